What follows belongs to an exercise in optimizing a design on an open flow for small area; a production flow would make more cautious choices.
At most, simulation tests tie the RTL to the original design; equivalence was not proved.
The runs stand in the order in which they began. Some may have run side by side, so a run need not build on the results above it, and the first need not be the original design.
Some runs may be left out. An edit can pass the tests and still lose a function that they never use.
No functional check of the RTL was part of runs 4 to 8, 15, 20 to 24 and 26.
Power figures rest on the tool's default switching activity, not on a simulated workload.

==> flow/design.v <==
package types_pkg;
typedef struct packed {logic start, fg_opto, phase, wire_sensor, detector_ready;} input_signals_t;
typedef struct packed {logic detonator_triggered, output_trigger, valid_scenario; logic [7:0] scenario_state;} output_signals_t;
typedef struct packed {integer FG_OPEN_DELAY, DETECTOR_READY_TIMEOUT, PHASE_SHIFT, DETONATE_LEN, TRIGGER_LEN;} parameters_t;
typedef enum byte {SELF_TEST, EXPERIMENT, CALIBRATION, EXPERIMENT_PHASE, CALIBRATION_PHASE} variants_t;
endpackage
module fsm_experiment(
	input  clock, reset,
	input types_pkg::input_signals_t  in,
	input types_pkg::parameters_t     par,
	output types_pkg::output_signals_t out
);
reg[31:0] counter;
reg[1:0] start_history; 
reg[1:0] fg_history; 
reg[1:0] wire_history;
logic detonator_triggered_reg;
logic output_trigger_reg   ;
assign out.output_trigger = output_trigger_reg;
assign out.detonator_triggered = detonator_triggered_reg;
enum logic [7:0] {IDLE, FG_WAIT_OPTO, FG_WAIT_OPEN, DETONATE, WIRE_TRIGGER, TRIGGER_PROLONG, DETECTOR_BUSY, DETECTOR_WAIT, DETECTOR_FINISHED} state;
assign out.scenario_state [7:0] = {4'b0, state [3:0]};
assign out.valid_scenario = 1;
always @(posedge clock) begin
	start_history[1:0] = {start_history[0], in.start}; 
    fg_history[1:0] = {fg_history[0], in.fg_opto};
	wire_history[1:0] = {wire_history[0], in.wire_sensor};
	if (reset) begin
		state <= IDLE;
		{detonator_triggered_reg, output_trigger_reg, counter} <= '0;
	end else
	case (state)
		IDLE: begin
			if (start_history == 2'b01) 
				state <= FG_WAIT_OPTO;
		end
		FG_WAIT_OPTO: begin
			if (fg_history == 2'b01) begin
				state <= FG_WAIT_OPEN;
                counter <= '0;
            end
		end
		FG_WAIT_OPEN: begin
			if (counter < par.FG_OPEN_DELAY)
				counter <= counter + 1;
            else begin
				state <= DETONATE;
				counter <= 0;
			end
		end
		DETONATE: begin
			if (counter < par.DETONATE_LEN) begin
				detonator_triggered_reg <= '1;
				counter <= counter + 1;
			end
			else begin
				detonator_triggered_reg <= '0;
				state <= WIRE_TRIGGER;
                counter <= 0;
			end
	   end
		WIRE_TRIGGER: begin
			if (wire_history == 2'b01) begin
                state <= TRIGGER_PROLONG;
                counter <= 0;
			end
		end
        TRIGGER_PROLONG: begin
			if (counter < par.TRIGGER_LEN) begin
                output_trigger_reg <= '1;
				counter <= counter + 1;
			end 
            else begin
                output_trigger_reg <= 0;
				state <= DETECTOR_BUSY;
			end
		end
        DETECTOR_BUSY: begin
            if (~in.detector_ready) begin
                state <= DETECTOR_WAIT;
			end
        end
		DETECTOR_WAIT: begin
			if ((counter < par.DETECTOR_READY_TIMEOUT) && (~in.detector_ready))
				counter <= counter + 1;
			else begin
				state <= DETECTOR_FINISHED;
				output_trigger_reg <= '0;
				counter <= 0;
			end
		end
		DETECTOR_FINISHED: begin
            if (in.start == '0)
                state <= IDLE;
		end
		default:
			state <= IDLE;
    endcase
end
endmodule
module fsm_experiment_phase(
	input  clock, reset,
	input types_pkg::input_signals_t  in,
	input types_pkg::parameters_t     par,
	output types_pkg::output_signals_t out
);
reg[31:0] counter;
reg[1:0] start_history; 
reg[1:0] phase_history; 
reg[1:0] fg_history; 
reg[1:0] wire_history;
reg detonator_triggered_reg;
reg output_trigger_reg   ;
assign out.output_trigger = output_trigger_reg;
assign out.detonator_triggered = detonator_triggered_reg;
enum logic [7:0] {IDLE, FG_WAIT_OPTO, FG_WAIT_OPEN, DETONATE, WIRE_TRIGGER, WAIT_PHASE_FRONT, WAIT_PHASE_DELAY, TRIGGER_PROLONG, DETECTOR_BUSY, DETECTOR_WAIT, DETECTOR_FINISHED} state;
assign out.scenario_state [7:0] = {4'b0, state [3:0]};
assign out.valid_scenario = 1;
always @(posedge clock) begin
	start_history[1:0] = {start_history[0], in.start}; 
    phase_history[1:0] = {phase_history[0], in.phase};
    fg_history[1:0] = {fg_history[0], in.fg_opto};
	wire_history[1:0] = {wire_history[0], in.wire_sensor};
	if (reset) begin
		state <= IDLE;
		{detonator_triggered_reg, output_trigger_reg, counter} <= '0;
	end else
	case (state)
		IDLE: begin
			if (start_history == 2'b01) 
				state <= FG_WAIT_OPTO;
		end
		FG_WAIT_OPTO: begin
			if (fg_history == 2'b01) begin
				state <= FG_WAIT_OPEN;
                counter <= '0;
            end
		end
		FG_WAIT_OPEN: begin
			if (counter < par.FG_OPEN_DELAY)
				counter <= counter + 1;
            else begin
				state <= DETONATE;
				counter <= 0;
			end
		end
		DETONATE: begin
			if (counter < par.DETONATE_LEN) begin
				detonator_triggered_reg <= '1;
				counter <= counter + 1;
			end
			else begin
				detonator_triggered_reg <= '0;
				state <= WIRE_TRIGGER;
                counter <= 0;
			end
	   end
		WIRE_TRIGGER: begin
			if (wire_history == 2'b01) begin
                state <= WAIT_PHASE_FRONT;
			end
		end
        WAIT_PHASE_FRONT: begin
            if (phase_history == 2'b01) begin
                state <= WAIT_PHASE_DELAY;
				counter <= 0;
			end
        end
        WAIT_PHASE_DELAY: begin
            if (counter < par.PHASE_SHIFT)
				counter <= counter + 1;
			else begin
                output_trigger_reg <= '1;
				state <= TRIGGER_PROLONG;
                counter <= 0;
			end
		end
        TRIGGER_PROLONG: begin
			if (counter < par.TRIGGER_LEN) begin
				counter <= counter + 1;
			end 
            else begin
                output_trigger_reg <= 0;
				state <= DETECTOR_BUSY;
			end
		end
        DETECTOR_BUSY: begin
            if (~in.detector_ready) begin
                state <= DETECTOR_WAIT;
			end
        end
		DETECTOR_WAIT: begin
			if ((counter < par.DETECTOR_READY_TIMEOUT) && (~in.detector_ready))
				counter <= counter + 1;
			else begin
				state <= DETECTOR_FINISHED;
				output_trigger_reg <= '0;
				counter <= 0;
			end
		end
		DETECTOR_FINISHED: begin
            if (in.start == '0)
                state <= IDLE;
		end
		default:
			state <= IDLE;
    endcase
end
endmodule
module fsm_calibration(
    input  clock, reset,
    input types_pkg::input_signals_t  in,
    input types_pkg::parameters_t     par,
    output types_pkg::output_signals_t out
);
reg[31:0] counter;
reg[1:0] start_history; 
reg[1:0] fg_history; 
logic output_trigger;
assign out.output_trigger = output_trigger;
enum logic [7:0] {IDLE, FG_WAIT_OPTO, FG_WAIT_OPEN, TRIGGER_PROLONG} state;
assign out.scenario_state = {6'b0, state [1:0]};
assign out.valid_scenario = 1;
assign out.detonator_triggered = 0;
always @(posedge clock) begin
    start_history[1:0] = {start_history[0], in.start}; 
    fg_history[1:0] = {fg_history[0], in.fg_opto};
	if (reset) begin
		state <= IDLE;
		counter <= 0;
        output_trigger <= 0;
	end else
	case (state)
		IDLE: begin
			if (start_history == 2'b01) 
				state <= FG_WAIT_OPTO;
		end
		FG_WAIT_OPTO: begin
			if (fg_history == 2'b01)
				state <= FG_WAIT_OPEN;
            counter <= 0;
		end
		FG_WAIT_OPEN: begin
			if (counter < par.FG_OPEN_DELAY)
				counter <= counter + 1;
			else begin
				state <= TRIGGER_PROLONG;
                counter <= 0;
			end
		end
		TRIGGER_PROLONG: begin
			if (counter < par.TRIGGER_LEN) begin
				counter <= counter + 1;
                output_trigger <= 1;
			end 
            else begin
                output_trigger <= 0;
				state <= IDLE;
			end
		end
		default:
			state <= IDLE;
    endcase
end
endmodule
module fsm_calibration_phase(
    input  clock, reset,
    input types_pkg::input_signals_t  in,
    input types_pkg::parameters_t     par,
    output types_pkg::output_signals_t out
);
logic output_trigger;
assign out.output_trigger = output_trigger;
reg[31:0] counter;
reg[1:0] start_history; 
reg[1:0] phase_history; 
reg[1:0] fg_history; 
enum logic [7:0] {IDLE, FG_WAIT_OPTO, FG_WAIT_OPEN, WAIT_PHASE_FRONT, WAIT_PHASE_DELAY, TRIGGER_PROLONG} state;
assign out.scenario_state = {5'b0, state [2:0]};
assign out.valid_scenario = 1;
assign out.detonator_triggered = 0;
always @(posedge clock) begin
    start_history[1:0] = {start_history[0], in.start}; 
    phase_history[1:0] = {phase_history[0], in.phase};
    fg_history[1:0] = {fg_history[0], in.fg_opto};
	if (reset) begin
		state <= IDLE;
		counter <= 0;
        output_trigger <= 0;
	end else
	case (state)
		IDLE: begin
			if (start_history == 2'b01) 
				state <= FG_WAIT_OPTO;
		end
		FG_WAIT_OPTO: begin
			if (fg_history == 2'b01)
				state <= FG_WAIT_OPEN;
            counter <= 0;
		end
		FG_WAIT_OPEN: begin
			if (counter < par.FG_OPEN_DELAY)
				counter <= counter + 1;
			else begin
				state <= WAIT_PHASE_FRONT;
                counter <= 0;
			end
		end
        WAIT_PHASE_FRONT: begin
            if (phase_history == 2'b01) 
                state <= WAIT_PHASE_DELAY;
            counter <= 0;
        end
        WAIT_PHASE_DELAY: begin
            if (counter < par.PHASE_SHIFT)
				counter <= counter + 1;
			else begin
				state <= TRIGGER_PROLONG;
                counter <= 0;
			end
		end
		TRIGGER_PROLONG: begin
			if (counter < par.TRIGGER_LEN) begin
				counter <= counter + 1;
                output_trigger <= 1;
			end 
            else begin
                output_trigger <= 0;
				state <= IDLE;
			end
		end
		default:
			state <= IDLE;
    endcase
end
endmodule
module fsm_self_test(
    input  clock, reset,
    input types_pkg::input_signals_t  in,
    output types_pkg::output_signals_t out
);
reg[63:0] counter;
enum logic {IDLE, TEST} state;
assign out.scenario_state = {counter[6:0], state};  
assign out.valid_scenario = 0;
assign out.output_trigger = 0;
assign out.detonator_triggered = 0;
always @(posedge clock) begin
	if (reset) begin
		state   <= IDLE;
		counter <= '0;
	end else
	case (state)
		IDLE: begin
            counter <= '0;
			if (in.start) 
				state <= TEST;
		end
		TEST: begin
            counter <= counter + 64'd1;
		end
    endcase
end
endmodule
module strategy_mux (
    input  clock, reset,
    input types_pkg::variants_t strategy_sel,
    input types_pkg::input_signals_t  in,
    input types_pkg::parameters_t     par,
    output types_pkg::output_signals_t out
);
types_pkg::output_signals_t out_self_test, out_experiment, out_calibration, out_experiment_phase, out_calibration_phase;
fsm_experiment fsm_exp(.clock(clock), .reset(reset), .in(in), .par(par), .out(out_experiment));
fsm_calibration fsm_clbr(.clock(clock), .reset(reset), .in(in), .par(par), .out(out_calibration));
fsm_experiment_phase fsm_exp_phase(.clock(clock), .reset(reset), .in(in), .par(par), .out(out_experiment_phase));
fsm_calibration_phase fsm_clbr_phase(.clock(clock), .reset(reset), .in(in), .par(par), .out(out_calibration_phase));
fsm_self_test fsm_self_tst(.clock(clock), .reset(reset), .in(in), .out(out_self_test));
always_comb begin 
    case (strategy_sel)
        types_pkg::SELF_TEST:          out = out_self_test;
        types_pkg::EXPERIMENT:         out = out_experiment;
        types_pkg::CALIBRATION:        out = out_calibration;
        types_pkg::EXPERIMENT_PHASE:   out = out_experiment_phase;
        types_pkg::CALIBRATION_PHASE:  out = out_calibration_phase;
        default:                       out = '0;
    endcase
end
endmodule
module sync_block (
    input         clock,
    input         reset,
    input  [7:0]  strategy_sel,
    input         start,
    input         fg_opto,
    input         phase,
    input         wire_sensor,
    input         detector_ready,
    input  [31:0] fg_open_delay,
    input  [31:0] detector_ready_timeout,
    input  [31:0] phase_shift,
    input  [31:0] detonate_len,
    input  [31:0] trigger_len,
    output        detonator_triggered,
    output        output_trigger,
    output        valid_scenario,
    output [7:0]  scenario_state
);
types_pkg::input_signals_t  in;
types_pkg::parameters_t     par;
types_pkg::output_signals_t out;
assign in  = {start, fg_opto, phase, wire_sensor, detector_ready};
assign par = {fg_open_delay, detector_ready_timeout, phase_shift, detonate_len, trigger_len};
assign {detonator_triggered, output_trigger, valid_scenario, scenario_state} = out;
strategy_mux mux (
    .clock(clock),
    .reset(reset),
    .strategy_sel(types_pkg::variants_t'(strategy_sel)),
    .in(in),
    .par(par),
    .out(out)
);
endmodule
==> flow/run.sh <==
#!/bin/bash
# synth_recipe.tcl (not shown) runs the flow's synth.tcl, then flattens the netlist and writes it again
# the make line also repeats each setting of config.mk as NAME=value (left out here)
make -C /OpenROAD-flow-scripts/flow DESIGN_CONFIG=/design/flow/config.mk WORK_HOME=/design/flow/orfs CLKGATE_MAP_FILE= SYNTH_SCRIPT=/design/flow/synth_recipe.tcl finish
==> flow/config.mk <==
export PLATFORM = sky130hd
export DESIGN_NAME = sync_block
export DESIGN_NICKNAME = sync_block
export VERILOG_FILES = /design/flow/design.v
export SDC_FILE = /design/flow/constraint.sdc
export NUM_CORES = 4
export LEC_CHECK = 0
export CAP_MARGIN = 20
export CORE_MARGIN = 2
export CORE_UTILIZATION = 40
export SLEW_MARGIN = 20
==> flow/constraint.sdc <==
create_clock -name core_clock -period 6.0 [get_ports {clock}]
set_input_delay 1.2000 -clock core_clock [delete_from_list [all_inputs] [get_ports {clock}]]
set_output_delay 1.2000 -clock core_clock [all_outputs]
set_load 0.01 [all_outputs]
==> flow_summary.toml, run 1 <==
[worst_hold_path]
hold_path.class = "reg2reg"

[grt]
gr-total-overflow = 0
first_global_vias = 18280
grt_start_max_net_pins = 46
grt_pass1_wl_um = 103700
antenna_found_initial = 0
grt_usage_pct = 28.23

[timing]
fin_crit_sh_pct = 86.08
setup_tns_ns = 0
timing.hold.ws_ns = 0.4698
slew_headroom_pct = 34.91
rsz0062_at_grt = "no"
finalSetupViolations = 0
min_period_ns = 5.165
final_max_slew_viol_count = 0
timing.fmax_ghz = 0.1936
final.setup_skew_ns = 0.01280
tightest_slew_ns = 0.9637
finalHoldViolations = 0

[clock_tree]
htreeDepth = 4
clkLatencyLatePin_ns = 0.46
cts_setup_buffers = 0
holdBufCountCts = 0
cts_made_buffers = 17
cts_resized = 0
clk_pin_slew_worst_paths_ns = 0.08
clock_sinks = 159
clockBufferDepth = 2
clock-root-buffer = "clkbuf_16"
cts_tree = "done"

[yosys]
synth_area_per_cell_um2 = 7.777
ys_types = 75
syn_nets = 2962
synth_seq_area_share_pct = 17.47
ys.flop_type = "dfxtp_1"
yosys_warnings = 6
synth_edf_count = 0
syn_inst = 2343
async_flop_share_pct = 0
ys_ff_latch = 159
synth_area_mm2 = 0.01822

[cells_and_area]
area_delta_synth_final_pct = 17.66
fin_area_mm2 = 0.02144
drive_gt1_share_pct = 3.402
diodes = 0
layout.nets = 3135
num-fill-cells = 4430
fin_util_pct = 47.45

[routing]
drtPass1Iterations = 5
drc_errors = 0
vias = 18750
wirelength_um = 66860
final_antenna_net_count = 0
via_per_inst = 5.994
drtIter0Drc = 1371
wl_per_cell_um = 21.38

[power]
powerDensity_mw_per_mm2 = 153.4
p_leak_nw = 10.08
peakVddDrop_mv = 0.1453
p_total_mw = 3.289

[critical_path]
crit_required_ns = 6.33
arrival_ns = 5.49
worstSetupPathType = "in2reg"
endpoint_kind = "flop"
path_max_fanout = 23
critPathLaunchType = "primary input"

[place]
dp_hpwl_um = 53870
io_buffers = 185
gp_congestion = 0.9468
place_area_mm2 = 0.02081

[job]
drv_cap = 0

[die]
core.rowCount = 78
die_area_mm2 = 0.04728
core_area_mm2 = 0.04519
start_util_pct = 40.33
die_h_um = 217.4
io_pins = 186
die_x_um = 217.4

[run_status]
status = "no timing/DRC/antenna violations"
==> Yosys cell counts (5+ instances only) <==
master	count	area, um^2
a2111oi_0	7	61.31
a211oi_1	38	285.3
a21o_1	58	435.4
a21oi_1	212	1061
a221o_1	6	60.06
a221oi_1	9	78.83
a22o_1	9	78.83
a22oi_1	14	105.1
a31oi_1	10	62.56
and2_1	17	106.4
and3_1	39	244.0
and4_1	12	105.1
clkbuf_1	47	176.4
dfxtp_1	159	3183
ha_1	444	5555
inv_1	206	773.2
mux2i_1	16	160.2
nand2_1	184	690.7
nand2b_1	19	118.9
nand3_1	95	475.5
nand3b_1	16	120.1
nand4_1	73	456.7
nor2_1	153	574.3
nor2b_1	18	112.6
nor3_1	63	315.3
nor3b_1	6	45.04
nor4_1	19	118.9
nor4b_1	5	43.79
o2111ai_1	5	43.79
o211ai_1	12	90.09
o21a_1	19	142.6
o21ai_0	161	805.8
o221ai_1	6	52.55
o22ai_1	10	62.56
o311ai_0	5	43.79
o31a_1	8	70.07
o31ai_1	28	210.2
o41ai_1	12	105.1
or2_2	6	37.54
or3_1	26	162.7
or4_1	21	157.7
xnor2_1	5	43.79
xor2_1	12	105.1
==> stage by stage <==
stage          cells  setup slack, ns
2_1_floorplan   2343            2.063
3_3_place_gp    3097           0.5848
3_5_place_dp    3097           0.4750
4_1_cts         3128           0.9438
5_1_grt         3128           0.5585
6_report        3128           0.8350
==> kinds of logic after synthesis <==
kind of cell    synth area share, %
flops                         17.47
fa+ha+maj                     30.49
buf+inv                       5.562
simple gates                  21.99
xor+xnor                     0.8171
compound gates                22.54
mux                           1.126
==> cell usage in the layout (no fill, tap or decap), drive strengths merged, types with 12 or more instances in the layout <==
master         netlist  final
ha                 444    444
a21oi              213    213
inv                206    212
nand2              185    185
clkdlybuf4s50        0    184
o21ai              162    162
dfxtp              159    159
nor2               153    153
nand3               95     95
nand4               73     73
nor3                65     65
a21o                58     58
and3                39     39
a211oi              39     39
o31ai               28     28
buf                 10     27
or3                 26     26
or4                 21     21
nor4                19     19
nand2b              19     19
o21a                19     19
nor2b               18     18
and2                18     18
clkbuf              47     17
mux2i               16     16
nand3b              16     16
a22oi               14     14
o41ai               14     14
xor2                12     12
and4                12     12
o211ai              12     12
==> critical path, stage by stage <==
cell and delay, ns:
clkdlybuf4s50_1 0.45, inv_1 0.06, ha_1 0.30, a211oi_1 0.24
o21ai_0 0.13, a21oi_1 0.21, o21ai_0 0.40, a41oi_1 0.70
nor4b_4 0.19, a21oi_4 0.61, nand2_2 0.46, o311ai_0 0.52
==> metal layers <==
layer	GRT usage (%)	share of wire (%)
met1	36.51	44
met2	47.98	47
met3	3.515	5.9
met4	10.27	3.5
met5	0	0
==> final timing paths <==
check | from | endpoint | slack (ns) | cells after the start
setup / recovery | detector_ready_timeout[2] | mux.fsm_exp_phase.counter[22] | 0.84 | 12
hold / removal | mux.fsm_self_tst.counter[0] | mux.fsm_self_tst.counter[0] | 0.47 | 1
setup reg to reg | mux.fsm_exp_phase.counter[14] | mux.fsm_exp_phase.counter[22] | 1.43 | 10
hold reg to reg | mux.fsm_self_tst.counter[0] | mux.fsm_self_tst.counter[0] | 0.47 | 1
==> where the power goes <==
part	switching (mW)	internal [mW]
clock network	0.514	0.670
registers	0.0618	1.08
logic	0.588	0.376
==> layout make-up <==
class,instances,area (um^2),share of cell area [%]
multi-input cells,1921,14050,65.53
repair buffers,211,2057,9.594
clock buffers,17,425.4,1.984
well taps,600,750.7,3.502
flip-flops and latches,159,3183,14.85
clock inverters,14,200.2,0.9338
inverters,206,773.2,3.607
==> run 2, diff against run 1 <==
==> flow/design.v (replaced) <==
module sync_block (
    input         clock,
    input         reset,
    input  [7:0]  strategy_sel,
    input         start,
    input         fg_opto,
    input         phase,
    input         wire_sensor,
    input         detector_ready,
    input  [31:0] fg_open_delay,
    input  [31:0] detector_ready_timeout,
    input  [31:0] phase_shift,
    input  [31:0] detonate_len,
    input  [31:0] trigger_len,
    output        detonator_triggered,
    output        output_trigger,
    output        valid_scenario,
    output [7:0]  scenario_state
);
wire s0 = (strategy_sel == 8'd0);
wire s1 = (strategy_sel == 8'd1);
wire s2 = (strategy_sel == 8'd2);
wire s3 = (strategy_sel == 8'd3);
wire s4 = (strategy_sel == 8'd4);
wire valid = s1 | s2 | s3 | s4;
reg [3:0]  st;
reg [31:0] cnt;
reg        det, trig;
reg        start_p, fg_p, wire_p, phase_p;
wire start_e = start & ~start_p;
wire fg_e    = fg_opto & ~fg_p;
wire wire_e  = wire_sensor & ~wire_p;
wire phase_e = phase & ~phase_p;
wire is_fgo  = (st == 4'd2);                                    
wire is_det  = (s1 | s3) & (st == 4'd3);
wire is_tp   = (s1 & st == 4'd5) | (s2 & st == 4'd3) | (s3 & st == 4'd7) | (s4 & st == 4'd5);
wire is_wpd  = (s3 & st == 4'd6) | (s4 & st == 4'd4);
wire is_db   = (s1 & st == 4'd6) | (s3 & st == 4'd8);
wire is_dw   = (s1 & st == 4'd7) | (s3 & st == 4'd9);
wire is_test = s0 & st[0];
reg [31:0] lim;
always @(*) begin
    lim = fg_open_delay;
    if (is_det) lim = detonate_len;
    if (is_tp)  lim = trigger_len;
    if (is_wpd) lim = phase_shift;
    if (is_dw)  lim = detector_ready_timeout;
end
wire lt  = cnt < lim;
wire inc = is_test | ((is_fgo | is_det | is_tp | is_wpd) & lt) | (is_dw & lt & ~detector_ready);
wire hold = is_tp | is_db;
reg [3:0] st_n;
always @(*) begin
    st_n = st;
    if (s0) begin
        if (st == 4'd0 && start) st_n = 4'd1;
    end else if (valid) begin
        case (st)
            4'd0: if (start_e) st_n = 4'd1;
            4'd1: if (fg_e) st_n = 4'd2;
            4'd2: if (!lt) st_n = 4'd3;
            default: ;
        endcase
        if (is_det & !lt) st_n = 4'd4;
        if (is_tp & !lt) st_n = (s1 | s3) ? st + 4'd1 : 4'd0;
        if (is_wpd & !lt) st_n = st + 4'd1;
        if (s3 & st == 4'd4 & wire_e) st_n = 4'd5;
        if (s1 & st == 4'd4 & wire_e) st_n = 4'd5;
        if ((s3 & st == 4'd5 | s4 & st == 4'd3) & phase_e) st_n = st + 4'd1;
        if (is_db & ~detector_ready) st_n = st + 4'd1;
        if (is_dw & ~(lt & ~detector_ready)) st_n = st + 4'd1;
        if ((s1 & st == 4'd8 | s3 & st == 4'd10) & ~start) st_n = 4'd0;
    end
end
always @(posedge clock) begin
    start_p <= start;
    fg_p    <= fg_opto;
    wire_p  <= wire_sensor;
    phase_p <= phase;
    if (reset) begin
        st   <= 4'd0;
        cnt  <= 32'd0;
        det  <= 1'b0;
        trig <= 1'b0;
    end else begin
        st   <= st_n;
        cnt  <= inc ? cnt + 32'd1 : (hold ? cnt : 32'd0);
        det  <= is_det & lt;
        trig <= (is_tp & lt) | (s3 & is_wpd & ~lt);
    end
end
assign detonator_triggered = det;
assign output_trigger      = trig;
assign valid_scenario      = valid;
assign scenario_state      = {cnt[6:3] & {4{s0}}, (cnt[2:0] & {3{s0}}) | st[3:1], st[0]};
endmodule
==> run 2 against run 1 <==
Effect of this change: clock-buffer cell count decreased by 11; global-route usage increased by 0.84 points; sequential share of layout area is 3.1 points lower; setup slack lost 0.72 ns; critical path type unchanged.
==> flow_summary.toml, run 2 <==
[routing]
via_per_inst = 5.851
final_antenna_net_count = 0
drtPass1Iterations = 5
wl_per_cell_um = 18.89
vias = 5728
drtIter0Drc = 407
wirelength_um = 18490
drc_errors = 0

[critical_path]
crit_family = "compound AO/OA/AOI/OAI gates"
path_max_fanout = 19
arrival_ns = 6.08
max_stage_delay_ns = 0.56
worstSetupPathType = "in2reg"
crit_required_ns = 6.20
cp_slowest_cell = "or4_4"
ff2ff_path_depth = 18
critPathLaunchType = "primary input"
crit_buf_inv = 5
worstPathCellList = "clkdlybuf4s50_1 > or4_4 > nor4b_4 > a22oi_2 > buf_6 > buf_4 > nand2_1 > o211ai_1 > a21oi_2 > a21oi_1 > ha_1 > nand4_1 > nor4_2 > buf_4 > nand3b_1 > a311oi_2 > a211oi_4 > a22o_2 > a21oi_4 > buf_12 > a21oi_1 > a211oi_1"
endpoint_kind = "flop"
worst_r2r_endpoint = "st[2]"
rrSetupSlack_ns = 0.91
reg2reg_from = "st[0]"

[power]
peakVddDrop_mv = 0.1308
powerDensity_mw_per_mm2 = 112.2
p_leak_nw = 2.948

[place]
dp_hpwl_um = 14710
io_buffers = 185
gp_congestion = 0.8910

[yosys]
yosys.area.top_type = "dfxtp_1"
synth-xor-area-share_pct = 0.7621
ys.flop_type = "dfxtp_1"
synth_top_family_by_area = "compound AO/OA/AOI/OAI gates"
ys_ff_latch = 42
synth_seq_area_share_pct = 18.29
syn_nets = 851
yosys.area_share.simple_pct = 27.74
synth_fa_ha_area_share_pct = 9.799
synth_edf_count = 0
synth_compound_area_share_pct = 30.92
synth.area.top_cells = "dfxtp_1, a21oi_1, ha_1"
yosysMostFrequentCell = "a21oi_1"
syn_inst = 640
synth_mux_area_share_pct = 7.539
synth_commonest_cells = "a21oi_1, nand2_1, nor2_1"
synth_area_mm2 = 0.004597
yosys_warnings = 1
ys_types = 61
netlist.area_leader.share_pct = 18.29
synth_area_per_cell_um2 = 7.183
async_flop_share_pct = 0

[clock_tree]
clockBufferDepth = 2
clock-root-buffer = "clkbuf_16"
cts_made_buffers = 5
htreeDepth = 2
clock_sinks = 42
holdBufCountCts = 0
cts_tree = "done"
clkLatencyLatePin_ns = 0.29
clk_pin_slew_worst_paths_ns = 0.06

[grt]
antenna_found_initial = 0
grt_start_max_net_pins = 39
gr-total-overflow = 0
first_global_vias = 5430
grt_pass1_wl_um = 29190
grt_usage_pct = 29.07

[worst_hold_path]
min_to = "cnt[31]"
hp-start = "cnt[31]"
hold_depth = 1
hold_path.class = "reg2reg"

[die]
die_x_um = 111.2
core_area_mm2 = 0.01132
io_pins = 186
die_h_um = 111.2
die_area_mm2 = 0.01237
start_util_pct = 40.61
core.rowCount = 39

[cells_and_area]
layout.nets = 1047
diodes = 0
fin_util_pct = 63.16
regMostFlops = "cnt"
area_delta_synth_final_pct = 55.55
final_common_cell = "clkdlybuf4s50_1"
top_regs = "cnt x32, st x4"
drive_gt1_share_pct = 10.05
mostFrequentLayoutCells = "clkdlybuf4s50_1, a21oi_1, nand2_1"
largest_reg_flops = 32

[run_status]
status = "no timing/DRC/antenna violations"

[timing]
finalSetupViolations = 0
finalHoldViolations = 0
final.setup_skew_ns = 0.004688
fin_crit_sh_pct = 98.02
final_max_slew_viol_count = 0
setup_tns_ns = 0
tightest_slew_ns = 0.6869
timing.fmax_ghz = 0.1700
min_period_ns = 5.881
slew_headroom_pct = 53.85

[job]
drv_cap = 0
run 2: metal layers:
metal	up-vias	global-route usage, %	part of all wire (%)
li1	2823	-	-
met1	2676	41.77	47
met2	204	44.80	45
met3	25	5.522	6.2
met4	0	7.160	1.8
met5	-	0	0
run 2: logic make-up after synthesis:
logic type / count (synthesis)
buffers and inverters: 53
xor gates and xnor gates: 4
DFF: 42
AOI/OAI and AO/OA: 231
and+or+nand+nor: 240
muxes: 34
adders and majority gates: 36
run 2: final cells by class:
cell class                      count  area [um^2]
Clock buffer                        6        138.9
Clock inverter                      1        30.03
Fill cell                        1017         4170
Inverter                            7        26.28
Multi-Input combinational cell    545         3592
Sequential cell                    42        840.8
Tap cell                          143        178.9
Timing Repair Buffer              235         2344
run 2: worst max-delay path by stage:
stage               startpoint  endpoint  slack [ns]  depth (start not counted)
2_1_floorplan  strategy_sel[5]     st[1]        0.52                         20
3_3_place_gp   strategy_sel[5]     st[2]        -0.1                         21
3_5_place_dp   strategy_sel[4]     st[1]       -0.19                         20
4_1_cts        strategy_sel[4]     st[1]        0.10                         20
5_1_grt        strategy_sel[4]   cnt[28]       -0.04                         22
6_report       strategy_sel[4]   cnt[15]        0.12                         22
run 2: through the flow:
step / area, um^2 / setup WS (ns) / cells / hold slack, ns / total power, mW
after global routing: 7151 / -0.04163 / 979 / 0.5176 / 0.8314
after global placement: 6874 / -0.09660 / 970 / 0.4794 / 0.4790
final: 7151 / 0.1188 / 979 / 0.4973 / 0.8022
after floorplan: 4597 / 0.5230 / 640 / 0.4467 / 0.3376
after detailed placement: 6874 / -0.1917 / 970 / 0.4865 / 0.4801
after CTS: 7043 / 0.1044 / 977 / 0.4990 / 0.8042
run 2: repair_timing:
item,CTS,global route
buffers inserted,0,1
endpoints found under the setup margin,0,36
gates resized for setup,0,19
run 2: report_power, final:
group | total (mW) | leakage [nW] | internal [mW] | switching [mW]
registers | 0.281 | 0.340 | 0.280 | 0.000381
logic | 0.197 | 2.53 | 0.131 | 0.0660
clock network | 0.324 | 0.0829 | 0.206 | 0.119
total | 0.802 | 2.95 | 0.617 | 0.185
run 2: worst reg2reg max path, delay by kind of cell (launching register included):
kind	cells	cell delay (ns)
AND/OR/NAND/NOR	4	1.20
flip-flops	1	0.61
AO/OA/AOI/OAI	9	2.00
adder cells (fa/ha/maj)	2	0.70
buffers and inverters	3	0.54
==> run 3, diff against run 2 <==
==> flow/flow/run.sh (new file) <==
#!/bin/bash
# Standard layout, with the port buffers made from the smallest buffer cell.
set -euo pipefail
export BUFFER_PORTS_ARGS="-buffer_cell sky130_fd_sc_hd__buf_1"
bash standard.sh > standard_flow.log 2>&1
==> flow/standard.sh (new file) <==
#!/bin/bash
# synth_recipe.tcl (not shown) runs the flow's synth.tcl, then flattens the netlist and writes it again
# the make line also repeats each setting of config.mk as NAME=value (left out here)
make -C /OpenROAD-flow-scripts/flow DESIGN_CONFIG=/design/flow/config.mk WORK_HOME=/design/flow/orfs CLKGATE_MAP_FILE= SYNTH_SCRIPT=/design/flow/synth_recipe.tcl "${@:-finish}"
removed: flow/run.sh
==> run 3 against run 2 <==
Effect of this change: final cell count shrank 2.5%; clock-buffer cell count shrank 1; register-to-register slack lost 0.07 ns; core utilization shrank 13 points; flip-flop and latch count is the same; fmax grew 5.2%; sequential power is essentially flat; non-clock buffer count shrank 25; global-route usage shrank 3.0 points; highest routed layer unchanged.
==> flow_summary.toml, run 3 <==
[routing]
drtPass1Iterations = 6
drc_errors = 0
drtIter0Drc = 460
via_per_inst = 5.855
wl_per_cell_um = 17.37
vias = 5592
wirelength_um = 16580
final_antenna_net_count = 0

[yosys]
syn_inst = 640
synth_mux_area_share_pct = 7.539
synth_compound_area_share_pct = 30.92
synth_commonest_cells = "a21oi_1, nand2_1, nor2_1"
synth_area_per_cell_um2 = 7.183
synth_area_mm2 = 0.004597
synth_seq_area_share_pct = 18.29
ys.flop_type = "dfxtp_1"
synth.area.top_cells = "dfxtp_1, a21oi_1, ha_1"
yosys.area.top_type = "dfxtp_1"
syn_nets = 851
netlist.area_leader.share_pct = 18.29
ys_types = 61
async_flop_share_pct = 0
synth_fa_ha_area_share_pct = 9.799
yosysMostFrequentCell = "a21oi_1"
yosys_warnings = 1
synth_edf_count = 0
ys_ff_latch = 42
synth_top_family_by_area = "compound AO/OA/AOI/OAI gates"
synth-xor-area-share_pct = 0.7621
yosys.area_share.simple_pct = 27.74

[grt]
grt_start_max_net_pins = 39
use_met1_pct = 37.02
grt_usage_pct = 26.07
gr-total-overflow = 0
grt_use_met2_pct = 40.61
grt_pass1_wl_um = 26500
met3_usage_pct = 5.577
antenna_found_initial = 0
first_global_vias = 5198
top_usage_layer = "met2"

[critical_path]
crit_family = "compound AO/OA/AOI/OAI gates"
cp_slowest_cell = "or4_4"
crit_required_ns = 6.24
worstPathCellList = "buf_1 > or4_4 > nor4b_4 > a22oi_2 > nand2_1 > o211ai_1 > a21oi_1 > a21oi_1 > ha_1 > a211oi_1 > o21ai_0 > a2111oi_0 > o22ai_1 > a211oi_4 > buf_4 > a21oi_2 > or4_4 > a21oi_1 > a22o_1"
arrival_ns = 5.83
critPathLaunchType = "primary input"
crit_buf_inv = 2
path_max_fanout = 9
cp_common_cell = "a21oi_1"
endpoint_kind = "flop"
max_stage_delay_ns = 0.58
worstSetupPathType = "in2reg"

[die]
core.rowCount = 39
start_util_pct = 40.61
core_area_mm2 = 0.01132
die_x_um = 111.2
io_pins = 186
die_area_mm2 = 0.01237
die_h_um = 111.2

[timing]
finalHoldViolations = 0
final_max_slew_viol_count = 0
setup_tns_ns = 0
min_period_ns = 5.593
final.setup_skew_ns = 0.006148
rsz0062_at_grt = "no"
tightest_slew_ns = 0.5406
fin_crit_sh_pct = 93.21
finalSetupViolations = 0
timing.fmax_ghz = 0.1788
setup_ws_ns = 0.4072
slew_headroom_pct = 63.83

[worst_hold_path]
hold_path.class = "reg2reg"

[run_status]
status = "no timing/DRC/antenna violations"

[clock_tree]
clock-root-buffer = "clkbuf_16"
clockBufferDepth = 2
clkLatencyLatePin_ns = 0.29
clock_sinks = 42
holdBufCountCts = 0
cts_setup_buffers = 0
htreeDepth = 2
cts_made_buffers = 5
clk_pin_slew_worst_paths_ns = 0.07
cts_tree = "done"

[cells_and_area]
layout.nets = 1022
regMostFlops = "cnt"
diodes = 0
mostFrequentLayoutCells = "buf_1, a21oi_1, nand2_1"
largest_reg_flops = 32
final_common_cell = "buf_1"
drive_gt1_share_pct = 6.034
top_regs = "cnt x32, st x4"
area_delta_synth_final_pct = 22.73

[power]
peakVddDrop_mv = 0.08992
p_leak_nw = 2.275
powerDensity_mw_per_mm2 = 119.4

[place]
io_buffers = 185
dp_hpwl_um = 13290
pre_cts_slack_ns = 0.05781
gp_congestion = 0.9638

[job]
drv_cap = 0
-- run 3: cell counts after synthesis --
No cell type changed its count.
-- run 3: cell type report --
class | instances | area [um^2]
flip-flops and latches | 42 | 840.8
clock buffers | 5 | 125.1
well taps | 143 | 178.9
clock inverters | 3 | 21.27
multi-input cells | 545 | 3542
inverters | 7 | 26.28
repair buffers | 210 | 907.1
fillers | 1177 | 5679
-- run 3: final timing paths --
| path | cells after the start | end | slack [ns] | start |
|---|---|---|---|---|
| min reg2reg | 1 | cnt[29] | 0.51 | cnt[29] |
| max | 19 | st[2] | 0.41 | strategy_sel[5] |
| min | 1 | cnt[29] | 0.51 | cnt[29] |
| max reg2reg | 19 | st[2] | 0.84 | st[2] |
-- run 3: cell families (layout without fill, tap and decap cells) --
group	Yosys count	count (layout)
AND/OR/NAND/NOR	240	240
AO/OA/AOI/OAI	231	231
buffers and inverters	53	225
flip-flops	42	42
adder cells (fa/ha/maj)	36	36
multiplexers	34	34
XOR/XNOR	4	4
-- run 3: where the power goes --
group	switching, mW	total (mW)	internal (mW)	leakage, nW
clock network	0.120	0.274	0.154	0.0698
registers	0.000389	0.281	0.280	0.340
logic	0.0634	0.119	0.0553	1.87
-- run 3: metrics by stage --
stage                     power [mW]  cells  cell area, um^2  utilization, %  hold slack [ns]
after global routing          0.7046    955             5642           49.83           0.5395
after global placement        0.4031    947             5482           48.42           0.4967
after detailed placement      0.4032    947             5482           48.42           0.4994
after CTS                     0.6784    955             5628           49.71           0.5111
final                         0.6733    955             5642           49.83           0.5131
after floorplan               0.3376    640             4597               -           0.4467
-- run 3: what timing repair did --
action	in CTS	in global routing
gates resized for setup	0	2
endpoints found under the setup margin	0	2
endpoints found under the hold margin	0	0
-- run 3: layer usage --
layer	wire, um	up-vias
li1	-	2760
met1	7559	2589
met2	7479	224
met3	1310	19
met5	0	-
met4	234	0
==> run 4, diff against run 3 <==
--- a/flow/design.v
+++ b/flow/design.v
@@ -40,13 +40,8 @@
 wire is_test = s0 & st[0];
-reg [31:0] lim;
-always @(*) begin
-    lim = fg_open_delay;
-    if (is_det) lim = detonate_len;
-    if (is_tp)  lim = trigger_len;
-    if (is_wpd) lim = phase_shift;
-    if (is_dw)  lim = detector_ready_timeout;
-end
+wire [31:0] lim = ({32{is_fgo}} & fg_open_delay) | ({32{is_det}} & detonate_len) |
+                  ({32{is_tp}} & trigger_len) | ({32{is_wpd}} & phase_shift) |
+                  ({32{is_dw}} & detector_ready_timeout);
 wire lt  = cnt < lim;
 wire inc = is_test | ((is_fgo | is_det | is_tp | is_wpd) & lt) | (is_dw & lt & ~detector_ready);
-wire hold = is_tp | is_db;
+wire keep = inc | is_tp | is_db;
 reg [3:0] st_n;
@@ -79,5 +74,5 @@
     phase_p <= phase;
+    cnt <= (cnt + {31'd0, inc}) & {32{keep & ~reset}};
     if (reset) begin
         st   <= 4'd0;
-        cnt  <= 32'd0;
         det  <= 1'b0;
@@ -86,3 +81,2 @@
         st   <= st_n;
-        cnt  <= inc ? cnt + 32'd1 : (hold ? cnt : 32'd0);
         det  <= is_det & lt;
==> flow/flow/run.sh (replaced) <==
#!/bin/bash
# Standard layout, with two changes:
#  - the port buffers use the smallest buffer cell (buf_1);
#  - synthesis maps logic with an area-oriented ABC script (flow/abc_area.script).
# Every tool's output goes to a log file in this folder.
set -euo pipefail
HERE=$(pwd)
mkdir -p "$HERE/scripts"
cp -r "$FLOW_HOME/scripts/." "$HERE/scripts/"
cp "$HERE/flow/abc_area.script" "$HERE/scripts/abc_area.script"
export SCRIPTS_DIR="$HERE/scripts"
export ABC_AREA=1
export BUFFER_PORTS_ARGS="-buffer_cell sky130_fd_sc_hd__buf_1"
bash standard.sh > standard_flow.log 2>&1
==> flow/flow/abc_area.script (new file) <==
strash
&get -n
&st
&dch
&nf -a
&put
topo
==> run 4 against run 3 <==
Effect of this change: still clean; routed wire length shrank 9.9%; combinational power shrank 37%; register-to-register slack lost 0.39 ns; sequential power is essentially flat; final area shrank 1.8%; die area shrank 20%; via count shrank 13%; critical path type unchanged; critical endpoint is now cnt[28]; largest cell class unchanged; highest routed layer unchanged.
==> flow_summary.toml, run 4 <==
[yosys]
syn_nets = 688
yosys.area.top_type = "dfxtp_1"
synth_edf_count = 0
synth_seq_area_share_pct = 22.92
syn_inst = 476
synth_area_per_cell_um2 = 7.707
async_flop_share_pct = 0
synth_area_mm2 = 0.003669
synth.area.top_cells = "dfxtp_1, ha_1, a21oi_1"
synth_commonest_cells = "a21oi_1, nand2_1, nor2_1"
ys_ff_latch = 42
yosysMostFrequentCell = "a21oi_1"
ys_types = 45
yosys_warnings = 1
netlist.area_leader.share_pct = 22.92
ys.flop_type = "dfxtp_1"

[timing]
min_period_ns = 5.879
timing.hold.ws_ns = 0.5630
tightest_slew_ns = 0.6629
finalSetupViolations = 0
timing.fmax_ghz = 0.1701
finalHoldViolations = 0
rsz0062_at_grt = "yes"
slew_headroom_pct = 55.34
final_max_slew_viol_count = 0
setup_tns_ns = 0
final.setup_skew_ns = 0.009590
fin_crit_sh_pct = 97.99

[grt]
grt_start_max_net_pins = 18
grt_pass1_wl_um = 22380
grt_usage_pct = 28.19
first_global_vias = 4735
gr-total-overflow = 0
antenna_found_initial = 0

[power]
p_total_uw = 553.0
peakVddDrop_mv = 0.06945
seq_power_share_pct = 50.7
p_sw_uw = 150.1
clkPwrFrac_pct = 35.7
p_leak_nw = 2.113
swShare_pct = 27.15
comb_power_share_pct = 13.6
intPower_uw = 402.9
powerDensity_mw_per_mm2 = 99.86

[critical_path]
cp_common_cell = "a21oi_2"
cp_slowest_cell = "nor4b_4"
path_max_fanout = 4
crit_required_ns = 6.17
rrSetupSlack_ns = 0.45
critPathLaunchType = "primary input"
max_stage_delay_ns = 0.40
arrival_ns = 6.05
endpoint_kind = "flop"
worstSetupPathType = "in2reg"

[place]
gp_congestion = 0.9022
dp_hpwl_um = 11800
io_buffers = 185

[clock_tree]
clockBufferDepth = 2
cts_tree = "done"
clkLatencyLatePin_ns = 0.31
holdBufCountCts = 0
cts_made_buffers = 5
clk_pin_slew_worst_paths_ns = 0.09
clock-root-buffer = "clkbuf_8"
clock_sinks = 42
htreeDepth = 2

[cells_and_area]
layout.nets = 951
regMostFlops = "cnt"
diodes = 0
area_delta_synth_final_pct = 50.95
num-fill-cells = 825
final_common_cell = "buf_1"
drive_gt1_share_pct = 18.38
largest_reg_flops = 32
mostFrequentLayoutCells = "buf_1, buf_4, nand2_1, nor2_1, dfxtp_1"
top_regs = "cnt x32, st x4"

[die]
die_x_um = 99.77
start_util_pct = 41.66
core.rowCount = 34
die_area_mm2 = 0.009953
die_h_um = 99.77
core_area_mm2 = 0.008806
io_pins = 186

[routing]
wirelength_um = 14950
vias = 4852
drc_errors = 0
wl_per_cell_um = 17.62
via_per_inst = 5.722
drtIter0Drc = 196
drtPass1Iterations = 5
final_antenna_net_count = 0

[run_status]
status = "no timing/DRC/antenna violations"

[job]
drv_cap = 0

[worst_hold_path]
hold_path.class = "reg2reg"
run 4: cell count changes after synthesis, sizes merged, moves of 16 or more:
cell	before	now
a221o	0	16
o211ai	32	0
a21oi	110	59
mux2i	32	0
nand2	75	57
a211oi	23	0
o21ai	29	10
clkbuf	31	0
run 4: stage by stage:
step	worst slack (ns)	util, %	instance area [um^2]	cells
after floorplan	0.01523	-	3725	476
final	0.1207	62.89	5538	848
after global routing	-0.1510	62.89	5538	848
after detailed placement	-0.3448	57.23	5040	827
after global placement	-0.1940	57.23	5040	827
after CTS	0.03767	58.35	5139	835
run 4: timing repair:
action / 4_1_cts / 5_1_grt
pin swaps: 0 / 31
gates resized for setup: 1 / 73
cloned: 0 / 1
endpoints found under the setup margin: 1 / 16
buffers inserted: 0 / 14
run 4: logic make-up (layout without fill, tap and decap cells):
group           after synthesis  after routing  synth area share, %
simple gates                209            209                27.59
compound gates              149            149                28.96
xor+xnor                     28             28                6.685
flops                        42             42                22.92
buf+inv                      11            275                1.228
fa+ha+maj                    37             37                12.62
run 4: routing by layer:
layer / part of all wire [%] / GRT usage, % / wire length, um / up-vias
met4: 2.4 / 9.168 / 356 / 0
met3: 5.9 / 3.233 / 876 / 26
li1: - / - / - / 2368
met5: 0 / 0 / 0 / -
met2: 50 / 50.31 / 7504 / 201
met1: 42 / 35.26 / 6208 / 2257
run 4: area by class of cell:
class	count	area [um^2]	area share, %
tap	108	135.1	2.440
multi-input combinational	423	3080	55.63
clock inverter	3	23.77	0.4293
timing repair buffer	257	1351	24.40
sequential	42	840.8	15.18
inverter	10	37.54	0.6778
clock buffer	5	68.82	1.243
run 4: power by group through the flow:
stage	Clock (mW)	Sequential (mW)	Combinational, mW
CTS	0.202	0.280	0.0674
global placement	0	0.287	0.0660
detailed placement	0	0.287	0.0670
floorplan	0	0.287	0.0113
finish	0.198	0.280	0.0750
global route	0.212	0.281	0.0812
run 4: worst max-delay path, delay by kind of cell:
family                   cells  cell delay, ns
AND/OR/NAND/NOR             13            2.19
XOR/XNOR                     1            0.15
buffers and inverters        6            0.76
adder cells (fa/ha/maj)      3            0.60
AO/OA/AOI/OAI                8            1.13
run 4: final timing paths:
kind,from,to,cells past startpoint
hold / removal,cnt[24],cnt[24],1
hold reg to reg,cnt[24],cnt[24],1
setup reg to reg,st[0],cnt[28],30
setup / recovery,strategy_sel[1],cnt[28],31
==> run 5, diff against run 4 <==
==> flow/flow/abc_area.script (replaced) <==
strash
dch
map -a
topo
dnsize
==> run 5 against run 4 <==
Effect of this change: fmax is 13% lower; via count is 12% higher; combinational power is 1% higher; critical path depth is 12 higher; hold slack worse by 0.058 ns; now fails the layout checks on setup timing; clock skew is 0.0024 ns higher; largest cell class unchanged; sequential power hardly changed; routed wire length is 9.4% higher; first-iteration DRC count is 22% higher; sequential share of layout area is 2.2 points lower; final cell count is 16% higher.
==> flow_summary.toml, run 5 <==
[critical_path]
cp_slowest_cell = "ha_1"
crit_required_ns = 6.21
critPathLaunchType = "primary input"
arrival_ns = 6.93
worstSetupPathType = "in2reg"
path_max_fanout = 7
max_stage_delay_ns = 0.31
endpoint_kind = "flop"

[clock_tree]
clock-root-buffer = "clkbuf_8"
cts_tree = "done"
cts_made_buffers = 5
clk_pin_slew_worst_paths_ns = 0.09
clockBufferDepth = 2
clock_sinks = 42
clkLatencyLatePin_ns = 0.30
htreeDepth = 2

[yosys]
yosys.area.top_type = "dfxtp_1"
ys_ff_latch = 42
async_flop_share_pct = 0
ys.flop_type = "dfxtp_1"
syn_nets = 750
syn_inst = 538
netlist.area_leader.share_pct = 22.77
synth_area_mm2 = 0.003692
synth_area_per_cell_um2 = 6.863
synth.area.top_cells = "dfxtp_1, ha_1, nand2_1"
synth_seq_area_share_pct = 22.77
yosysMostFrequentCell = "nand2_1"
synth_edf_count = 0
yosys_warnings = 1
ys_types = 34
synth_commonest_cells = "nand2_1, nor2_1, clkinv_1"

[cells_and_area]
layout.nets = 1081
num-fill-cells = 777
multiInputGateArea_mm2 = 0.003070
top_regs = "cnt x32, st x4"
regMostFlops = "cnt"
mostFrequentLayoutCells = "buf_1, buf_4, nand2_1"
area_delta_synth_final_pct = 75.23
regArea_um2 = 840.8
drive_gt1_share_pct = 28.05
final_common_cell = "buf_1"
diodes = 0
instances_no_fill = 981
largest_reg_flops = 32

[power]
p_total_uw = 642.1
powerDensity_mw_per_mm2 = 99.25
p_leak_nw = 2.539
peakVddDrop_mv = 0.1018

[timing]
tightest_slew_ns = 0.5851
finalHoldViolations = 0
finalSetupViolations = 17
rsz0062_at_grt = "yes"
min_period_ns = 6.722
final.setup_skew_ns = 0.01195
timing.fmax_ghz = 0.1488
setup_ws_ns = -0.7215
timing.hold.ws_ns = 0.5048
final_max_slew_viol_count = 0
slew_headroom_pct = 60.82
fin_crit_sh_pct = 112.0

[routing]
final_antenna_net_count = 0
wirelength_um = 16350
drtPass1Iterations = 5
via_per_inst = 5.560
wl_per_cell_um = 16.67
vias = 5454
drtIter0Drc = 239
drc_errors = 0

[place]
placed_cells = 908
io_buffers = 185
dp_hpwl_um = 11890
gp_congestion = 0.9031
pre_cts_slack_ns = -1.046

[job]
drv_cap = 0

[die]
core_area_mm2 = 0.009109
io_pins = 186
die_area_mm2 = 0.01002
start_util_pct = 40.54
core.rowCount = 35
die_h_um = 100.1
die_x_um = 100.1

[run_status]
status = "complete, but fails checks"
so.violations = "setup timing"

[grt]
grt_pass1_wl_um = 24660
gr-total-overflow = 0
antenna_found_initial = 0
first_global_vias = 5266
grt_usage_pct = 30.96
grt_start_max_net_pins = 14

[worst_hold_path]
hold_path.class = "reg2reg"
## run 5: cell types whose count changed after synthesis, moves of 9 or more
| cell | before | now |
|---|---|---|
| and2_0 | 13 | 0 |
| xnor2_1 | 15 | 3 |
| and3_1 | 11 | 1 |
| a32o_1 | 0 | 9 |
| a221oi_1 | 0 | 10 |
| nand4_1 | 23 | 6 |
| a22o_1 | 17 | 0 |
| clkinv_1 | 10 | 66 |
| a222oi_1 | 15 | 0 |
| nand2_1 | 57 | 89 |
| a221o_1 | 16 | 2 |
| a22oi_1 | 0 | 33 |
| nor2_1 | 54 | 69 |
## run 5: metal layers
metal	global-route usage (%)	routed length, um	share of wire (%)	vias up
met3	4.248	1021	6.2	29
li1	-	-	-	2632
met2	57.85	8222	50	250
met1	37.08	6816	42	2543
met4	8.219	289	1.8	0
met5	0	0	0	-
## run 5: logic make-up (layout without fill, tap and decap cells)
family / Yosys count / after routing / synth area share (%)
fa+ha+maj: 37 / 37 / 12.54
compound gates: 162 / 162 / 29.58
simple gates: 220 / 220 / 25.82
flops: 42 / 42 / 22.77
buf+inv: 67 / 399 / 6.913
xor+xnor: 10 / 10 / 2.372
## run 5: per-stage QoR
step,area [um^2],TNS (ns),util [%]
after floorplan,3865,-6.215,-
after global placement,5308,-8.845,58.27
after detailed placement,5308,-11.15,58.27
after CTS,6180,-15.46,67.84
after global routing,6470,-15.19,71.03
final,6470,-8.132,71.03
## run 5: area by class of cell
cell class	count	area share (%)
Inverter	66	4.100
Multi-Input combinational cell	429	47.46
Timing Repair Buffer	325	31.10
Tap cell	111	2.147
Clock buffer	6	1.276
Sequential cell	42	13.00
Clock inverter	2	0.9283
## run 5: critical path: cells and delay by family
kind,cells,cell delay [ns]
AOI/OAI and AO/OA,10,1.07
adders and majority gates,3,0.62
buffers and inverters,9,1.15
and+or+nand+nor,21,2.87
## run 5: path summary, 6_finish.rpt
check                  startpoint       to  slack [ns]  depth (start not counted)
setup / recovery  strategy_sel[5]  cnt[30]       -0.72                         43
hold / removal            cnt[13]  cnt[13]        0.50                          2
setup reg to reg            st[0]  cnt[30]       -0.11                         41
hold reg to reg           cnt[13]  cnt[13]        0.50                          2
## run 5: repair_timing
| action | CTS | global route |
|---|---|---|
| hold buffers | 0 | 0 |
| endpoints found under the setup margin | 14 | 32 |
| gates resized for setup | 52 | 47 |
| pin swaps | 31 | 36 |
| setup buffers | 55 | 16 |
| gates cloned | 2 | 1 |
## run 5: power breakdown
| group | total, mW | internal (mW) | switching, mW |
|---|---|---|---|
| combinational | 0.0760 | 0.0380 | 0.0380 |
| clock | 0.285 | 0.178 | 0.108 |
| sequential | 0.281 | 0.280 | 0.000611 |
==> run 6, diff against run 5 <==
==> flow/flow/abc_area.script (replaced) <==
strash
&get -n
&st
&dch
&nf -a
&put
topo
--- a/flow/config.mk
+++ b/flow/config.mk
@@ -10,2 +10,3 @@
 export CORE_UTILIZATION = 40
+export GPL_TIMING_DRIVEN = 0
 export SLEW_MARGIN = 20
==> run 6 against run 5 <==
Effect of this change: now clean on timing, DRC and antenna; core utilization decreased by 8.8 points; setup slack better by 0.81 ns; fmax up 14%; via count fell by 9.0%; combinational power barely moved; non-clock buffer count down 80; hold slack better by 0.040 ns; first-iteration DRC count increased by 31%; total power is 7.9% lower; critical path depth down 14; clock skew barely moved; critical endpoint is now cnt[28]; highest routed layer unchanged.
==> flow_summary.toml, run 6 <==
[run_status]
status = "no timing/DRC/antenna violations"

[critical_path]
worst_r2r_endpoint = "cnt[28]"
crit_required_ns = 6.17
crit_family = "simple AND/OR/NAND/NOR gates"
path_max_fanout = 8
max_stage_delay_ns = 0.38
cp_slowest_cell = "nor4_4"
critPathLaunchType = "primary input"
worstSetupPathType = "in2reg"
endpoint_kind = "flop"
ff2ff_path_depth = 27
arrival_ns = 6.08
rrSetupSlack_ns = 0.37
reg2reg_from = "st[0]"
crit_buf_inv = 6
cp_common_cell = "a21oi_2"

[yosys]
async_flop_share_pct = 0
synth_area_per_cell_um2 = 7.707
synth_edf_count = 0
netlist.area_leader.share_pct = 22.92
synth_seq_area_share_pct = 22.92
synth_area_mm2 = 0.003669
syn_nets = 688
synth.area.top_cells = "dfxtp_1, ha_1, a21oi_1"
yosysMostFrequentCell = "a21oi_1"
syn_inst = 476
synth_commonest_cells = "a21oi_1, nand2_1, nor2_1"
ys.flop_type = "dfxtp_1"
ys_ff_latch = 42
yosys_warnings = 1
ys_types = 45
yosys.area.top_type = "dfxtp_1"

[power]
seq_power_share_pct = 47.5
p_leak_nw = 2.134
peakVddDrop_mv = 0.08098
swShare_pct = 24.37
p_sw_uw = 144.1
intPower_uw = 447.1
clkPwrFrac_pct = 39.7
comb_power_share_pct = 12.8
powerDensity_mw_per_mm2 = 107.9

[grt]
gr-total-overflow = 0
grt_usage_pct = 28.13
grt_pass1_wl_um = 22310
antenna_found_initial = 0
first_global_vias = 4637
grt_start_max_net_pins = 34

[clock_tree]
clk_pin_slew_worst_paths_ns = 0.09
htreeDepth = 2
clkLatencyLatePin_ns = 0.30
holdBufCountCts = 0
clockBufferDepth = 2
cts_made_buffers = 5
clock-root-buffer = "clkbuf_8"
clock_sinks = 42
cts_tree = "done"

[timing]
final.setup_skew_ns = 0.01185
fin_crit_sh_pct = 98.54
final_max_slew_viol_count = 0
timing.fmax_ghz = 0.1691
slew_headroom_pct = 53.52
timing.hold.ws_ns = 0.5452
tightest_slew_ns = 0.6972
min_period_ns = 5.912
finalHoldViolations = 0
finalSetupViolations = 0
rsz0062_at_grt = "yes"
setup_tns_ns = 0
setup_ws_ns = 0.08789

[die]
core_area_mm2 = 0.008806
die_area_mm2 = 0.009953
io_pins = 186
die_x_um = 99.77
start_util_pct = 41.66
core.rowCount = 34
die_h_um = 99.77

[cells_and_area]
drive_gt1_share_pct = 17.08
num-fill-cells = 826
mostFrequentLayoutCells = "buf_1, nand2_1, buf_4"
regMostFlops = "cnt"
diodes = 0
top_regs = "cnt x32, st x4"
area_delta_synth_final_pct = 49.35
largest_reg_flops = 32
instances_no_fill = 840
layout.nets = 943
fin_util_pct = 62.22
final_common_cell = "buf_1"

[worst_hold_path]
hold_path.class = "reg2reg"
min_to = "cnt[31]"
hold_depth = 2
hp-start = "cnt[31]"

[routing]
drc_errors = 0
drtIter0Drc = 314
final_antenna_net_count = 0
vias = 4965
via_per_inst = 5.911
wl_per_cell_um = 18.13
wirelength_um = 15230
drtPass1Iterations = 8

[place]
pre_cts_slack_ns = -1.249
gp_congestion = 0.9150
dp_hpwl_um = 9737
placed_cells = 770
io_buffers = 185

[job]
drv_cap = 0
-- run 6: worst max-delay path by stage --
| stage | slack [ns] | to | depth (start not counted) | startpoint |
|---|---|---|---|---|
| 2_1_floorplan | 0.02 | cnt[31] | 25 | strategy_sel[6] |
| 3_3_place_gp | -1.24 | cnt[28] | 27 | strategy_sel[0] |
| 5_1_grt | -0.08 | cnt[28] | 28 | strategy_sel[0] |
| 4_1_cts | -0.004 | cnt[28] | 27 | strategy_sel[0] |
| 6_report | 0.09 | cnt[28] | 29 | strategy_sel[7] |
| 3_5_place_dp | -1.25 | cnt[28] | 27 | strategy_sel[0] |
-- run 6: area by class of cell --
cell class | instances | area [um^2] | share of cell area [%]
Sequential cell | 42 | 842.1 | 15.37
Inverter | 10 | 37.54 | 0.6851
Clock buffer | 5 | 68.82 | 1.256
Clock inverter | 3 | 43.79 | 0.7993
Multi-Input combinational cell | 427 | 3133 | 57.18
Buffer | 1 | 7.507 | 0.1370
Tap cell | 108 | 135.1 | 2.466
Timing Repair Buffer | 244 | 1211 | 22.11
-- run 6: power by group through the flow --
stage	Sequential [mW]	Combinational, mW	Clock [mW]
after floorplan	0.287	0.0113	0
after global routing	0.281	0.0827	0.252
final	0.281	0.0759	0.235
after CTS	0.280	0.0644	0.238
after global placement	0.287	0.0585	0
after detailed placement	0.287	0.0603	0
-- run 6: metal layers --
| metal | part of all wire, % | track usage, % | vias up |
|---|---|---|---|
| met5 | 0 | 0 | - |
| met4 | 3.4 | 9.800 | 0 |
| met3 | 7.5 | 4.357 | 39 |
| met2 | 48 | 49.06 | 258 |
| met1 | 42 | 35.16 | 2304 |
| li1 | - | - | 2364 |
-- run 6: metrics by stage --
step / cell area (um^2) / total power, mW
finish: 5479 / 0.5912
global route: 5479 / 0.6150
CTS: 5011 / 0.5827
detailed placement: 4568 / 0.3473
global placement: 4554 / 0.3454
floorplan: 3725 / 0.2982
-- run 6: worst min-delay path, cell delays in order (launching register included) --
cell and delay, ns:
dfxtp_1 0.36, xnor2_1 0.08, nor2_1 0.08
-- run 6: logic make-up (layout without fill, tap and decap cells) --
group	after synthesis	after routing	synth area share, %
adders and majority gates	37	37	12.62
xor gates and xnor gates	28	28	6.685
and+or+nand+nor	209	213	27.59
AOI/OAI and AO/OA	149	149	28.96
buffers and inverters	11	263	1.228
DFF	42	42	22.92
-- run 6: repair_timing --
| action | CTS | global route |
|---|---|---|
| pin swaps | 11 | 31 |
| gates resized for setup | 21 | 59 |
| cloned | 3 | 2 |
| endpoints found under the setup margin | 22 | 18 |
| setup buffers | 23 | 34 |
==> run 7, diff against run 6 <==
--- a/flow/design.v
+++ b/flow/design.v
@@ -43,3 +43,9 @@
                   ({32{is_dw}} & detector_ready_timeout);
-wire lt  = cnt < lim;
+wire [32:0] bw;
+assign bw[0] = 1'b0;
+genvar gi;
+generate for (gi = 0; gi < 32; gi = gi + 1) begin : g_lt
+    assign bw[gi+1] = (~cnt[gi] & lim[gi]) | (~cnt[gi] & bw[gi]) | (lim[gi] & bw[gi]);
+end endgenerate
+wire lt = bw[32];
 wire inc = is_test | ((is_fgo | is_det | is_tp | is_wpd) & lt) | (is_dw & lt & ~detector_ready);
==> run 7 against run 6 <==
Effect of this change: now fails the layout checks on setup timing; first-iteration DRC count stayed put; setup slack worse by 3.1 ns; flip-flop and latch count stayed put; non-clock buffer count is 6 lower; largest power group unchanged; highest routed layer unchanged.
==> flow_summary.toml, run 7 <==
[run_status]
status = "complete, but fails checks"
so.violations = "setup timing"

[clock_tree]
clk_pin_slew_worst_paths_ns = 0.08
clock-root-buffer = "clkbuf_8"
clockBufferDepth = 2
cts_made_buffers = 5
holdBufCountCts = 0
clkLatencyLatePin_ns = 0.30
clock_sinks = 42
cts_tree = "done"
htreeDepth = 2

[timing]
tightest_slew_ns = 0.7341
final.setup_skew_ns = 0.006644
finalHoldViolations = 0
fin_crit_sh_pct = 150.1
timing.fmax_ghz = 0.1111
setup_ws_ns = -3.004
slew_headroom_pct = 51.06
rsz0062_at_grt = "yes"
final_max_slew_viol_count = 0
finalSetupViolations = 38
setup_tns_ns = -62.71
min_period_ns = 9.004

[place]
place_area_mm2 = 0.004335
gp_congestion = 0.9218
dp_hpwl_um = 8814
io_buffers = 185

[cells_and_area]
mostFrequentLayoutCells = "buf_1, nand2_1, buf_4"
layout.nets = 879
largest_reg_flops = 32
final_common_cell = "buf_1"
area_delta_synth_final_pct = 55.41
fin_area_mm2 = 0.005071
top_regs = "cnt x32, st x4"
diodes = 0
drive_gt1_share_pct = 18.48
regMostFlops = "cnt"
num-fill-cells = 713

[power]
comb_power_share_pct = 13.3
p_total_uw = 592.6
powerDensity_mw_per_mm2 = 116.9
clkPwrFrac_pct = 39.3
intPower_uw = 456.8
seq_power_share_pct = 47.4
p_leak_nw = 1.840
peakVddDrop_mv = 0.07847
p_sw_uw = 135.8
swShare_pct = 22.92

[yosys]
synth_area_per_cell_um2 = 7.251
synth_seq_area_share_pct = 25.77
syn_nets = 631
synth.area.top_cells = "dfxtp_1, nand2_1, a222oi_1"
synth_commonest_cells = "nand2_1, a21oi_1, nor2_1"
yosys_warnings = 1
ys_ff_latch = 42
async_flop_share_pct = 0
synth_area_mm2 = 0.003263
ys_types = 45
ys.flop_type = "dfxtp_1"
netlist.area_leader.share_pct = 25.77
syn_inst = 450
yosysMostFrequentCell = "nand2_1"
synth_edf_count = 0
yosys.area.top_type = "dfxtp_1"

[grt]
use_met1_pct = 35.74
top_usage_layer = "met2"
first_global_vias = 4321
antenna_found_initial = 0
met3_usage_pct = 3.692
grt_usage_pct = 27.96
gr-total-overflow = 0
grt_start_max_net_pins = 35
grt_use_met2_pct = 49.35
grt_pass1_wl_um = 20190

[die]
die_x_um = 94.32
start_util_pct = 41.79
die_h_um = 94.32
io_pins = 186
core_area_mm2 = 0.007807
core.rowCount = 32
die_area_mm2 = 0.008896

[routing]
drtPass1Iterations = 6
via_per_inst = 5.766
drtIter0Drc = 314
wirelength_um = 12770
drc_errors = 0
wl_per_cell_um = 15.96
vias = 4613
final_antenna_net_count = 0

[critical_path]
critPathLaunchType = "primary input"
max_stage_delay_ns = 0.32
endpoint_kind = "flop"
cp_slowest_cell = "maj3_2"
cp_common_cell = "and3_4"
worstSetupPathType = "in2reg"
path_max_fanout = 8
arrival_ns = 9.19
crit_required_ns = 6.19

[worst_hold_path]
hold_path.class = "reg2reg"

[job]
drv_cap = 0
==> run 7: cell count changes after synthesis, sizes merged, moves of 9 or more <==
| cell | previous run | this run |
|---|---|---|
| a21oi | 59 | 48 |
| a221o | 16 | 0 |
| a222oi | 15 | 32 |
| a22o | 17 | 6 |
| ha | 37 | 6 |
| nand2 | 57 | 92 |
| nand3 | 17 | 8 |
| nand4 | 23 | 14 |
| nor2 | 54 | 45 |
| o22ai | 1 | 10 |
==> run 7: logic make-up after synthesis <==
logic type	Yosys count	synth area share, %
buf+inv	11	1.381
fa+ha+maj	13	4.448
xor+xnor	19	5.100
simple gates	221	31.82
compound gates	144	31.48
flops	42	25.77
==> run 7: what timing repair did <==
item,4_1_cts,5_1_grt
pin swaps,33,27
endpoints found under the setup margin,38,38
gates cloned,3,0
resized for setup,49,16
setup buffers,56,14
==> run 7: final timing paths <==
check                  start       to  slack [ns]  cells after the start
max          strategy_sel[6]  cnt[30]       -3.00                     52
min                   cnt[9]   cnt[9]        0.56                      2
max reg2reg            st[2]  cnt[30]       -2.85                     47
min reg2reg           cnt[9]   cnt[9]        0.56                      2
==> run 7: power by group through the flow <==
| stage | logic, mW | registers (mW) | clock network [mW] |
|---|---|---|---|
| CTS | 0.0740 | 0.281 | 0.236 |
| global placement | 0.0615 | 0.287 | 0 |
| detailed placement | 0.0630 | 0.287 | 0 |
| global route | 0.0856 | 0.281 | 0.253 |
| finish | 0.0790 | 0.281 | 0.233 |
| floorplan | 0.0158 | 0.287 | 0 |
==> run 7: metal layers <==
metal | vias to the layer above | wire (um)
li1 | 2253 | -
met1 | 2175 | 5506
met2 | 171 | 6430
met3 | 14 | 678
met4 | 0 | 150
met5 | - | 0
==> run 7: area by class of cell <==
type / count / area [um^2] / area share [%]
multi-input cells: 400 / 2755 / 54.33
repair buffers: 238 / 1187 / 23.41
flip-flops and latches: 42 / 840.8 / 16.58
well taps: 102 / 127.6 / 2.517
clock buffers: 6 / 82.58 / 1.628
inverters: 10 / 40.04 / 0.7895
clock inverters: 1 / 30.03 / 0.5922
plain buffers: 1 / 7.507 / 0.1480
==> run 7: per-stage QoR <==
step           hold WS [ns]  worst slack (ns)  util, %  instances
3_3_place_gp         0.5404            -5.920    54.36        737
2_1_floorplan        0.5059            -4.059        -        450
5_1_grt              0.5796            -3.403    64.95        800
4_1_cts              0.5631            -2.975    64.50        800
3_5_place_dp         0.5515            -4.442    55.53        743
6_report             0.5634            -3.004    64.95        800
==> run 7: critical path, delay by kind of cell <==
| family | cells | cell delay (ns) |
|---|---|---|
| AOI/OAI and AO/OA | 17 | 2.02 |
| xor gates and xnor gates | 1 | 0.14 |
| adders and majority gates | 9 | 2.29 |
| buffers and inverters | 5 | 0.64 |
| and+or+nand+nor | 20 | 2.84 |
==> run 8, diff against run 7 <==
==> flow/design.v (replaced) <==
module sync_block (
    input         clock,
    input         reset,
    input  [7:0]  strategy_sel,
    input         start,
    input         fg_opto,
    input         phase,
    input         wire_sensor,
    input         detector_ready,
    input  [31:0] fg_open_delay,
    input  [31:0] detector_ready_timeout,
    input  [31:0] phase_shift,
    input  [31:0] detonate_len,
    input  [31:0] trigger_len,
    output        detonator_triggered,
    output        output_trigger,
    output        valid_scenario,
    output [7:0]  scenario_state
);
localparam [3:0] IDLE = 4'd0, FG_WAIT_OPTO = 4'd1, FG_WAIT_OPEN = 4'd2, DETONATE = 4'd3,
                 WIRE_TRIGGER = 4'd4, WAIT_PHASE_FRONT = 4'd5, WAIT_PHASE_DELAY = 4'd6,
                 TRIGGER_PROLONG = 4'd7, DETECTOR_BUSY = 4'd8, DETECTOR_WAIT = 4'd9,
                 DETECTOR_FINISHED = 4'd10;
wire s0 = (strategy_sel == 8'd0);
wire s1 = (strategy_sel == 8'd1);
wire s2 = (strategy_sel == 8'd2);
wire s3 = (strategy_sel == 8'd3);
wire s4 = (strategy_sel == 8'd4);
wire valid = s1 | s2 | s3 | s4;
reg [3:0]  st;       
reg [31:0] cnt;
reg        det, trig;
reg        start_p, fg_p, wire_p, phase_p;
wire start_e = start & ~start_p;
wire fg_e    = fg_opto & ~fg_p;
wire wire_e  = wire_sensor & ~wire_p;
wire phase_e = phase & ~phase_p;
wire is_fgo  = (st == FG_WAIT_OPEN);
wire is_det  = (st == DETONATE);
wire is_wpd  = (st == WAIT_PHASE_DELAY);
wire is_tp   = (st == TRIGGER_PROLONG);
wire is_db   = (st == DETECTOR_BUSY);
wire is_dw   = (st == DETECTOR_WAIT);
wire is_test = s0 & st[0];
wire [31:0] lim = ({32{is_fgo}} & fg_open_delay) | ({32{is_det}} & detonate_len) |
                  ({32{is_tp}} & trigger_len) | ({32{is_wpd}} & phase_shift) |
                  ({32{is_dw}} & detector_ready_timeout);
wire [32:0] bw;
assign bw[0] = 1'b0;
genvar gi;
generate for (gi = 0; gi < 32; gi = gi + 1) begin : g_lt
    assign bw[gi+1] = (~cnt[gi] & lim[gi]) | (~cnt[gi] & bw[gi]) | (lim[gi] & bw[gi]);
end endgenerate
wire lt = bw[32];
wire inc  = is_test | ((is_fgo | is_det | is_tp | is_wpd) & lt) | (is_dw & lt & ~detector_ready);
wire keep = inc | is_tp | is_db;
wire [31:0] all_ones_below;
assign all_ones_below[0] = 1'b1;
generate for (gi = 1; gi < 32; gi = gi + 1) begin : g_inc
    assign all_ones_below[gi] = all_ones_below[gi-1] & cnt[gi-1];
end endgenerate
reg [3:0] st_n;
always @(*) begin
    st_n = st;
    if (s0) begin
        if (st == IDLE && start) st_n = FG_WAIT_OPTO;
    end else if (valid) begin
        case (st)
            IDLE:              if (start_e) st_n = FG_WAIT_OPTO;
            FG_WAIT_OPTO:      if (fg_e) st_n = FG_WAIT_OPEN;
            FG_WAIT_OPEN:      if (!lt) st_n = s2 ? TRIGGER_PROLONG : s4 ? WAIT_PHASE_FRONT : DETONATE;
            DETONATE:          if (!lt) st_n = WIRE_TRIGGER;
            WIRE_TRIGGER:      if (wire_e) st_n = s1 ? TRIGGER_PROLONG : WAIT_PHASE_FRONT;
            WAIT_PHASE_FRONT:  if (phase_e) st_n = WAIT_PHASE_DELAY;
            WAIT_PHASE_DELAY:  if (!lt) st_n = TRIGGER_PROLONG;
            TRIGGER_PROLONG:   if (!lt) st_n = (s2 | s4) ? IDLE : DETECTOR_BUSY;
            DETECTOR_BUSY:     if (~detector_ready) st_n = DETECTOR_WAIT;
            DETECTOR_WAIT:     if (!(lt & ~detector_ready)) st_n = DETECTOR_FINISHED;
            DETECTOR_FINISHED: if (~start) st_n = IDLE;
            default:           st_n = IDLE;
        endcase
    end
end
always @(posedge clock) begin
    start_p <= start;
    fg_p    <= fg_opto;
    wire_p  <= wire_sensor;
    phase_p <= phase;
    cnt <= (cnt ^ ({32{inc}} & all_ones_below)) & {32{keep & ~reset}};
    if (reset) begin
        st   <= IDLE;
        det  <= 1'b0;
        trig <= 1'b0;
    end else begin
        st   <= st_n;
        det  <= is_det & lt;
        trig <= (is_tp & lt) | (s3 & is_wpd & ~lt);
    end
end
reg [3:0] st_out;
always @(*) begin
    st_out = st;
    if (s1 & st[3]) st_out = st - 4'd2;                    
    if (s1 & st == TRIGGER_PROLONG) st_out = 4'd5;
    if (s2 & st == TRIGGER_PROLONG) st_out = 4'd3;
    if (s4 & st[2] & (st[1] | st[0])) st_out = st - 4'd2;  
end
assign detonator_triggered = det;
assign output_trigger      = trig;
assign valid_scenario      = valid;
assign scenario_state      = {cnt[6:3] & {4{s0}}, (cnt[2:0] & {3{s0}}) | st_out[3:1], st_out[0]};
endmodule
==> flow/flow/abc_area.script (replaced) <==
strash
dch
map -D 4000
topo
dnsize
==> run 8 against run 7 <==
Effect of this change: clock-buffer cell count decreased by 1; sequential power is essentially flat; sequential share of layout area is 0.95 points higher; first-iteration DRC count shrank 3.5%; hold slack got worse by 0.094 ns; combinational power shrank 9.5%; final cell count rose by 13%; via count is 10% higher; the run now finishes clean; core utilization decreased by 8.5 points; clock power about the same; synthesized area rose by 7.6%; final area shrank 4.3%.
==> flow_summary.toml, run 8 <==
[run_status]
status = "no timing/DRC/antenna violations"

[cells_and_area]
regMostFlops = "cnt"
final_common_cell = "buf_1"
drive_gt1_share_pct = 7.528
area_delta_synth_final_pct = 38.29
top_regs = "cnt x32, st x4"
fin_area_mm2 = 0.004853
diodes = 0
layout.nets = 973
regArea_um2 = 850.8
multiInputGateArea_mm2 = 0.002614
mostFrequentLayoutCells = "buf_1, nand2_1, nor2_1"
fin_util_pct = 56.48
instances_no_fill = 905
largest_reg_flops = 32
num-fill-cells = 908

[yosys]
yosysMostFrequentCell = "nand2_1"
yosys_warnings = 1
synth_seq_area_share_pct = 23.96
synth_edf_count = 0
synth_area_per_cell_um2 = 6.051
ys.flop_type = "dfxtp_1"
async_flop_share_pct = 0
ys_ff_latch = 42
netlist.area_leader.share_pct = 23.96
synth_area_mm2 = 0.003510
synth.area.top_cells = "dfxtp_1, nand2_1, nor2_1"
synth_commonest_cells = "nand2_1, nor2_1, clkinv_1"
yosys.area.top_type = "dfxtp_1"
syn_inst = 580
syn_nets = 757
ys_types = 37

[clock_tree]
cts_tree = "done"
htreeDepth = 2
clkLatencyLatePin_ns = 0.31
cts_made_buffers = 5
clk_pin_slew_worst_paths_ns = 0.09
clockBufferDepth = 2
clock_sinks = 42
holdBufCountCts = 0
clock-root-buffer = "clkbuf_8"

[grt]
grt_usage_pct = 26.35
grt_start_max_net_pins = 25
gr-total-overflow = 0
first_global_vias = 4615
antenna_found_initial = 0
grt_pass1_wl_um = 21180

[worst_hold_path]
hold_path.class = "reg2reg"

[place]
gp_congestion = 0.8801
placed_cells = 874
dp_hpwl_um = 9265
io_buffers = 185
place_area_mm2 = 0.004400

[die]
die_area_mm2 = 0.009539
core_area_mm2 = 0.008593
start_util_pct = 40.84
io_pins = 186
die_h_um = 97.67
die_x_um = 97.67
core.rowCount = 34

[timing]
final_max_slew_viol_count = 0
min_period_ns = 5.539
fin_crit_sh_pct = 92.31
final.setup_skew_ns = 0.004879
tightest_slew_ns = 0.9773
timing.fmax_ghz = 0.1805
finalSetupViolations = 0
slew_headroom_pct = 34.69
finalHoldViolations = 0

[power]
powerDensity_mw_per_mm2 = 121.0
p_total_uw = 587.2
peakVddDrop_mv = 0.07444
p_leak_nw = 1.540

[critical_path]
cp_slowest_cell = "a41oi_4"
arrival_ns = 5.78
worstSetupPathType = "reg2reg"
crit_required_ns = 6.24
critPathLaunchType = "flop"
cp_common_cell = "o22ai_1"
path_max_fanout = 15
endpoint_kind = "flop"
max_stage_delay_ns = 0.49

[routing]
vias = 5088
via_per_inst = 5.622
drc_errors = 0
top_layer_used = "met4"
wl_met1_um = 5638
final_antenna_net_count = 0
drtIter0Drc = 303
wl_per_cell_um = 15.05
wirelength_um = 13620
dr_wl_met2_um = 6544
dr_wl_met3_um = 1210
drtPass1Iterations = 5

[job]
drv_cap = 0
==> run 8: repair_timing <==
item                       in CTS  in global routing
buffers inserted                6                  8
setup endpoints to repair      36                 36
gates cloned                    5                  4
gates resized for setup        16                 15
pin swaps                       5                  5
==> run 8: worst paths after layout <==
kind	slack (ns)	start	cells after the start	end
max	0.46	st[1]	36	cnt[22]
min	0.47	cnt[30]	2	cnt[30]
max reg2reg	0.46	st[1]	36	cnt[22]
min reg2reg	0.47	cnt[30]	2	cnt[30]
==> run 8: cells by family (layout without fill, tap and decap cells) <==
logic type,after synthesis,after routing,synth area share (%)
and+or+nand+nor,291,299,35.65
AOI/OAI and AO/OA,166,167,31.23
buffers and inverters,79,287,8.449
DFF,42,42,23.96
adders and majority gates,2,2,0.7129
==> run 8: critical path: cells and delay by family (launching register included) <==
family                 cells  cell delay [ns]
AO/OA/AOI/OAI             27             3.56
buffers and inverters      2             0.34
AND/OR/NAND/NOR            7             1.11
flip-flops                 1             0.43
==> run 8: area by class of cell <==
cell class,count,area share (%)
multi-input cells,468,53.85
flip-flops and latches,42,17.53
repair buffers,200,17.14
inverters,78,6.290
well taps,108,2.784
clock buffers,5,1.418
clock inverters,3,0.9023
plain buffers,1,0.07734
==> run 8: power by group <==
part           switching [mW]  internal (mW)
Combinational          0.0365         0.0351
Sequential            0.00124          0.280
Clock                   0.110          0.125
Total                   0.148          0.440
==> run 8: layer usage <==
| layer | track usage [%] | vias up |
|---|---|---|
| met2 | 46.74 | 239 |
| li1 | - | 2528 |
| met4 | 7.051 | 0 |
| met3 | 3.453 | 23 |
| met1 | 33.52 | 2298 |
| met5 | 0 | - |
==> run 8: stage by stage <==
stage / hold WS (ns) / worst slack [ns] / setup TNS (ns)
after CTS: 0.4713 / 0.004637 / 0
after global placement: 0.4525 / -2.099 / -62.35
final: 0.4693 / 0.4611 / 0
after global routing: 0.5107 / -0.01572 / -0.04025
after floorplan: 0.4431 / 0.09573 / 0
after detailed placement: 0.4598 / -1.745 / -56.02
==> run 9, diff against run 8 <==
--- a/flow/design.v
+++ b/flow/design.v
@@ -47,9 +47,15 @@
                   ({32{is_dw}} & detector_ready_timeout);
-wire [32:0] bw;
-assign bw[0] = 1'b0;
-genvar gi;
-generate for (gi = 0; gi < 32; gi = gi + 1) begin : g_lt
-    assign bw[gi+1] = (~cnt[gi] & lim[gi]) | (~cnt[gi] & bw[gi]) | (lim[gi] & bw[gi]);
+wire [3:0] glt, geq;
+genvar gi, gj;
+generate for (gj = 0; gj < 4; gj = gj + 1) begin : g_grp
+    wire [8:0] bw;
+    assign bw[0] = 1'b0;
+    for (gi = 0; gi < 8; gi = gi + 1) begin : g_bit
+        wire c = cnt[8*gj+gi], l = lim[8*gj+gi];
+        assign bw[gi+1] = (~c & l) | (~c & bw[gi]) | (l & bw[gi]);
+    end
+    assign glt[gj] = bw[8];
+    assign geq[gj] = (cnt[8*gj+7:8*gj] == lim[8*gj+7:8*gj]);
 end endgenerate
-wire lt = bw[32];
+wire lt = glt[3] | geq[3] & (glt[2] | geq[2] & (glt[1] | geq[1] & glt[0]));
 wire inc  = is_test | ((is_fgo | is_det | is_tp | is_wpd) & lt) | (is_dw & lt & ~detector_ready);
==> run 9 against run 8 <==
Effect of this change: still clean; clock skew is 0.0027 ns higher; synthesized cell count is 8.1% lower; routed wire length is 16% lower; final area is 4.0% lower; sequential power hardly changed; setup slack better by 0.21 ns; synthesized area is 1.1% lower; sequential share of layout area is 0.54 points higher; clock-buffer cell count is 2 higher; global-route usage is 2.6 points lower.
==> flow_summary.toml, run 9 <==
[cells_and_area]
drive_gt1_share_pct = 4.336
regMostFlops = "cnt"
layout.nets = 938
top_regs = "cnt x32, st x4"
fin_area_mm2 = 0.004659
regArea_um2 = 842.1
area_delta_synth_final_pct = 34.25
diodes = 0
mostFrequentLayoutCells = "buf_1, clkinv_1, nor2_1, nand2_1, a22oi_1"
num-fill-cells = 833
fin_util_pct = 56.14
final_common_cell = "buf_1"
multiInputGateArea_mm2 = 0.002397
largest_reg_flops = 32

[routing]
final_antenna_net_count = 0
wl_per_cell_um = 13.58
drc_errors = 0
vias = 4584
drtPass1Iterations = 5
wirelength_um = 11450
via_per_inst = 5.438
drtIter0Drc = 191

[die]
start_util_pct = 41.82
die_h_um = 97.15
core.rowCount = 33
io_pins = 186
core_area_mm2 = 0.008299
die_x_um = 97.15
die_area_mm2 = 0.009438

[power]
peakVddDrop_mv = 0.08453
p_leak_nw = 1.539
powerDensity_mw_per_mm2 = 120.4

[yosys]
yosys_warnings = 1
yosys.area.top_type = "dfxtp_1"
syn_nets = 734
ys.flop_type = "dfxtp_1"
ys_ff_latch = 42
async_flop_share_pct = 0
syn_inst = 533
synth_seq_area_share_pct = 24.22
synth_commonest_cells = "clkinv_1, nor2_1, nand2_1"
ys_types = 26
synth_edf_count = 0
synth.area.top_cells = "dfxtp_1, a22oi_1, ha_1"
netlist.area_leader.share_pct = 24.22
synth_area_per_cell_um2 = 6.512
synth_area_mm2 = 0.003471

[clock_tree]
holdBufCountCts = 0
cts_made_buffers = 5
clk_pin_slew_worst_paths_ns = 0.08
clock-root-buffer = "clkbuf_8"
clockBufferDepth = 2
htreeDepth = 2
clock_sinks = 42
clkLatencyLatePin_ns = 0.29
cts_tree = "done"

[timing]
finalHoldViolations = 0
setup_ws_ns = 0.6665
tightest_slew_ns = 0.8006
slew_headroom_pct = 46.14
fin_crit_sh_pct = 88.89
final_max_slew_viol_count = 0
timing.fmax_ghz = 0.1875
setup_tns_ns = 0
finalSetupViolations = 0
final.setup_skew_ns = 0.007568
min_period_ns = 5.333
timing.hold.ws_ns = 0.4951
rsz0062_at_grt = "no"

[place]
gp_congestion = 0.8796
place_area_mm2 = 0.004453
io_buffers = 185
pre_cts_slack_ns = -0.3951
dp_hpwl_um = 9363

[grt]
grt_usage_pct = 23.79
first_global_vias = 4258
grt_start_max_net_pins = 33
gr-total-overflow = 0
grt_pass1_wl_um = 19310
antenna_found_initial = 0

[run_status]
status = "no timing/DRC/antenna violations"

[critical_path]
endpoint_kind = "flop"
arrival_ns = 5.54
critPathLaunchType = "flop"
crit_path_start = "st[2]"
crit_required_ns = 6.21
cp_slowest_cell = "dfxtp_1"
reg2reg_from = "st[2]"
cp_common_cell = "clkinv_1"
max_stage_delay_ns = 0.43
path_max_fanout = 19
worstSetupPathType = "reg2reg"

[worst_hold_path]
hp-start = "cnt[11]"
hold_path.class = "reg2reg"

[job]
drv_cap = 0
## run 9: changes by cell type after synthesis, moves of 7 or more
cell,previous run,this run
nand2_1,111,73
a22oi_1,46,63
ha_1,2,26
nor3_1,15,41
a31oi_1,23,4
o21ai_0,25,12
nand4_1,21,14
nor2_1,93,78
## run 9: where the power goes
part           internal (mW)  switching (mW)  leakage (nW)
Combinational         0.0318          0.0296          1.15
Sequential             0.280        0.000681         0.340
Clock                  0.125          0.0941        0.0524
## run 9: cells by family (layout without fill, tap and decap cells)
group | count (synthesis) | in the layout | synth area share [%]
flops | 42 | 42 | 24.23
compound gates | 132 | 132 | 25.81
simple gates | 253 | 253 | 31.76
buf+inv | 79 | 284 | 8.543
fa+ha+maj | 27 | 27 | 9.661
## run 9: metrics by stage
step | cells | power (mW)
global route | 843 | 0.5906
floorplan | 533 | 0.3002
global placement | 823 | 0.3459
detailed placement | 828 | 0.3480
CTS | 839 | 0.5698
finish | 843 | 0.5612
## run 9: routing by layer
metal	GRT usage (%)	routed length (um)	up-vias
met3	4.388	710	4
li1	-	-	2337
met1	31.92	5264	2076
met4	3.792	46	0
met2	40.54	5429	167
met5	0	0	-
## run 9: layout make-up
class | count | area share [%]
flip-flops and latches | 42 | 18.07
clock buffers | 7 | 1.638
plain buffers | 1 | 0.08056
repair buffers | 197 | 18.45
well taps | 105 | 2.820
clock inverters | 1 | 0.6445
multi-input cells | 412 | 51.45
inverters | 78 | 6.847
## run 9: what timing repair did
| action | CTS | global route |
|---|---|---|
| setup endpoints to repair | 23 | 5 |
| setup buffers | 3 | 4 |
| pin swaps | 3 | 2 |
| gates resized for setup | 2 | 10 |
## run 9: final timing paths
kind / cells after the start / endpoint / slack, ns
worst min register to register: 2 / cnt[11] / 0.50
worst min-delay path: 2 / cnt[11] / 0.50
worst max register to register: 36 / cnt[30] / 0.67
worst max-delay path: 36 / cnt[30] / 0.67
## run 9: worst max-delay path, delay by kind of cell (launching register included)
| family | cells | cell delay (ns) |
|---|---|---|
| AO/OA/AOI/OAI | 8 | 1.01 |
| adder cells (fa/ha/maj) | 1 | 0.36 |
| buffers and inverters | 8 | 0.86 |
| flip-flops | 1 | 0.43 |
| AND/OR/NAND/NOR | 19 | 2.57 |
==> run 10, diff against run 9 <==
--- a/flow/design.v
+++ b/flow/design.v
@@ -30,3 +30,5 @@
 reg [3:0]  st;       
-reg [31:0] cnt;
+reg [31:0] cq;        
+localparam [31:0] CPOL = 32'hFFFFFFFF;
+wire [31:0] cnt = cq ^ CPOL;
 reg        det, trig;
@@ -94,3 +96,3 @@
     phase_p <= phase;
-    cnt <= (cnt ^ ({32{inc}} & all_ones_below)) & {32{keep & ~reset}};
+    cq <= CPOL ^ ((cnt ^ ({32{inc}} & all_ones_below)) & {32{keep & ~reset}});
     if (reset) begin
==> run 10 against run 9 <==
Effect of this change: flip-flop and latch count stayed put; highest routed layer unchanged; register-to-register slack worse by 0.29 ns; combinational power is 7.8% higher; setup slack worse by 0.31 ns; hold slack worse by 0.020 ns; clock skew is 0.0022 ns higher; via count is 1.3% higher; clock power is 19% lower; synthesized area is 4.1% lower; largest cell class unchanged.
==> flow_summary.toml, run 10 <==
[yosys]
synth_seq_area_share_pct = 25.26
synth_area_mm2 = 0.003328
synth_commonest_cells = "nand2_1, nand3_1, a22oi_1"
syn_nets = 696
async_flop_share_pct = 0
syn_inst = 495
netlist.area_leader.share_pct = 25.26
yosys.area.top_type = "dfxtp_1"
ys_ff_latch = 42
yosys_warnings = 1
ys.flop_type = "dfxtp_1"
synth.area.top_cells = "dfxtp_1, a22oi_1, nand2_1"
synth_edf_count = 0
synth_area_per_cell_um2 = 6.724
yosysMostFrequentCell = "nand2_1"
ys_types = 32

[timing]
finalHoldViolations = 0
timing.fmax_ghz = 0.1772
rsz0062_at_grt = "no"
finalSetupViolations = 0
setup_ws_ns = 0.3578
tightest_slew_ns = 0.9458
slew_headroom_pct = 36.88
final.setup_skew_ns = 0.009798
fin_crit_sh_pct = 94.04
min_period_ns = 5.642
final_max_slew_viol_count = 0

[power]
powerDensity_mw_per_mm2 = 109.2
p_leak_nw = 1.856
peakVddDrop_mv = 0.08038
p_total_uw = 524.8

[die]
die_x_um = 95.22
core.rowCount = 33
io_pins = 186
die_area_mm2 = 0.009066
die_h_um = 95.22
start_util_pct = 40.92
core_area_mm2 = 0.008134

[routing]
vias = 4642
drc_errors = 0
drtIter0Drc = 232
drtPass1Iterations = 5
wl_per_cell_um = 15.50
wirelength_um = 12830
via_per_inst = 5.606
final_antenna_net_count = 0

[place]
place_area_mm2 = 0.004250
io_buffers = 185
gp_congestion = 0.8677
pre_cts_slack_ns = -1.118
dp_hpwl_um = 8456

[cells_and_area]
fin_util_pct = 59.10
fin_area_mm2 = 0.004807
largest_reg_flops = 32
top_regs = "cq x32, st x4"
area_delta_synth_final_pct = 44.44
diodes = 0
final_common_cell = "buf_1"
layout.nets = 924
mostFrequentLayoutCells = "buf_1, nand2_1, a22oi_1, nand3_1, clkinv_1"
drive_gt1_share_pct = 11.62
num-fill-cells = 805
regMostFlops = "cq"

[clock_tree]
cts_made_buffers = 5
clock-root-buffer = "clkbuf_8"
cts_tree = "done"
clk_pin_slew_worst_paths_ns = 0.09
clockBufferDepth = 2
htreeDepth = 2
clkLatencyLatePin_ns = 0.30
holdBufCountCts = 0
clock_sinks = 42

[critical_path]
endpoint_kind = "flop"
max_stage_delay_ns = 0.43
crit_family = "simple AND/OR/NAND/NOR gates"
arrival_ns = 5.88
critPathLaunchType = "primary input"
worstSetupPathType = "in2reg"
cp_slowest_cell = "or4_4"
rrSetupSlack_ns = 0.38
crit_required_ns = 6.24
path_max_fanout = 4
crit_buf_inv = 2

[grt]
first_global_vias = 4017
antenna_found_initial = 0
grt_pass1_wl_um = 19130
grt_usage_pct = 27.23
gr-total-overflow = 0
grt_start_max_net_pins = 27

[run_status]
status = "no timing/DRC/antenna violations"

[worst_hold_path]
hold_path.class = "reg2reg"

[job]
drv_cap = 0
==> run 10: cell types whose count changed after synthesis, moves of 4 or more <==
cell	change
nand2_1	+29
nand4_1	-4
nor2_1	-29
clkinv_1	-27
nor3_1	-33
nand3_1	+23
or2_2	+6
a21oi_1	-4
==> run 10: per-stage QoR <==
stage	std cells	setup TNS, ns	hold WS [ns]
2_1_floorplan	495	0	0.4367
3_3_place_gp	785	-19.15	0.4495
3_5_place_dp	786	-7.333	0.4540
4_1_cts	818	0	0.4761
5_1_grt	828	0	0.5345
6_report	828	0	0.4755
==> run 10: layout make-up <==
class                   count  area (um^2)  share of cell area [%]
flip-flops and latches     42        848.3                   17.65
inverters                  51        197.7                   4.112
plain buffers               1        3.754                 0.07808
repair buffers            216         1022                   21.26
clock inverters             2        10.01                  0.2082
well taps                 105        131.4                   2.733
clock buffers               5        68.82                   1.432
multi-input cells         406         2525                   52.52
==> run 10: layer usage <==
layer | up-vias | track usage, % | wire [um]
li1 | 2274 | - | -
met1 | 2149 | 36.92 | 5554
met2 | 201 | 43.90 | 6081
met3 | 18 | 5.455 | 994
met4 | 0 | 7.609 | 201
met5 | - | 0 | 0
==> run 10: final timing paths <==
path                  startpoint      to  depth (start not counted)
hold / removal             cq[7]   cq[7]                          2
setup / recovery  trigger_len[0]  cq[31]                         31
hold reg to reg            cq[7]   cq[7]                          2
setup reg to reg           st[3]  cq[31]                         32
==> run 10: logic make-up after synthesis <==
kind of cell               after synthesis  share of synthesized area, %
AOI/OAI and AO/OA                      127                         26.17
xor gates and xnor gates                 2                        0.5264
adders and majority gates               27                         10.08
buffers and inverters                   52                         5.864
DFF                                     42                         25.26
and+or+nand+nor                        245                         32.11
==> run 10: report_power, final <==
| group | switching, mW | total [mW] | leakage [nW] | internal [mW] |
|---|---|---|---|---|
| registers | 0.000872 | 0.281 | 0.344 | 0.280 |
| logic | 0.0314 | 0.0662 | 1.47 | 0.0348 |
| clock network | 0.0994 | 0.178 | 0.0438 | 0.0783 |
| total | 0.132 | 0.525 | 1.86 | 0.393 |
==> run 10: worst reg2reg max path: cells and delay by family, from the launching register on <==
kind                   cells  cell delay (ns)
AO/OA/AOI/OAI              9             1.18
buffers and inverters      2             0.34
flip-flops                 1             0.37
AND/OR/NAND/NOR           21             3.69
==> run 10: what timing repair did <==
item                       in CTS  in global routing
pin swaps                      12                 10
setup endpoints to repair      10                  6
buffers inserted               20                 10
cloned                          5                  0
resized for setup              19                 26
==> run 11, diff against run 10 <==
--- a/flow/design.v
+++ b/flow/design.v
@@ -30,5 +30,3 @@
 reg [3:0]  st;       
-reg [31:0] cq;        
-localparam [31:0] CPOL = 32'hFFFFFFFF;
-wire [31:0] cnt = cq ^ CPOL;
+reg [31:0] cnt;
 reg        det, trig;
@@ -96,3 +94,3 @@
     phase_p <= phase;
-    cq <= CPOL ^ ((cnt ^ ({32{inc}} & all_ones_below)) & {32{keep & ~reset}});
+    cnt <= (cnt ^ ({32{inc}} & all_ones_below)) & {32{keep & ~reset}};
     if (reset) begin
==> flow/flow/abc_area.script (replaced) <==
strash
dch
map -D 5000
topo
dnsize
--- a/flow/config.mk
+++ b/flow/config.mk
@@ -7,3 +7,3 @@
 export LEC_CHECK = 0
-export CAP_MARGIN = 20
+export CAP_MARGIN = 5
 export CORE_MARGIN = 2
@@ -11,2 +11,2 @@
 export GPL_TIMING_DRIVEN = 0
-export SLEW_MARGIN = 20
+export SLEW_MARGIN = 5
==> run 11 against run 10 <==
Effect of this change: still clean on timing, DRC and antenna; clock skew grew 0.00077 ns; synthesized area up 4.3%; setup slack improved by 0.22 ns; core utilization shrank 3.7 points; flip-flop and latch count did not move; sequential share of layout area is 0.67 points higher; sequential power hardly changed; global-route usage decreased by 2.1 points; combinational power fell by 7.6%; hold slack improved by 0.022 ns; register-to-register slack improved by 0.19 ns; critical endpoint is now cnt[30].
==> flow_summary.toml, run 11 <==
[grt]
grt_start_max_net_pins = 33
antenna_found_initial = 0
grt_usage_pct = 25.11
grt_pass1_wl_um = 20180
gr-total-overflow = 0
first_global_vias = 4407

[cells_and_area]
area_delta_synth_final_pct = 32.48
regMostFlops = "cnt"
layout.nets = 941
fin_area_mm2 = 0.004598
instances_no_fill = 846
top_regs = "cnt x32, st x4"
fin_util_pct = 55.40
diodes = 0
drive_gt1_share_pct = 4.993
final_common_cell = "buf_1"
num-fill-cells = 882
mostFrequentLayoutCells = "buf_1, clkinv_1, nor2_1, nand2_1, a22oi_1"
largest_reg_flops = 32

[routing]
drtIter0Drc = 215
wirelength_um = 12050
via_per_inst = 5.541
final_antenna_net_count = 0
vias = 4688
drtPass1Iterations = 5
drc_errors = 0
wl_per_cell_um = 14.24

[yosys]
synth_edf_count = 0
ys_types = 26
synth_area_mm2 = 0.003471
synth_area_per_cell_um2 = 6.512
synth_commonest_cells = "clkinv_1, nor2_1, nand2_1"
syn_inst = 533
yosys_warnings = 1
yosys.area.top_type = "dfxtp_1"
synth_seq_area_share_pct = 24.22
async_flop_share_pct = 0
syn_nets = 734
netlist.area_leader.share_pct = 24.22
ys_ff_latch = 42
synth.area.top_cells = "dfxtp_1, a22oi_1, ha_1"
ys.flop_type = "dfxtp_1"

[power]
clkPwrFrac_pct = 36.5
p_total_uw = 538.7
powerDensity_mw_per_mm2 = 117.2
comb_power_share_pct = 11.4
p_leak_nw = 1.510
intPower_uw = 404.7
swShare_pct = 24.88
p_sw_uw = 134.0
seq_power_share_pct = 52.2
peakVddDrop_mv = 0.1050

[critical_path]
crit_required_ns = 6.22
worst_r2r_endpoint = "cnt[30]"
ff2ff_path_depth = 35
critPathLaunchType = "flop"
cp_slowest_cell = "dfxtp_1"
max_stage_delay_ns = 0.43
path_max_fanout = 32
reg2reg_from = "st[0]"
worstSetupPathType = "reg2reg"
arrival_ns = 5.64
endpoint_kind = "flop"
cp_common_cell = "clkinv_1"
rrSetupSlack_ns = 0.57

[place]
gp_congestion = 0.8796
place_area_mm2 = 0.004355
pre_cts_slack_ns = -0.5185
placed_cells = 824
io_buffers = 185
dp_hpwl_um = 9022

[die]
start_util_pct = 41.82
core_area_mm2 = 0.008299
core.rowCount = 33
die_h_um = 97.15
io_pins = 186
die_x_um = 97.15
die_area_mm2 = 0.009438

[clock_tree]
cts_tree = "done"
cts_made_buffers = 5
clkLatencyLatePin_ns = 0.30
htreeDepth = 2
clockBufferDepth = 2
holdBufCountCts = 0
clock-root-buffer = "clkbuf_8"
clock_sinks = 42
clk_pin_slew_worst_paths_ns = 0.09

[timing]
timing.hold.ws_ns = 0.4974
tightest_slew_ns = 0.9687
fin_crit_sh_pct = 90.42
setup_ws_ns = 0.5748
final.setup_skew_ns = 0.01057
timing.fmax_ghz = 0.1843
finalHoldViolations = 0
finalSetupViolations = 0
min_period_ns = 5.425
setup_tns_ns = 0
slew_headroom_pct = 35.35
rsz0062_at_grt = "no"
final_max_slew_viol_count = 0

[worst_hold_path]
hold_depth = 2
hp-start = "cnt[11]"
hold_path.class = "reg2reg"
min_to = "cnt[11]"

[run_status]
status = "no timing/DRC/antenna violations"

[job]
drv_cap = 0
==> run 11: area by class of cell <==
class,count,area [um^2],area share [%]
inverters,78,319.1,6.939
clock buffers,6,82.58,1.796
plain buffers,1,3.754,0.08163
multi-input cells,416,2422,52.68
clock inverters,2,12.51,0.2721
repair buffers,196,784.5,17.06
well taps,105,131.4,2.857
flip-flops and latches,42,842.1,18.31
==> run 11: logic make-up (layout without fill, tap and decap cells) <==
| group | after synthesis | in the layout | synth area share [%] |
|---|---|---|---|
| buffers and inverters | 79 | 283 | 8.543 |
| DFF | 42 | 42 | 24.23 |
| and+or+nand+nor | 253 | 257 | 31.76 |
| AOI/OAI and AO/OA | 132 | 132 | 25.81 |
| adders and majority gates | 27 | 27 | 9.661 |
==> run 11: routing by layer <==
| layer | track usage (%) | wire (um) |
|---|---|---|
| met1 | 33.30 | 5256 |
| met2 | 42.57 | 5681 |
| met3 | 3.741 | 935 |
| met4 | 6.717 | 177 |
| met5 | 0 | 0 |
==> run 11: how the worst max path moves through the flow <==
stage                     start  endpoint  cells after the start
final                     st[0]   cnt[30]                     35
after global routing      st[0]   cnt[30]                     37
after CTS                 st[1]   cnt[30]                     35
after detailed placement  st[2]   cnt[30]                     37
after global placement    st[2]   cnt[17]                     17
after floorplan           st[2]   cnt[12]                     17
==> run 11: repair_timing <==
action,in CTS,in global routing
setup buffers,6,4
endpoints found under the setup margin,5,4
resized for setup,2,11
pin swaps,4,2
hold endpoints to repair,0,0
gates cloned,4,0
==> run 11: power by group through the flow <==
stage,sequential [mW],combinational (mW),clock (mW)
after floorplan,0.288,0.0124,0
after global placement,0.288,0.0582,0
after detailed placement,0.288,0.0598,0
after CTS,0.281,0.0608,0.199
after global routing,0.281,0.0694,0.209
final,0.281,0.0612,0.196
==> run 11: worst max-delay path: cells and delay by family (launching register included) <==
kind / cells / cell delay, ns
buffers and inverters: 7 / 0.82
and+or+nand+nor: 19 / 2.70
adders and majority gates: 1 / 0.36
AOI/OAI and AO/OA: 8 / 1.00
DFF: 1 / 0.43
==> run 12, diff against run 11 <==
--- a/flow/flow/run.sh
+++ b/flow/flow/run.sh
@@ -1,5 +1,6 @@
 #!/bin/bash
-# Standard layout, with two changes:
+# Standard layout, with these changes:
 #  - the port buffers use the smallest buffer cell (buf_1);
-#  - synthesis maps logic with an area-oriented ABC script (flow/abc_area.script).
+#  - synthesis maps logic with an area-oriented ABC script (flow/abc_area.script);
+#  - clock tree synthesis uses clkbuf_8 buffers and no dummy loads.
 # Every tool's output goes to a log file in this folder.
@@ -13,2 +14,3 @@
 export BUFFER_PORTS_ARGS="-buffer_cell sky130_fd_sc_hd__buf_1"
+export CTS_ARGS="-sink_clustering_enable -repair_clock_nets -buf_list sky130_fd_sc_hd__clkbuf_8 -dont_use_dummy_load"
 bash standard.sh > standard_flow.log 2>&1
==> flow/flow/abc_area.script (replaced) <==
strash
dch
map -D 4000
topo
dnsize
==> run 12 against run 11 <==
Effect of this change: still clean on timing, DRC and antenna; final cell count fell by 0.35%; core utilization fell by 0.38 points; sequential power barely moved; via count fell by 0.30%; register-to-register slack got worse by 0.02 ns; synthesized area did not move; highest routed layer unchanged.
==> flow_summary.toml, run 12 <==
[routing]
wl_per_cell_um = 14.28
vias = 4674
final_antenna_net_count = 0
drtIter0Drc = 223
drc_errors = 0
drtPass1Iterations = 5
via_per_inst = 5.544
wirelength_um = 12040

[critical_path]
crit_required_ns = 6.20
endpoint_kind = "flop"
rrSetupSlack_ns = 0.56
critPathLaunchType = "flop"
cp_common_cell = "clkinv_1"
cp_slowest_cell = "dfxtp_1"
worst_r2r_endpoint = "cnt[30]"
path_max_fanout = 32
reg2reg_from = "st[0]"
ff2ff_path_depth = 35
arrival_ns = 5.64
max_stage_delay_ns = 0.44
worstSetupPathType = "reg2reg"

[clock_tree]
clk_pin_slew_worst_paths_ns = 0.07
cts_made_buffers = 5
clock-root-buffer = "clkbuf_8"
clock_sinks = 42
clkLatencyLatePin_ns = 0.29
cts_tree = "done"
clockBufferDepth = 2
htreeDepth = 2

[timing]
min_period_ns = 5.444
fin_crit_sh_pct = 90.73
tightest_slew_ns = 0.9596
final.setup_skew_ns = 0.01503
finalHoldViolations = 0
slew_headroom_pct = 35.96
rsz0062_at_grt = "no"
timing.hold.ws_ns = 0.4963
final_max_slew_viol_count = 0
finalSetupViolations = 0
timing.fmax_ghz = 0.1837
setup_tns_ns = 0
setup_ws_ns = 0.5563

[worst_hold_path]
min_to = "cnt[11]"
hp-start = "cnt[11]"
hold_path.class = "reg2reg"
hold_depth = 2

[yosys]
syn_nets = 734
synth.area.top_cells = "dfxtp_1, a22oi_1, ha_1"
netlist.area_leader.share_pct = 24.22
syn_inst = 533
yosys_warnings = 1
ys.flop_type = "dfxtp_1"
synth_seq_area_share_pct = 24.22
synth_commonest_cells = "clkinv_1, nor2_1, nand2_1"
yosys.area.top_type = "dfxtp_1"
synth_area_per_cell_um2 = 6.512
synth_edf_count = 0
ys_ff_latch = 42
synth_area_mm2 = 0.003471
ys_types = 26
async_flop_share_pct = 0

[die]
core.rowCount = 33
die_x_um = 97.15
io_pins = 186
die_area_mm2 = 0.009438
core_area_mm2 = 0.008299
die_h_um = 97.15
start_util_pct = 41.82

[place]
dp_hpwl_um = 9022
pre_cts_slack_ns = -0.5185
gp_congestion = 0.8796
io_buffers = 185

[power]
p_leak_nw = 1.498
peakVddDrop_mv = 0.1012
powerDensity_mw_per_mm2 = 110.8

[cells_and_area]
top_regs = "cnt x32, st x4"
mostFrequentLayoutCells = "buf_1, clkinv_1, nor2_1, nand2_1, a22oi_1"
area_delta_synth_final_pct = 31.58
layout.nets = 941
diodes = 0
multiInputGateArea_mm2 = 0.002417
regArea_um2 = 842.1
regMostFlops = "cnt"
num-fill-cells = 882
final_common_cell = "buf_1"
drive_gt1_share_pct = 4.607
largest_reg_flops = 32
fin_util_pct = 55.03

[grt]
grt_start_max_net_pins = 33
antenna_found_initial = 0
first_global_vias = 4412
gr-total-overflow = 0
grt_usage_pct = 25.00
grt_pass1_wl_um = 20100

[run_status]
status = "no timing/DRC/antenna violations"

[job]
drv_cap = 0
run 12: cell counts after synthesis:
Identical to the previous run, type by type.
run 12: repair_timing:
action / in CTS / in global routing
hold buffers: 0 / 0
setup endpoints to repair: 5 / 4
resized for setup: 2 / 10
cloned: 4 / 0
pin swaps: 4 / 2
setup buffers: 6 / 4
run 12: power breakdown:
part           leakage [nW]  total [mW]  internal [mW]  switching (mW)
Sequential            0.340       0.281          0.281        0.000720
Clock                0.0359       0.164         0.0752          0.0887
Combinational          1.12      0.0611         0.0316          0.0295
run 12: layout make-up:
| class | instances | share of cell area (%) |
|---|---|---|
| multi-input cells | 416 | 52.93 |
| plain buffers | 1 | 0.08219 |
| inverters | 78 | 6.986 |
| flip-flops and latches | 42 | 18.44 |
| well taps | 105 | 2.877 |
| clock buffers | 5 | 1.507 |
| repair buffers | 196 | 17.18 |
run 12: metal layers:
layer	GRT usage, %	vias to the layer above	share of wire (%)	routed length [um]
met5	0	-	0	0
met4	7.151	0	1.2	139
met3	3.741	12	6.4	775
met2	42.20	178	47	5670
met1	33.13	2141	45	5454
li1	-	2343	-	-
run 12: through the flow:
stage / std cells / power (mW) / instance area [um^2]
after floorplan: 533 / 0.3002 / 3471
after detailed placement: 824 / 0.3476 / 4355
final: 843 / 0.5062 / 4567
after CTS: 839 / 0.5119 / 4501
after global placement: 823 / 0.3459 / 4297
after global routing: 843 / 0.5302 / 4567
run 12: critical path, delay by kind of cell (launching register included):
family | cells | cell delay [ns]
buffers and inverters | 7 | 0.84
and+or+nand+nor | 19 | 2.68
AOI/OAI and AO/OA | 8 | 1.01
adders and majority gates | 1 | 0.36
DFF | 1 | 0.44
run 12: how the worst max path moves through the flow:
stage	endpoint	from
6_report	cnt[30]	st[0]
5_1_grt	cnt[30]	st[0]
4_1_cts	cnt[30]	st[1]
3_5_place_dp	cnt[30]	st[2]
3_3_place_gp	cnt[17]	st[2]
2_1_floorplan	cnt[12]	st[2]
run 12: kinds of logic after synthesis:
kind of cell | Yosys count | share of synthesized area [%]
flops | 42 | 24.23
compound gates | 132 | 25.81
fa+ha+maj | 27 | 9.661
simple gates | 253 | 31.76
buf+inv | 79 | 8.543
==> run 13, diff against run 12 <==
--- a/flow/design.v
+++ b/flow/design.v
@@ -30,3 +30,5 @@
 reg [3:0]  st;       
-reg [31:0] cnt;
+reg [31:0] cq;        
+localparam [31:0] CPOL = 32'hFFFFFFFF;
+wire [31:0] cnt = cq ^ CPOL;
 reg        det, trig;
@@ -94,3 +96,3 @@
     phase_p <= phase;
-    cnt <= (cnt ^ ({32{inc}} & all_ones_below)) & {32{keep & ~reset}};
+    cq <= CPOL ^ ((cnt ^ ({32{inc}} & all_ones_below)) & {32{keep & ~reset}});
     if (reset) begin
==> flow/flow/abc_area.script (replaced) <==
strash
&get -n
&st
&dch
&nf -R 50
&put
topo
==> run 13 against run 12 <==
Effect of this change: still clean; hold slack gained 0.0037 ns; flip-flop and latch count is the same; sequential power is essentially flat; clock power is essentially flat; sequential share of layout area grew 1.0 points; die area shrank 7.4%; largest power group unchanged; final cell count shrank 16%; setup slack lost 0.14 ns.
==> flow_summary.toml, run 13 <==
[run_status]
status = "no timing/DRC/antenna violations"

[routing]
vias = 4105
wl_per_cell_um = 15.66
drc_errors = 0
via_per_inst = 5.814
wirelength_um = 11060
final_antenna_net_count = 0
drtPass1Iterations = 6
drtIter0Drc = 304

[place]
placed_cells = 696
io_buffers = 185
dp_hpwl_um = 8469
pre_cts_slack_ns = 0.1331
gp_congestion = 0.8565

[die]
io_pins = 186
die_h_um = 93.47
start_util_pct = 41.43
die_area_mm2 = 0.008737
die_x_um = 93.47
core.rowCount = 32
core_area_mm2 = 0.007727

[timing]
setup_ws_ns = 0.4195
finalHoldViolations = 0
slew_headroom_pct = 37.22
final.setup_skew_ns = 0.009408
timing.fmax_ghz = 0.1792
fin_crit_sh_pct = 93.01
min_period_ns = 5.581
setup_tns_ns = 0
tightest_slew_ns = 0.9407
final_max_slew_viol_count = 0
finalSetupViolations = 0

[clock_tree]
holdBufCountCts = 0
clkLatencyLatePin_ns = 0.29
clk_pin_slew_worst_paths_ns = 0.07
clock_sinks = 42
clock-root-buffer = "clkbuf_8"
cts_made_buffers = 5
htreeDepth = 2
clockBufferDepth = 2
cts_tree = "done"

[cells_and_area]
area_delta_synth_final_pct = 34.97
num-fill-cells = 768
mostFrequentLayoutCells = "buf_1, nand2_1, dfxtp_1"
drive_gt1_share_pct = 3.974
fin_util_pct = 55.93
instances_no_fill = 706
largest_reg_flops = 32
final_common_cell = "buf_1"
layout.nets = 807
regMostFlops = "cq"
diodes = 0
top_regs = "cq x32, st x4"

[grt]
first_global_vias = 3614
antenna_found_initial = 0
grt_start_max_net_pins = 36
gr-total-overflow = 0
grt_pass1_wl_um = 16850
grt_usage_pct = 23.47

[critical_path]
crit_required_ns = 6.17
critPathLaunchType = "flop"
reg2reg_from = "st[0]"
cp_common_cell = "a21oi_1"
worstSetupPathType = "reg2reg"
worstPathCellList = "nand2_1 > nor2_4 > a22oi_1 > a21oi_1 > maj3_1 > a21oi_1 > o21ai_0 > maj3_1 > a21oi_1 > o21ai_0 > a21oi_1 > o211ai_1 > a211o_1 > a211oi_4 > nor3b_1 > o31ai_2 > or4_1 > or4_1 > nor2_1 > nand3b_1 > nand2_1 > o211ai_1"
endpoint_kind = "flop"
path_max_fanout = 18
ff2ff_path_depth = 22
arrival_ns = 5.75
rrSetupSlack_ns = 0.42
worst_r2r_endpoint = "cq[31]"
cp_slowest_cell = "dfxtp_1"
max_stage_delay_ns = 0.60

[yosys]
yosys_warnings = 1
yosys.area_share.simple_pct = 27.24
netlist.area_leader.share_pct = 26.26
ys_ff_latch = 42
async_flop_share_pct = 0
yosys.area.top_type = "dfxtp_1"
syn_nets = 605
synth_fa_ha_area_share_pct = 10.79
yosysMostFrequentCell = "nand2_1"
synth_area_per_cell_um2 = 7.925
synth_compound_area_share_pct = 33.65
synth_edf_count = 0
synth_seq_area_share_pct = 26.26
syn_inst = 404
ys_types = 39
synth_commonest_cells = "nand2_1, dfxtp_1, a222oi_1, a22oi_1"
synth.area.top_cells = "dfxtp_1, ha_1, a222oi_1"
ys.flop_type = "dfxtp_1"
synth_area_mm2 = 0.003202
synth_mux_area_share_pct = 0
synth_top_family_by_area = "compound AO/OA/AOI/OAI gates"
synth-xor-area-share_pct = 1.368

[worst_hold_path]
min_to = "cq[30]"
hold_path.class = "reg2reg"
hold_depth = 2
hp-start = "cq[30]"

[job]
drv_cap = 0

[power]
p_total_uw = 510.5
p_leak_nw = 1.626
peakVddDrop_mv = 0.06578
powerDensity_mw_per_mm2 = 118.1
## run 13: how the worst max path moves through the flow
stage	startpoint	endpoint	slack [ns]	cells after the start
final	st[0]	cq[31]	0.42	22
after global routing	st[0]	cq[31]	-0.002	22
after CTS	st[3]	cq[31]	0.13	22
after detailed placement	detonate_len[8]	cq[31]	0.13	22
after global placement	st[1]	cq[7]	-1.42	19
after floorplan	st[0]	cq[31]	0.67	22
## run 13: cell type report
class	instances	area (um^2)	area share, %
Multi-Input combinational cell	357	2400	55.53
Timing Repair Buffer	194	862.1	19.95
Sequential cell	42	840.8	19.46
Tap cell	102	127.6	2.953
Clock buffer	5	68.82	1.592
Inverter	5	18.77	0.4343
Buffer	1	3.754	0.08686
## run 13: metrics by stage
stage	cell area, um^2	hold slack (ns)
global placement	4034	0.4877
global route	4322	0.5582
detailed placement	4182	0.4910
finish	4322	0.5001
floorplan	3212	0.4630
CTS	4250	0.5025
## run 13: power breakdown
group          switching (mW)  internal, mW  leakage [nW]
sequential           0.000904         0.280         0.341
clock                  0.0919        0.0752        0.0359
combinational          0.0291        0.0330          1.25
## run 13: kinds of logic after synthesis
family	after synthesis
adder cells (fa/ha/maj)	28
XOR/XNOR	5
buffers and inverters	6
AO/OA/AOI/OAI	141
AND/OR/NAND/NOR	182
flip-flops	42
## run 13: critical path: cells and delay by family, from the launching register on
kind	cells	cell delay, ns
DFF	1	0.60
adders and majority gates	2	0.37
and+or+nand+nor	8	2.80
AOI/OAI and AO/OA	12	1.68
## run 13: repair_timing
action,in CTS,in global routing
gates resized for setup,0,6
setup buffers,0,4
endpoints found under the setup margin,0,32
## run 13: per-layer routing
layer,vias up,wire length [um],track usage [%]
li1,2052,-,-
met1,1858,4779,30.43
met2,184,5218,41.37
met3,11,903,3.465
met4,0,157,4.657
met5,-,0,0
==> run 14, diff against run 13 <==
--- a/flow/flow/run.sh
+++ b/flow/flow/run.sh
@@ -4,3 +4,3 @@
 #  - synthesis maps logic with an area-oriented ABC script (flow/abc_area.script);
-#  - clock tree synthesis uses clkbuf_8 buffers and no dummy loads.
+#  - clock tree synthesis uses clkbuf_16 buffers, one sink cluster and no dummy loads.
 # Every tool's output goes to a log file in this folder.
@@ -14,3 +14,3 @@
 export BUFFER_PORTS_ARGS="-buffer_cell sky130_fd_sc_hd__buf_1"
-export CTS_ARGS="-sink_clustering_enable -repair_clock_nets -buf_list sky130_fd_sc_hd__clkbuf_8 -dont_use_dummy_load"
+export CTS_ARGS="-sink_clustering_enable -sink_clustering_size 50 -sink_clustering_max_diameter 500 -buf_list sky130_fd_sc_hd__clkbuf_16 -root_buf sky130_fd_sc_hd__clkbuf_16 -dont_use_dummy_load -repair_clock_nets"
 bash standard.sh > standard_flow.log 2>&1
==> run 14 against run 13 <==
Effect of this change: register-to-register slack barely moved; first-iteration DRC count rose by 4.3%; final area rose by 1.3%; clock power rose by 47%; largest cell class unchanged; global-route usage rose by 0.42 points; clock-buffer cell count did not move; core utilization rose by 0.73 points; sequential share of layout area fell by 0.25 points; highest routed layer unchanged; flip-flop and latch count did not move; final cell count did not move; fmax rose by 0.23%; sequential power barely moved.
==> flow_summary.toml, run 14 <==
[yosys]
ys_types = 39
syn_inst = 404
syn_nets = 605
synth_seq_area_share_pct = 26.26
synth_commonest_cells = "nand2_1, dfxtp_1, a222oi_1, a22oi_1"
yosys_warnings = 1
ys.flop_type = "dfxtp_1"
async_flop_share_pct = 0
synth_area_mm2 = 0.003202
yosys.area.top_type = "dfxtp_1"
synth_edf_count = 0
synth.area.top_cells = "dfxtp_1, ha_1, a222oi_1"
netlist.area_leader.share_pct = 26.26
synth_area_per_cell_um2 = 7.925
ys_ff_latch = 42
yosysMostFrequentCell = "nand2_1"

[place]
gp_congestion = 0.8565
placed_cells = 696
dp_hpwl_um = 8469
io_buffers = 185

[grt]
grt_start_max_net_pins = 36
antenna_found_initial = 0
grt_pass1_wl_um = 16970
first_global_vias = 3647
gr-total-overflow = 0
grt_usage_pct = 23.89

[power]
comb_power_share_pct = 10.5
intPower_uw = 460.8
p_sw_uw = 129.4
clkPwrFrac_pct = 41.7
swShare_pct = 21.93
peakVddDrop_mv = 0.1005
p_leak_nw = 1.651
powerDensity_mw_per_mm2 = 134.8
seq_power_share_pct = 47.7
p_total_uw = 590.3

[timing]
final.setup_skew_ns = 0.006178
fin_crit_sh_pct = 92.80
timing.fmax_ghz = 0.1796
finalSetupViolations = 0
finalHoldViolations = 0
min_period_ns = 5.568
final_max_slew_viol_count = 0
slew_headroom_pct = 35.93
tightest_slew_ns = 0.9600

[cells_and_area]
layout.nets = 807
final_common_cell = "buf_1"
drive_gt1_share_pct = 3.974
largest_reg_flops = 32
area_delta_synth_final_pct = 36.73
regMostFlops = "cq"
instances_no_fill = 706
fin_util_pct = 56.65
top_regs = "cq x32, st x4"
mostFrequentLayoutCells = "buf_1, nand2_1, dfxtp_1"
diodes = 0

[job]
drv_cap = 0

[die]
core_area_mm2 = 0.007727
core.rowCount = 32
die_h_um = 93.47
io_pins = 186
die_area_mm2 = 0.008737
die_x_um = 93.47
start_util_pct = 41.43

[critical_path]
arrival_ns = 5.73
crit_path_start = "st[0]"
path_max_fanout = 18
endpoint_kind = "flop"
crit_required_ns = 6.16
critPathLaunchType = "flop"
reg2reg_from = "st[0]"
worstSetupPathType = "reg2reg"

[clock_tree]
clock-root-buffer = "clkbuf_16"
clockBufferDepth = 2
htreeDepth = 2
clock_sinks = 42
clk_pin_slew_worst_paths_ns = 0.05
cts_tree = "done"
cts_made_buffers = 5
clkLatencyLatePin_ns = 0.28
holdBufCountCts = 0

[routing]
drtPass1Iterations = 8
wirelength_um = 11080
final_antenna_net_count = 0
drc_errors = 0
via_per_inst = 5.846
wl_per_cell_um = 15.69
vias = 4127
drtIter0Drc = 317

[worst_hold_path]
hp-start = "cq[30]"
hold_path.class = "reg2reg"

[run_status]
status = "no timing/DRC/antenna violations"
-- run 14: cell counts after synthesis --
Identical to the previous run, type by type.
-- run 14: routing by layer --
metal	part of all wire [%]	GRT usage [%]
met5	0	0
met4	1.8	6.127
met3	8.7	3.707
met2	47	41.67
met1	42	30.67
-- run 14: power groups by stage --
stage | Clock (mW) | Sequential (mW) | Combinational, mW
2_1_floorplan | 0 | 0.288 | 0.0114
3_3_place_gp | 0 | 0.288 | 0.0582
3_5_place_dp | 0 | 0.288 | 0.0603
4_1_cts | 0.254 | 0.282 | 0.0607
5_1_grt | 0.262 | 0.282 | 0.0693
6_report | 0.246 | 0.282 | 0.0621
-- run 14: path summary, 6_finish.rpt --
kind	end	slack, ns	cells after the start
max	cq[31]	0.43	22
min	cq[30]	0.50	2
max reg2reg	cq[31]	0.43	22
min reg2reg	cq[30]	0.50	2
-- run 14: area by class of cell --
type	instances	area (um^2)
fillers	756	3349
multi-input cells	357	2400
repair buffers	194	862.1
flip-flops and latches	42	840.8
well taps	102	127.6
clock buffers	5	125.1
inverters	5	18.77
plain buffers	1	3.754
-- run 14: timing repair --
item	4_1_cts	5_1_grt
buffers inserted	0	4
resized for setup	0	6
endpoints found under the setup margin	0	32
-- run 14: cell families after synthesis --
family                   after synthesis  share of synthesized area, %
AO/OA/AOI/OAI                        141                         33.65
flip-flops                            42                         26.26
adder cells (fa/ha/maj)               28                         10.79
XOR/XNOR                               5                         1.368
AND/OR/NAND/NOR                      182                         27.24
buffers and inverters                  6                        0.7033
-- run 14: per-stage QoR --
| step | setup slack (ns) | hold WS [ns] | setup TNS (ns) | area (um^2) |
|---|---|---|---|---|
| floorplan | 0.6691 | 0.4630 | 0 | 3212 |
| global placement | -1.423 | 0.4877 | -43.17 | 4034 |
| detailed placement | 0.1331 | 0.4910 | 0 | 4182 |
| CTS | 0.1339 | 0.4999 | 0 | 4307 |
| global route | -0.01546 | 0.5538 | -0.01546 | 4378 |
| finish | 0.4321 | 0.4960 | 0 | 4378 |
-- run 14: worst max-delay path, stage by stage, from the launching register on --
cell and delay (ns):
dfxtp_1 0.60, nand2_1 0.35, nor2_4 0.53, a22oi_1 0.13, a21oi_1 0.16, maj3_1 0.17
a21oi_1 0.04, o21ai_0 0.20, maj3_1 0.20, a21oi_1 0.04, o21ai_0 0.21, a21oi_1 0.07
o211ai_1 0.24, a211o_1 0.23, a211oi_4 0.12, nor3b_1 0.37, o31ai_2 0.16, or4_1 0.49
or4_1 0.50, nor2_1 0.27, nand3b_1 0.18, nand2_1 0.10, o211ai_1 0.08
==> run 15, diff against run 14 <==
--- a/flow/design.v
+++ b/flow/design.v
@@ -49,15 +49,20 @@
                   ({32{is_dw}} & detector_ready_timeout);
-wire [3:0] glt, geq;
-genvar gi, gj;
-generate for (gj = 0; gj < 4; gj = gj + 1) begin : g_grp
-    wire [8:0] bw;
-    assign bw[0] = 1'b0;
-    for (gi = 0; gi < 8; gi = gi + 1) begin : g_bit
-        wire c = cnt[8*gj+gi], l = lim[8*gj+gi];
-        assign bw[gi+1] = (~c & l) | (~c & bw[gi]) | (l & bw[gi]);
+function automatic borrow_out(input [10:0] c, input [10:0] l, input integer n, input bin);
+    integer k;
+    reg b;
+    begin
+        b = bin;
+        for (k = 0; k < n; k = k + 1)
+            b = (~c[k] & l[k]) | (~c[k] & b) | (l[k] & b);
+        borrow_out = b;
     end
-    assign glt[gj] = bw[8];
-    assign geq[gj] = (cnt[8*gj+7:8*gj] == lim[8*gj+7:8*gj]);
-end endgenerate
-wire lt = glt[3] | geq[3] & (glt[2] | geq[2] & (glt[1] | geq[1] & glt[0]));
+endfunction
+wire b1   = borrow_out(cnt[10:0], lim[10:0], 11, 1'b0);
+wire b2_0 = borrow_out(cnt[21:11], lim[21:11], 11, 1'b0);
+wire b2_1 = borrow_out(cnt[21:11], lim[21:11], 11, 1'b1);
+wire b3_0 = borrow_out({1'b0, cnt[31:22]}, {1'b0, lim[31:22]}, 10, 1'b0);
+wire b3_1 = borrow_out({1'b0, cnt[31:22]}, {1'b0, lim[31:22]}, 10, 1'b1);
+wire b2   = b1 ? b2_1 : b2_0;
+wire lt   = b2 ? b3_1 : b3_0;
+genvar gi;
 wire inc  = is_test | ((is_fgo | is_det | is_tp | is_wpd) & lt) | (is_dw & lt & ~detector_ready);
==> flow/flow/run.sh (replaced) <==
#!/bin/bash
# Standard layout, with these changes:
#  - the port buffers use the smallest buffer cell (buf_1);
#  - synthesis maps logic with an area-oriented ABC script (flow/abc_area.script);
#  - clock tree synthesis uses clkbuf_8 buffers and no dummy loads.
# Every tool's output goes to a log file in this folder.
set -euo pipefail
HERE=$(pwd)
mkdir -p "$HERE/scripts"
cp -r "$FLOW_HOME/scripts/." "$HERE/scripts/"
cp "$HERE/flow/abc_area.script" "$HERE/scripts/abc_area.script"
export SCRIPTS_DIR="$HERE/scripts"
export ABC_AREA=1
export BUFFER_PORTS_ARGS="-buffer_cell sky130_fd_sc_hd__buf_1"
export CTS_ARGS="-sink_clustering_enable -repair_clock_nets -buf_list sky130_fd_sc_hd__clkbuf_8 -dont_use_dummy_load"
bash standard.sh > standard_flow.log 2>&1
==> run 15 against run 14 <==
Effect of this change: now fails the layout checks on setup timing; total power decreased by 14%; core utilization increased by 6.3 points; largest cell class unchanged; clock-buffer cell count unchanged; critical endpoint unchanged; global-route usage increased by 0.19 points; die area decreased by 4.2%; non-clock buffer count increased by 26.
==> flow_summary.toml, run 15 <==
[run_status]
so.violations = "setup timing"
status = "complete, but fails checks"

[yosys]
netlist.area_leader.share_pct = 27.45
synth_area_per_cell_um2 = 7.657
ys_types = 49
async_flop_share_pct = 0
synth_edf_count = 0
yosys.area.top_type = "dfxtp_1"
synth_area_mm2 = 0.003063
synth_commonest_cells = "nand2_1, dfxtp_1, a22oi_1"
ys.flop_type = "dfxtp_1"
synth.area.top_cells = "dfxtp_1, a222oi_1, nand2_1"
yosysMostFrequentCell = "nand2_1"
synth_seq_area_share_pct = 27.45
syn_nets = 577
syn_inst = 400
yosys_warnings = 1
ys_ff_latch = 42

[power]
peakVddDrop_mv = 0.1119
powerDensity_mw_per_mm2 = 110.3
p_leak_nw = 1.648

[cells_and_area]
top_regs = "cq x32, st x4"
diodes = 0
largest_reg_flops = 32
fin_util_pct = 62.91
mostFrequentLayoutCells = "buf_1, nand2_1, dfxtp_1"
final_common_cell = "buf_1"
area_delta_synth_final_pct = 50.57
regMostFlops = "cq"
drive_gt1_share_pct = 17.25
num-fill-cells = 656
multiInputGateArea_mm2 = 0.002496
layout.nets = 805
regArea_um2 = 848.3

[clock_tree]
clockBufferDepth = 2
htreeDepth = 2
cts_made_buffers = 5
cts_tree = "done"
clkLatencyLatePin_ns = 0.28
clock_sinks = 42
clock-root-buffer = "clkbuf_8"
clk_pin_slew_worst_paths_ns = 0.08

[timing]
setup_tns_ns = -36.23
setup_ws_ns = -2.436
slew_headroom_pct = 32.58
rsz0062_at_grt = "yes"
finalHoldViolations = 0
fin_crit_sh_pct = 140.6
tightest_slew_ns = 1.007
timing.hold.ws_ns = 0.5076
min_period_ns = 8.436
timing.fmax_ghz = 0.1185
final.setup_skew_ns = 0.008546
finalSetupViolations = 36
final_max_slew_viol_count = 0

[grt]
grt_start_max_net_pins = 37
grt_usage_pct = 24.09
antenna_found_initial = 0
gr-total-overflow = 0
grt_pass1_wl_um = 17060
first_global_vias = 3813

[critical_path]
critPathLaunchType = "primary input"
path_max_fanout = 3
arrival_ns = 8.61
rrSetupSlack_ns = -2.35
crit_required_ns = 6.17
worstSetupPathType = "in2reg"
endpoint_kind = "flop"

[routing]
drc_errors = 0
wirelength_um = 10850
via_per_inst = 5.735
vias = 4158
drtIter0Drc = 265
final_antenna_net_count = 0
drtPass1Iterations = 7
wl_per_cell_um = 14.97

[die]
start_util_pct = 41.78
core_area_mm2 = 0.007331
die_area_mm2 = 0.008373
die_h_um = 91.51
core.rowCount = 31
die_x_um = 91.51
io_pins = 186

[place]
gp_congestion = 0.8571
dp_hpwl_um = 7795
io_buffers = 185

[worst_hold_path]
hold_path.class = "reg2reg"

[job]
drv_cap = 0
## run 15: cell count changes after synthesis, moves of 5 or more
cell | before | now
or4_1 | 3 | 8
ha_1 | 26 | 2
maj3_1 | 2 | 14
o22a_1 | 16 | 0
nand4_1 | 7 | 1
o21ai_0 | 18 | 23
## run 15: worst paths after layout
path         depth (start not counted)             start      to
max                                 27  fg_open_delay[0]  cq[31]
min                                  2             cq[9]   cq[9]
max reg2reg                         27             st[3]  cq[31]
min reg2reg                          2             cq[9]   cq[9]
## run 15: report_power, final
| group | switching (mW) | total, mW | leakage, nW | internal [mW] |
|---|---|---|---|---|
| registers | 0.00121 | 0.281 | 0.344 | 0.280 |
| clock network | 0.0888 | 0.164 | 0.0359 | 0.0752 |
| logic | 0.0278 | 0.0635 | 1.27 | 0.0357 |
| total | 0.118 | 0.509 | 1.65 | 0.391 |
## run 15: cell families (layout without fill, tap and decap cells)
group	after synthesis	count (layout)	synth area share, %
AO/OA/AOI/OAI	147	148	35.66
XOR/XNOR	3	3	0.8580
adder cells (fa/ha/maj)	16	16	5.392
buffers and inverters	10	235	1.225
flip-flops	42	42	27.45
multiplexers	2	2	0.6944
AND/OR/NAND/NOR	180	180	28.72
## run 15: metrics by stage
stage                     cells  power, mW  worst slack [ns]  area, um^2
after CTS                   714     0.5093            -2.452        4370
final                       725     0.5088            -2.436        4612
after floorplan             400     0.3024            -3.072        3154
after detailed placement    691     0.3492            -4.002        4094
after global placement      684     0.3477            -4.517        3973
after global routing        725     0.5296            -2.723        4612
## run 15: area by class of cell
class / count / area share, %
plain buffers: 1 / 0.08139
repair buffers: 220 / 22.49
well taps: 99 / 2.686
flip-flops and latches: 42 / 18.39
inverters: 9 / 0.7325
multi-input cells: 349 / 54.12
clock buffers: 5 / 1.492
## run 15: worst max-delay path: stages
cell,delay (ns)
buf_1,0.07
a222oi_1,0.30
a21oi_1,0.11
maj3_2,0.30
maj3_2,0.29
maj3_2,0.29
maj3_2,0.29
maj3_2,0.30
maj3_2,0.30
maj3_2,0.29
maj3_2,0.29
maj3_2,0.30
maj3_2,0.31
mux2_4,0.32
mux2i_4,0.20
or3_1,0.33
a21boi_2,0.17
a211o_1,0.30
or4_4,0.45
nor2_4,0.11
nand2_2,0.06
or4_4,0.44
or4_4,0.44
or4_4,0.44
or4_4,0.46
a21boi_2,0.14
o21ai_1,0.08
## run 15: layer usage
layer | GRT usage, % | share of wire, % | up-vias
met2 | 44.98 | 50 | 157
met1 | 29.98 | 43 | 1907
li1 | - | - | 2087
met3 | 3.154 | 5.9 | 7
met5 | 0 | 0 | -
met4 | 3.030 | 0.53 | 0
## run 15: repair_timing
item                                    CTS  global route
pin swaps                                13            20
resized for setup                        23            41
buffers inserted                         17            11
gates cloned                              1             0
hold buffers                              0             0
endpoints found under the setup margin   37            36
==> run 16, diff against run 15 <==
--- a/flow/design.v
+++ b/flow/design.v
@@ -49,20 +49,15 @@
                   ({32{is_dw}} & detector_ready_timeout);
-function automatic borrow_out(input [10:0] c, input [10:0] l, input integer n, input bin);
-    integer k;
-    reg b;
-    begin
-        b = bin;
-        for (k = 0; k < n; k = k + 1)
-            b = (~c[k] & l[k]) | (~c[k] & b) | (l[k] & b);
-        borrow_out = b;
+wire [3:0] glt, geq;
+genvar gi, gj;
+generate for (gj = 0; gj < 4; gj = gj + 1) begin : g_grp
+    wire [8:0] bw;
+    assign bw[0] = 1'b0;
+    for (gi = 0; gi < 8; gi = gi + 1) begin : g_bit
+        wire c = cnt[8*gj+gi], l = lim[8*gj+gi];
+        assign bw[gi+1] = (~c & l) | (~c & bw[gi]) | (l & bw[gi]);
     end
-endfunction
-wire b1   = borrow_out(cnt[10:0], lim[10:0], 11, 1'b0);
-wire b2_0 = borrow_out(cnt[21:11], lim[21:11], 11, 1'b0);
-wire b2_1 = borrow_out(cnt[21:11], lim[21:11], 11, 1'b1);
-wire b3_0 = borrow_out({1'b0, cnt[31:22]}, {1'b0, lim[31:22]}, 10, 1'b0);
-wire b3_1 = borrow_out({1'b0, cnt[31:22]}, {1'b0, lim[31:22]}, 10, 1'b1);
-wire b2   = b1 ? b2_1 : b2_0;
-wire lt   = b2 ? b3_1 : b3_0;
-genvar gi;
+    assign glt[gj] = bw[8];
+    assign geq[gj] = (cnt[8*gj+7:8*gj] == lim[8*gj+7:8*gj]);
+end endgenerate
+wire lt = glt[3] | geq[3] & (glt[2] | geq[2] & (glt[1] | geq[1] & glt[0]));
 wire inc  = is_test | ((is_fgo | is_det | is_tp | is_wpd) & lt) | (is_dw & lt & ~detector_ready);
--- a/flow/config.mk
+++ b/flow/config.mk
@@ -9,4 +9,5 @@
 export CORE_MARGIN = 2
-export CORE_UTILIZATION = 40
+export CORE_UTILIZATION = 50
 export GPL_TIMING_DRIVEN = 0
+export PLACE_DENSITY = 0.75
 export SLEW_MARGIN = 5
==> run 16 against run 15 <==
Effect of this change: the run now finishes clean; register-to-register slack gained 2.8 ns; synthesized area grew 4.5%; synthesized cell count grew 1.0%; via count grew 1.5%; setup slack gained 2.9 ns.
==> flow_summary.toml, run 16 <==
[run_status]
status = "no timing/DRC/antenna violations"

[critical_path]
reg2reg_from = "st[0]"
worstSetupPathType = "reg2reg"
crit_path_start = "st[0]"
cp-endpoint = "cq[31]"
rrSetupSlack_ns = 0.45
endpoint_kind = "flop"
worst_r2r_endpoint = "cq[31]"
arrival_ns = 5.68
crit_required_ns = 6.14
ff2ff_path_depth = 23
critPathLaunchType = "flop"
path_max_fanout = 18

[grt]
gr-total-overflow = 0
grt_usage_pct = 28.29
first_global_vias = 3833
antenna_found_initial = 0
grt_start_max_net_pins = 36
grt_pass1_wl_um = 16790

[timing]
timing.fmax_ghz = 0.1803
fin_crit_sh_pct = 92.42
final_max_slew_viol_count = 0
finalHoldViolations = 0
min_period_ns = 5.545
setup_tns_ns = 0
finalSetupViolations = 0
tightest_slew_ns = 0.9283
final.setup_skew_ns = 0.01555
slew_headroom_pct = 38.05

[clock_tree]
clk_pin_slew_worst_paths_ns = 0.07
holdBufCountCts = 0
cts_made_buffers = 5
clockBufferDepth = 2
clkLatencyLatePin_ns = 0.30
clock_sinks = 42
clock-root-buffer = "clkbuf_8"
cts_tree = "done"
htreeDepth = 2

[yosys]
async_flop_share_pct = 0
ys.flop_type = "dfxtp_1"
synth_edf_count = 0
synth_seq_area_share_pct = 26.26
syn_inst = 404
yosys_warnings = 1
synth.area.top_cells = "dfxtp_1, ha_1, a222oi_1"
synth_area_mm2 = 0.003202
ys_ff_latch = 42
synth_commonest_cells = "nand2_1, dfxtp_1, a222oi_1, a22oi_1"
syn_nets = 605
yosysMostFrequentCell = "nand2_1"
yosys.area.top_type = "dfxtp_1"
synth_area_per_cell_um2 = 7.925
netlist.area_leader.share_pct = 26.26
ys_types = 39

[cells_and_area]
layout.nets = 805
mostFrequentLayoutCells = "buf_1, nand2_1, dfxtp_1"
regMostFlops = "cq"
diodes = 0
largest_reg_flops = 32
drive_gt1_share_pct = 3.488
final_common_cell = "buf_1"
top_regs = "cq x32, st x4"
area_delta_synth_final_pct = 32.32

[routing]
drc_errors = 0
wl_per_cell_um = 15.97
wirelength_um = 10850
drtIter0Drc = 342
drtPass1Iterations = 6
final_antenna_net_count = 0
vias = 4219
via_per_inst = 6.214

[place]
gp_congestion = 0.8966
dp_hpwl_um = 8267
io_buffers = 185

[power]
comb_power_share_pct = 11.9
p_leak_nw = 1.608
intPower_uw = 388.0
seq_power_share_pct = 55.3
p_total_uw = 508.7
p_sw_uw = 120.7
powerDensity_mw_per_mm2 = 120.1
peakVddDrop_mv = 0.09601
clkPwrFrac_pct = 32.8
swShare_pct = 23.72

[die]
die_h_um = 84.02
io_pins = 186
start_util_pct = 51.01
core_area_mm2 = 0.006277
die_x_um = 84.02
die_area_mm2 = 0.007059
core.rowCount = 29

[job]
drv_cap = 0

[worst_hold_path]
hold_path.class = "reg2reg"
## run 16: layer usage
layer / share of wire (%) / vias up / track usage [%]
met3: 8.3 / 18 / 5.836
met4: 1.9 / 0 / 9.677
met5: 0 / - / 0
met2: 48 / 202 / 48.27
met1: 42 / 1942 / 35.26
li1: - / 2057 / -
## run 16: worst max-delay path, cell delays in order (launching register included)
cell	delay, ns
dfxtp_1	0.60
nor2b_1	0.28
and2_2	0.43
buf_16	0.20
a222oi_1	0.09
a21oi_1	0.16
maj3_1	0.17
a21oi_1	0.04
o21ai_0	0.20
maj3_1	0.21
a21oi_1	0.04
o21ai_0	0.20
a21oi_1	0.06
o211ai_1	0.23
a211o_1	0.18
a211oi_2	0.12
nor3b_1	0.33
o31ai_1	0.21
or4_1	0.51
or4_1	0.50
nor2_1	0.26
nand3b_1	0.17
nand2_1	0.11
o211ai_1	0.08
## run 16: repair_timing
item | in CTS | in global routing
buffers inserted | 0 | 2
endpoints found under the setup margin | 0 | 25
resized for setup | 0 | 4
## run 16: final cells by class
cell class              instances  area [um^2]
clock buffers                   5        68.82
inverters                       5        18.77
repair buffers                192        822.0
fillers                       575         2041
plain buffers                   1        3.754
flip-flops and latches         42        842.1
multi-input cells             357         2385
well taps                      77        96.34
## run 16: worst min path at each step
stage          depth (start not counted)      to  slack (ns)  startpoint
2_1_floorplan                          2  cq[30]        0.46      cq[30]
3_3_place_gp                           2  cq[30]        0.48      cq[30]
3_5_place_dp                           2  cq[30]        0.49      cq[30]
4_1_cts                                2  cq[30]        0.50      cq[30]
5_1_grt                                2  cq[25]        0.54      cq[25]
6_report                               2  cq[30]        0.50      cq[30]
## run 16: cells by family (layout without fill, tap and decap cells)
group | count (synthesis) | after routing | share of synthesized area (%)
simple gates | 182 | 183 | 27.24
fa+ha+maj | 28 | 28 | 10.79
compound gates | 141 | 141 | 33.65
flops | 42 | 42 | 26.26
buf+inv | 6 | 203 | 0.7033
xor+xnor | 5 | 5 | 1.368
## run 16: power by group through the flow
stage	Combinational (mW)	Clock, mW	Sequential (mW)
floorplan	0.0114	0	0.288
CTS	0.0595	0.168	0.281
global route	0.0670	0.181	0.282
finish	0.0604	0.167	0.281
detailed placement	0.0590	0	0.288
global placement	0.0572	0	0.288
## run 16: metrics by stage
step | area (um^2) | cells | setup slack (ns) | hold WS [ns] | utilization, %
after CTS | 4182 | 676 | 0.1151 | 0.5030 | 66.61
final | 4237 | 679 | 0.4546 | 0.4986 | 67.49
after global routing | 4237 | 679 | -0.01282 | 0.5434 | 67.49
after detailed placement | 4113 | 671 | 0.1526 | 0.4938 | 65.52
after floorplan | 3212 | 404 | 0.6691 | 0.4630 | -
after global placement | 4003 | 666 | -1.183 | 0.4846 | 63.76
==> run 17, diff against run 16 <==
--- a/flow/config.mk
+++ b/flow/config.mk
@@ -9,5 +9,5 @@
 export CORE_MARGIN = 2
-export CORE_UTILIZATION = 50
+export CORE_UTILIZATION = 55
 export GPL_TIMING_DRIVEN = 0
-export PLACE_DENSITY = 0.75
+export PLACE_DENSITY = 0.85
 export SLEW_MARGIN = 5
==> run 17 against run 16 <==
Effect of this change: synthesized area stayed put; clock skew increased by 0.0077 ns; critical path depth fell by 1; via count up 1.5%; fmax is 2.2% lower; routed wire length about the same; combinational power up 2%; clock power shrank 5%; critical path type unchanged; largest cell class unchanged; largest power group unchanged.
==> flow_summary.toml, run 17 <==
[place]
place_area_mm2 = 0.004129
pre_cts_slack_ns = 0.1274
gp_congestion = 0.9407
io_buffers = 185
dp_hpwl_um = 8387
placed_cells = 667

[yosys]
synth_compound_area_share_pct = 33.65
synth_edf_count = 0
synth_fa_ha_area_share_pct = 10.79
ys_ff_latch = 42
synth_commonest_cells = "nand2_1, dfxtp_1, a222oi_1, a22oi_1"
synth_seq_area_share_pct = 26.26
yosys.area_share.simple_pct = 27.24
netlist.area_leader.share_pct = 26.26
synth.area.top_cells = "dfxtp_1, ha_1, a222oi_1"
synth_area_per_cell_um2 = 7.925
yosys_warnings = 1
async_flop_share_pct = 0
ys.flop_type = "dfxtp_1"
yosysMostFrequentCell = "nand2_1"
synth-xor-area-share_pct = 1.368
ys_types = 39
synth_area_mm2 = 0.003202
syn_nets = 605
syn_inst = 404
synth_mux_area_share_pct = 0
synth_top_family_by_area = "compound AO/OA/AOI/OAI gates"
yosys.area.top_type = "dfxtp_1"

[clock_tree]
clock_sinks = 42
holdBufCountCts = 0
clk_pin_slew_worst_paths_ns = 0.08
htreeDepth = 2
cts_tree = "done"
clockBufferDepth = 2
clkLatencyLatePin_ns = 0.29
clock-root-buffer = "clkbuf_8"
cts_made_buffers = 5

[timing]
setup_tns_ns = 0
final.setup_skew_ns = 0.02321
timing.hold.ws_ns = 0.5136
finalHoldViolations = 0
setup_ws_ns = 0.3271
slew_headroom_pct = 53.15
fin_crit_sh_pct = 94.55
finalSetupViolations = 0
timing.fmax_ghz = 0.1763
rsz0062_at_grt = "no"
min_period_ns = 5.673
final_max_slew_viol_count = 0
tightest_slew_ns = 0.6975

[cells_and_area]
multiInputGateArea_mm2 = 0.002377
top_regs = "cq x32, st x4"
diodes = 0
final_common_cell = "buf_1"
instances_no_fill = 678
drive_gt1_share_pct = 4.125
layout.nets = 809
regArea_um2 = 843.3
regMostFlops = "cq"
area_delta_synth_final_pct = 33.72
largest_reg_flops = 32
mostFrequentLayoutCells = "buf_1, nand2_1, dfxtp_1"
num-fill-cells = 418
fin_area_mm2 = 0.004282

[critical_path]
path_max_fanout = 15
rrSetupSlack_ns = 0.33
worstPathCellList = "nor2b_1 > and2_1 > a222oi_1 > a21oi_1 > maj3_1 > a21oi_1 > o21ai_0 > maj3_1 > a21oi_1 > o21ai_0 > a21oi_1 > o211ai_1 > a211o_1 > a211oi_2 > nor3b_1 > o31ai_1 > or4_1 > or4_1 > nor2_1 > nand3b_1 > nand2_1 > o211ai_1"
worst_r2r_endpoint = "cq[31]"
ff2ff_path_depth = 22
endpoint_kind = "flop"
max_stage_delay_ns = 0.60
arrival_ns = 5.82
reg2reg_from = "st[1]"
cp_slowest_cell = "and2_1"
critPathLaunchType = "flop"
cp_common_cell = "a21oi_1"
crit_required_ns = 6.15
worstSetupPathType = "reg2reg"

[grt]
gr-total-overflow = 0
first_global_vias = 3837
grt_usage_pct = 32.06
grt_start_max_net_pins = 23
grt_pass1_wl_um = 16480
antenna_found_initial = 0

[power]
powerDensity_mw_per_mm2 = 117.3
peakVddDrop_mv = 0.1446
p_leak_nw = 1.640

[routing]
vias = 4281
drc_errors = 0
final_antenna_net_count = 0
drtIter0Drc = 390
via_per_inst = 6.314
wl_per_cell_um = 16.01
wirelength_um = 10860
drtPass1Iterations = 6

[run_status]
status = "no timing/DRC/antenna violations"

[die]
io_pins = 186
core_area_mm2 = 0.005574
die_area_mm2 = 0.006448
die_x_um = 80.30
core.rowCount = 27
start_util_pct = 57.44
die_h_um = 80.30

[job]
drv_cap = 0

[worst_hold_path]
hold_path.class = "reg2reg"
hold_depth = 2
min_to = "cq[30]"
hp-start = "cq[30]"
-- run 17: cell count changes in the layout (fill, tap and decap cells not counted) --
cell,before,now
and2_1,0,1
and2_2,2,1
buf_16,1,2
buf_4,0,4
dfxtp_1,41,40
dfxtp_2,1,2
nor2_2,2,1
-- run 17: through the flow --
stage	util [%]	power, mW
2_1_floorplan	-	0.2991
3_3_place_gp	71.69	0.3453
3_5_place_dp	74.07	0.3475
4_1_cts	75.31	0.5029
5_1_grt	76.81	0.5257
6_report	76.81	0.5023
-- run 17: how the worst max path moves through the flow --
stage | depth (start not counted) | end | start | slack (ns)
after floorplan | 22 | cq[31] | st[0] | 0.67
after global placement | 19 | cq[16] | st[0] | -1.12
after detailed placement | 23 | cq[31] | st[3] | 0.13
after CTS | 23 | cq[31] | st[3] | 0.11
after global routing | 22 | cq[31] | st[1] | 0.006
final | 22 | cq[31] | st[1] | 0.33
-- run 17: what timing repair did --
action	CTS	global route
endpoints found under the setup margin	0	26
gates resized for setup	0	5
setup buffers	0	6
-- run 17: logic make-up after synthesis --
family                   after synthesis
AND/OR/NAND/NOR                      182
buffers and inverters                  6
flip-flops                            42
XOR/XNOR                               5
adder cells (fa/ha/maj)               28
AO/OA/AOI/OAI                        141
-- run 17: power breakdown --
part | internal (mW) | total [mW] | switching (mW)
Combinational | 0.0324 | 0.0619 | 0.0294
Sequential | 0.281 | 0.281 | 0.000754
Clock | 0.0750 | 0.159 | 0.0842
Total | 0.388 | 0.502 | 0.114
-- run 17: final cells by class --
| type | count | share of cell area (%) |
|---|---|---|
| inverters | 5 | 0.4383 |
| plain buffers | 1 | 0.08767 |
| clock buffers | 5 | 1.607 |
| well taps | 72 | 2.104 |
| repair buffers | 197 | 20.54 |
| flip-flops and latches | 42 | 19.70 |
| multi-input cells | 356 | 55.52 |
-- run 17: routing by layer --
metal  global-route usage (%)  vias up  wire, um
met5                        0        -         0
met4                    11.86        0       314
met3                    4.831       24       912
met2                    56.83      261      5274
met1                    38.95     1943      4355
li1                         -     2053         -
-- run 17: worst max-delay path: cells and delay by family, from the launching register on --
kind,cells,cell delay [ns]
DFF,1,0.57
and+or+nand+nor,8,2.74
AOI/OAI and AO/OA,12,1.83
adders and majority gates,2,0.37
==> run 18, diff against run 17 <==
--- a/flow/config.mk
+++ b/flow/config.mk
@@ -9,5 +9,4 @@
 export CORE_MARGIN = 2
-export CORE_UTILIZATION = 55
+export CORE_UTILIZATION = 65
 export GPL_TIMING_DRIVEN = 0
-export PLACE_DENSITY = 0.85
 export SLEW_MARGIN = 5
==> run 18 against run 17 <==
Effect of this change: still clean; fmax shrank 1.2%; first-iteration DRC count up 46%; register-to-register slack worse by 0.07 ns; hold slack worse by 0.0048 ns; sequential share of layout area rose by 0.28 points; critical path type unchanged; largest cell class unchanged.
==> flow_summary.toml, run 18 <==
[cells_and_area]
regMostFlops = "cq"
regArea_um2 = 842.1
final_common_cell = "buf_1"
num-fill-cells = 238
fin_util_pct = 89.24
area_delta_synth_final_pct = 31.65
top_regs = "cq x32, st x4"
largest_reg_flops = 32
diodes = 0
mostFrequentLayoutCells = "buf_1, nand2_1, dfxtp_1"
multiInputGateArea_mm2 = 0.002391
layout.nets = 806
drive_gt1_share_pct = 3.814

[routing]
vias = 4605
wl_per_cell_um = 18.60
final_antenna_net_count = 0
drc_errors = 0
drtPass1Iterations = 10
wirelength_um = 12460
drtIter0Drc = 568
via_per_inst = 6.873

[yosys]
synth_area_per_cell_um2 = 7.925
synth_seq_area_share_pct = 26.26
synth_compound_area_share_pct = 33.65
synth_mux_area_share_pct = 0
yosys.area.top_type = "dfxtp_1"
netlist.area_leader.share_pct = 26.26
synth_area_mm2 = 0.003202
synth_top_family_by_area = "compound AO/OA/AOI/OAI gates"
synth_fa_ha_area_share_pct = 10.79
synth_edf_count = 0
syn_inst = 404
ys.flop_type = "dfxtp_1"
async_flop_share_pct = 0
syn_nets = 605
ys_ff_latch = 42
synth_commonest_cells = "nand2_1, dfxtp_1, a222oi_1, a22oi_1"
synth-xor-area-share_pct = 1.368
yosys_warnings = 1
ys_types = 39
yosys.area_share.simple_pct = 27.24
synth.area.top_cells = "dfxtp_1, ha_1, a222oi_1"
yosysMostFrequentCell = "nand2_1"

[run_status]
status = "no timing/DRC/antenna violations"

[critical_path]
critPathLaunchType = "flop"
path_max_fanout = 18
worstSetupPathType = "reg2reg"
endpoint_kind = "flop"
crit_required_ns = 6.19
arrival_ns = 5.93

[timing]
timing.hold.ws_ns = 0.5087
final.setup_skew_ns = 0.01491
slew_headroom_pct = 55.62
fin_crit_sh_pct = 95.67
timing.fmax_ghz = 0.1742
finalHoldViolations = 0
finalSetupViolations = 0
min_period_ns = 5.740
tightest_slew_ns = 0.6596
final_max_slew_viol_count = 0

[die]
die_h_um = 74.19
die_area_mm2 = 0.005503
core_area_mm2 = 0.004723
start_util_pct = 67.79
die_x_um = 74.19
io_pins = 186
core.rowCount = 25

[clock_tree]
holdBufCountCts = 0
clk_pin_slew_worst_paths_ns = 0.08
clock-root-buffer = "clkbuf_8"
cts_tree = "done"
clock_sinks = 42
cts_made_buffers = 5
clkLatencyLatePin_ns = 0.30
clockBufferDepth = 2
htreeDepth = 2

[power]
powerDensity_mw_per_mm2 = 122.5
p_total_uw = 516.2
p_leak_nw = 1.608
peakVddDrop_mv = 0.09780

[place]
dp_hpwl_um = 8670
gp_congestion = 0.9132
io_buffers = 185

[grt]
first_global_vias = 4051
grt_usage_pct = 39.69
gr-total-overflow = 0
antenna_found_initial = 0
grt_pass1_wl_um = 17110
grt_start_max_net_pins = 22

[job]
drv_cap = 0

[worst_hold_path]
hold_path.class = "reg2reg"
[run 18: cell counts after synthesis]
No cell type changed its count.
[run 18: final timing paths]
kind	startpoint	endpoint	slack (ns)	depth (start not counted)
worst max-delay path	st[2]	cq[31]	0.26	23
worst min-delay path	cq[30]	cq[30]	0.51	2
worst max register to register	st[2]	cq[31]	0.26	23
worst min register to register	cq[30]	cq[30]	0.51	2
[run 18: per-stage QoR]
stage               worst slack [ns]  setup TNS, ns  instance area (um^2)  cells
floorplan                     0.6691              0                  3212    404
global placement              -1.097         -32.90                  3990    656
detailed placement         -0.006944      -0.006944                  4098    662
CTS                          0.07239              0                  4172    667
global route                -0.05222       -0.05222                  4215    670
finish                        0.2598              0                  4215    670
[run 18: what timing repair did]
action,4_1_cts,5_1_grt
gates resized for setup,1,6
pin swaps,0,2
setup endpoints to repair,3,18
setup buffers,0,3
[run 18: final cells by class]
class | instances | share of cell area (%)
multi-input combinational | 356 | 56.72
sequential | 42 | 19.98
timing repair buffer | 194 | 19.15
tap | 67 | 1.989
clock buffer | 5 | 1.633
inverter | 5 | 0.4452
buffer | 1 | 0.08905
[run 18: routing by layer]
layer | share of wire [%] | up-vias | track usage, % | wire length [um]
met5 | 0 | - | 0 | 0
met4 | 4.6 | 0 | 23.84 | 574
met3 | 11 | 85 | 9.892 | 1358
met2 | 49 | 377 | 71.53 | 6148
met1 | 35 | 2100 | 41.39 | 4382
li1 | - | 2043 | - | -
[run 18: kinds of logic after synthesis]
logic type / Yosys count
xor gates and xnor gates: 5
and+or+nand+nor: 182
DFF: 42
buffers and inverters: 6
AOI/OAI and AO/OA: 141
adders and majority gates: 28
[run 18: report_power, final]
| group | switching (mW) | total, mW | internal (mW) |
|---|---|---|---|
| registers | 0.00122 | 0.282 | 0.280 |
| logic | 0.0305 | 0.0635 | 0.0330 |
| clock network | 0.0958 | 0.171 | 0.0752 |
| total | 0.128 | 0.516 | 0.389 |
[run 18: worst max-delay path, stage by stage (launching register included)]
cell and delay, ns:
dfxtp_1 0.59, nand2b_1 0.31, nor2_4 0.49, buf_8 0.24, a222oi_1 0.12, nand2_1 0.13
ha_1 0.18, o21a_1 0.12, o22a_1 0.13, o22a_1 0.13, o22a_1 0.13, o22a_1 0.16
o22a_1 0.14, o22a_1 0.15, a211o_1 0.15, a211oi_4 0.11, nor3b_1 0.45, o31ai_2 0.18
or4_1 0.51, or4_1 0.53, nor2_1 0.30, nand3b_1 0.18, nand2_1 0.10, o211ai_1 0.08
==> run 19, diff against run 18 <==
--- a/flow/flow/run.sh
+++ b/flow/flow/run.sh
@@ -4,3 +4,3 @@
 #  - synthesis maps logic with an area-oriented ABC script (flow/abc_area.script);
-#  - clock tree synthesis uses clkbuf_8 buffers and no dummy loads.
+#  - clock tree synthesis uses small sink clusters driven by clkbuf_4 buffers, and no dummy loads.
 # Every tool's output goes to a log file in this folder.
@@ -14,3 +14,3 @@
 export BUFFER_PORTS_ARGS="-buffer_cell sky130_fd_sc_hd__buf_1"
-export CTS_ARGS="-sink_clustering_enable -repair_clock_nets -buf_list sky130_fd_sc_hd__clkbuf_8 -dont_use_dummy_load"
+export CTS_ARGS="-sink_clustering_enable -sink_clustering_size 8 -sink_clustering_max_diameter 50 -buf_list sky130_fd_sc_hd__clkbuf_4 -root_buf sky130_fd_sc_hd__clkbuf_8 -dont_use_dummy_load -repair_clock_nets"
 bash standard.sh > standard_flow.log 2>&1
--- a/flow/config.mk
+++ b/flow/config.mk
@@ -9,4 +9,5 @@
 export CORE_MARGIN = 2
-export CORE_UTILIZATION = 65
+export CORE_UTILIZATION = 50
 export GPL_TIMING_DRIVEN = 0
+export PLACE_DENSITY = 0.75
 export SLEW_MARGIN = 5
==> run 19 against run 18 <==
Effect of this change: critical endpoint unchanged; largest cell class unchanged; clock-buffer cell count unchanged; combinational power down 4.9%; hold slack lost 0.010 ns; still clean; clock skew is 0.00065 ns higher; global-route usage is 11 points lower.
==> flow_summary.toml, run 19 <==
[routing]
vias = 4219
drtPass1Iterations = 6
via_per_inst = 6.214
drtIter0Drc = 342
wl_per_cell_um = 15.97
wirelength_um = 10850
drc_errors = 0
final_antenna_net_count = 0

[yosys]
yosys.area.top_type = "dfxtp_1"
synth.area.top_cells = "dfxtp_1, ha_1, a222oi_1"
synth_edf_count = 0
netlist.area_leader.share_pct = 26.26
syn_nets = 605
synth_commonest_cells = "nand2_1, dfxtp_1, a222oi_1, a22oi_1"
yosysMostFrequentCell = "nand2_1"
synth_area_per_cell_um2 = 7.925
ys.flop_type = "dfxtp_1"
synth_compound_area_share_pct = 33.65
ys_types = 39
yosys.area_share.simple_pct = 27.24
synth-xor-area-share_pct = 1.368
synth_seq_area_share_pct = 26.26
ys_ff_latch = 42
async_flop_share_pct = 0
synth_fa_ha_area_share_pct = 10.79
synth_top_family_by_area = "compound AO/OA/AOI/OAI gates"
syn_inst = 404
yosys_warnings = 1
synth_area_mm2 = 0.003202
synth_mux_area_share_pct = 0

[cells_and_area]
regMostFlops = "cq"
drive_gt1_share_pct = 3.488
largest_reg_flops = 32
layout.nets = 805
area_delta_synth_final_pct = 32.32
regArea_um2 = 842.1
fin_util_pct = 67.49
instances_no_fill = 679
multiInputGateArea_mm2 = 0.002385
final_common_cell = "buf_1"
fin_area_mm2 = 0.004237
num-fill-cells = 575
mostFrequentLayoutCells = "buf_1, nand2_1, dfxtp_1"
top_regs = "cq x32, st x4"
diodes = 0

[timing]
slew_headroom_pct = 38.05
min_period_ns = 5.545
timing.fmax_ghz = 0.1803
finalHoldViolations = 0
final_max_slew_viol_count = 0
timing.hold.ws_ns = 0.4986
fin_crit_sh_pct = 92.42
tightest_slew_ns = 0.9283
setup_ws_ns = 0.4546
final.setup_skew_ns = 0.01555
finalSetupViolations = 0
setup_tns_ns = 0

[critical_path]
cp_slowest_cell = "dfxtp_1"
rrSetupSlack_ns = 0.45
cp_num_cells = 23
reg2reg_from = "st[0]"
crit_buf_inv = 1
worstSetupPathType = "reg2reg"
ff2ff_path_depth = 23
crit_path_start = "st[0]"
crit_required_ns = 6.14
arrival_ns = 5.68
crit_family = "simple AND/OR/NAND/NOR gates"
cp_common_cell = "a21oi_1"
critPathLaunchType = "flop"
max_stage_delay_ns = 0.60
worstPathCellList = "nor2b_1 > and2_2 > buf_16 > a222oi_1 > a21oi_1 > maj3_1 > a21oi_1 > o21ai_0 > maj3_1 > a21oi_1 > o21ai_0 > a21oi_1 > o211ai_1 > a211o_1 > a211oi_2 > nor3b_1 > o31ai_1 > or4_1 > or4_1 > nor2_1 > nand3b_1 > nand2_1 > o211ai_1"
endpoint_kind = "flop"
path_max_fanout = 18

[job]
drv_cap = 0

[run_status]
status = "no timing/DRC/antenna violations"

[grt]
first_global_vias = 3833
grt_usage_pct = 28.29
grt_start_max_net_pins = 36
antenna_found_initial = 0
gr-total-overflow = 0
grt_pass1_wl_um = 16790

[clock_tree]
clockBufferDepth = 2
cts_tree = "done"
htreeDepth = 2
cts_made_buffers = 5
holdBufCountCts = 0
clkLatencyLatePin_ns = 0.30
clock_sinks = 42
clk_pin_slew_worst_paths_ns = 0.07
clock-root-buffer = "clkbuf_8"

[die]
die_h_um = 84.02
die_x_um = 84.02
core_area_mm2 = 0.006277
io_pins = 186
core.rowCount = 29
start_util_pct = 51.01
die_area_mm2 = 0.007059

[worst_hold_path]
hp-start = "cq[30]"
hold_depth = 2
hold_path.class = "reg2reg"

[power]
peakVddDrop_mv = 0.09601
p_total_uw = 508.7
powerDensity_mw_per_mm2 = 120.1
p_leak_nw = 1.608

[place]
dp_hpwl_um = 8267
place_area_mm2 = 0.004113
io_buffers = 185
placed_cells = 671
gp_congestion = 0.8966
pre_cts_slack_ns = 0.1526
run 19: per-layer routing:
layer | track usage (%) | routed length, um | up-vias
li1 | - | - | 2057
met1 | 35.26 | 4556 | 1942
met2 | 48.27 | 5178 | 202
met3 | 5.836 | 903 | 18
met4 | 9.677 | 208 | 0
met5 | 0 | 0 | -
run 19: worst register-to-register path: stages (launching register included):
cell,delay [ns]
dfxtp_1,0.60
nor2b_1,0.28
and2_2,0.43
buf_16,0.20
a222oi_1,0.10
a21oi_1,0.16
maj3_1,0.17
a21oi_1,0.04
o21ai_0,0.20
maj3_1,0.21
a21oi_1,0.04
o21ai_0,0.21
a21oi_1,0.06
o211ai_1,0.23
a211o_1,0.18
a211oi_2,0.12
nor3b_1,0.33
o31ai_1,0.21
or4_1,0.51
or4_1,0.50
nor2_1,0.26
nand3b_1,0.17
nand2_1,0.11
o211ai_1,0.08
run 19: final cells by class:
type | count | share of cell area (%)
inverter | 5 | 0.4430
multi-input combinational | 357 | 56.29
sequential | 42 | 19.88
buffer | 1 | 0.08860
tap | 77 | 2.274
timing repair buffer | 192 | 19.40
clock buffer | 5 | 1.624
run 19: what timing repair did:
action / in CTS / in global routing
resized for setup: 0 / 4
endpoints found under the setup margin: 0 / 25
buffers inserted: 0 / 2
endpoints found under the hold margin: 0 / 0
run 19: worst paths after layout:
kind         endpoint
max            cq[31]
min            cq[30]
max reg2reg    cq[31]
min reg2reg    cq[30]
run 19: where the power goes:
| group | switching (mW) | internal, mW |
|---|---|---|
| combinational | 0.0280 | 0.0324 |
| sequential | 0.000918 | 0.280 |
| clock | 0.0918 | 0.0751 |
run 19: cells by family after synthesis:
group,Yosys count
AO/OA/AOI/OAI,141
XOR/XNOR,5
adder cells (fa/ha/maj),28
buffers and inverters,6
flip-flops,42
AND/OR/NAND/NOR,182
==> run 20, diff against run 19 <==
--- a/flow/design.v
+++ b/flow/design.v
@@ -49,15 +49,21 @@
                   ({32{is_dw}} & detector_ready_timeout);
-wire [3:0] glt, geq;
-genvar gi, gj;
-generate for (gj = 0; gj < 4; gj = gj + 1) begin : g_grp
-    wire [8:0] bw;
-    assign bw[0] = 1'b0;
-    for (gi = 0; gi < 8; gi = gi + 1) begin : g_bit
-        wire c = cnt[8*gj+gi], l = lim[8*gj+gi];
-        assign bw[gi+1] = (~c & l) | (~c & bw[gi]) | (l & bw[gi]);
+function automatic group_lt(input [31:0] c, input [31:0] l, input integer lo, input integer n);
+    integer k;
+    reg b;
+    begin
+        b = 1'b0;
+        for (k = lo; k < lo + n; k = k + 1)
+            b = (~c[k] & l[k]) | (~c[k] & b) | (l[k] & b);
+        group_lt = b;
     end
-    assign glt[gj] = bw[8];
-    assign geq[gj] = (cnt[8*gj+7:8*gj] == lim[8*gj+7:8*gj]);
-end endgenerate
-wire lt = glt[3] | geq[3] & (glt[2] | geq[2] & (glt[1] | geq[1] & glt[0]));
+endfunction
+wire glt0 = group_lt(cnt, lim, 0, 11);
+wire glt1 = group_lt(cnt, lim, 11, 7);
+wire geq1 = (cnt[17:11] == lim[17:11]);
+wire glt2 = group_lt(cnt, lim, 18, 7);
+wire geq2 = (cnt[24:18] == lim[24:18]);
+wire glt3 = group_lt(cnt, lim, 25, 7);
+wire geq3 = (cnt[31:25] == lim[31:25]);
+wire lt = glt3 | geq3 & (glt2 | geq2 & (glt1 | geq1 & (glt0)));
+genvar gi;
 wire inc  = is_test | ((is_fgo | is_det | is_tp | is_wpd) & lt) | (is_dw & lt & ~detector_ready);
==> flow/flow/run.sh (replaced) <==
#!/bin/bash
# Standard layout, with these changes:
#  - the port buffers use the smallest buffer cell (buf_1);
#  - synthesis maps logic with an area-oriented ABC script (flow/abc_area.script);
#  - clock tree synthesis uses clkbuf_8 buffers and no dummy loads.
# Every tool's output goes to a log file in this folder.
set -euo pipefail
HERE=$(pwd)
mkdir -p "$HERE/scripts"
cp -r "$FLOW_HOME/scripts/." "$HERE/scripts/"
cp "$HERE/flow/abc_area.script" "$HERE/scripts/abc_area.script"
export SCRIPTS_DIR="$HERE/scripts"
export ABC_AREA=1
export BUFFER_PORTS_ARGS="-buffer_cell sky130_fd_sc_hd__buf_1"
export CTS_ARGS="-sink_clustering_enable -repair_clock_nets -buf_list sky130_fd_sc_hd__clkbuf_8 -dont_use_dummy_load"
bash standard.sh > standard_flow.log 2>&1
==> run 20 against run 19 <==
Effect of this change: critical endpoint unchanged; sequential share of layout area down 0.40 points; critical path depth up 2; core utilization up 4.6 points; non-clock buffer count up 15; synthesized cell count down 2.5%; synthesized area down 1.5%; largest power group unchanged; clock skew up 0.0064 ns; register-to-register slack about the same; clock-buffer cell count unchanged; final cell count up 0.29%; hold slack worse by 0.0029 ns; fmax up 0.16%.
==> flow_summary.toml, run 20 <==
[run_status]
status = "no timing/DRC/antenna violations"

[die]
die_x_um = 83.43
die_h_um = 83.43
core.rowCount = 28
start_util_pct = 52.35
io_pins = 186
core_area_mm2 = 0.006026
die_area_mm2 = 0.006960

[yosys]
ys.flop_type = "dfxtp_1"
netlist.area_leader.share_pct = 26.66
yosysMostFrequentCell = "nand2_1"
yosys.area.top_type = "dfxtp_1"
yosys_warnings = 1
syn_nets = 592
ys_types = 43
async_flop_share_pct = 0
synth_area_mm2 = 0.003154
synth_edf_count = 0
ys_ff_latch = 42
synth.area.top_cells = "dfxtp_1, a222oi_1, ha_1"
syn_inst = 394
synth_seq_area_share_pct = 26.66
synth_commonest_cells = "nand2_1, dfxtp_1, a22oi_1"
synth_area_per_cell_um2 = 8.006

[routing]
final_antenna_net_count = 0
wl_per_cell_um = 16.53
via_per_inst = 6.329
drc_errors = 0
wirelength_um = 11260
vias = 4310
drtIter0Drc = 446
drtPass1Iterations = 7

[clock_tree]
clock-root-buffer = "clkbuf_8"
clockBufferDepth = 2
cts_made_buffers = 5
cts_tree = "done"
clk_pin_slew_worst_paths_ns = 0.08
clkLatencyLatePin_ns = 0.30
htreeDepth = 2
clock_sinks = 42

[critical_path]
crit_required_ns = 6.18
path_max_fanout = 21
max_stage_delay_ns = 0.58
worstSetupPathType = "reg2reg"
endpoint_kind = "flop"
critPathLaunchType = "flop"
cp_slowest_cell = "dfxtp_2"
arrival_ns = 5.71

[grt]
grt_start_max_net_pins = 23
first_global_vias = 4125
antenna_found_initial = 0
grt_pass1_wl_um = 18240
gr-total-overflow = 0
grt_usage_pct = 31.09

[cells_and_area]
layout.nets = 806
diodes = 0
drive_gt1_share_pct = 6.931
area_delta_synth_final_pct = 37.68
fin_area_mm2 = 0.004343
final_common_cell = "buf_1"
regMostFlops = "cq"
largest_reg_flops = 32
mostFrequentLayoutCells = "buf_1, nand2_1, dfxtp_1"
top_regs = "cq x32, st x4"

[timing]
final_max_slew_viol_count = 0
finalHoldViolations = 0
timing.fmax_ghz = 0.1806
fin_crit_sh_pct = 92.28
setup_tns_ns = 0
min_period_ns = 5.537
finalSetupViolations = 0
final.setup_skew_ns = 0.02195
tightest_slew_ns = 0.5622
slew_headroom_pct = 62.23

[power]
peakVddDrop_mv = 0.1238
powerDensity_mw_per_mm2 = 117.8
p_leak_nw = 1.634

[worst_hold_path]
hold_path.class = "reg2reg"

[place]
gp_congestion = 0.9104
io_buffers = 185
place_area_mm2 = 0.004154
dp_hpwl_um = 8637

[job]
drv_cap = 0
==> run 20: changes by cell type after synthesis, sizes merged, moves of 3 or more <==
| cell | delta |
|---|---|
| or4 | +3 |
| ha | -3 |
| nor2 | -4 |
| a21oi | -4 |
| nand2 | -3 |
| clkinv | +3 |
==> run 20: path summary, 6_finish.rpt <==
| check | slack [ns] | depth (start not counted) | startpoint | to |
|---|---|---|---|---|
| max reg2reg | 0.46 | 25 | st[3] | cq[31] |
| max | 0.46 | 25 | st[3] | cq[31] |
| min reg2reg | 0.50 | 2 | cq[9] | cq[9] |
| min | 0.50 | 2 | cq[9] | cq[9] |
==> run 20: where the power goes <==
part / internal (mW) / switching [mW] / leakage, nW / total [mW]
clock: 0.0751 / 0.0924 / 0.0359 / 0.168
sequential: 0.281 / 0.000874 / 0.343 / 0.281
combinational: 0.0341 / 0.0285 / 1.26 / 0.0626
total: 0.390 / 0.122 / 1.63 / 0.512
==> run 20: area by class of cell <==
type	count	area [um^2]
clock buffer	5	68.82
fill	519	1683
sequential	42	845.8
tap	75	93.84
buffer	1	3.754
multi-input combinational	343	2351
timing repair buffer	207	942.2
inverter	8	37.54
==> run 20: what timing repair did <==
action	4_1_cts	5_1_grt
setup buffers	6	7
resized for setup	2	8
setup endpoints to repair	3	13
hold buffers	0	0
pin swaps	4	2
==> run 20: layer usage <==
layer	track usage, %	vias up	part of all wire [%]	wire length, um
met5	0	-	0	0
met4	9.971	0	1.9	212
met3	6.064	20	9.0	1015
met2	53.15	238	49	5509
met1	39.39	2005	40	4519
li1	-	2047	-	-
==> run 20: stage by stage <==
stage                     setup slack, ns  power, mW  hold WS, ns  utilization (%)  instances
after floorplan                   0.03017     0.3003       0.4546                -        394
after global placement             -1.939     0.3458       0.4799            66.09        654
after detailed placement          -0.2687     0.3477       0.4819            68.94        663
after CTS                         0.03003     0.5131       0.5014            70.87        674
after global routing             -0.01319     0.5360       0.5378            72.07        681
final                              0.4632     0.5116       0.4958            72.07        681
==> run 20: logic make-up (layout without fill, tap and decap cells) <==
logic type | Yosys count | count (layout) | synth area share, %
AOI/OAI and AO/OA | 142 | 142 | 35.07
xor gates and xnor gates | 4 | 4 | 1.111
adders and majority gates | 25 | 25 | 9.758
buffers and inverters | 9 | 221 | 1.071
DFF | 42 | 42 | 26.66
muxes | 1 | 1 | 0.3173
and+or+nand+nor | 171 | 171 | 26.02
==> run 20: critical path: cells and delay by family (launching register included) <==
family | cells | cell delay, ns
compound gates | 11 | 1.48
fa+ha+maj | 2 | 0.38
buf+inv | 3 | 0.55
flops | 1 | 0.58
simple gates | 9 | 2.41
==> run 21, diff against run 20 <==
--- a/flow/design.v
+++ b/flow/design.v
@@ -49,3 +49,3 @@
                   ({32{is_dw}} & detector_ready_timeout);
-function automatic group_lt(input [31:0] c, input [31:0] l, input integer lo, input integer n);
+function automatic borrow_out(input [31:0] c, input [31:0] l, input integer lo, input integer n, input bin);
     integer k;
@@ -53,16 +53,25 @@
     begin
-        b = 1'b0;
+        b = bin;
         for (k = lo; k < lo + n; k = k + 1)
             b = (~c[k] & l[k]) | (~c[k] & b) | (l[k] & b);
-        group_lt = b;
+        borrow_out = b;
     end
 endfunction
-wire glt0 = group_lt(cnt, lim, 0, 11);
-wire glt1 = group_lt(cnt, lim, 11, 7);
-wire geq1 = (cnt[17:11] == lim[17:11]);
-wire glt2 = group_lt(cnt, lim, 18, 7);
-wire geq2 = (cnt[24:18] == lim[24:18]);
-wire glt3 = group_lt(cnt, lim, 25, 7);
-wire geq3 = (cnt[31:25] == lim[31:25]);
-wire lt = glt3 | geq3 & (glt2 | geq2 & (glt1 | geq1 & (glt0)));
+wire bs0 = borrow_out(cnt, lim, 0, 5, 1'b0);
+wire bs1_0 = borrow_out(cnt, lim, 5, 5, 1'b0);
+wire bs1_1 = borrow_out(cnt, lim, 5, 5, 1'b1);
+wire bs1 = bs0 ? bs1_1 : bs1_0;
+wire bs2_0 = borrow_out(cnt, lim, 10, 5, 1'b0);
+wire bs2_1 = borrow_out(cnt, lim, 10, 5, 1'b1);
+wire bs2 = bs1 ? bs2_1 : bs2_0;
+wire bs3_0 = borrow_out(cnt, lim, 15, 5, 1'b0);
+wire bs3_1 = borrow_out(cnt, lim, 15, 5, 1'b1);
+wire bs3 = bs2 ? bs3_1 : bs3_0;
+wire bs4_0 = borrow_out(cnt, lim, 20, 6, 1'b0);
+wire bs4_1 = borrow_out(cnt, lim, 20, 6, 1'b1);
+wire bs4 = bs3 ? bs4_1 : bs4_0;
+wire bs5_0 = borrow_out(cnt, lim, 26, 6, 1'b0);
+wire bs5_1 = borrow_out(cnt, lim, 26, 6, 1'b1);
+wire bs5 = bs4 ? bs5_1 : bs5_0;
+wire lt = bs5;
 genvar gi;
==> run 21 against run 20 <==
Effect of this change: now fails the layout checks on setup timing; fmax down 8.9%; critical endpoint is now cq[30]; synthesized area down 2.4%; via count down 4.1%; highest routed layer unchanged; hold slack better by 0.012 ns; die area down 2.3%.
==> flow_summary.toml, run 21 <==
[run_status]
status = "complete, but fails checks"
so.violations = "setup timing"

[critical_path]
endpoint_kind = "flop"
crit_required_ns = 6.19
critPathLaunchType = "primary input"
path_max_fanout = 2
worstSetupPathType = "in2reg"
arrival_ns = 6.27

[timing]
slew_headroom_pct = 47.12
final_max_slew_viol_count = 0
finalSetupViolations = 2
timing.fmax_ghz = 0.1645
fin_crit_sh_pct = 101.3
min_period_ns = 6.077
tightest_slew_ns = 0.7871
setup_ws_ns = -0.07745
final.setup_skew_ns = 0.01866
finalHoldViolations = 0
rsz0062_at_grt = "yes"

[yosys]
yosys.area.top_type = "dfxtp_1"
synth_area_mm2 = 0.003079
yosys_warnings = 1
syn_nets = 587
yosysMostFrequentCell = "nand2_1"
synth_edf_count = 0
synth.area.top_cells = "dfxtp_1, a222oi_1, nand2_1"
syn_inst = 410
async_flop_share_pct = 0
synth_area_per_cell_um2 = 7.510
ys_ff_latch = 42
ys.flop_type = "dfxtp_1"
netlist.area_leader.share_pct = 27.31
ys_types = 41
synth_commonest_cells = "nand2_1, dfxtp_1, a22oi_1"
synth_seq_area_share_pct = 27.31

[worst_hold_path]
hold_path.class = "reg2reg"

[cells_and_area]
final_common_cell = "buf_1"
fin_util_pct = 70.92
layout.nets = 790
diodes = 0
fin_area_mm2 = 0.004199
mostFrequentLayoutCells = "buf_1, nand2_1, dfxtp_1"
area_delta_synth_final_pct = 36.37
regMostFlops = "cq"
largest_reg_flops = 32
top_regs = "cq x32, st x4"
drive_gt1_share_pct = 7.529

[routing]
vias = 4132
wirelength_um = 10410
via_per_inst = 6.023
drc_errors = 0
drtIter0Drc = 294
drtPass1Iterations = 5
final_antenna_net_count = 0
wl_per_cell_um = 15.17

[die]
core.rowCount = 28
die_x_um = 82.48
die_area_mm2 = 0.006802
core_area_mm2 = 0.005921
io_pins = 186
die_h_um = 82.48
start_util_pct = 52.01

[clock_tree]
cts_tree = "done"
htreeDepth = 2
clk_pin_slew_worst_paths_ns = 0.08
cts_made_buffers = 5
holdBufCountCts = 0
clock_sinks = 42
clockBufferDepth = 2
clkLatencyLatePin_ns = 0.29
clock-root-buffer = "clkbuf_8"

[place]
pre_cts_slack_ns = -1.197
place_area_mm2 = 0.003996
io_buffers = 185
gp_congestion = 0.8756
dp_hpwl_um = 7695

[power]
peakVddDrop_mv = 0.1333
powerDensity_mw_per_mm2 = 121.7
p_leak_nw = 1.488

[grt]
grt_usage_pct = 28.93
grt_pass1_wl_um = 15400
top_usage_layer = "met2"
grt_start_max_net_pins = 35
antenna_found_initial = 0
gr-total-overflow = 0
grt_use_met2_pct = 51.94
use_met1_pct = 35.20
met3_usage_pct = 4.891
first_global_vias = 3506

[job]
drv_cap = 0
## run 21: cell types whose count changed after synthesis, sizes merged, moves of 7 or more
cell   before  now
a21oi      12   19
o22ai       2   10
o21ai      16   25
ha         23    2
nand2      69   82
o22a       17    2
## run 21: per-stage QoR
step / total power [mW] / cells / hold WS [ns] / TNS (ns)
after floorplan: 0.3021 / 410 / 0.4721 / -0.5136
after global placement: 0.3476 / 670 / 0.4916 / -49.29
after detailed placement: 0.3493 / 673 / 0.5019 / -13.14
after CTS: 0.5123 / 686 / 0.5135 / -0.4501
after global routing: 0.5317 / 686 / 0.5397 / -0.6846
final: 0.5110 / 686 / 0.5076 / -0.1100
## run 21: logic make-up after synthesis
logic type	share of synthesized area, %
flip-flops	27.31
buffers and inverters	1.463
AND/OR/NAND/NOR	26.05
XOR/XNOR	2.560
AO/OA/AOI/OAI	37.79
multiplexers	2.072
adder cells (fa/ha/maj)	2.763
## run 21: where the power goes
| part | internal (mW) | switching (mW) | total [mW] |
|---|---|---|---|
| sequential | 0.280 | 0.000800 | 0.281 |
| combinational | 0.0367 | 0.0302 | 0.0668 |
| clock | 0.0751 | 0.0881 | 0.163 |
## run 21: per-layer routing
layer / vias up / wire (um)
li1: 2067 / -
met1: 1874 / 4497
met2: 179 / 4990
met3: 12 / 787
met4: 0 / 134
met5: - / 0
## run 21: cell type report
| class | count | area (um^2) |
|---|---|---|
| multi-input cells | 356 | 2338 |
| fillers | 527 | 1722 |
| flip-flops and latches | 42 | 848.3 |
| repair buffers | 196 | 804.5 |
| well taps | 75 | 93.84 |
| clock buffers | 5 | 68.82 |
| inverters | 11 | 41.29 |
| plain buffers | 1 | 3.754 |
## run 21: final timing paths
check        cells past startpoint  endpoint  slack [ns]      startpoint
max reg2reg                     22    cq[30]       -0.05           st[1]
min reg2reg                      2    cq[25]        0.51          cq[25]
min                              2    cq[25]        0.51          cq[25]
max                             21    cq[30]       -0.08  phase_shift[0]
## run 21: critical path, cell delays in order
cell,delay [ns]
buf_1,0.08
a222oi_1,0.30
a21oi_1,0.15
maj3_2,0.33
maj3_2,0.30
maj3_2,0.30
maj3_2,0.33
mux2_4,0.32
mux2_4,0.33
mux2i_4,0.21
mux2i_2,0.29
mux2_4,0.22
nand2_4,0.05
nor2_4,0.12
a221oi_4,0.05
or4_4,0.47
or3_4,0.34
or3_4,0.34
or3_1,0.32
xor2_1,0.14
nand2_1,0.07
## run 21: what timing repair did
item                       CTS  global route
setup buffers                8             0
pin swaps                   12             5
gates resized for setup     15             8
setup endpoints to repair   32             7
==> run 22, diff against run 21 <==
--- a/flow/config.mk
+++ b/flow/config.mk
@@ -12,2 +12,3 @@
 export PLACE_DENSITY = 0.75
+export SETUP_SLACK_MARGIN = 0.2
 export SLEW_MARGIN = 5
==> run 22 against run 21 <==
Effect of this change: the layout still fails its checks (setup timing); synthesized area did not move; critical path depth did not move; clock skew fell by 0.011 ns; sequential power barely moved; first-iteration DRC count rose by 18%; core utilization fell by 0.084 points.
==> flow_summary.toml, run 22 <==
[routing]
drtPass1Iterations = 6
drc_errors = 0
wl_per_cell_um = 15.33
vias = 4241
via_per_inst = 6.191
final_antenna_net_count = 0
drtIter0Drc = 346
wirelength_um = 10500

[clock_tree]
clock-root-buffer = "clkbuf_8"
clkLatencyLatePin_ns = 0.29
clk_pin_slew_worst_paths_ns = 0.08
htreeDepth = 2
clockBufferDepth = 2
clock_sinks = 42
cts_made_buffers = 5
cts_tree = "done"
holdBufCountCts = 0

[place]
dp_hpwl_um = 7698
io_buffers = 185
placed_cells = 672
gp_congestion = 0.8805

[timing]
setup_ws_ns = -0.2074
final_max_slew_viol_count = 0
fin_crit_sh_pct = 103.5
timing.fmax_ghz = 0.1611
rsz0062_at_grt = "yes"
finalHoldViolations = 0
tightest_slew_ns = 0.8828
min_period_ns = 6.207
slew_headroom_pct = 40.96
setup_tns_ns = -0.4478
finalSetupViolations = 3
final.setup_skew_ns = 0.007600

[critical_path]
cp_slowest_cell = "or4_4"
max_stage_delay_ns = 0.49
critPathLaunchType = "primary input"
worstSetupPathType = "in2reg"
endpoint_kind = "flop"
path_max_fanout = 4
cp_common_cell = "maj3_2"
arrival_ns = 6.37
crit_buf_inv = 1
crit_family = "simple AND/OR/NAND/NOR gates"
worstPathCellList = "buf_1 > a222oi_1 > a21oi_1 > maj3_2 > maj3_2 > maj3_2 > maj3_2 > mux2_4 > mux2_4 > mux2i_4 > mux2i_2 > mux2_4 > nand2_4 > nor2_4 > a221oi_4 > or4_4 > or3_4 > or3_4 > or3_1 > xor2_1 > nand2_1"
crit_required_ns = 6.16

[yosys]
synth_area_mm2 = 0.003079
synth_area_per_cell_um2 = 7.510
netlist.area_leader.share_pct = 27.31
yosysMostFrequentCell = "nand2_1"
yosys_warnings = 1
ys_types = 41
yosys.area.top_type = "dfxtp_1"
syn_nets = 587
synth_commonest_cells = "nand2_1, dfxtp_1, a22oi_1"
ys.flop_type = "dfxtp_1"
synth_edf_count = 0
synth.area.top_cells = "dfxtp_1, a222oi_1, nand2_1"
synth_seq_area_share_pct = 27.31
syn_inst = 410
ys_ff_latch = 42
async_flop_share_pct = 0

[grt]
grt_usage_pct = 28.72
antenna_found_initial = 0
grt_start_max_net_pins = 35
first_global_vias = 3481
gr-total-overflow = 0
grt_pass1_wl_um = 15260

[die]
core.rowCount = 28
die_h_um = 82.48
core_area_mm2 = 0.005921
start_util_pct = 52.01
die_x_um = 82.48
die_area_mm2 = 0.006802
io_pins = 186

[power]
powerDensity_mw_per_mm2 = 122.7
p_leak_nw = 1.468
p_total_uw = 514.6
peakVddDrop_mv = 0.1010

[cells_and_area]
instances_no_fill = 685
final_common_cell = "buf_1"
diodes = 0
mostFrequentLayoutCells = "buf_1, nand2_1, dfxtp_1"
top_regs = "cq x32, st x4"
layout.nets = 789
drive_gt1_share_pct = 6.885
area_delta_synth_final_pct = 36.20
regMostFlops = "cq"
fin_util_pct = 70.84
largest_reg_flops = 32

[run_status]
so.violations = "setup timing"
status = "complete, but fails checks"

[worst_hold_path]
hold_path.class = "reg2reg"

[job]
drv_cap = 0
-- run 22: cell counts after synthesis --
Identical to the previous run, type by type.
-- run 22: layout make-up --
| cell class | count | area [um^2] |
|---|---|---|
| clock buffer | 5 | 68.82 |
| sequential | 42 | 848.3 |
| timing repair buffer | 194 | 793.3 |
| fill | 522 | 1727 |
| buffer | 1 | 3.754 |
| inverter | 11 | 41.29 |
| multi-input combinational | 357 | 2345 |
| tap | 75 | 93.84 |
-- run 22: timing repair --
item	CTS	global route
buffers inserted	6	1
pin swaps	8	4
setup endpoints to repair	34	18
gates cloned	0	1
endpoints found under the hold margin	0	0
resized for setup	18	3
-- run 22: cell families (layout without fill, tap and decap cells) --
family | count (synthesis) | after routing | synth area share, %
adders and majority gates | 8 | 8 | 2.763
DFF | 42 | 42 | 27.31
AOI/OAI and AO/OA | 159 | 160 | 37.79
and+or+nand+nor | 174 | 174 | 26.05
buffers and inverters | 12 | 211 | 1.463
muxes | 6 | 6 | 2.072
xor gates and xnor gates | 9 | 9 | 2.560
-- run 22: where the power goes --
group          switching (mW)  total [mW]  internal, mW
clock                  0.0912       0.166        0.0751
combinational          0.0309      0.0675        0.0366
sequential           0.000818       0.281         0.280
-- run 22: tightest hold or removal path: cells and delay by family, from the launching register on --
family / cells / cell delay (ns)
flip-flops: 1 / 0.34
AND/OR/NAND/NOR: 2 / 0.13
-- run 22: metrics by stage --
step	hold WS (ns)	worst slack [ns]	cell area (um^2)
floorplan	0.4721	-0.2879	3151
global placement	0.4880	-1.593	3939
detailed placement	0.5033	-1.310	3994
CTS	0.5137	-0.2482	4160
global route	0.5414	-0.3563	4194
finish	0.5128	-0.2074	4194
-- run 22: path summary, 6_finish.rpt --
kind | start | end | slack, ns | cells after the start
max | fg_open_delay[0] | cq[30] | -0.21 | 21
min | cq[12] | cq[12] | 0.51 | 2
max reg2reg | st[1] | cq[30] | -0.13 | 22
min reg2reg | cq[12] | cq[12] | 0.51 | 2
-- run 22: per-layer routing --
metal  part of all wire (%)  GRT usage, %
met4                    1.2         8.833
met3                    7.8         4.022
met5                      0             0
met1                     42         36.31
met2                     49         50.32
==> run 23, diff against run 22 <==
--- a/flow/config.mk
+++ b/flow/config.mk
@@ -12,3 +12,3 @@
 export PLACE_DENSITY = 0.75
-export SETUP_SLACK_MARGIN = 0.2
+export SETUP_SLACK_MARGIN = 0.4
 export SLEW_MARGIN = 5
==> run 23 against run 22 <==
Effect of this change: critical endpoint unchanged; routed wire length increased by 2.1%; highest routed layer unchanged; largest power group unchanged; the layout still fails its checks (setup timing); global-route usage increased by 0.50 points; die area unchanged; fmax decreased by 0.37%.
==> flow_summary.toml, run 23 <==
[routing]
drtPass1Iterations = 6
drtIter0Drc = 304
wirelength_um = 10720
wl_per_cell_um = 15.42
final_antenna_net_count = 0
via_per_inst = 6.137
drc_errors = 0
vias = 4265

[critical_path]
critPathLaunchType = "primary input"
crit_path_start = "fg_open_delay[0]"
endpoint_kind = "flop"
crit_required_ns = 6.17
arrival_ns = 6.40
cp_slowest_cell = "or4_4"
worstPathCellList = "buf_1 > a222oi_1 > a21oi_1 > maj3_2 > maj3_2 > maj3_2 > maj3_2 > mux2_4 > mux2_4 > mux2i_4 > mux2i_2 > mux2_4 > nand2_4 > nor2_4 > a221oi_4 > or4_4 > or3_4 > or3_4 > or3_1 > xor2_1 > nand2_1"
reg2reg_from = "st[1]"
path_max_fanout = 4
worstSetupPathType = "in2reg"
max_stage_delay_ns = 0.49
cp_common_cell = "maj3_2"

[yosys]
synth_area_per_cell_um2 = 7.510
async_flop_share_pct = 0
syn_inst = 410
ys.flop_type = "dfxtp_1"
yosys.area.top_type = "dfxtp_1"
ys_ff_latch = 42
synth_commonest_cells = "nand2_1, dfxtp_1, a22oi_1"
synth_area_mm2 = 0.003079
netlist.area_leader.share_pct = 27.31
synth.area.top_cells = "dfxtp_1, a222oi_1, nand2_1"
synth_edf_count = 0
yosys_warnings = 1
yosysMostFrequentCell = "nand2_1"
syn_nets = 587
synth_seq_area_share_pct = 27.31
ys_types = 41

[die]
io_pins = 186
die_x_um = 82.48
core.rowCount = 28
start_util_pct = 52.01
core_area_mm2 = 0.005921
die_h_um = 82.48
die_area_mm2 = 0.006802

[cells_and_area]
regMostFlops = "cq"
diodes = 0
largest_reg_flops = 32
layout.nets = 799
final_common_cell = "buf_1"
area_delta_synth_final_pct = 41.57
num-fill-cells = 484
top_regs = "cq x32, st x4"
drive_gt1_share_pct = 10.00
mostFrequentLayoutCells = "buf_1, nand2_1, dfxtp_1"

[power]
p_leak_nw = 1.550
peakVddDrop_mv = 0.1032
seq_power_share_pct = 54.4
intPower_uw = 391.9
powerDensity_mw_per_mm2 = 118.3
swShare_pct = 24.03
comb_power_share_pct = 13.2
p_total_uw = 515.9
clkPwrFrac_pct = 32.4
p_sw_uw = 123.9

[grt]
antenna_found_initial = 0
gr-total-overflow = 0
grt_usage_pct = 29.22
first_global_vias = 3504
grt_pass1_wl_um = 15500
grt_start_max_net_pins = 35

[clock_tree]
holdBufCountCts = 0
clkLatencyLatePin_ns = 0.29
htreeDepth = 2
cts_made_buffers = 5
clock-root-buffer = "clkbuf_8"
cts_tree = "done"
clk_pin_slew_worst_paths_ns = 0.08
clockBufferDepth = 2
clock_sinks = 42

[timing]
finalHoldViolations = 0
min_period_ns = 6.231
final_max_slew_viol_count = 0
timing.fmax_ghz = 0.1605
final.setup_skew_ns = 0.007368
slew_headroom_pct = 34.37
tightest_slew_ns = 0.9755
rsz0062_at_grt = "yes"
setup_ws_ns = -0.2306
fin_crit_sh_pct = 103.8
finalSetupViolations = 3

[run_status]
status = "complete, but fails checks"
so.violations = "setup timing"

[place]
dp_hpwl_um = 7698
pre_cts_slack_ns = -1.310
io_buffers = 185
gp_congestion = 0.8805

[worst_hold_path]
hold_path.class = "reg2reg"
hp-start = "cq[12]"

[job]
drv_cap = 0
run 23: cell count changes in the layout (fill, tap and decap cells not counted), moves of 3 or more:
cell   previous run  this run
buf_4             6        11
buf_6             1         6
or3_1             7         4
or3_4             2         5
run 23: power groups by stage:
stage	logic, mW	registers, mW	clock network [mW]
after floorplan	0.0142	0.288	0
after global placement	0.0604	0.288	0
after detailed placement	0.0620	0.288	0
after CTS	0.0667	0.281	0.169
after global routing	0.0750	0.281	0.177
final	0.0679	0.281	0.167
run 23: final cells by class:
| type | instances | area, um^2 | share of cell area, % |
|---|---|---|---|
| inverters | 11 | 45.04 | 1.033 |
| well taps | 75 | 93.84 | 2.153 |
| repair buffers | 204 | 887.1 | 20.35 |
| plain buffers | 1 | 3.754 | 0.08611 |
| clock buffers | 5 | 68.82 | 1.579 |
| flip-flops and latches | 42 | 848.3 | 19.46 |
| multi-input cells | 357 | 2412 | 55.34 |
run 23: metal layers:
| layer | routed length [um] | up-vias | global-route usage (%) |
|---|---|---|---|
| met3 | 740 | 8 | 3.804 |
| met4 | 81 | 0 | 8.667 |
| li1 | - | 2084 | - |
| met2 | 5311 | 182 | 51.13 |
| met5 | 0 | - | 0 |
| met1 | 4583 | 1991 | 37.32 |
run 23: worst paths after layout:
kind,end,slack (ns),cells after the start
setup / recovery,cq[30],-0.23,21
hold / removal,cq[12],0.52,2
setup reg to reg,cq[30],-0.16,22
hold reg to reg,cq[12],0.52,2
run 23: cells by family (layout without fill, tap and decap cells):
kind of cell    Yosys count  after routing  share of synthesized area [%]
compound gates          159            160                          37.79
fa+ha+maj                 8              8                          2.763
mux                       6              6                          2.072
buf+inv                  12            221                          1.463
xor+xnor                  9              9                          2.560
flops                    42             42                          27.31
simple gates            174            174                          26.05
run 23: critical path, delay by kind of cell:
family,cells,cell delay (ns)
AO/OA/AOI/OAI,3,0.62
XOR/XNOR,1,0.14
adder cells (fa/ha/maj),4,1.27
buffers and inverters,1,0.07
multiplexers,5,1.33
AND/OR/NAND/NOR,7,1.75
run 23: per-stage QoR:
step | cell area, um^2 | hold WS [ns] | util [%] | std cells | TNS, ns
floorplan | 3151 | 0.4721 | - | 410 | -0.4467
global placement | 3939 | 0.4880 | 66.53 | 670 | -32.62
detailed placement | 3994 | 0.5033 | 67.46 | 672 | -21.99
CTS | 4169 | 0.5137 | 70.41 | 684 | -0.5714
global route | 4359 | 0.5414 | 73.63 | 695 | -1.187
finish | 4359 | 0.5175 | 73.63 | 695 | -0.5341
run 23: what timing repair did:
action	4_1_cts	5_1_grt
pin swaps	9	9
cloned	1	0
buffers inserted	6	11
resized for setup	18	24
endpoints found under the hold margin	0	0
endpoints found under the setup margin	36	30
==> run 24, diff against run 23 <==
--- a/flow/design.v
+++ b/flow/design.v
@@ -30,5 +30,4 @@
 reg [3:0]  st;       
-reg [31:0] cq;        
-localparam [31:0] CPOL = 32'hFFFFFFFF;
-wire [31:0] cnt = cq ^ CPOL;
+reg [32:0] cq;
+wire [32:0] cnt = ~cq;
 reg        det, trig;
@@ -59,25 +58,16 @@
 endfunction
-wire bs0 = borrow_out(cnt, lim, 0, 5, 1'b0);
-wire bs1_0 = borrow_out(cnt, lim, 5, 5, 1'b0);
-wire bs1_1 = borrow_out(cnt, lim, 5, 5, 1'b1);
+wire bs0 = borrow_out(cnt[31:0], lim, 0, 11, is_dw);
+wire bs1_0 = borrow_out(cnt[31:0], lim, 11, 11, 1'b0);
+wire bs1_1 = borrow_out(cnt[31:0], lim, 11, 11, 1'b1);
 wire bs1 = bs0 ? bs1_1 : bs1_0;
-wire bs2_0 = borrow_out(cnt, lim, 10, 5, 1'b0);
-wire bs2_1 = borrow_out(cnt, lim, 10, 5, 1'b1);
+wire bs2_0 = borrow_out(cnt[31:0], lim, 22, 10, 1'b0);
+wire bs2_1 = borrow_out(cnt[31:0], lim, 22, 10, 1'b1);
 wire bs2 = bs1 ? bs2_1 : bs2_0;
-wire bs3_0 = borrow_out(cnt, lim, 15, 5, 1'b0);
-wire bs3_1 = borrow_out(cnt, lim, 15, 5, 1'b1);
-wire bs3 = bs2 ? bs3_1 : bs3_0;
-wire bs4_0 = borrow_out(cnt, lim, 20, 6, 1'b0);
-wire bs4_1 = borrow_out(cnt, lim, 20, 6, 1'b1);
-wire bs4 = bs3 ? bs4_1 : bs4_0;
-wire bs5_0 = borrow_out(cnt, lim, 26, 6, 1'b0);
-wire bs5_1 = borrow_out(cnt, lim, 26, 6, 1'b1);
-wire bs5 = bs4 ? bs5_1 : bs5_0;
-wire lt = bs5;
+wire lt = ~cnt[32] & bs2;
 genvar gi;
-wire inc  = is_test | ((is_fgo | is_det | is_tp | is_wpd) & lt) | (is_dw & lt & ~detector_ready);
-wire keep = inc | is_tp | is_db;
-wire [31:0] all_ones_below;
+wire inc  = is_test | is_fgo | is_det | is_tp | is_wpd | is_dw;
+wire keep = is_test | is_tp | is_db | ((is_fgo | is_det | is_wpd) & lt) | (is_dw & lt & ~detector_ready);
+wire [32:0] all_ones_below;
 assign all_ones_below[0] = 1'b1;
-generate for (gi = 1; gi < 32; gi = gi + 1) begin : g_inc
+generate for (gi = 1; gi < 33; gi = gi + 1) begin : g_inc
     assign all_ones_below[gi] = all_ones_below[gi-1] & cnt[gi-1];
@@ -111,3 +101,3 @@
     phase_p <= phase;
-    cq <= CPOL ^ ((cnt ^ ({32{inc}} & all_ones_below)) & {32{keep & ~reset}});
+    cq <= ~((cnt ^ ({33{inc}} & all_ones_below)) & {33{keep & ~reset}});
     if (reset) begin
--- a/flow/config.mk
+++ b/flow/config.mk
@@ -12,3 +12,2 @@
 export PLACE_DENSITY = 0.75
-export SETUP_SLACK_MARGIN = 0.4
 export SLEW_MARGIN = 5
==> run 24 against run 23 <==
Effect of this change: the run now finishes clean; largest cell class unchanged; critical endpoint is now cq[12]; hold slack improved by 0.011 ns; core utilization decreased by 3.9 points; highest routed layer unchanged; critical path depth increased by 4; total power decreased by 2.7%; non-clock buffer count decreased by 14.
==> flow_summary.toml, run 24 <==
[die]
die_h_um = 82.97
core.rowCount = 28
die_x_um = 82.97
io_pins = 186
die_area_mm2 = 0.006884
core_area_mm2 = 0.005991
start_util_pct = 52.05

[place]
dp_hpwl_um = 8083
io_buffers = 185
gp_congestion = 0.8553
placed_cells = 675

[grt]
gr-total-overflow = 0
grt_pass1_wl_um = 18080
grt_usage_pct = 30.40
first_global_vias = 4089
grt_start_max_net_pins = 38
antenna_found_initial = 0

[yosys]
synth_mux_area_share_pct = 1.003
ys_ff_latch = 43
synth_edf_count = 0
synth_fa_ha_area_share_pct = 3.692
syn_nets = 589
synth_area_per_cell_um2 = 7.568
synth.area.top_cells = "dfxtp_1, a222oi_1, a22oi_1"
ys.flop_type = "dfxtp_1"
synth_area_mm2 = 0.003118
netlist.area_leader.share_pct = 27.61
yosys.area.top_type = "dfxtp_1"
async_flop_share_pct = 0
yosysMostFrequentCell = "nand2_1"
yosys.area_share.simple_pct = 25.08
synth_commonest_cells = "nand2_1, dfxtp_1, a22oi_1, o21ai_0, a222oi_1"
synth_seq_area_share_pct = 27.61
synth-xor-area-share_pct = 1.685
syn_inst = 412
synth_compound_area_share_pct = 39.85
yosys_warnings = 1
ys_types = 45
synth_top_family_by_area = "compound AO/OA/AOI/OAI gates"

[critical_path]
critPathLaunchType = "flop"
rrSetupSlack_ns = 0.31
crit_required_ns = 6.17
reg2reg_from = "st[2]"
endpoint_kind = "flop"
ff2ff_path_depth = 25
arrival_ns = 5.86
worst_r2r_endpoint = "cq[12]"
worstSetupPathType = "reg2reg"
path_max_fanout = 18

[cells_and_area]
layout.nets = 788
area_delta_synth_final_pct = 33.91
top_regs = "cq x33, st x4"
diodes = 0
fin_util_pct = 69.70
final_common_cell = "buf_1"
drive_gt1_share_pct = 4.598
instances_no_fill = 684
regMostFlops = "cq"
largest_reg_flops = 33
num-fill-cells = 553
mostFrequentLayoutCells = "buf_1, nand2_1, dfxtp_1"

[worst_hold_path]
min_to = "cq[3]"
hp-start = "cq[3]"
hold_path.class = "reg2reg"
hold_depth = 2

[power]
p_sw_uw = 113.9
intPower_uw = 388.2
comb_power_share_pct = 10.0
powerDensity_mw_per_mm2 = 120.3
p_leak_nw = 1.362
p_total_uw = 502.1
peakVddDrop_mv = 0.09283
seq_power_share_pct = 57.0
swShare_pct = 22.68
clkPwrFrac_pct = 33.1

[routing]
drtPass1Iterations = 6
wl_per_cell_um = 16.28
via_per_inst = 6.282
wirelength_um = 11140
drc_errors = 0
drtIter0Drc = 508
vias = 4297
final_antenna_net_count = 0

[timing]
rsz0062_at_grt = "no"
final_max_slew_viol_count = 0
final.setup_skew_ns = 0.01282
fin_crit_sh_pct = 94.87
tightest_slew_ns = 0.9736
min_period_ns = 5.692
timing.fmax_ghz = 0.1757
finalSetupViolations = 0
slew_headroom_pct = 35.03
finalHoldViolations = 0

[clock_tree]
clock-root-buffer = "clkbuf_8"
cts_made_buffers = 5
clockBufferDepth = 2
cts_tree = "done"
clkLatencyLatePin_ns = 0.29
clk_pin_slew_worst_paths_ns = 0.08
htreeDepth = 2
clock_sinks = 43
holdBufCountCts = 0

[job]
drv_cap = 0

[run_status]
status = "no timing/DRC/antenna violations"
-- run 24: worst max-delay path by stage --
stage | startpoint | end | slack [ns] | cells after the start
after floorplan | st[3] | cq[22] | 0.23 | 22
final | st[2] | cq[12] | 0.31 | 25
after global routing | st[2] | cq[12] | 0.04 | 25
after CTS | st[3] | cq[28] | 0.04 | 24
after detailed placement | st[3] | cq[22] | -0.84 | 22
after global placement | st[2] | cq[22] | -1.07 | 21
-- run 24: kinds of logic after synthesis --
family          Yosys count
compound gates          173
xor+xnor                  6
fa+ha+maj                11
buf+inv                   9
flops                    43
mux                       3
simple gates            167
-- run 24: area by class of cell --
cell class | count | area, um^2 | area share, %
Buffer | 1 | 3.754 | 0.08990
Timing Repair Buffer | 190 | 779.5 | 18.67
Sequential cell | 43 | 873.3 | 20.92
Inverter | 8 | 33.78 | 0.8091
Tap cell | 75 | 93.84 | 2.248
Multi-Input combinational cell | 362 | 2322 | 55.62
Clock buffer | 5 | 68.82 | 1.648
-- run 24: timing repair --
action                     in CTS  in global routing
setup endpoints to repair      36                 37
gates resized for setup         6                 12
buffers inserted                2                  0
pin swaps                       2                  1
gates cloned                    1                  1
-- run 24: power by group through the flow --
stage               registers (mW)  clock network (mW)  logic, mW
floorplan                    0.294                   0    0.00420
global placement             0.294                   0     0.0465
detailed placement           0.294                   0     0.0482
CTS                          0.287               0.169     0.0493
global route                 0.286               0.179     0.0554
finish                       0.286               0.166     0.0501
-- run 24: critical path, stage by stage (launching register included) --
cell,delay [ns]
dfxtp_4,0.46
clkinvlp_4,0.19
nand2_2,0.16
nor2_4,0.12
buf_8,0.18
a222oi_1,0.29
nand2_1,0.13
o221ai_1,0.21
nand2_1,0.09
maj3_1,0.36
maj3_1,0.37
maj3_1,0.36
maj3_1,0.33
maj3_1,0.36
o21ai_0,0.09
a21oi_1,0.11
a221oi_2,0.19
nor2_1,0.11
mux2i_1,0.23
mux2_1,0.19
nand2_1,0.12
o21a_2,0.30
a21oi_4,0.17
buf_12,0.16
a21boi_0,0.19
o21ai_0,0.10
-- run 24: layer usage --
| metal | GRT usage, % | vias up | routed length [um] |
|---|---|---|---|
| met5 | 0 | - | 0 |
| met4 | 11.03 | 0 | 190 |
| met3 | 5.169 | 17 | 931 |
| met2 | 54.69 | 232 | 5484 |
| met1 | 36.07 | 1954 | 4529 |
| li1 | - | 2094 | - |
-- run 24: per-stage QoR --
| step | setup slack, ns | cell area, um^2 | TNS, ns | hold WS (ns) |
|---|---|---|---|---|
| 2_1_floorplan | 0.2348 | 3132 | 0 | 0.4795 |
| 3_3_place_gp | -1.074 | 3920 | -30.68 | 0.5056 |
| 3_5_place_dp | -0.8367 | 4008 | -21.88 | 0.5039 |
| 4_1_cts | 0.03862 | 4131 | 0 | 0.5150 |
| 5_1_grt | 0.03845 | 4175 | 0 | 0.5524 |
| 6_report | 0.3078 | 4175 | 0 | 0.5281 |
==> run 25, diff against run 24 <==
--- a/flow/design.v
+++ b/flow/design.v
@@ -58,10 +58,19 @@
 endfunction
-wire bs0 = borrow_out(cnt[31:0], lim, 0, 11, is_dw);
-wire bs1_0 = borrow_out(cnt[31:0], lim, 11, 11, 1'b0);
-wire bs1_1 = borrow_out(cnt[31:0], lim, 11, 11, 1'b1);
+wire bs0 = borrow_out(cnt[31:0], lim, 0, 5, is_dw);
+wire bs1_0 = borrow_out(cnt[31:0], lim, 5, 5, 1'b0);
+wire bs1_1 = borrow_out(cnt[31:0], lim, 5, 5, 1'b1);
 wire bs1 = bs0 ? bs1_1 : bs1_0;
-wire bs2_0 = borrow_out(cnt[31:0], lim, 22, 10, 1'b0);
-wire bs2_1 = borrow_out(cnt[31:0], lim, 22, 10, 1'b1);
+wire bs2_0 = borrow_out(cnt[31:0], lim, 10, 5, 1'b0);
+wire bs2_1 = borrow_out(cnt[31:0], lim, 10, 5, 1'b1);
 wire bs2 = bs1 ? bs2_1 : bs2_0;
-wire lt = ~cnt[32] & bs2;
+wire bs3_0 = borrow_out(cnt[31:0], lim, 15, 5, 1'b0);
+wire bs3_1 = borrow_out(cnt[31:0], lim, 15, 5, 1'b1);
+wire bs3 = bs2 ? bs3_1 : bs3_0;
+wire bs4_0 = borrow_out(cnt[31:0], lim, 20, 6, 1'b0);
+wire bs4_1 = borrow_out(cnt[31:0], lim, 20, 6, 1'b1);
+wire bs4 = bs3 ? bs4_1 : bs4_0;
+wire bs5_0 = borrow_out(cnt[31:0], lim, 26, 6, 1'b0);
+wire bs5_1 = borrow_out(cnt[31:0], lim, 26, 6, 1'b1);
+wire bs5 = bs4 ? bs5_1 : bs5_0;
+wire lt = ~cnt[32] & bs5;
 genvar gi;
==> run 25 against run 24 <==
Effect of this change: routed wire length shrank 7.0%; core utilization is 0.10 points lower; via count is 1.6% lower; largest power group unchanged.
==> flow_summary.toml, run 25 <==
[run_status]
status = "no timing/DRC/antenna violations"

[cells_and_area]
drive_gt1_share_pct = 3.241
area_delta_synth_final_pct = 32.27
regArea_um2 = 867.1
mostFrequentLayoutCells = "buf_1, nand2_1, dfxtp_1"
instances_no_fill = 692
top_regs = "cq x33, st x4"
diodes = 0
layout.nets = 796
final_common_cell = "buf_1"
num-fill-cells = 548
regMostFlops = "cq"
multiInputGateArea_mm2 = 0.002296
largest_reg_flops = 33
fin_util_pct = 69.59

[routing]
via_per_inst = 6.110
final_antenna_net_count = 0
top_layer_used = "met4"
dr_wl_met2_um = 5046
vias = 4228
drtPass1Iterations = 8
dr_wl_met3_um = 790
drc_errors = 0
drtIter0Drc = 316
wl_per_cell_um = 14.97
wl_met1_um = 4390
wirelength_um = 10360

[grt]
grt_start_max_net_pins = 38
gr-total-overflow = 0
grt_usage_pct = 28.53
antenna_found_initial = 0
grt_pass1_wl_um = 16950
first_global_vias = 3879

[timing]
finalHoldViolations = 0
final_max_slew_viol_count = 0
setup_tns_ns = 0
slew_headroom_pct = 39.40
final.setup_skew_ns = 0.01373
rsz0062_at_grt = "no"
min_period_ns = 5.551
finalSetupViolations = 0
tightest_slew_ns = 0.9060
fin_crit_sh_pct = 92.52
timing.fmax_ghz = 0.1801

[yosys]
async_flop_share_pct = 0
synth_commonest_cells = "nand2_1, dfxtp_1, a22oi_1"
ys_types = 44
synth-xor-area-share_pct = 1.112
yosysMostFrequentCell = "nand2_1"
yosys.area.top_type = "dfxtp_1"
synth_top_family_by_area = "compound AO/OA/AOI/OAI gates"
synth_mux_area_share_pct = 1.588
synth_seq_area_share_pct = 27.31
synth_area_per_cell_um2 = 7.486
ys.flop_type = "dfxtp_1"
syn_nets = 598
synth_compound_area_share_pct = 37.08
yosys.area_share.simple_pct = 28.27
synth_area_mm2 = 0.003152
netlist.area_leader.share_pct = 27.31
synth_edf_count = 0
synth.area.top_cells = "dfxtp_1, a222oi_1, nand2_1"
synth_fa_ha_area_share_pct = 3.335
ys_ff_latch = 43
syn_inst = 421
yosys_warnings = 1

[worst_hold_path]
hp-start = "cq[19]"
hold_path.class = "reg2reg"
hold_depth = 2
min_to = "cq[19]"

[clock_tree]
holdBufCountCts = 0
clk_pin_slew_worst_paths_ns = 0.08
clock_sinks = 43
clock-root-buffer = "clkbuf_8"
cts_made_buffers = 5
htreeDepth = 2
cts_tree = "done"
clockBufferDepth = 2
clkLatencyLatePin_ns = 0.30

[power]
p_leak_nw = 1.414
powerDensity_mw_per_mm2 = 122.7
peakVddDrop_mv = 0.1266

[die]
core_area_mm2 = 0.005991
die_area_mm2 = 0.006955
core.rowCount = 28
io_pins = 186
die_h_um = 83.40
start_util_pct = 52.61
die_x_um = 83.40

[critical_path]
worst_r2r_endpoint = "cq[26]"
reg2reg_from = "st[1]"
rrSetupSlack_ns = 0.45
critPathLaunchType = "flop"
worstPathCellList = "clkinv_1 > nand2_1 > nor2_2 > buf_16 > a222oi_1 > nand2_1 > o221ai_1 > nand2_1 > maj3_1 > maj3_1 > maj3_1 > mux2i_1 > nand2_1 > o211ai_1 > mux2i_1 > mux2i_1 > a211o_1 > nand3_1 > or2_0 > a21oi_4 > buf_4 > a21boi_0 > o21ai_0"
worstSetupPathType = "reg2reg"
crit_required_ns = 6.18
crit_family = "simple AND/OR/NAND/NOR gates"
path_max_fanout = 22
endpoint_kind = "flop"
arrival_ns = 5.73
cp_slowest_cell = "dfxtp_2"
max_stage_delay_ns = 0.45
crit_buf_inv = 3
ff2ff_path_depth = 23
cp_common_cell = "nand2_1"

[place]
placed_cells = 686
gp_congestion = 0.8923
dp_hpwl_um = 7966
io_buffers = 185

[job]
drv_cap = 0
[run 25: changes by cell type in the layout (fill, tap and decap cells not counted), sizes merged, moves of 3 or more]
cell and change:
nand3 +3, nand2b +3, o21ai -9, clkinv +3, nand4 -3, mux2i +3, nor2b +4, a31oi +3
o211ai +3, nand2 +5, or4 +5
[run 25: tightest hold or removal path, stage by stage, from the launching register on]
cell and delay (ns):
dfxtp_1 0.33, nand2_1 0.06, nand3_1 0.06
[run 25: kinds of logic (layout without fill, tap and decap cells)]
logic type	after synthesis	count (layout)
buffers and inverters	11	207
AO/OA/AOI/OAI	161	161
XOR/XNOR	4	4
flip-flops	43	43
multiplexers	5	5
AND/OR/NAND/NOR	187	187
adder cells (fa/ha/maj)	10	10
[run 25: cell type report]
type | count | share of cell area [%]
Multi-Input combinational cell | 367 | 55.07
Sequential cell | 43 | 20.80
Timing Repair Buffer | 191 | 19.24
Tap cell | 75 | 2.251
Clock buffer | 5 | 1.651
Inverter | 10 | 0.9004
Buffer | 1 | 0.09004
[run 25: how the worst max path moves through the flow]
stage                   to  slack [ns]  cells after the start  startpoint
finish              cq[26]        0.45                     23       st[1]
global route        cq[14]        0.07                     23       st[1]
CTS                 cq[14]         0.1                     23       st[1]
detailed placement  cq[12]       -0.22                     22       st[3]
global placement    cq[22]       -2.08                     19       st[2]
floorplan           cq[22]        0.02                     19       st[2]
[run 25: per-layer routing]
metal | global-route usage, % | vias to the layer above
li1 | - | 2105
met1 | 35.33 | 1927
met2 | 51.10 | 184
met3 | 4.573 | 12
met4 | 7.601 | 0
met5 | 0 | -
[run 25: timing repair]
action                     CTS  global route
gates cloned                 0             0
setup buffers                0             1
pin swaps                    0             1
setup endpoints to repair   21            21
resized for setup            2             3
[run 25: report_power, final]
| group | switching [mW] | internal, mW |
|---|---|---|
| logic | 0.0273 | 0.0315 |
| clock network | 0.0903 | 0.0751 |
| registers | 0.000909 | 0.287 |
| total | 0.119 | 0.393 |
[run 25: metrics by stage]
step / cell area (um^2) / hold WS [ns] / setup WS, ns / power [mW]
floorplan: 3162 / 0.4595 / 0.01834 / 0.3059
global placement: 3950 / 0.4754 / -2.083 / 0.3497
detailed placement: 4079 / 0.4791 / -0.2196 / 0.3524
CTS: 4156 / 0.5029 / 0.09656 / 0.5141
global route: 4169 / 0.5265 / 0.07168 / 0.5303
finish: 4169 / 0.4982 / 0.4489 / 0.5117
==> run 26, diff against run 25 <==
--- a/flow/design.v
+++ b/flow/design.v
@@ -58,19 +58,10 @@
 endfunction
-wire bs0 = borrow_out(cnt[31:0], lim, 0, 5, is_dw);
-wire bs1_0 = borrow_out(cnt[31:0], lim, 5, 5, 1'b0);
-wire bs1_1 = borrow_out(cnt[31:0], lim, 5, 5, 1'b1);
+wire bs0 = borrow_out(cnt[31:0], lim, 0, 11, is_dw);
+wire bs1_0 = borrow_out(cnt[31:0], lim, 11, 11, 1'b0);
+wire bs1_1 = borrow_out(cnt[31:0], lim, 11, 11, 1'b1);
 wire bs1 = bs0 ? bs1_1 : bs1_0;
-wire bs2_0 = borrow_out(cnt[31:0], lim, 10, 5, 1'b0);
-wire bs2_1 = borrow_out(cnt[31:0], lim, 10, 5, 1'b1);
+wire bs2_0 = borrow_out(cnt[31:0], lim, 22, 10, 1'b0);
+wire bs2_1 = borrow_out(cnt[31:0], lim, 22, 10, 1'b1);
 wire bs2 = bs1 ? bs2_1 : bs2_0;
-wire bs3_0 = borrow_out(cnt[31:0], lim, 15, 5, 1'b0);
-wire bs3_1 = borrow_out(cnt[31:0], lim, 15, 5, 1'b1);
-wire bs3 = bs2 ? bs3_1 : bs3_0;
-wire bs4_0 = borrow_out(cnt[31:0], lim, 20, 6, 1'b0);
-wire bs4_1 = borrow_out(cnt[31:0], lim, 20, 6, 1'b1);
-wire bs4 = bs3 ? bs4_1 : bs4_0;
-wire bs5_0 = borrow_out(cnt[31:0], lim, 26, 6, 1'b0);
-wire bs5_1 = borrow_out(cnt[31:0], lim, 26, 6, 1'b1);
-wire bs5 = bs4 ? bs5_1 : bs5_0;
-wire lt = ~cnt[32] & bs5;
+wire lt = ~cnt[32] & bs2;
 genvar gi;
==> flow/flow/abc_area.script (replaced) <==
strash
&get -n
&st
&dch
&nf -R 100
&put
topo
--- a/flow/config.mk
+++ b/flow/config.mk
@@ -9,5 +9,4 @@
 export CORE_MARGIN = 2
-export CORE_UTILIZATION = 50
+export CORE_UTILIZATION = 65
 export GPL_TIMING_DRIVEN = 0
-export PLACE_DENSITY = 0.75
 export SLEW_MARGIN = 5
==> run 26 against run 25 <==
Effect of this change: clock skew increased by 0.011 ns; combinational power increased by 11%; first-iteration DRC count increased to 3.4 times the previous value; final area decreased by 0.21%; critical path depth increased by 1; total power increased by 3.2%; register-to-register slack got worse by 0.27 ns; synthesized cell count decreased by 3.3%; clock-buffer cell count unchanged; sequential power about the same; fmax decreased by 4.6%; final cell count decreased by 4.0%; critical path type unchanged; largest power group unchanged.
==> flow_summary.toml, run 26 <==
[run_status]
status = "no timing/DRC/antenna violations"

[timing]
fin_crit_sh_pct = 97.00
final_max_slew_viol_count = 0
finalHoldViolations = 0
tightest_slew_ns = 0.9519
setup_tns_ns = 0
slew_headroom_pct = 36.34
finalSetupViolations = 0
min_period_ns = 5.820
final.setup_skew_ns = 0.02450
setup_ws_ns = 0.1802
timing.hold.ws_ns = 0.5496
timing.fmax_ghz = 0.1718

[job]
drv_cap = 0

[die]
start_util_pct = 66.42
io_pins = 186
core.rowCount = 25
core_area_mm2 = 0.004661
die_x_um = 73.01
die_area_mm2 = 0.005330
die_h_um = 73.01

[yosys]
ys_ff_latch = 43
ys.flop_type = "dfxtp_1"
netlist.area_leader.share_pct = 27.81
syn_nets = 584
ys_types = 44
yosys_warnings = 1
synth.area.top_cells = "dfxtp_1, a222oi_1, a22oi_1"
synth_commonest_cells = "nand2_1, dfxtp_1, o21ai_0"
synth_seq_area_share_pct = 27.81
synth_edf_count = 0
async_flop_share_pct = 0
yosysMostFrequentCell = "nand2_1"
synth_area_mm2 = 0.003095
syn_inst = 407
yosys.area.top_type = "dfxtp_1"
synth_area_per_cell_um2 = 7.606

[grt]
first_global_vias = 4173
grt_pass1_wl_um = 19370
gr-total-overflow = 0
antenna_found_initial = 0
grt_usage_pct = 45.67
grt_start_max_net_pins = 38

[clock_tree]
htreeDepth = 2
clock_sinks = 43
holdBufCountCts = 0
clkLatencyLatePin_ns = 0.31
cts_tree = "done"
clk_pin_slew_worst_paths_ns = 0.09
cts_made_buffers = 5
clock-root-buffer = "clkbuf_8"
clockBufferDepth = 2

[critical_path]
max_stage_delay_ns = 0.48
arrival_ns = 6.02
worstSetupPathType = "reg2reg"
critPathLaunchType = "flop"
worstPathCellList = "clkinvlp_4 > nand2_4 > nor2_4 > a222oi_1 > nand2_1 > o221ai_1 > nand2_1 > maj3_1 > maj3_1 > maj3_1 > maj3_1 > maj3_1 > o21ai_0 > a21oi_1 > a221oi_1 > nor2_1 > mux2i_2 > mux2_1 > nand2_1 > o21a_1 > a21oi_4 > buf_4 > a21boi_0 > o21ai_0"
rrSetupSlack_ns = 0.18
crit_required_ns = 6.20
path_max_fanout = 19
ff2ff_path_depth = 24
cp_slowest_cell = "dfxtp_4"
cp_common_cell = "maj3_1"
endpoint_kind = "flop"

[cells_and_area]
diodes = 0
area_delta_synth_final_pct = 34.40
final_common_cell = "buf_1"
regArea_um2 = 875.8
instances_no_fill = 664
top_regs = "cq x33, st x4"
largest_reg_flops = 33
fin_area_mm2 = 0.004160
multiInputGateArea_mm2 = 0.002280
mostFrequentLayoutCells = "buf_1, nand2_1, o21ai_0"
regMostFlops = "cq"
num-fill-cells = 249
fin_util_pct = 89.26
layout.nets = 789
drive_gt1_share_pct = 5.738

[routing]
drtPass1Iterations = 12
wl_per_cell_um = 19.78
vias = 4894
final_antenna_net_count = 0
via_per_inst = 7.370
wirelength_um = 13130
drc_errors = 0
drtIter0Drc = 1084

[place]
gp_congestion = 0.9064
pre_cts_slack_ns = -0.7740
io_buffers = 185
dp_hpwl_um = 8357
placed_cells = 650
place_area_mm2 = 0.003969

[power]
peakVddDrop_mv = 0.09873
comb_power_share_pct = 12.3
p_sw_uw = 133.8
swShare_pct = 25.33
p_total_uw = 528.1
seq_power_share_pct = 54.4
p_leak_nw = 1.391
powerDensity_mw_per_mm2 = 126.9
clkPwrFrac_pct = 33.3
intPower_uw = 394.3

[worst_hold_path]
hold_depth = 1
hold_path.class = "reg2reg"
[run 26: cell types whose count changed in the layout (fill, tap and decap cells not counted), sizes merged, moves of 4 or more]
cell | before | now
clkinv | 10 | 6
nand2 | 76 | 65
or4 | 11 | 6
nor2b | 5 | 1
o21ai | 28 | 40
buf | 192 | 197
[run 26: cells by family (layout without fill, tap and decap cells)]
family / Yosys count / count (layout) / synth area share (%)
adder cells (fa/ha/maj): 11 / 11 / 3.719
buffers and inverters: 10 / 211 / 1.212
AO/OA/AOI/OAI: 174 / 175 / 40.14
flip-flops: 43 / 43 / 27.81
multiplexers: 3 / 3 / 1.011
AND/OR/NAND/NOR: 160 / 161 / 24.41
XOR/XNOR: 6 / 6 / 1.698
[run 26: cell type report]
cell class / count / share of cell area [%]
tap: 54 / 1.624
timing repair buffer: 196 / 19.70
multi-input combinational: 356 / 54.80
clock buffer: 5 / 1.654
buffer: 1 / 0.09023
sequential: 43 / 21.05
inverter: 9 / 1.083
[run 26: path summary, 6_finish.rpt]
check / from / end
worst max-delay path: st[3] / cq[26]
worst min-delay path: cq[14] / cq[14]
worst max register to register: st[3] / cq[26]
worst min register to register: cq[14] / cq[14]
[run 26: per-layer routing]
layer / wire [um] / vias up / global-route usage, %
met3: 1789 / 122 / 9.530
li1: - / 2090 / -
met5: 0 / - / 0
met2: 6057 / 517 / 76.58
met4: 770 / 0 / 18.93
met1: 4516 / 2165 / 56.63
[run 26: power by group through the flow]
stage                     combinational [mW]  clock, mW  sequential [mW]
after floorplan                       0.0130          0            0.295
after global placement                0.0577          0            0.295
after detailed placement              0.0601          0            0.295
after CTS                             0.0615      0.166            0.288
after global routing                  0.0707      0.179            0.287
final                                 0.0652      0.176            0.287
[run 26: timing repair]
item,CTS,global route
endpoints found under the setup margin,35,37
pin swaps,2,1
buffers inserted,7,0
hold endpoints to repair,0,0
gates resized for setup,3,16
cloned,1,1
[run 26: critical path, delay by kind of cell (launching register included)]
| family | cells | cell delay (ns) |
|---|---|---|
| buf+inv | 2 | 0.39 |
| compound gates | 9 | 1.59 |
| simple gates | 6 | 0.82 |
| flops | 1 | 0.48 |
| fa+ha+maj | 5 | 1.82 |
| mux | 2 | 0.63 |
==> run 27, diff against run 26 <==
--- a/flow/design.v
+++ b/flow/design.v
@@ -58,10 +58,19 @@
 endfunction
-wire bs0 = borrow_out(cnt[31:0], lim, 0, 11, is_dw);
-wire bs1_0 = borrow_out(cnt[31:0], lim, 11, 11, 1'b0);
-wire bs1_1 = borrow_out(cnt[31:0], lim, 11, 11, 1'b1);
+wire bs0 = borrow_out(cnt[31:0], lim, 0, 5, is_dw);
+wire bs1_0 = borrow_out(cnt[31:0], lim, 5, 5, 1'b0);
+wire bs1_1 = borrow_out(cnt[31:0], lim, 5, 5, 1'b1);
 wire bs1 = bs0 ? bs1_1 : bs1_0;
-wire bs2_0 = borrow_out(cnt[31:0], lim, 22, 10, 1'b0);
-wire bs2_1 = borrow_out(cnt[31:0], lim, 22, 10, 1'b1);
+wire bs2_0 = borrow_out(cnt[31:0], lim, 10, 5, 1'b0);
+wire bs2_1 = borrow_out(cnt[31:0], lim, 10, 5, 1'b1);
 wire bs2 = bs1 ? bs2_1 : bs2_0;
-wire lt = ~cnt[32] & bs2;
+wire bs3_0 = borrow_out(cnt[31:0], lim, 15, 5, 1'b0);
+wire bs3_1 = borrow_out(cnt[31:0], lim, 15, 5, 1'b1);
+wire bs3 = bs2 ? bs3_1 : bs3_0;
+wire bs4_0 = borrow_out(cnt[31:0], lim, 20, 6, 1'b0);
+wire bs4_1 = borrow_out(cnt[31:0], lim, 20, 6, 1'b1);
+wire bs4 = bs3 ? bs4_1 : bs4_0;
+wire bs5_0 = borrow_out(cnt[31:0], lim, 26, 6, 1'b0);
+wire bs5_1 = borrow_out(cnt[31:0], lim, 26, 6, 1'b1);
+wire bs5 = bs4 ? bs5_1 : bs5_0;
+wire lt = ~cnt[32] & bs5;
 genvar gi;
==> flow/flow/abc_area.script (replaced) <==
strash
&get -n
&st
&dch
&nf -R 50
&put
topo
==> run 27 against run 26 <==
Effect of this change: die area rose by 1.7%; sequential power barely moved; via count fell by 6.4%; core utilization fell by 1.3 points; largest power group unchanged.
==> flow_summary.toml, run 27 <==
[run_status]
status = "no timing/DRC/antenna violations"

[routing]
vias = 4583
final_antenna_net_count = 0
via_per_inst = 6.820
drc_errors = 0
drtPass1Iterations = 9
wl_per_cell_um = 17.08
wirelength_um = 11480
drtIter0Drc = 672

[yosys]
synth_fa_ha_area_share_pct = 3.335
yosys.area.top_type = "dfxtp_1"
ys_types = 44
synth.area.top_cells = "dfxtp_1, a222oi_1, nand2_1"
synth-xor-area-share_pct = 1.112
syn_inst = 421
synth_compound_area_share_pct = 37.08
ys.flop_type = "dfxtp_1"
synth_seq_area_share_pct = 27.31
synth_edf_count = 0
async_flop_share_pct = 0
synth_commonest_cells = "nand2_1, dfxtp_1, a22oi_1"
synth_area_per_cell_um2 = 7.486
synth_top_family_by_area = "compound AO/OA/AOI/OAI gates"
yosys_warnings = 1
yosys.area_share.simple_pct = 28.27
netlist.area_leader.share_pct = 27.31
synth_area_mm2 = 0.003152
synth_mux_area_share_pct = 1.588
yosysMostFrequentCell = "nand2_1"
syn_nets = 598
ys_ff_latch = 43

[grt]
grt_pass1_wl_um = 16820
gr-total-overflow = 0
antenna_found_initial = 0
grt_start_max_net_pins = 38
grt_usage_pct = 38.85
first_global_vias = 4076

[clock_tree]
clk_pin_slew_worst_paths_ns = 0.08
cts_tree = "done"
clock-root-buffer = "clkbuf_8"
clock_sinks = 43
holdBufCountCts = 0
htreeDepth = 2
clockBufferDepth = 2
clkLatencyLatePin_ns = 0.30
cts_made_buffers = 5

[cells_and_area]
drive_gt1_share_pct = 3.560
diodes = 0
area_delta_synth_final_pct = 30.96
largest_reg_flops = 33
regArea_um2 = 867.1
mostFrequentLayoutCells = "buf_1, nand2_1, dfxtp_1"
multiInputGateArea_mm2 = 0.002298
num-fill-cells = 285
layout.nets = 797
top_regs = "cq x33, st x4"
final_common_cell = "buf_1"
regMostFlops = "cq"

[place]
pre_cts_slack_ns = -0.3425
dp_hpwl_um = 8318
gp_congestion = 0.9274
io_buffers = 185

[timing]
fin_crit_sh_pct = 95.76
final_max_slew_viol_count = 0
final.setup_skew_ns = 0.01290
finalSetupViolations = 0
rsz0062_at_grt = "no"
timing.fmax_ghz = 0.1740
tightest_slew_ns = 0.8945
finalHoldViolations = 0
setup_ws_ns = 0.2541
min_period_ns = 5.746
slew_headroom_pct = 40.23

[power]
seq_power_share_pct = 56.2
intPower_uw = 393.2
p_total_uw = 512.4
clkPwrFrac_pct = 32.0
p_sw_uw = 119.2
powerDensity_mw_per_mm2 = 124.1
swShare_pct = 23.26
p_leak_nw = 1.411
comb_power_share_pct = 11.8
peakVddDrop_mv = 0.1194

[critical_path]
path_max_fanout = 37
endpoint_kind = "flop"
worstSetupPathType = "reg2reg"
critPathLaunchType = "flop"
arrival_ns = 5.92
crit_required_ns = 6.17

[die]
die_area_mm2 = 0.005422
die_x_um = 73.64
core_area_mm2 = 0.004692
io_pins = 186
core.rowCount = 25
start_util_pct = 67.17
die_h_um = 73.64

[worst_hold_path]
hold_path.class = "reg2reg"

[job]
drv_cap = 0
run 27: cell types whose count changed after synthesis, moves of 4 or more:
| cell | before | now |
|---|---|---|
| or4_1 | 6 | 11 |
| nor2b_1 | 1 | 5 |
| nor2_1 | 25 | 29 |
| nand2_1 | 65 | 76 |
| o21ai_0 | 40 | 28 |
run 27: power by group through the flow:
stage,combinational [mW],clock (mW),sequential (mW)
after floorplan,0.0112,0,0.295
after global placement,0.0553,0,0.295
after detailed placement,0.0585,0,0.295
after CTS,0.0592,0.163,0.288
after global routing,0.0662,0.177,0.288
final,0.0607,0.164,0.288
run 27: what timing repair did:
action                                  CTS  global route
endpoints found under the setup margin   24            21
gates resized for setup                   2             4
pin swaps                                 0             1
buffers inserted                          0             2
run 27: kinds of logic (layout without fill, tap and decap cells):
group,Yosys count,after routing
compound gates,161,161
xor+xnor,4,4
fa+ha+maj,10,10
buf+inv,11,208
flops,43,43
mux,5,5
simple gates,187,187
run 27: path summary, 6_finish.rpt:
kind               start  endpoint  slack [ns]  cells after the start
hold / removal    cq[31]    cq[31]        0.52                      2
hold reg to reg   cq[31]    cq[31]        0.52                      2
setup / recovery   st[3]    cq[14]        0.25                     22
setup reg to reg   st[3]    cq[14]        0.25                     22
run 27: through the flow:
stage	cells	util, %	instance area (um^2)	setup TNS, ns	hold WS (ns)
final	672	87.97	4128	0	0.5195
after global placement	660	83.63	3924	-60.47	0.4740
after detailed placement	665	85.84	4028	-3.067	0.4967
after CTS	670	87.49	4105	0	0.5124
after floorplan	421	-	3162	0	0.4595
after global routing	672	87.97	4128	0	0.5523
run 27: critical path, stage by stage, from the launching register on:
cell      delay [ns]
dfxtp_4         0.46
clkinv_1        0.19
nand2_2         0.20
nor2_4          0.19
a222oi_1        0.42
nand2_1         0.12
o221ai_1        0.18
nand2_1         0.08
maj3_1          0.36
maj3_1          0.36
maj3_1          0.40
mux2i_1         0.26
nand2_1         0.11
o211ai_1        0.15
mux2i_1         0.28
mux2i_1         0.32
a211o_1         0.15
nand3_1         0.24
or2_0           0.35
a21oi_4         0.21
buf_8           0.18
a21boi_0        0.26
o21ai_0         0.13
run 27: layout make-up:
type / instances / area share, %
buffer: 1 / 0.09094
timing repair buffer: 192 / 19.01
multi-input combinational: 367 / 55.68
inverter: 10 / 0.9094
clock buffer: 5 / 1.667
tap: 54 / 1.637
sequential: 43 / 21.01
run 27: per-layer routing:
metal  up-vias  part of all wire, %  global-route usage (%)
met3        49                  9.8                   8.642
li1       2113                    -                       -
met5         -                    0                       0
met1      2077                   37                   45.02
met2       344                   50                   67.66
met4         0                  3.2                   17.78

## afterwards: timing with drivers on the ports
How much do the figures lean on ideal ports? The routed layouts below were timed once more, with nothing changed but the port constraints. Step 1, drivers: a clkbuf_16 drives clock and a buf_2 each remaining input, both assumed. Step 2 also shifts input and output timing later by t, the mid clock arrival at the registers, as if the neighbouring blocks saw the same clock. Slacks: ideal ports / drivers / drivers and shift; pairs: ideal ports / drivers.
run | t, ns | setup slack, ns | clock arrival spread, ns
run 1 | 0.502 | 0.835 / 0.854 / 0.352 | 0.018 / 0.018
run 2 | 0.330 | 0.119 / 0.124 / -0.205 | 0.005 / 0.005
run 3 | 0.326 | 0.407 / 0.423 / 0.098 | 0.007 / 0.007
run 4 | 0.334 | 0.121 / 0.132 / -0.202 | 0.010 / 0.010
run 5 | 0.333 | -0.722 / -0.723 / -1.056 | 0.012 / 0.012
run 6 | 0.327 | 0.088 / 0.088 / -0.239 | 0.012 / 0.012
run 7 | 0.321 | -3.004 / -3.009 / -3.330 | 0.007 / 0.006
run 8 | 0.334 | 0.461 / 0.461 / 0.158 | 0.005 / 0.005
run 9 | 0.319 | 0.667 / 0.667 / 0.585 | 0.008 / 0.009
run 10 | 0.324 | 0.358 / 0.367 / 0.043 | 0.010 / 0.010
run 11 | 0.325 | 0.575 / 0.575 / 0.509 | 0.011 / 0.011
run 12 | 0.309 | 0.556 / 0.556 / 0.512 | 0.015 / 0.015
run 13 | 0.314 | 0.419 / 0.419 / 0.419 | 0.009 / 0.010
run 14 | 0.315 | 0.432 / 0.432 / 0.432 | 0.007 / 0.006
run 15 | 0.309 | -2.436 / -2.429 / -2.738 | 0.009 / 0.008
run 16 | 0.319 | 0.455 / 0.455 / 0.455 | 0.016 / 0.016
run 17 | 0.308 | 0.327 / 0.327 / 0.327 | 0.023 / 0.023
run 18 | 0.327 | 0.260 / 0.260 / 0.260 | 0.015 / 0.014
run 19 | 0.319 | 0.455 / 0.455 / 0.455 | 0.016 / 0.016
run 20 | 0.324 | 0.463 / 0.463 / 0.146 | 0.022 / 0.022
run 21 | 0.316 | -0.077 / -0.070 / -0.386 | 0.019 / 0.019
run 22 | 0.320 | -0.207 / -0.196 / -0.516 | 0.008 / 0.008
run 23 | 0.322 | -0.231 / -0.219 / -0.540 | 0.007 / 0.007
run 24 | 0.314 | 0.308 / 0.308 / 0.119 | 0.013 / 0.013
run 25 | 0.323 | 0.449 / 0.449 / 0.378 | 0.013 / 0.013
run 26 | 0.330 | 0.180 / 0.180 / -0.089 | 0.025 / 0.024
run 27 | 0.316 | 0.254 / 0.254 / 0.098 | 0.013 / 0.013
Met with ideal ports but missed after step 2: setup timing in run 2, run 4, run 6 and run 26. The setup slack of run 1, which loses most, moves by +0.019 ns with the drivers and by -0.483 ns with both steps.
